Context: an optimization exercise on an open-source flow, tuned for small area. The choices shown serve that exercise and are no tape-out recipe.
Where RTL was checked, it was by simulation tests only, not by an equivalence proof against the original.
Runs are listed by start time; runs that overlapped did not see each other's results, and the first one shown may already differ from the original design.
Not every run is shown, and edits may drop behaviour that the tests do not exercise.
No functional check of the RTL was part of runs 2, 6, 7, 10 and 15.
Power figures rest on the tool's default switching activity, not on a simulated workload.

### design/flow/run.sh
#!/bin/bash
# synth_recipe.tcl (not shown) runs the flow's synth.tcl, then flattens the netlist and writes it again
# the make line also repeats each setting of config.mk as NAME=value (left out here)
make -C /OpenROAD-flow-scripts/flow DESIGN_CONFIG=/design/flow/config.mk WORK_HOME=/design/flow/orfs CLKGATE_MAP_FILE= SYNTH_SCRIPT=/design/flow/synth_recipe.tcl finish
### design/flow/config.mk
export PLATFORM = sky130hd
export DESIGN_NAME = scrolling_avalon_interface
export DESIGN_NICKNAME = scrolling_avalon_interface
export VERILOG_FILES = /design/flow/design.v
export SDC_FILE = /design/flow/constraint.sdc
export NUM_CORES = 4
export LEC_CHECK = 0
export CAP_MARGIN = 20
export CORE_MARGIN = 2
export CORE_UTILIZATION = 40
export SLEW_MARGIN = 20
### design/flow/constraint.sdc
create_clock -name core_clock -period 10.0 [get_ports {clock}]
set_input_delay 2.0000 -clock core_clock [delete_from_list [all_inputs] [get_ports {clock}]]
set_output_delay 2.0000 -clock core_clock [all_outputs]
set_load 0.01 [all_outputs]
### design/flow/design.v
module scrolling (clock, resetn, byteenable, speed_in, val_out);
	input clock, resetn;
	input [31:0] speed_in;
	output reg [31:0] val_out;
	input [3:0] byteenable;
	reg [31:0] count;
	reg [31:0] speed, prev_speed;
	reg [3:0] hex7, hex6, hex5, hex4, hex3, hex2, hex1, hex0;
	wire [31:0] new_speed;
	assign new_speed[7:0]   = byteenable[0] ? speed_in[7:0]   : prev_speed[7:0];
	assign new_speed[15:8]  = byteenable[1] ? speed_in[15:8]  : prev_speed[15:8];
	assign new_speed[23:16] = byteenable[2] ? speed_in[23:16] : prev_speed[23:16];
	assign new_speed[31:24] = byteenable[3] ? speed_in[31:24] : prev_speed[31:24];
	always @(posedge clock or negedge resetn) begin
		if (resetn == 0) begin
			prev_speed <= 50;
			speed <= 101010000 - 1010000*50;
			hex0 <= 4'h5;
			hex1 <= 4'h5;
			hex2 <= 4'hA;
			hex3 <= 4'h0;
			hex4 <= 4'h0;
			hex5 <= 4'h0;
			hex6 <= 4'h0;
			hex7 <= 4'h0;
			count <= 0;
			val_out <= 32'h00000A55;
		end
		else begin
			if (byteenable != 4'b0000) begin
				speed <= 101010000 - 1010000*new_speed;
				prev_speed <= new_speed;
			end
			if (count < speed)begin
				count <= count + 1;
			end
			else begin
				hex0 <= hex7;
				hex1 <= hex0;
				hex2 <= hex1;
				hex3 <= hex2;
				hex4 <= hex3;
				hex5 <= hex4;
				hex6 <= hex5;
				hex7 <= hex6;
				count <= 0;
			end
			val_out[3:0] <= hex0;
			val_out[7:4] <= hex1;
			val_out[11:8] <= hex2;
			val_out[15:12] <= hex3;
			val_out[19:16] <= hex4;
			val_out[23:20] <= hex5;
			val_out[27:24] <= hex6;
			val_out[31:28] <= hex7;
		end
	end
endmodule
module scrolling_avalon_interface (clock, resetn, write, writedata, read, readdata, byteenable, chipselect, val_out);
	input clock, resetn;
	input read, write, chipselect;
	input [3:0] byteenable;
	input [31:0] writedata;
	output [31:0] readdata;
	output [31:0] val_out;
	wire [3:0] local_byteenable;
	wire [31:0] to_reg, from_reg;
	assign to_reg = writedata;
	assign local_byteenable = (chipselect & write) ? byteenable : 4'b0;
	assign readdata = from_reg;
	assign val_out = from_reg;
	scrolling U1 (.clock(clock), .resetn(resetn), .byteenable(local_byteenable), .speed_in(to_reg), .val_out(from_reg));
endmodule
==> impl_metrics.toml, run 1 <==
[cts]
cts-buffers-inserted = 17
clk_lat_worst_skew_ns = 0.44
clk_pin_slew_worst_paths_ns = 0.07
clock_tree.buffer_depth = 2
cts-root-buf = "clkbuf_16"
tritoncts_clock_tree = "built"
post_cts_resized = 0
post_cts.repair.setup_buffers = 0
ctsHoldBuffers = 0
clock_sinks = 151
cts_htree_levels = 4

[global_routing]
largest_net_degree_at_the_start_of_global_routing = 80
first_global_vias = 8973
grt_pass1_wl_mm = 44.8
initial_antenna_violation_count = 0
grt.total_usage = 0.169
global_route.overflow_total = 0

[timing]
fin_worst_hold_slack_ns = 0.374
timing.slew.headroom = 0.251
timing.final.max_slew_violations = 0
rsz_0062_raised_after_global_routing = "false"
layout_worst_path_cycle_share = 0.922
finalSetupViolations = 0
totalNegativeSetupSlack_ns = 0
finalClockSkew_ns = 0.0179
achievable-frequency_ghz = 0.108
period_minus_slack_ns = 9.22
finalHoldViolations = 0
tightest_slew_ns = 1.10

[critical_path]
reg2reg_depth = 23
worst-path-stages = 25
critical_path.slowest_cell = "fa_1"
timing_worst_setup_path_type = "input pin to register"
crit_path_dat_ns = 9.54
setup.worst_path.start_class = "input pin"
crit_path_max_fanout = 15
number_of_buffers_and_inverters_on_the_critical_path = 6
cp_data_required_time_ns = 10.31
critPathMaxStageDelay_ns = 0.55
crit_family = "adder cells"
critPathCaptureType = "register"

[finish]
nNetsFinal = 1595
drive_above_1_share = 0.122
diodes = 0
layout-area-overhead-vs-synth_pct = 14.7

[synthesis]
ys_ff_latch = 151
synth.cell_area_mm2 = 0.0128
synthDominantCellAreaShare = 0.248
number_of_flops_mapped_to_enable_cells_by_yosys = 0
synth_async_sr_flop_share = 1.00
synth_unique_cells = 66
synthTopCellsByArea = "dfrtp_1, fa_1, ha_1"
synthesis.instances = 1246
synthFlopType = "dfrtp_1"
postSynthAreaPerCell_um2 = 10.3
synth_top_area_cell = "dfrtp_1"
yosysSeqAreaShare = 0.297
synth_warnings = 1

[placed_design]
hpwlAfterDp_mm = 21.0
placement.io_buffers = 99
gp_congestion = 0.877

[job]
max-cap-violations = 0

[die]
number_of_rows_created_at_floorplan = 65
die_area_mm2 = 0.0335
floorplan.die.height_um = 183
die_x_um = 183
start_util = 0.406
pin_count = 105
core_area_mm2 = 0.0316

[detailed_routing]
drt-pass1-iter-count = 4
detailroute.via_count = 8365
vias_per_cell = 4.84
route.detailed.drc = 0
antenna_left = 0
drt_iter0_drc = 399
postRouteWirelength_mm = 26.2
routed_wire_length_per_instance_um = 15.2

[hold_path]
hold-path-cell-count = 0
min_path_type = "register to register"

[run_status]
outcome = "timing/DRC/antenna clean"
-- metal layers --
| layer | track usage | vias to the layer above | routed length (um) |
|---|---|---|---|
| met4 | 0.0381 | 0 | 265 |
| li1 | - | 4155 | - |
| met2 | 0.304 | 114 | 13400 |
| met3 | 0.0260 | 17 | 616 |
| met1 | 0.214 | 4079 | 12000 |
| met5 | 0 | - | 0 |
-- final timing paths --
| kind | from | to | slack, ns |
|---|---|---|---|
| worst max-delay path | chipselect | U1.speed[30]$_DFFE_PN0P_ | 0.78 |
| worst min-delay path | U1.hex0[2]$_DFFE_PN1N_ | U1.val_out[2]$_DFF_PN1_ | 0.37 |
| worst max register to register | U1.prev_speed[5]$_DFFE_PN1P_ | U1.speed[30]$_DFFE_PN0P_ | 2.88 |
| worst min register to register | U1.hex0[2]$_DFFE_PN1N_ | U1.val_out[2]$_DFF_PN1_ | 0.37 |
| max in group asynchronous | resetn | U1.count[20]$_DFF_PN0_ | 6.96 |
| min in group asynchronous | resetn | U1.count[2]$_DFF_PN0_ | 1.59 |
-- final cells by class --
class / count / area, um2
inverter: 233 / 875
tap: 402 / 503
sequential: 151 / 3810
timing repair buffer: 110 / 1100
clock buffer: 17 / 425
clock inverter: 15 / 206
multi-input combinational: 802 / 7790
fill: 2979 / 16900
-- kinds of logic after synthesis --
family                     after synthesis  share of synthesized area
adders and majority gates              240                      0.303
buffers and inverters                  293                     0.0969
DFF                                    151                      0.297
and+or+nand+nor                        228                     0.0859
AOI/OAI and AO/OA                      160                     0.0823
xor gates and xnor gates                90                     0.0615
muxes                                   84                     0.0735
-- cell usage after synthesis (7+ instances only) --
cell	number
a21o_1	19
a21oi_1	39
and2_1	9
and3_1	15
buf_4	33
clkbuf_1	21
dfrtp_1	127
dfstp_2	24
fa_1	118
ha_1	121
inv_1	232
mux2_2	78
nand2_1	52
nand2b_1	7
nand3_1	20
nand4_1	13
nor2_1	76
nor3_1	8
o21a_1	8
o21ai_0	35
o21ai_1	8
o31ai_1	8
xnor2_1	56
xor2_1	34
-- per-stage QoR --
stage / setup WS (ns) / cells / util / cell area [um2]
5_1_grt: 0.228 / 1730 / 0.466 / 14700
2_1_floorplan: 1.07 / 1246 / - / 12800
3_5_place_dp: 0.309 / 1698 / 0.446 / 14100
3_3_place_gp: 0.357 / 1696 / 0.445 / 14000
6_report: 0.777 / 1730 / 0.466 / 14700
4_1_cts: 0.753 / 1730 / 0.466 / 14700
-- registers in the layout (all words and copies together) (netlist names) --
signal / count
U1.count: 32
U1.hex0: 4
U1.hex1: 4
U1.hex2: 4
U1.hex3: 4
U1.hex4: 4
U1.hex5: 4
U1.hex6: 4
U1.hex7: 4
U1.prev_speed: 28
U1.speed: 27
U1.val_out: 32
-- layout by cell type, fill, tap and decap left out, types with 6 or more instances in the layout --
cell type	n
clkdlybuf4s50_1	98
ha_1	121
nand2_1	52
a21oi_1	39
nor2_1	76
xnor2_1	56
xor2_1	34
nor2b_1	6
dfrtp_1	127
dfstp_2	24
o31ai_1	7
nand3_1	20
and2_1	9
nand4_1	13
nor3_1	8
inv_1	232
buf_4	9
a211oi_1	6
o21ai_1	8
o21ai_0	35
o21a_1	8
o211ai_1	6
nand2b_1	7
a21o_1	19
and3_1	15
mux2_2	78
fa_1	118
clkbuf_16	17
Power of run 1 is not shown: default switching activity piles up to over one toggle a cycle in this logic, so the estimate is an artifact.
==> run 2, diff against run 1 <==
==> design/flow/design.v (replaced) <==
module scrolling (clock, resetn, we, byteenable, speed_in, val_out);
	input clock, resetn, we;
	input [31:0] speed_in;
	input [3:0] byteenable;
	output [31:0] val_out;
	reg [27:0] speed;
	reg [31:0] count;
	reg [2:0] rot;
	reg rotated;
	wire [27:0] m1, m2, m3, m4, t;
	sub_shl #(.W(28), .K(3)) a1 (.a(speed), .b(speed), .y(m1));  
	add_shl #(.W(28), .K(9)) a2 (.a(m1),    .b(speed), .y(m2));  
	sub_shl #(.W(28), .K(2)) a3 (.a(m2),    .b(m2),    .y(m3));  
	add_shl #(.W(28), .K(7)) a4 (.a(m3),    .b(m2),    .y(m4));  
	assign t = 28'd6313125 - m4;
	wire below = count[31:4] < t;
	always @(posedge clock or negedge resetn) begin
		if (!resetn) begin
			speed <= 28'd50;
			count <= 32'd0;
			rot <= 3'd0;
			rotated <= 1'b0;
		end else begin
			if (we & byteenable[0]) speed[7:0]   <= speed_in[7:0];
			if (we & byteenable[1]) speed[15:8]  <= speed_in[15:8];
			if (we & byteenable[2]) speed[23:16] <= speed_in[23:16];
			if (we & byteenable[3]) speed[27:24] <= speed_in[27:24];
			count <= below ? count + 32'd1 : 32'd0;
			rotated <= ~below;
			rot <= rot + {2'b00, rotated};
		end
	end
	genvar k;
	generate for (k = 0; k < 8; k = k + 1) begin : dig
		wire five = (rot == k) | (rot == ((k + 7) % 8));
		wire ten  = (rot == ((k + 6) % 8));
		assign val_out[4*k+3:4*k] = {ten, five, ten, five};
	end endgenerate
endmodule
module add_shl #(parameter W = 28, parameter K = 1) (a, b, y);
	input [W-1:0] a, b;
	output [W-1:0] y;
	wire [W-K-1:0] x = a[W-1:K];
	wire [W-K-1:0] z = b[W-K-1:0];
	wire [W-K:0] c;
	assign c[0] = 1'b0;
	genvar i;
	generate for (i = 0; i < W - K; i = i + 1) begin : fa
		assign y[K+i] = x[i] ^ z[i] ^ c[i];
		assign c[i+1] = (x[i] & z[i]) | (c[i] & (x[i] ^ z[i]));
	end endgenerate
	assign y[K-1:0] = a[K-1:0];
endmodule
module sub_shl #(parameter W = 28, parameter K = 1) (a, b, y);
	input [W-1:0] a, b;
	output [W-1:0] y;
	wire [W-K-1:0] x = a[W-1:K];
	wire [W-K-1:0] z = ~b[W-K-1:0];
	wire [W-K:0] c;
	assign c[0] = 1'b1;
	genvar i;
	generate for (i = 0; i < W - K; i = i + 1) begin : fa
		assign y[K+i] = x[i] ^ z[i] ^ c[i];
		assign c[i+1] = (x[i] & z[i]) | (c[i] & (x[i] ^ z[i]));
	end endgenerate
	assign y[K-1:0] = a[K-1:0];
endmodule
module scrolling_avalon_interface (clock, resetn, write, writedata, read, readdata, byteenable, chipselect, val_out);
	input clock, resetn;
	input read, write, chipselect;
	input [3:0] byteenable;
	input [31:0] writedata;
	output [31:0] readdata;
	output [31:0] val_out;
	wire [31:0] from_reg;
	assign readdata = from_reg;
	assign val_out = from_reg;
	scrolling U1 (.clock(clock), .resetn(resetn), .we(chipselect & write), .byteenable(byteenable),
	              .speed_in(writedata), .val_out(from_reg));
endmodule
==> run 2 against run 1 <==
Effect of this change:
- the layout now fails its checks (setup timing)
- register-to-register slack got worse by 4.9 ns
- via count decreased by 47%
- worst hold slack improved by 0.10 ns
- critical path type is now register to register
==> impl_metrics.toml, run 2 <==
[run_status]
outcome = "failed layout checks"
layout.failed_checks = "setup timing"

[synthesis]
synthDominantCellAreaShare = 0.236
ys_ff_latch = 64
most_common_cell_in_the_synthesized_netlist = "inv_1"
synthesized_area_fraction_occupied_by_xor_and_xnor_cells = 0.0988
synth_mux_area_frac = 0.0487
synthFlopType = "dfrtp_1"
synthTopCellsByArea = "dfrtp_1, fa_1, ha_1"
main_combinational_cell_family_by_area_after_synthesis = "adder cells"
netlist_top_cells_count = "inv_1, fa_1, buf_4, dfrtp_1, nor2_1"
post_synthesis_share_of_cell_area_spent_on_and_or_nand_and_nor_gates = 0.120
synth_fa_ha_area_frac = 0.312
synth_async_sr_flop_share = 1.00
area_fraction_in_compound_gates_after_synthesis = 0.0501
synth.cell_area_mm2 = 0.00647
synth_top_area_cell = "dfrtp_1"
synth_warnings = 1
synthesis.instances = 636
yosysSeqAreaShare = 0.248
postSynthAreaPerCell_um2 = 10.2
synth_unique_cells = 43
number_of_flops_mapped_to_enable_cells_by_yosys = 0

[finish]
final_core_utilization = 0.512
nNetsFinal = 894
drive_above_1_share = 0.226
mostFrequentLayoutCells = "clkdlybuf4s50_1, inv_1, dfrtp_1, buf_4, nor2_1"
diodes = 0
fin_cells = 956
final_common_cell = "clkdlybuf4s50_1"
flip_flop_count_of_the_largest_register_all_copies_and_words_added = 32
reg.largest.list = "U1.count: 32 flops, U1.speed: 28 flops, U1.rot: 3 flops"
layout-area-overhead-vs-synth_pct = 25.3
registers.top_by_ff_count = "U1.count"

[global_routing]
grt_pass1_wl_mm = 21.6
grt.total_usage = 0.152
first_global_vias = 4806
largest_net_degree_at_the_start_of_global_routing = 65
initial_antenna_violation_count = 0
global_route.overflow_total = 0

[critical_path]
cp_data_required_time_ns = 10.27
critical-path-top-cell-by-count = "fa_2"
r2r_setup_slack_ns = -2.07
setup.worst_path.start_class = "register"
crit_path_max_fanout = 33
critical_path.slowest_cell = "fa_2"
timing_worst_setup_path_type = "register to register"
critPathMaxStageDelay_ns = 0.54
critPathCaptureType = "register"
crit_path_dat_ns = 12.34

[detailed_routing]
drt-pass1-iter-count = 4
antenna_left = 0
route.detailed.drc = 0
drt_iter0_drc = 163
postRouteWirelength_mm = 12.1
detailroute.via_count = 4419
vias_per_cell = 4.62
routed_wire_length_per_instance_um = 12.7

[timing]
finalClockSkew_ns = 0.00805
finalHoldViolations = 0
setup_ws_ns = -2.07
period_minus_slack_ns = 12.07
layout_worst_path_cycle_share = 1.21
rsz_0062_raised_after_global_routing = "true"
tightest_slew_ns = 0.798
timing.slew.headroom = 0.461
timing.final.max_slew_violations = 0
finalSetupViolations = 33
achievable-frequency_ghz = 0.0829

[cts]
cts-buffers-inserted = 9
clock_sinks = 64
cts_htree_levels = 3
clk_pin_slew_worst_paths_ns = 0.06
cts-root-buf = "clkbuf_16"
tritoncts_clock_tree = "built"
clock_tree.buffer_depth = 2
clk_lat_worst_skew_ns = 0.34

[placed_design]
placement.io_buffers = 99
placed_cells = 940
hpwlAfterDp_mm = 10.4
gp_congestion = 0.799

[hold_path]
min_path_type = "register to register"

[die]
floorplan.die.height_um = 131
start_util = 0.409
pin_count = 105
die_area_mm2 = 0.0172
core_area_mm2 = 0.0158
die_x_um = 131
number_of_rows_created_at_floorplan = 46

[job]
max-cap-violations = 0
[run 2: changes by cell type in the layout (fill, tap and decap cells not counted), sizes merged, moves of 8 or more]
cell / change
inv: -161
o21ai: -29
nand2: -31
mux2: -50
dfrtp: -66
nor2: -19
fa: -46
o31ai: -8
buf: +46
ha: -75
a21oi: -28
a21o: -10
dfstp: -21
xnor2: -13
[run 2: logic make-up (layout without fill, tap and decap cells)]
family | after synthesis | after routing
AO/OA/AOI/OAI | 51 | 51
buffers and inverters | 146 | 250
multiplexers | 28 | 28
adder cells (fa/ha/maj) | 118 | 118
XOR/XNOR | 73 | 73
AND/OR/NAND/NOR | 156 | 156
flip-flops | 64 | 64
[run 2: timing repair]
| item | 4_1_cts | 5_1_grt |
|---|---|---|
| gates resized for setup | 1 | 1 |
| setup endpoints to repair | 33 | 33 |
| pin swaps | 3 | 0 |
| setup buffers | 0 | 0 |
| hold buffers | 0 | 0 |
| endpoints found under the hold margin | 0 | 0 |
[run 2: stage by stage]
stage / instance area [um2] / hold WS [ns] / setup TNS [ns] / worst slack [ns]
after global routing: 8110 / 0.497 / -82.36 / -2.53
after global placement: 7790 / 0.455 / -64.27 / -1.96
after floorplan: 6620 / 0.437 / -62.30 / -1.92
after detailed placement: 7790 / 0.470 / -69.74 / -2.14
final: 8110 / 0.475 / -67.59 / -2.07
after CTS: 8100 / 0.482 / -69.45 / -2.12
[run 2: final timing paths]
kind                                              start                      end  cells after the start
worst max-delay path            U1.speed[3]$_DFFE_PN0P_    U1.count[7]$_DFF_PN0_                     43
worst min-delay path               U1.rotated$_DFF_PN0_      U1.rot[0]$_DFF_PN0_                      1
worst max register to register  U1.speed[3]$_DFFE_PN0P_    U1.count[7]$_DFF_PN0_                     43
worst min register to register     U1.rotated$_DFF_PN0_      U1.rot[0]$_DFF_PN0_                      1
max in group asynchronous                        resetn   U1.count[29]$_DFF_PN0_                      2
min in group asynchronous                        resetn  U1.speed[8]$_DFFE_PN0P_                      2
[run 2: per-layer routing]
| layer | GRT usage | wire length, um |
|---|---|---|
| met5 | 0 | 0 |
| met2 | 0.282 | 6320 |
| met1 | 0.174 | 5100 |
| met4 | 0.0453 | 181 |
| met3 | 0.0324 | 529 |
[run 2: area by class of cell]
type                    instances  area [um2]
clock buffers                  10         229
clock inverters                 6        83.8
fillers                      1428        7720
inverters                      78         293
multi-input cells             426        4200
flip-flops and latches         64        1610
well taps                     216         270
repair buffers                156        1430
[run 2: worst max-delay path: cells and delay by family (launching register included)]
family | cells | cell delay [ns]
AOI/OAI and AO/OA | 3 | 0.64
xor gates and xnor gates | 5 | 0.80
adders and majority gates | 28 | 9.54
buffers and inverters | 4 | 0.36
DFF | 1 | 0.37
and+or+nand+nor | 3 | 0.27
Power of run 2 is left out for the same reason.
==> run 3, diff against run 2 <==
==> design/flow/design.v (replaced) <==
module scrolling (clock, resetn, we, byteenable, speed_in, val_out);
	input clock, resetn, we;
	input [31:0] speed_in;
	input [3:0] byteenable;
	output [31:0] val_out;
	reg [27:0] speed;
	reg [31:0] count;
	reg [2:0] rot;
	reg rotated;
	wire below;
	tcalc tc (.s(speed), .ch(count[31:4]), .below(below));
	always @(posedge clock or negedge resetn) begin
		if (!resetn) begin
			speed <= 28'd50;
			count <= 32'd0;
			rot <= 3'd0;
			rotated <= 1'b0;
		end else begin
			if (we & byteenable[0]) speed[7:0]   <= speed_in[7:0];
			if (we & byteenable[1]) speed[15:8]  <= speed_in[15:8];
			if (we & byteenable[2]) speed[23:16] <= speed_in[23:16];
			if (we & byteenable[3]) speed[27:24] <= speed_in[27:24];
			count <= below ? count + 32'd1 : 32'd0;
			rotated <= ~below;
			rot <= rot + {2'b00, rotated};
		end
	end
	genvar k;
	generate for (k = 0; k < 8; k = k + 1) begin : dig
		wire five = (rot == k) | (rot == ((k + 7) % 8));
		wire ten  = (rot == ((k + 6) % 8));
		assign val_out[4*k+3:4*k] = {ten, five, ten, five};
	end endgenerate
endmodule
module tcalc (s, ch, below);
	input [27:0] s, ch;
	output below;
	wire [27:0] ns = ~s;
	wire n1 = ~(ns[1] ^ ns[3]);
	wire n2 = ns[1] | ns[3];
	wire n3 = ~(ns[0] ^ ns[2]);
	wire n4 = ns[0] | ns[2];
	wire n5 = ~(ns[1] ^ ns[3]);
	wire n6 = ns[1] | ns[3];
	wire n7 = ns[2] ^ ns[4] ^ ns[6];
	wire n8 = (ns[2] & ns[4]) | (ns[2] & ns[6]) | (ns[4] & ns[6]);
	wire n9 = ns[0] ^ ns[3] ^ ns[5];
	wire n10 = (ns[0] & ns[3]) | (ns[0] & ns[5]) | (ns[3] & ns[5]);
	wire n11 = ~(ns[1] ^ ns[4]);
	wire n12 = ns[1] | ns[4];
	wire n13 = s[0] ^ ns[2] ^ ns[5];
	wire n14 = (s[0] & ns[2]) | (s[0] & ns[5]) | (ns[2] & ns[5]);
	wire n15 = ~(s[1] ^ ns[3]);
	wire n16 = s[1] | ns[3];
	wire n17 = ns[6] ^ ns[8] ^ ns[10];
	wire n18 = (ns[6] & ns[8]) | (ns[6] & ns[10]) | (ns[8] & ns[10]);
	wire n19 = s[0] ^ s[2] ^ ns[4];
	wire n20 = (s[0] & s[2]) | (s[0] & ns[4]) | (s[2] & ns[4]);
	wire n21 = ns[7] ^ ns[9] ^ ns[11];
	wire n22 = (ns[7] & ns[9]) | (ns[7] & ns[11]) | (ns[9] & ns[11]);
	wire n23 = ~(s[1] ^ s[3]);
	wire n24 = s[1] | s[3];
	wire n25 = ns[5] ^ ns[8] ^ ns[10];
	wire n26 = (ns[5] & ns[8]) | (ns[5] & ns[10]) | (ns[8] & ns[10]);
	wire n27 = s[2] ^ s[4] ^ ns[6];
	wire n28 = (s[2] & s[4]) | (s[2] & ns[6]) | (s[4] & ns[6]);
	wire n29 = ns[9] ^ ns[11] ^ ns[13];
	wire n30 = (ns[9] & ns[11]) | (ns[9] & ns[13]) | (ns[11] & ns[13]);
	wire n31 = ~(s[3] ^ s[5]);
	wire n32 = s[3] | s[5];
	wire n33 = ns[7] ^ ns[10] ^ ns[12];
	wire n34 = (ns[7] & ns[10]) | (ns[7] & ns[12]) | (ns[10] & ns[12]);
	wire n35 = s[4] ^ s[6] ^ ns[8];
	wire n36 = (s[4] & s[6]) | (s[4] & ns[8]) | (s[6] & ns[8]);
	wire n37 = ns[11] ^ ns[13] ^ ns[15];
	wire n38 = (ns[11] & ns[13]) | (ns[11] & ns[15]) | (ns[13] & ns[15]);
	wire n39 = ~(ns[0] ^ s[5]);
	wire n40 = ns[0] | s[5];
	wire n41 = s[7] ^ ns[9] ^ ns[12];
	wire n42 = (s[7] & ns[9]) | (s[7] & ns[12]) | (ns[9] & ns[12]);
	wire n43 = ns[1] ^ s[6] ^ s[8];
	wire n44 = (ns[1] & s[6]) | (ns[1] & s[8]) | (s[6] & s[8]);
	wire n45 = ns[10] ^ ns[13] ^ ns[15];
	wire n46 = (ns[10] & ns[13]) | (ns[10] & ns[15]) | (ns[13] & ns[15]);
	wire n47 = ns[2] ^ s[7] ^ s[9];
	wire n48 = (ns[2] & s[7]) | (ns[2] & s[9]) | (s[7] & s[9]);
	wire n49 = ns[11] ^ ns[14] ^ ns[16];
	wire n50 = (ns[11] & ns[14]) | (ns[11] & ns[16]) | (ns[14] & ns[16]);
	wire n51 = ns[3] ^ s[8] ^ s[10];
	wire n52 = (ns[3] & s[8]) | (ns[3] & s[10]) | (s[8] & s[10]);
	wire n53 = ns[12] ^ ns[15] ^ ns[17];
	wire n54 = (ns[12] & ns[15]) | (ns[12] & ns[17]) | (ns[15] & ns[17]);
	wire n55 = ns[4] ^ s[9] ^ s[11];
	wire n56 = (ns[4] & s[9]) | (ns[4] & s[11]) | (s[9] & s[11]);
	wire n57 = ns[13] ^ ns[16] ^ ns[18];
	wire n58 = (ns[13] & ns[16]) | (ns[13] & ns[18]) | (ns[16] & ns[18]);
	wire n59 = ~(ns[5] ^ s[10]);
	wire n60 = ns[5] | s[10];
	wire n61 = s[12] ^ ns[14] ^ ns[17];
	wire n62 = (s[12] & ns[14]) | (s[12] & ns[17]) | (ns[14] & ns[17]);
	wire n63 = ~(ns[6] ^ s[11]);
	wire n64 = ns[6] | s[11];
	wire n65 = s[13] ^ ns[15] ^ ns[18];
	wire n66 = (s[13] & ns[15]) | (s[13] & ns[18]) | (ns[15] & ns[18]);
	wire n67 = ns[7] ^ s[12] ^ s[14];
	wire n68 = (ns[7] & s[12]) | (ns[7] & s[14]) | (s[12] & s[14]);
	wire n69 = ns[16] ^ ns[19] ^ ns[21];
	wire n70 = (ns[16] & ns[19]) | (ns[16] & ns[21]) | (ns[19] & ns[21]);
	wire n71 = ns[8] ^ s[13] ^ s[15];
	wire n72 = (ns[8] & s[13]) | (ns[8] & s[15]) | (s[13] & s[15]);
	wire n73 = ns[17] ^ ns[20] ^ ns[22];
	wire n74 = (ns[17] & ns[20]) | (ns[17] & ns[22]) | (ns[20] & ns[22]);
	wire n75 = ns[9] ^ s[14] ^ s[16];
	wire n76 = (ns[9] & s[14]) | (ns[9] & s[16]) | (s[14] & s[16]);
	wire n77 = ns[18] ^ ns[21] ^ ns[23];
	wire n78 = (ns[18] & ns[21]) | (ns[18] & ns[23]) | (ns[21] & ns[23]);
	wire n79 = ns[10] ^ s[15] ^ s[17];
	wire n80 = (ns[10] & s[15]) | (ns[10] & s[17]) | (s[15] & s[17]);
	wire n81 = ns[19] ^ ns[22] ^ ns[24];
	wire n82 = (ns[19] & ns[22]) | (ns[19] & ns[24]) | (ns[22] & ns[24]);
	wire n83 = ns[11] ^ s[16] ^ s[18];
	wire n84 = (ns[11] & s[16]) | (ns[11] & s[18]) | (s[16] & s[18]);
	wire n85 = ns[20] ^ ns[23] ^ ns[25];
	wire n86 = (ns[20] & ns[23]) | (ns[20] & ns[25]) | (ns[23] & ns[25]);
	wire n87 = ns[4] ^ n3 ^ n2;
	wire n88 = (ns[4] & n3) | (ns[4] & n2) | (n3 & n2);
	wire n89 = ns[5] ^ n5 ^ n4;
	wire n90 = (ns[5] & n5) | (ns[5] & n4) | (n5 & n4);
	wire n91 = ns[7] ^ n9 ^ n8;
	wire n92 = (ns[7] & n9) | (ns[7] & n8) | (n9 & n8);
	wire n93 = ns[6] ^ ns[8] ^ n11;
	wire n94 = (ns[6] & ns[8]) | (ns[6] & n11) | (ns[8] & n11);
	wire n95 = ns[7] ^ ns[9] ^ n13;
	wire n96 = (ns[7] & ns[9]) | (ns[7] & n13) | (ns[9] & n13);
	wire n97 = n17 ^ n15 ^ n14;
	wire n98 = (n17 & n15) | (n17 & n14) | (n15 & n14);
	wire n99 = n21 ^ n19 ^ n18;
	wire n100 = (n21 & n19) | (n21 & n18) | (n19 & n18);
	wire n101 = ns[12] ^ n25 ^ n23;
	wire n102 = (ns[12] & n25) | (ns[12] & n23) | (n25 & n23);
	wire n103 = n29 ^ n27 ^ n26;
	wire n104 = (n29 & n27) | (n29 & n26) | (n27 & n26);
	wire n105 = ns[14] ^ n33 ^ n31;
	wire n106 = (ns[14] & n33) | (ns[14] & n31) | (n33 & n31);
	wire n107 = n37 ^ n35 ^ n34;
	wire n108 = (n37 & n35) | (n37 & n34) | (n35 & n34);
	wire n109 = ns[14] ^ ns[16] ^ n41;
	wire n110 = (ns[14] & ns[16]) | (ns[14] & n41) | (ns[16] & n41);
	wire n111 = n39 ^ n38 ^ n36;
	wire n112 = (n39 & n38) | (n39 & n36) | (n38 & n36);
	wire n113 = ns[17] ^ n45 ^ n43;
	wire n114 = (ns[17] & n45) | (ns[17] & n43) | (n45 & n43);
	wire n115 = ns[18] ^ n49 ^ n47;
	wire n116 = (ns[18] & n49) | (ns[18] & n47) | (n49 & n47);
	wire n117 = ns[19] ^ n53 ^ n51;
	wire n118 = (ns[19] & n53) | (ns[19] & n51) | (n53 & n51);
	wire n119 = ns[20] ^ n57 ^ n55;
	wire n120 = (ns[20] & n57) | (ns[20] & n55) | (n57 & n55);
	wire n121 = ns[19] ^ ns[21] ^ n61;
	wire n122 = (ns[19] & ns[21]) | (ns[19] & n61) | (ns[21] & n61);
	wire n123 = n59 ^ n58 ^ n56;
	wire n124 = (n59 & n58) | (n59 & n56) | (n58 & n56);
	wire n125 = ns[20] ^ ns[22] ^ n65;
	wire n126 = (ns[20] & ns[22]) | (ns[20] & n65) | (ns[22] & n65);
	wire n127 = n63 ^ n62 ^ n60;
	wire n128 = (n63 & n62) | (n63 & n60) | (n62 & n60);
	wire n129 = ns[23] ^ n69 ^ n67;
	wire n130 = (ns[23] & n69) | (ns[23] & n67) | (n69 & n67);
	wire n131 = ns[24] ^ n73 ^ n71;
	wire n132 = (ns[24] & n73) | (ns[24] & n71) | (n73 & n71);
	wire n133 = ns[25] ^ n77 ^ n75;
	wire n134 = (ns[25] & n77) | (ns[25] & n75) | (n77 & n75);
	wire n135 = ns[26] ^ n81 ^ n79;
	wire n136 = (ns[26] & n81) | (ns[26] & n79) | (n81 & n79);
	wire n137 = ns[27] ^ n85 ^ n83;
	wire n138 = (ns[27] & n85) | (ns[27] & n83) | (n85 & n83);
	wire n139 = n7 ^ n6 ^ n90;
	wire n140 = (n7 & n6) | (n7 & n90) | (n6 & n90);
	wire n141 = n10 ^ n93 ^ n92;
	wire n142 = (n10 & n93) | (n10 & n92) | (n93 & n92);
	wire n143 = n12 ^ n95 ^ n94;
	wire n144 = (n12 & n95) | (n12 & n94) | (n95 & n94);
	wire n145 = n16 ^ n99 ^ n98;
	wire n146 = (n16 & n99) | (n16 & n98) | (n99 & n98);
	wire n147 = n22 ^ n20 ^ n101;
	wire n148 = (n22 & n20) | (n22 & n101) | (n20 & n101);
	wire n149 = n24 ^ n103 ^ n102;
	wire n150 = (n24 & n103) | (n24 & n102) | (n103 & n102);
	wire n151 = n30 ^ n28 ^ n105;
	wire n152 = (n30 & n28) | (n30 & n105) | (n28 & n105);
	wire n153 = n32 ^ n107 ^ n106;
	wire n154 = (n32 & n107) | (n32 & n106) | (n107 & n106);
	wire n155 = n111 ^ n109 ^ n108;
	wire n156 = (n111 & n109) | (n111 & n108) | (n109 & n108);
	wire n157 = n42 ^ n40 ^ n113;
	wire n158 = (n42 & n40) | (n42 & n113) | (n40 & n113);
	wire n159 = n46 ^ n44 ^ n115;
	wire n160 = (n46 & n44) | (n46 & n115) | (n44 & n115);
	wire n161 = n50 ^ n48 ^ n117;
	wire n162 = (n50 & n48) | (n50 & n117) | (n48 & n117);
	wire n163 = n54 ^ n52 ^ n119;
	wire n164 = (n54 & n52) | (n54 & n119) | (n52 & n119);
	wire n165 = n123 ^ n121 ^ n120;
	wire n166 = (n123 & n121) | (n123 & n120) | (n121 & n120);
	wire n167 = n127 ^ n125 ^ n124;
	wire n168 = (n127 & n125) | (n127 & n124) | (n125 & n124);
	wire n169 = n66 ^ n64 ^ n129;
	wire n170 = (n66 & n64) | (n66 & n129) | (n64 & n129);
	wire n171 = n70 ^ n68 ^ n131;
	wire n172 = (n70 & n68) | (n70 & n131) | (n68 & n131);
	wire n173 = n74 ^ n72 ^ n133;
	wire n174 = (n74 & n72) | (n74 & n133) | (n72 & n133);
	wire n175 = n78 ^ n76 ^ n135;
	wire n176 = (n78 & n76) | (n78 & n135) | (n76 & n135);
	wire n177 = n82 ^ n80 ^ n137;
	wire n178 = (n82 & n80) | (n82 & n137) | (n80 & n137);
	wire n179 = n97 ^ n96 ^ n144;
	wire n180 = (n97 & n96) | (n97 & n144) | (n96 & n144);
	wire n181 = n100 ^ n147 ^ n146;
	wire n182 = (n100 & n147) | (n100 & n146) | (n147 & n146);
	wire n183 = n104 ^ n151 ^ n150;
	wire n184 = (n104 & n151) | (n104 & n150) | (n151 & n150);
	wire n185 = n112 ^ n110 ^ n157;
	wire n186 = (n112 & n110) | (n112 & n157) | (n110 & n157);
	wire n187 = n114 ^ n159 ^ n158;
	wire n188 = (n114 & n159) | (n114 & n158) | (n159 & n158);
	wire n189 = n116 ^ n161 ^ n160;
	wire n190 = (n116 & n161) | (n116 & n160) | (n161 & n160);
	wire n191 = n118 ^ n163 ^ n162;
	wire n192 = (n118 & n163) | (n118 & n162) | (n163 & n162);
	wire n193 = n122 ^ n167 ^ n166;
	wire n194 = (n122 & n167) | (n122 & n166) | (n167 & n166);
	wire n195 = n128 ^ n126 ^ n169;
	wire n196 = (n128 & n126) | (n128 & n169) | (n126 & n169);
	wire n197 = n130 ^ n171 ^ n170;
	wire n198 = (n130 & n171) | (n130 & n170) | (n171 & n170);
	wire n199 = n132 ^ n173 ^ n172;
	wire n200 = (n132 & n173) | (n132 & n172) | (n173 & n172);
	wire n201 = n134 ^ n175 ^ n174;
	wire n202 = (n134 & n175) | (n134 & n174) | (n175 & n174);
	wire n203 = n136 ^ n177 ^ n176;
	wire n204 = (n136 & n177) | (n136 & n176) | (n177 & n176);
	wire n205 = n149 ^ n148 ^ n182;
	wire n206 = (n149 & n148) | (n149 & n182) | (n148 & n182);
	wire n207 = n153 ^ n152 ^ n184;
	wire n208 = (n153 & n152) | (n153 & n184) | (n152 & n184);
	wire n209 = n165 ^ n164 ^ n192;
	wire n210 = (n165 & n164) | (n165 & n192) | (n164 & n192);
	wire n211 = n168 ^ n195 ^ n194;
	wire n212 = (n168 & n195) | (n168 & n194) | (n195 & n194);
	wire n213 = n155 ^ n154 ^ n208;
	wire n214 = (n155 & n154) | (n155 & n208) | (n154 & n208);
	wire n215 = n197 ^ n196 ^ n212;
	wire n216 = (n197 & n196) | (n197 & n212) | (n196 & n212);
	wire n217 = n156 ^ n185 ^ n214;
	wire n218 = (n156 & n185) | (n156 & n214) | (n185 & n214);
	wire n219 = n199 ^ n198 ^ n216;
	wire n220 = (n199 & n198) | (n199 & n216) | (n198 & n216);
	wire n221 = n187 ^ n186 ^ n218;
	wire n222 = (n187 & n186) | (n187 & n218) | (n186 & n218);
	wire n223 = n201 ^ n200 ^ n220;
	wire n224 = (n201 & n200) | (n201 & n220) | (n200 & n220);
	wire n225 = n189 ^ n188 ^ n222;
	wire n226 = (n189 & n188) | (n189 & n222) | (n188 & n222);
	wire n227 = n203 ^ n202 ^ n224;
	wire n228 = (n203 & n202) | (n203 & n224) | (n202 & n224);
	wire n229 = n191 ^ n190 ^ n226;
	wire n230 = (n191 & n190) | (n191 & n226) | (n190 & n226);
	wire [27:0] x = {n227,n223,n219,n215,n211,n210,n230,n229,n225,n221,n217,n213,n207,n206,n205,n181,n180,n179,n142,n141,n140,n139,n88,n87,n1,ns[2],ns[1],ns[0]};
	wire [27:0] y = {1'b0,1'b0,1'b0,1'b0,1'b0,n193,n209,1'b0,1'b0,1'b0,1'b0,1'b0,1'b0,n183,1'b0,1'b0,n145,1'b0,n143,1'b0,n91,1'b0,n89,1'b0,1'b0,ns[0],1'b1,1'b0};
	wire [28:0] c; assign c[0]=1'b0;
	wire [27:0] t;
	wire [28:0] d; assign d[0]=1'b0;
	genvar i;
	generate for (i=0;i<28;i=i+1) begin : cpa
		assign t[i] = x[i]^y[i]^c[i];
		assign c[i+1] = (x[i]&y[i])|(x[i]&c[i])|(y[i]&c[i]);
		assign d[i+1] = (t[i]&~ch[i])|(t[i]&d[i])|(~ch[i]&d[i]);
	end endgenerate
	assign below = d[28];
endmodule
module scrolling_avalon_interface (clock, resetn, write, writedata, read, readdata, byteenable, chipselect, val_out);
	input clock, resetn;
	input read, write, chipselect;
	input [3:0] byteenable;
	input [31:0] writedata;
	output [31:0] readdata;
	output [31:0] val_out;
	wire [31:0] from_reg;
	assign readdata = from_reg;
	assign val_out = from_reg;
	scrolling U1 (.clock(clock), .resetn(resetn), .we(chipselect & write), .byteenable(byteenable),
	              .speed_in(writedata), .val_out(from_reg));
endmodule
==> run 3 against run 2 <==
Effect of this change:
- now clean on timing, DRC and antenna
- setup slack improved by 3.0 ns
- fmax up 32%
- first-iteration DRC count is 6.7% higher
- highest routed layer unchanged
==> impl_metrics.toml, run 3 <==
[critical_path]
crit_path_max_fanout = 32
critical-path-top-cell-by-count = "ha_1"
critPathCaptureType = "register"
critical_path.slowest_cell = "nand2_1"
setup.worst_path.start_class = "register"
crit_path_dat_ns = 9.33
cp_data_required_time_ns = 10.21
timing_worst_setup_path_type = "register to register"
critPathMaxStageDelay_ns = 0.68

[synthesis]
synth_top_area_cell = "fa_1"
netlist_top_cells_count = "inv_1, fa_1, buf_4, dfrtp_1"
synth.cell_area_mm2 = 0.00699
synth_async_sr_flop_share = 1.00
ys_ff_latch = 64
synthFlopType = "dfrtp_1"
number_of_flops_mapped_to_enable_cells_by_yosys = 0
synth_unique_cells = 44
most_common_cell_in_the_synthesized_netlist = "inv_1"
postSynthAreaPerCell_um2 = 10.5
synthDominantCellAreaShare = 0.306
synthTopCellsByArea = "fa_1, dfrtp_1, inv_1"
synth_warnings = 1
synthesis.instances = 669
yosysSeqAreaShare = 0.230

[job]
max-cap-violations = 0

[detailed_routing]
antenna_left = 0
postRouteWirelength_mm = 13.7
detailroute.via_count = 4418
drt_iter0_drc = 174
vias_per_cell = 4.70
routed_wire_length_per_instance_um = 14.6
drt-pass1-iter-count = 4
route.detailed.drc = 0

[global_routing]
first_global_vias = 4726
grt_pass1_wl_mm = 23.6
initial_antenna_violation_count = 0
global_route.overflow_total = 0
grt.total_usage = 0.164
largest_net_degree_at_the_start_of_global_routing = 65

[finish]
final_common_cell = "inv_1"
drive_above_1_share = 0.0978
multi_input_area_mm2 = 0.00434
flip_flop_count_of_the_largest_register_all_copies_and_words_added = 32
mostFrequentLayoutCells = "inv_1, fa_1, clkdlybuf4s50_1, dfrtp_1"
ff_latch_area_mm2 = 0.00161
fill_cells = 1601
layout-area-overhead-vs-synth_pct = 15.5
diodes = 0
registers.top_by_ff_count = "U1.count"
reg.largest.list = "U1.count: 32 flops, U1.speed: 28 flops, U1.rot: 3 flops"
nNetsFinal = 892

[die]
start_util = 0.407
pin_count = 105
floorplan.die.height_um = 136
number_of_rows_created_at_floorplan = 48
core_area_mm2 = 0.0172
die_x_um = 136
die_area_mm2 = 0.0186

[cts]
cts_htree_levels = 3
clock_sinks = 64
ctsHoldBuffers = 0
clk_lat_worst_skew_ns = 0.34
post_cts.repair.setup_buffers = 0
clk_pin_slew_worst_paths_ns = 0.06
tritoncts_clock_tree = "built"
clock_tree.buffer_depth = 2
cts-buffers-inserted = 9
post_cts_resized = 0
cts-root-buf = "clkbuf_16"

[timing]
totalNegativeSetupSlack_ns = 0
tightest_slew_ns = 1.00
timing.slew.headroom = 0.329
layout_worst_path_cycle_share = 0.912
rsz_0062_raised_after_global_routing = "false"
finalSetupViolations = 0
achievable-frequency_ghz = 0.110
finalClockSkew_ns = 0.00612
finalHoldViolations = 0
fin_worst_hold_slack_ns = 0.478
period_minus_slack_ns = 9.12
timing.final.max_slew_violations = 0

[placed_design]
gp_congestion = 0.888
hpwlAfterDp_mm = 11.3
placement.io_buffers = 99

[run_status]
outcome = "timing/DRC/antenna clean"

[hold_path]
min_path_type = "register to register"
-- run 3: cell types whose count changed in the layout (fill, tap and decap cells not counted), moves of 10 or more --
| cell | previous run | this run |
|---|---|---|
| nor3b_2 | 0 | 12 |
| a21oi_1 | 11 | 1 |
| xor2_1 | 30 | 17 |
| xnor2_1 | 43 | 25 |
| nand2_1 | 21 | 33 |
| buf_4 | 56 | 2 |
| nor2_1 | 52 | 30 |
| nand3_1 | 25 | 13 |
| inv_1 | 76 | 142 |
| fa_2 | 44 | 0 |
| fa_1 | 28 | 107 |
| ha_1 | 43 | 33 |
| nand2b_1 | 2 | 13 |
-- run 3: metrics by stage --
stage | cell area, um2 | cells | setup slack (ns) | util
detailed placement | 7760 | 925 | 0.723 | 0.452
global placement | 7760 | 925 | 0.923 | 0.452
CTS | 8080 | 941 | 0.797 | 0.470
finish | 8080 | 941 | 0.885 | 0.470
global route | 8080 | 941 | 0.239 | 0.470
floorplan | 6990 | 669 | 1.87 | -
-- run 3: area by class of cell --
cell class,count,share of cell area
clock inverter,5,0.00790
clock buffer,11,0.0313
tap,225,0.0349
inverter,142,0.0660
timing repair buffer,101,0.124
sequential,64,0.199
multi-input combinational,393,0.537
-- run 3: cell families (layout without fill, tap and decap cells) --
family,count (synthesis),after routing,share of synthesized area
XOR/XNOR,42,42,0.0526
AND/OR/NAND/NOR,153,153,0.123
AO/OA/AOI/OAI,25,25,0.0268
adder cells (fa/ha/maj),145,145,0.373
flip-flops,64,64,0.230
multiplexers,28,28,0.0451
buffers and inverters,212,259,0.150
-- run 3: final timing paths --
kind                                           end                    start  slack (ns)  cells after the start
min reg2reg                    U1.rot[0]$_DFF_PN0_     U1.rotated$_DFF_PN0_        0.48                      1
min                            U1.rot[0]$_DFF_PN0_     U1.rotated$_DFF_PN0_        0.48                      1
max in group asynchronous      U1.rot[2]$_DFF_PN0_                   resetn        7.63                      2
max                          U1.count[0]$_DFF_PN0_  U1.speed[2]$_DFFE_PN0P_        0.88                     35
max reg2reg                  U1.count[0]$_DFF_PN0_  U1.speed[2]$_DFFE_PN0P_        0.88                     35
min in group asynchronous  U1.speed[9]$_DFFE_PN0P_                   resetn        1.83                      2
-- run 3: metal layers --
layer  part of all wire  GRT usage  vias to the layer above  wire length [um]
met5                  0          0                        -                 0
met4              0.020     0.0579                        0               273
met3              0.037     0.0235                       18               513
met2               0.49      0.276                      111              6720
met1               0.45      0.217                     2218              6210
li1                   -          -                     2071                 -
-- run 3: worst max-delay path: cells and delay by family (launching register included) --
family,cells,cell delay (ns)
fa+ha+maj,25,6.18
buf+inv,4,0.39
simple gates,2,1.09
xor+xnor,4,0.80
flops,1,0.51
Power of run 3 is left out for the same reason.
==> run 4, diff against run 3 <==
==> design/flow/flow/run.sh (new file) <==
#!/bin/bash
# Standard layout, with plain buf_1 cells as the port buffers.
set -euo pipefail
bash standard.sh finish "BUFFER_PORTS_ARGS=-buffer_cell sky130_fd_sc_hd__buf_1" > standard.log 2>&1
==> design/flow/standard.sh (new file) <==
#!/bin/bash
# synth_recipe.tcl (not shown) runs the flow's synth.tcl, then flattens the netlist and writes it again
# the make line also repeats each setting of config.mk as NAME=value (left out here)
make -C /OpenROAD-flow-scripts/flow DESIGN_CONFIG=/design/flow/config.mk WORK_HOME=/design/flow/orfs CLKGATE_MAP_FILE= SYNTH_SCRIPT=/design/flow/synth_recipe.tcl "${@:-finish}"
--- a/design/flow/config.mk
+++ b/design/flow/config.mk
@@ -10,2 +10,3 @@
 export CORE_UTILIZATION = 40
+export CTS_BUF_LIST = sky130_fd_sc_hd__clkbuf_4 sky130_fd_sc_hd__clkbuf_2
 export SLEW_MARGIN = 20
removed: design/flow/run.sh
==> run 4 against run 3 <==
Effect of this change:
- still clean on timing, DRC and antenna
- critical path depth increased by 1
- wire length decreased by 6.7%
- critical path type unchanged
- register-to-register slack gained 0.15 ns
- highest routed layer unchanged
==> impl_metrics.toml, run 4 <==
[run_status]
outcome = "timing/DRC/antenna clean"

[finish]
diodes = 0
reg.largest.list = "U1.count: 32 flops, U1.speed: 28 flops, U1.rot: 3 flops"
final_common_cell = "inv_1"
registers.top_by_ff_count = "U1.count"
mostFrequentLayoutCells = "inv_1, fa_1, buf_1, dfrtp_1"
flip_flop_count_of_the_largest_register_all_copies_and_words_added = 32
layout-area-overhead-vs-synth_pct = 4.58
drive_above_1_share = 0.0976
nNetsFinal = 893

[critical_path]
crit_path_max_fanout = 32
timing_worst_setup_path_type = "register to register"
cp_data_required_time_ns = 10.31
critPathCaptureType = "register"
critical-path-top-cell-by-count = "ha_1"
setup.worst_path.start_class = "register"
crit_path_dat_ns = 9.27
critical_path.slowest_cell = "dfrtp_1"
critPathMaxStageDelay_ns = 0.52

[timing]
finalClockSkew_ns = 0.0262
finalHoldViolations = 0
achievable-frequency_ghz = 0.112
rsz_0062_raised_after_global_routing = "false"
setup_ws_ns = 1.03
timing.final.max_slew_violations = 0
tightest_slew_ns = 0.814
finalSetupViolations = 0
fin_worst_hold_slack_ns = 0.489
totalNegativeSetupSlack_ns = 0
period_minus_slack_ns = 8.97
layout_worst_path_cycle_share = 0.897
timing.slew.headroom = 0.457

[die]
die_area_mm2 = 0.0186
number_of_rows_created_at_floorplan = 48
floorplan.die.height_um = 136
core_area_mm2 = 0.0172
start_util = 0.407
die_x_um = 136
pin_count = 105

[global_routing]
grt_pass1_wl_mm = 22.0
largest_net_degree_at_the_start_of_global_routing = 65
initial_antenna_violation_count = 0
first_global_vias = 4436
global_route.overflow_total = 0
grt.total_usage = 0.154

[cts]
clk_pin_slew_worst_paths_ns = 0.10
cts-buffers-inserted = 9
tritoncts_clock_tree = "built"
post_cts.repair.setup_buffers = 0
clock_tree.buffer_depth = 2
ctsHoldBuffers = 0
clock_sinks = 64
post_cts_resized = 0
clk_lat_worst_skew_ns = 0.45
cts-root-buf = "clkbuf_4"
cts_htree_levels = 3

[detailed_routing]
drt-pass1-iter-count = 4
postRouteWirelength_mm = 12.8
antenna_left = 0
drt_iter0_drc = 148
vias_per_cell = 4.52
routed_wire_length_per_instance_um = 13.6
detailroute.via_count = 4256
route.detailed.drc = 0

[synthesis]
synthFlopType = "dfrtp_1"
synthTopCellsByArea = "fa_1, dfrtp_1, inv_1"
synth_async_sr_flop_share = 1.00
postSynthAreaPerCell_um2 = 10.5
ys_ff_latch = 64
synth.cell_area_mm2 = 0.00699
synth_unique_cells = 44
synth_top_area_cell = "fa_1"
yosysSeqAreaShare = 0.230
netlist_top_cells_count = "inv_1, fa_1, buf_4, dfrtp_1"
number_of_flops_mapped_to_enable_cells_by_yosys = 0
synth_warnings = 1
most_common_cell_in_the_synthesized_netlist = "inv_1"
synthDominantCellAreaShare = 0.306
synthesis.instances = 669

[placed_design]
gp_congestion = 0.843
placement.io_buffers = 99
hpwlAfterDp_mm = 10.3
post-place-ws_ns = 0.960

[hold_path]
min_path_type = "register to register"

[job]
max-cap-violations = 0
## run 4: cell counts after synthesis
Identical to the previous run, type by type.
## run 4: critical path, delay by kind of cell (launching register included)
family / cells / cell delay (ns)
AOI/OAI and AO/OA: 4 / 0.78
and+or+nand+nor: 3 / 0.66
DFF: 1 / 0.52
adders and majority gates: 24 / 6.09
buffers and inverters: 5 / 0.76
## run 4: cells by family after synthesis
group | share of synthesized area
buffers and inverters | 0.150
multiplexers | 0.0451
flip-flops | 0.230
adder cells (fa/ha/maj) | 0.373
AO/OA/AOI/OAI | 0.0268
XOR/XNOR | 0.0526
AND/OR/NAND/NOR | 0.123
## run 4: final cells by class
cell class / count / area [um2]
Clock inverter: 6 / 83.8
Timing Repair Buffer: 102 / 395
Fill cell: 1716 / 9860
Multi-Input combinational cell: 393 / 4340
Inverter: 142 / 533
Sequential cell: 64 / 1610
Clock buffer: 10 / 75.1
Tap cell: 225 / 282
## run 4: per-stage QoR
stage / utilization / cells / area (um2)
6_report: 0.426 / 942 / 7310
5_1_grt: 0.426 / 942 / 7310
4_1_cts: 0.426 / 942 / 7310
3_5_place_dp: 0.416 / 926 / 7150
3_3_place_gp: 0.416 / 926 / 7150
2_1_floorplan: - / 669 / 6990
## run 4: path summary, 6_finish.rpt
path / start / to / slack, ns / cells past startpoint
setup / recovery: U1.speed[2]$_DFFE_PN0P_ / U1.count[25]$_DFF_PN0_ / 1.03 / 36
hold / removal: U1.rotated$_DFF_PN0_ / U1.rot[0]$_DFF_PN0_ / 0.49 / 1
setup reg to reg: U1.speed[2]$_DFFE_PN0P_ / U1.count[25]$_DFF_PN0_ / 1.03 / 36
hold reg to reg: U1.rotated$_DFF_PN0_ / U1.rot[0]$_DFF_PN0_ / 0.49 / 1
max in group asynchronous: resetn / U1.count[25]$_DFF_PN0_ / 7.73 / 2
min in group asynchronous: resetn / U1.count[11]$_DFF_PN0_ / 1.72 / 2
## run 4: metal layers
layer / vias to the layer above / part of all wire / routed length (um) / track usage
met3: 13 / 0.034 / 437 / 0.0231
met1: 2077 / 0.48 / 6160 / 0.213
met2: 87 / 0.47 / 6030 / 0.250
li1: 2079 / - / - / -
met4: 0 / 0.014 / 180 / 0.0463
met5: - / 0 / 0 / 0
Power of run 4 is left out for the same reason.
==> run 5, diff against run 4 <==
==> design/flow/flow/run.sh (replaced) <==
#!/bin/bash
# Standard layout without Yosys's early generic abc pass, with plain buf_1 port buffers.
set -euo pipefail
bash standard.sh finish SYNTH_ARGS=-noabc "BUFFER_PORTS_ARGS=-buffer_cell sky130_fd_sc_hd__buf_1" > standard.log 2>&1
==> run 5 against run 4 <==
Effect of this change:
- sequential cell count unchanged
- wire length increased by 1.2%
- fmax grew 0.91%
- final cell count down 5.1%
- worst hold slack improved by 0.0024 ns
- utilization up 0.37 points
- via count fell by 0.23%
- synthesized cell count down 6.3%
- still clean on timing, DRC and antenna
- clock skew decreased by 0.013 ns
- largest cell class unchanged
- final area is 2.3% lower
==> impl_metrics.toml, run 5 <==
[synthesis]
synth_fa_ha_area_frac = 0.382
area_fraction_in_compound_gates_after_synthesis = 0.0361
yosysSeqAreaShare = 0.234
most_common_cell_in_the_synthesized_netlist = "inv_1"
ys_ff_latch = 64
postSynthAreaPerCell_um2 = 10.9
synth_async_sr_flop_share = 1.00
synthDominantCellAreaShare = 0.315
number_of_flops_mapped_to_enable_cells_by_yosys = 0
synthTopCellsByArea = "fa_1, dfrtp_1, buf_4"
synth_unique_cells = 57
synth_mux_area_frac = 0.0460
synth.cell_area_mm2 = 0.00686
synthesized_area_fraction_occupied_by_xor_and_xnor_cells = 0.0498
synth_top_area_cell = "fa_1"
post_synthesis_share_of_cell_area_spent_on_and_or_nand_and_nor_gates = 0.110
synthFlopType = "dfrtp_1"
main_combinational_cell_family_by_area_after_synthesis = "adder cells"
synth_warnings = 1
netlist_top_cells_count = "inv_1, fa_1, buf_4, dfrtp_1"
synthesis.instances = 627

[finish]
registers.top_by_ff_count = "U1.count"
flip_flop_count_of_the_largest_register_all_copies_and_words_added = 32
final_cell_area_mm2 = 0.00715
fill_cells = 1602
mostFrequentLayoutCells = "inv_1, fa_1, buf_1, dfrtp_1"
layout-area-overhead-vs-synth_pct = 4.23
nNetsFinal = 850
drive_above_1_share = 0.108
final_common_cell = "inv_1"
diodes = 0
reg.largest.list = "U1.count: 32 flops, U1.speed: 28 flops, U1.rot: 3 flops"

[timing]
rsz_0062_raised_after_global_routing = "false"
totalNegativeSetupSlack_ns = 0
timing.slew.headroom = 0.452
finalHoldViolations = 0
finalSetupViolations = 0
achievable-frequency_ghz = 0.113
timing.final.max_slew_violations = 0
layout_worst_path_cycle_share = 0.889
period_minus_slack_ns = 8.89
tightest_slew_ns = 0.821
finalClockSkew_ns = 0.0128
setup_ws_ns = 1.11

[critical_path]
timing_worst_setup_path_type = "register to register"
worst_r2r_endpoint = "U1.count[6]$_DFF_PN0_"
critical-path-top-cell-by-count = "ha_1"
reg2reg_from = "U1.speed[2]$_DFFE_PN0P_"
r2r_setup_slack_ns = 1.11
crit_path_dat_ns = 9.21
critPathMaxStageDelay_ns = 0.71
critPathCaptureType = "register"
cp_data_required_time_ns = 10.32
reg2reg_depth = 33
critical_path.slowest_cell = "dfrtp_1"
crit_path_max_fanout = 23
setup.worst_path.start_class = "register"

[die]
die_area_mm2 = 0.0182
core_area_mm2 = 0.0166
floorplan.die.height_um = 135
die_x_um = 135
start_util = 0.412
number_of_rows_created_at_floorplan = 47
pin_count = 105

[job]
max-cap-violations = 0

[run_status]
outcome = "timing/DRC/antenna clean"

[global_routing]
grt_pass1_wl_mm = 22.4
grt.total_usage = 0.156
first_global_vias = 4587
global_route.overflow_total = 0
initial_antenna_violation_count = 0
largest_net_degree_at_the_start_of_global_routing = 65

[cts]
clock_sinks = 64
ctsHoldBuffers = 0
cts-buffers-inserted = 9
cts-root-buf = "clkbuf_4"
clk_lat_worst_skew_ns = 0.44
tritoncts_clock_tree = "built"
post_cts.repair.setup_buffers = 0
clock_tree.buffer_depth = 2
cts_htree_levels = 3
clk_pin_slew_worst_paths_ns = 0.10
post_cts_resized = 0

[hold_path]
worstHoldStart = "U1.rotated$_DFF_PN0_"
hold_path_end = "U1.rot[0]$_DFF_PN0_"
min_path_type = "register to register"
hold-path-cell-count = 1

[placed_design]
gp_congestion = 0.878
placedInstanceArea_mm2 = 0.00702
hpwlAfterDp_mm = 10.7
placement.io_buffers = 99
post-place-ws_ns = 1.02

[detailed_routing]
postRouteWirelength_mm = 13.0
route.detailed.drc = 0
drt_iter0_drc = 152
vias_per_cell = 4.75
detailroute.via_count = 4246
routed_wire_length_per_instance_um = 14.5
antenna_left = 0
drt-pass1-iter-count = 4
## run 5: final cells by class
class,instances,area [um2],share of cell area
Multi-Input combinational cell,370,4280,0.599
Sequential cell,64,1610,0.225
Inverter,121,454,0.0636
Timing Repair Buffer,103,403,0.0564
Tap cell,220,275,0.0385
Clock buffer,11,82.6,0.0116
Clock inverter,5,47.5,0.00665
## run 5: logic make-up (layout without fill, tap and decap cells)
logic type      after synthesis  count (layout)
flops                        64              64
compound gates               31              31
buf+inv                     193             240
xor+xnor                     39              39
simple gates                127             127
fa+ha+maj                   145             145
mux                          28              28
## run 5: worst max-delay path by stage
stage,start,slack [ns],cells after the start,end
6_report,U1.speed[2]$_DFFE_PN0P_,1.11,33,U1.count[6]$_DFF_PN0_
5_1_grt,U1.speed[2]$_DFFE_PN0P_,0.63,33,U1.count[5]$_DFF_PN0_
4_1_cts,U1.speed[2]$_DFFE_PN0P_,1.01,33,U1.count[18]$_DFF_PN0_
3_5_place_dp,U1.speed[2]$_DFFE_PN0P_,1.02,33,U1.count[6]$_DFF_PN0_
3_3_place_gp,U1.speed[2]$_DFFE_PN0P_,1.09,33,U1.count[18]$_DFF_PN0_
2_1_floorplan,U1.speed[2]$_DFFE_PN0P_,1.81,34,U1.count[7]$_DFF_PN0_
## run 5: worst max-delay path: cells and delay by family, from the launching register on
family | cells | cell delay [ns]
and+or+nand+nor | 2 | 0.57
xor gates and xnor gates | 4 | 0.69
DFF | 1 | 0.71
adders and majority gates | 25 | 6.41
buffers and inverters | 2 | 0.41
## run 5: stage by stage
stage,util,hold WS [ns],std cells
floorplan,-,0.441,627
global placement,0.422,0.464,878
detailed placement,0.422,0.472,878
CTS,0.429,0.495,894
global route,0.429,0.532,894
finish,0.429,0.491,894
## run 5: metal layers
layer	routed length (um)	up-vias	track usage
li1	-	1992	-
met1	5750	2122	0.200
met2	6560	116	0.272
met3	450	16	0.0229
met4	199	0	0.0520
met5	0	-	0
Power of run 5 is left out for the same reason.
==> run 6, diff against run 5 <==
==> design/flow/design.v (replaced) <==
module scrolling (clock, resetn, we, byteenable, speed_in, val_out);
	input clock, resetn, we;
	input [31:0] speed_in;
	input [3:0] byteenable;
	output [31:0] val_out;
	reg [27:0] speed;
	reg [31:0] count;
	reg [2:0] rot;
	reg rotated;
	wire below;
	tcalc tc (.s(speed), .ch(count[31:4]), .below(below));
	always @(posedge clock or negedge resetn) begin
		if (!resetn) begin
			speed <= 28'd50;
			count <= 32'd0;
			rot <= 3'd0;
			rotated <= 1'b0;
		end else begin
			if (we & byteenable[0]) speed[7:0]   <= speed_in[7:0];
			if (we & byteenable[1]) speed[15:8]  <= speed_in[15:8];
			if (we & byteenable[2]) speed[23:16] <= speed_in[23:16];
			if (we & byteenable[3]) speed[27:24] <= speed_in[27:24];
			count <= below ? count + 32'd1 : 32'd0;
			rotated <= ~below;
			rot <= rot + {2'b00, rotated};
		end
	end
	genvar k;
	generate for (k = 0; k < 8; k = k + 1) begin : dig
		wire five = (rot == k) | (rot == ((k + 7) % 8));
		wire ten  = (rot == ((k + 6) % 8));
		assign val_out[4*k+3:4*k] = {ten, five, ten, five};
	end endgenerate
endmodule
module tcalc (s, ch, below);
	input [27:0] s, ch;
	output below;
	wire [18:0] ns = ~s[18:0];
	wire w1;
	xn xn1 (.a(s[13]), .b(s[11]), .y(w1));
	wire w2;
	orr orr1 (.a(s[13]), .b(s[11]), .y(w2));
	wire w3, w4;
	ha ha1 (.a(s[14]), .b(s[12]), .s(w3), .y(w4));
	wire w5;
	xn xn2 (.a(s[15]), .b(s[13]), .y(w5));
	wire w6;
	orr orr2 (.a(s[15]), .b(s[13]), .y(w6));
	wire w7;
	xn xn3 (.a(s[16]), .b(s[14]), .y(w7));
	wire w8;
	orr orr3 (.a(s[16]), .b(s[14]), .y(w8));
	wire w9, w10;
	ha ha2 (.a(s[12]), .b(s[9]), .s(w9), .y(w10));
	wire w11;
	xn xn4 (.a(s[17]), .b(s[15]), .y(w11));
	wire w12;
	orr orr4 (.a(s[17]), .b(s[15]), .y(w12));
	wire w13, w14;
	fa fa1 (.a(s[13]), .b(s[10]), .c(ns[8]), .s(w13), .y(w14));
	wire w15;
	xn xn5 (.a(s[18]), .b(s[16]), .y(w15));
	wire w16;
	orr orr5 (.a(s[18]), .b(s[16]), .y(w16));
	wire w17, w18;
	fa fa2 (.a(s[14]), .b(s[11]), .c(ns[9]), .s(w17), .y(w18));
	wire w19;
	xn xn6 (.a(s[19]), .b(s[17]), .y(w19));
	wire w20;
	orr orr6 (.a(s[19]), .b(s[17]), .y(w20));
	wire w21, w22;
	fa fa3 (.a(s[15]), .b(s[12]), .c(ns[10]), .s(w21), .y(w22));
	wire w23;
	xn xn7 (.a(s[20]), .b(s[18]), .y(w23));
	wire w24;
	orr orr7 (.a(s[20]), .b(s[18]), .y(w24));
	wire w25, w26;
	fa fa4 (.a(s[16]), .b(s[13]), .c(ns[11]), .s(w25), .y(w26));
	wire w27, w28;
	fa fa5 (.a(s[21]), .b(s[19]), .c(s[17]), .s(w27), .y(w28));
	wire w29, w30;
	ha ha3 (.a(s[14]), .b(ns[12]), .s(w29), .y(w30));
	wire w31, w32;
	fa fa6 (.a(s[22]), .b(s[20]), .c(s[18]), .s(w31), .y(w32));
	wire w33, w34;
	ha ha4 (.a(s[15]), .b(ns[13]), .s(w33), .y(w34));
	wire w35;
	xn xn8 (.a(s[23]), .b(s[21]), .y(w35));
	wire w36;
	orr orr8 (.a(s[23]), .b(s[21]), .y(w36));
	wire w37, w38;
	fa fa7 (.a(s[19]), .b(s[16]), .c(ns[14]), .s(w37), .y(w38));
	wire w39;
	xn xn9 (.a(s[24]), .b(s[22]), .y(w39));
	wire w40;
	orr orr9 (.a(s[24]), .b(s[22]), .y(w40));
	wire w41, w42;
	fa fa8 (.a(s[20]), .b(s[17]), .c(ns[15]), .s(w41), .y(w42));
	wire w43;
	xn xn10 (.a(s[25]), .b(s[23]), .y(w43));
	wire w44;
	orr orr10 (.a(s[25]), .b(s[23]), .y(w44));
	wire w45, w46;
	fa fa9 (.a(s[21]), .b(s[18]), .c(ns[16]), .s(w45), .y(w46));
	wire w47;
	xn xn11 (.a(s[26]), .b(s[24]), .y(w47));
	wire w48;
	orr orr11 (.a(s[26]), .b(s[24]), .y(w48));
	wire w49, w50;
	fa fa10 (.a(s[22]), .b(s[19]), .c(ns[17]), .s(w49), .y(w50));
	wire w51;
	xn xn12 (.a(s[27]), .b(s[25]), .y(w51));
	wire w52;
	orr orr12 (.a(s[27]), .b(s[25]), .y(w52));
	wire w53, w54;
	fa fa11 (.a(s[23]), .b(s[20]), .c(ns[18]), .s(w53), .y(w54));
	wire w55, w56;
	fa fa12 (.a(s[9]), .b(s[7]), .c(s[5]), .s(w55), .y(w56));
	wire w57;
	xn xn13 (.a(s[10]), .b(s[8]), .y(w57));
	wire w58;
	orr orr13 (.a(s[10]), .b(s[8]), .y(w58));
	wire w59, w60;
	ha ha5 (.a(s[6]), .b(s[3]), .s(w59), .y(w60));
	wire w61, w62;
	fa fa13 (.a(s[11]), .b(s[9]), .c(s[7]), .s(w61), .y(w62));
	wire w63, w64;
	fa fa14 (.a(s[4]), .b(ns[2]), .c(ns[0]), .s(w63), .y(w64));
	wire w65, w66;
	fa fa15 (.a(~s[12]), .b(s[10]), .c(s[8]), .s(w65), .y(w66));
	wire w67, w68;
	fa fa16 (.a(s[5]), .b(ns[3]), .c(ns[1]), .s(w67), .y(w68));
	wire w69, w70;
	fa fa17 (.a(s[12]), .b(w1), .c(s[9]), .s(w69), .y(w70));
	wire w71, w72;
	fa fa18 (.a(s[6]), .b(ns[4]), .c(ns[2]), .s(w71), .y(w72));
	wire w73, w74;
	fa fa19 (.a(w2), .b(w3), .c(s[10]), .s(w73), .y(w74));
	wire w75, w76;
	fa fa20 (.a(s[7]), .b(ns[5]), .c(ns[3]), .s(w75), .y(w76));
	wire w77, w78;
	fa fa21 (.a(w4), .b(w5), .c(s[11]), .s(w77), .y(w78));
	wire w79, w80;
	fa fa22 (.a(s[8]), .b(ns[6]), .c(ns[4]), .s(w79), .y(w80));
	wire w81, w82;
	fa fa23 (.a(w6), .b(w7), .c(w9), .s(w81), .y(w82));
	wire w83, w84;
	fa fa24 (.a(ns[7]), .b(ns[5]), .c(s[0]), .s(w83), .y(w84));
	wire w85, w86;
	fa fa25 (.a(w8), .b(w10), .c(w11), .s(w85), .y(w86));
	wire w87, w88;
	fa fa26 (.a(w13), .b(ns[6]), .c(s[1]), .s(w87), .y(w88));
	wire w89, w90;
	fa fa27 (.a(w12), .b(w14), .c(w15), .s(w89), .y(w90));
	wire w91, w92;
	fa fa28 (.a(w17), .b(ns[7]), .c(s[2]), .s(w91), .y(w92));
	wire w93, w94;
	fa fa29 (.a(w16), .b(w18), .c(w19), .s(w93), .y(w94));
	wire w95, w96;
	fa fa30 (.a(w21), .b(ns[8]), .c(s[3]), .s(w95), .y(w96));
	wire w97, w98;
	fa fa31 (.a(w20), .b(w22), .c(w23), .s(w97), .y(w98));
	wire w99, w100;
	fa fa32 (.a(w25), .b(ns[9]), .c(s[4]), .s(w99), .y(w100));
	wire w101, w102;
	fa fa33 (.a(w24), .b(w26), .c(w27), .s(w101), .y(w102));
	wire w103, w104;
	fa fa34 (.a(w29), .b(ns[10]), .c(s[5]), .s(w103), .y(w104));
	wire w105, w106;
	fa fa35 (.a(w28), .b(w30), .c(w31), .s(w105), .y(w106));
	wire w107, w108;
	fa fa36 (.a(w33), .b(ns[11]), .c(s[6]), .s(w107), .y(w108));
	wire w109, w110;
	fa fa37 (.a(w32), .b(w34), .c(w35), .s(w109), .y(w110));
	wire w111, w112;
	fa fa38 (.a(w37), .b(ns[12]), .c(s[7]), .s(w111), .y(w112));
	wire w113, w114;
	fa fa39 (.a(w36), .b(w38), .c(w39), .s(w113), .y(w114));
	wire w115, w116;
	fa fa40 (.a(w41), .b(ns[13]), .c(s[8]), .s(w115), .y(w116));
	wire w117, w118;
	fa fa41 (.a(w40), .b(w42), .c(w43), .s(w117), .y(w118));
	wire w119, w120;
	fa fa42 (.a(w45), .b(ns[14]), .c(s[9]), .s(w119), .y(w120));
	wire w121, w122;
	fa fa43 (.a(w44), .b(w46), .c(w47), .s(w121), .y(w122));
	wire w123, w124;
	fa fa44 (.a(w49), .b(ns[15]), .c(s[10]), .s(w123), .y(w124));
	wire w125, w126;
	fa fa45 (.a(w48), .b(w50), .c(w51), .s(w125), .y(w126));
	wire w127, w128;
	fa fa46 (.a(w53), .b(ns[16]), .c(s[11]), .s(w127), .y(w128));
	wire w129, w130;
	ha ha6 (.a(s[5]), .b(s[3]), .s(w129), .y(w130));
	wire w131;
	xn xn14 (.a(s[6]), .b(s[4]), .y(w131));
	wire w132;
	orr orr14 (.a(s[6]), .b(s[4]), .y(w132));
	wire w133, w134;
	fa fa47 (.a(s[7]), .b(s[5]), .c(s[3]), .s(w133), .y(w134));
	wire w135, w136;
	fa fa48 (.a(~s[8]), .b(s[6]), .c(s[4]), .s(w135), .y(w136));
	wire w137, w138;
	fa fa49 (.a(s[8]), .b(w55), .c(s[2]), .s(w137), .y(w138));
	wire w139, w140;
	fa fa50 (.a(w56), .b(w57), .c(w59), .s(w139), .y(w140));
	wire w141, w142;
	fa fa51 (.a(w58), .b(w60), .c(w61), .s(w141), .y(w142));
	wire w143, w144;
	fa fa52 (.a(w62), .b(w64), .c(w65), .s(w143), .y(w144));
	wire w145, w146;
	fa fa53 (.a(w66), .b(w68), .c(w69), .s(w145), .y(w146));
	wire w147, w148;
	fa fa54 (.a(w70), .b(w72), .c(w73), .s(w147), .y(w148));
	wire w149, w150;
	fa fa55 (.a(w74), .b(w76), .c(w77), .s(w149), .y(w150));
	wire w151, w152;
	fa fa56 (.a(w78), .b(w80), .c(w81), .s(w151), .y(w152));
	wire w153, w154;
	fa fa57 (.a(w82), .b(w84), .c(w85), .s(w153), .y(w154));
	wire w155, w156;
	fa fa58 (.a(w86), .b(w88), .c(w89), .s(w155), .y(w156));
	wire w157, w158;
	fa fa59 (.a(w90), .b(w92), .c(w93), .s(w157), .y(w158));
	wire w159, w160;
	fa fa60 (.a(w94), .b(w96), .c(w97), .s(w159), .y(w160));
	wire w161, w162;
	fa fa61 (.a(w98), .b(w100), .c(w101), .s(w161), .y(w162));
	wire w163, w164;
	fa fa62 (.a(w102), .b(w104), .c(w105), .s(w163), .y(w164));
	wire w165, w166;
	fa fa63 (.a(w106), .b(w108), .c(w109), .s(w165), .y(w166));
	wire w167, w168;
	fa fa64 (.a(w110), .b(w112), .c(w113), .s(w167), .y(w168));
	wire w169, w170;
	fa fa65 (.a(w114), .b(w116), .c(w117), .s(w169), .y(w170));
	wire w171, w172;
	fa fa66 (.a(w118), .b(w120), .c(w121), .s(w171), .y(w172));
	wire w173, w174;
	fa fa67 (.a(w122), .b(w124), .c(w125), .s(w173), .y(w174));
	wire w175, w176;
	fa fa68 (.a(~s[4]), .b(s[2]), .c(s[0]), .s(w175), .y(w176));
	wire w177, w178;
	fa fa69 (.a(s[4]), .b(w129), .c(s[1]), .s(w177), .y(w178));
	wire w179, w180;
	fa fa70 (.a(w130), .b(w131), .c(s[2]), .s(w179), .y(w180));
	wire w181, w182;
	fa fa71 (.a(w132), .b(w133), .c(s[0]), .s(w181), .y(w182));
	wire w183, w184;
	fa fa72 (.a(w134), .b(w135), .c(s[1]), .s(w183), .y(w184));
	wire w185, w186;
	fa fa73 (.a(w136), .b(w137), .c(ns[0]), .s(w185), .y(w186));
	wire w187, w188;
	fa fa74 (.a(w138), .b(w139), .c(ns[1]), .s(w187), .y(w188));
	wire w189, w190;
	fa fa75 (.a(w140), .b(w141), .c(w63), .s(w189), .y(w190));
	wire w191, w192;
	fa fa76 (.a(w142), .b(w143), .c(w67), .s(w191), .y(w192));
	wire w193, w194;
	fa fa77 (.a(w144), .b(w145), .c(w71), .s(w193), .y(w194));
	wire w195, w196;
	fa fa78 (.a(w146), .b(w147), .c(w75), .s(w195), .y(w196));
	wire w197, w198;
	fa fa79 (.a(w148), .b(w149), .c(w79), .s(w197), .y(w198));
	wire w199, w200;
	fa fa80 (.a(w150), .b(w151), .c(w83), .s(w199), .y(w200));
	wire w201, w202;
	fa fa81 (.a(w152), .b(w153), .c(w87), .s(w201), .y(w202));
	wire w203, w204;
	fa fa82 (.a(w154), .b(w155), .c(w91), .s(w203), .y(w204));
	wire w205, w206;
	fa fa83 (.a(w156), .b(w157), .c(w95), .s(w205), .y(w206));
	wire w207, w208;
	fa fa84 (.a(w158), .b(w159), .c(w99), .s(w207), .y(w208));
	wire w209, w210;
	fa fa85 (.a(w160), .b(w161), .c(w103), .s(w209), .y(w210));
	wire w211, w212;
	fa fa86 (.a(w162), .b(w163), .c(w107), .s(w211), .y(w212));
	wire w213, w214;
	fa fa87 (.a(w164), .b(w165), .c(w111), .s(w213), .y(w214));
	wire w215, w216;
	fa fa88 (.a(w166), .b(w167), .c(w115), .s(w215), .y(w216));
	wire w217, w218;
	fa fa89 (.a(w168), .b(w169), .c(w119), .s(w217), .y(w218));
	wire w219, w220;
	fa fa90 (.a(w170), .b(w171), .c(w123), .s(w219), .y(w220));
	wire w221, w222;
	fa fa91 (.a(w172), .b(w173), .c(w127), .s(w221), .y(w222));
	wire w223, w224;
	fa fa92 (.a(w194), .b(w195), .c(ch[14]), .s(w223), .y(w224));
	wire w225, w226;
	fa fa93 (.a(w196), .b(w197), .c(ch[15]), .s(w225), .y(w226));
	wire w227, w228;
	fa fa94 (.a(w198), .b(w199), .c(ch[16]), .s(w227), .y(w228));
	wire w229, w230;
	fa fa95 (.a(w200), .b(w201), .c(ch[17]), .s(w229), .y(w230));
	wire w231, w232;
	fa fa96 (.a(w202), .b(w203), .c(ch[18]), .s(w231), .y(w232));
	wire w233, w234;
	fa fa97 (.a(w204), .b(w205), .c(ch[19]), .s(w233), .y(w234));
	wire w235, w236;
	fa fa98 (.a(w206), .b(w207), .c(ch[20]), .s(w235), .y(w236));
	wire w237, w238;
	fa fa99 (.a(w208), .b(w209), .c(ch[21]), .s(w237), .y(w238));
	wire w239, w240;
	fa fa100 (.a(w210), .b(w211), .c(ch[22]), .s(w239), .y(w240));
	wire w241, w242;
	fa fa101 (.a(w212), .b(w213), .c(ch[23]), .s(w241), .y(w242));
	wire w243, w244;
	fa fa102 (.a(w214), .b(w215), .c(ch[24]), .s(w243), .y(w244));
	wire w245, w246;
	fa fa103 (.a(w216), .b(w217), .c(ch[25]), .s(w245), .y(w246));
	wire w247, w248;
	fa fa104 (.a(w218), .b(w219), .c(ch[26]), .s(w247), .y(w248));
	wire w249, w250;
	fa fa105 (.a(w220), .b(w221), .c(ch[27]), .s(w249), .y(w250));
	wire [27:0] x = {w220, w218, w216, w214, w212, w210, w208, w206, w204, w202, w200, w198, w196, w194, w192, w190, w188, w186, w184, w182, w180, w178, w176, s[3], ~s[3], s[2], 1'b1, s[0]};
	wire [27:0] y = {w221, w219, w217, w215, w213, w211, w209, w207, w205, w203, w201, w199, w197, w195, w193, w191, w189, w187, w185, w183, w181, w179, w177, w175, s[1], s[0], s[1], 1'b0};
	wire [13:0] tn;
	wire cc, cf;
	rca #(.N(14)) lo (.x(x[13:0]), .y(y[13:0]), .ci(1'b0), .s(tn), .co(cc));
	wire [14:0] cl;
	assign cl[0] = 1'b1;
	genvar i;
	generate for (i = 0; i < 14; i = i + 1) begin : cmp
		assign cl[i+1] = (tn[i] & ch[i]) | (cl[i] & (tn[i] | ch[i]));
	end endgenerate
	assign cf = cl[14];
	wire [13:0] u = {w249, w247, w245, w243, w241, w239, w237, w235, w233, w231, w229, w227, w225, w223};
	wire [14:0] v = {w250, w248, w246, w244, w242, w240, w238, w236, w234, w232, w230, w228, w226, w224, 1'b0};
	wire [14:0] ce, cg;
	assign ce[0] = cc;
	assign cg[1] = (u[0] & cc) | (u[0] & cf) | (cc & cf);
	assign cg[0] = 1'b0;
	generate for (i = 0; i < 14; i = i + 1) begin : hi
		assign ce[i+1] = (x[14+i] & y[14+i]) | (ce[i] & (x[14+i] | y[14+i]));
		if (i > 0) begin : g
			assign cg[i+1] = (u[i] & v[i]) | (cg[i] & (u[i] | v[i]));
		end
	end endgenerate
	assign below = ce[14] ? (v[14] ^ cg[14]) : ~(v[14] | cg[14]);
endmodule
module rca #(parameter N = 4) (x, y, ci, s, co);
	input [N-1:0] x, y;
	input ci;
	output [N-1:0] s;
	output co;
	wire [N:0] c;
	assign c[0] = ci;
	genvar i;
	generate for (i = 0; i < N; i = i + 1) begin : b
		fa f (.a(x[i]), .b(y[i]), .c(c[i]), .s(s[i]), .y(c[i+1]));
	end endgenerate
	assign co = c[N];
endmodule
module fa (a, b, c, s, y);
	input a, b, c;
	output s, y;
	assign s = a ^ b ^ c;
	assign y = (a & b) | (c & (a ^ b));
endmodule
module ha (a, b, s, y);
	input a, b;
	output s, y;
	assign s = a ^ b;
	assign y = a & b;
endmodule
module xn (a, b, y);
	input a, b;
	output y;
	assign y = ~(a ^ b);
endmodule
module orr (a, b, y);
	input a, b;
	output y;
	assign y = a | b;
endmodule
module scrolling_avalon_interface (clock, resetn, write, writedata, read, readdata, byteenable, chipselect, val_out);
	input clock, resetn;
	input read, write, chipselect;
	input [3:0] byteenable;
	input [31:0] writedata;
	output [31:0] readdata;
	output [31:0] val_out;
	wire [31:0] from_reg;
	assign readdata = from_reg;
	assign val_out = from_reg;
	scrolling U1 (.clock(clock), .resetn(resetn), .we(chipselect & write), .byteenable(byteenable),
	              .speed_in(writedata), .val_out(from_reg));
endmodule
==> design/flow/flow/run.sh (replaced) <==
#!/bin/bash
# Standard layout, with plain buf_1 cells as the port buffers.
set -euo pipefail
bash standard.sh finish "BUFFER_PORTS_ARGS=-buffer_cell sky130_fd_sc_hd__buf_1" > standard.log 2>&1
--- a/design/flow/config.mk
+++ b/design/flow/config.mk
@@ -10,3 +10,5 @@
 export CORE_UTILIZATION = 40
-export CTS_BUF_LIST = sky130_fd_sc_hd__clkbuf_4 sky130_fd_sc_hd__clkbuf_2
+export CTS_BUF_LIST = sky130_fd_sc_hd__clkbuf_8 sky130_fd_sc_hd__clkbuf_4
 export SLEW_MARGIN = 20
+export SYNTH_HIERARCHICAL = 1
+export SYNTH_MINIMUM_KEEP_SIZE = 0
==> run 6 against run 5 <==
Effect of this change:
- sequential cell count is the same
- via count up 10%
- register-to-register slack better by 0.41 ns
- first-iteration DRC count increased by 26%
- sequential share of layout area shrank 0.45 points
- area after synthesis grew 0.71%
- final cell count is 1.6% lower
- critical path depth decreased by 10
- non-clock buffer count decreased by 3
- utilization shrank 0.18 points
- wire length is 13% higher
- clock skew rose by 0.0032 ns
- critical path type unchanged
==> impl_metrics.toml, run 6 <==
[synthesis]
number_of_flops_mapped_to_enable_cells_by_yosys = 0
yosysSeqAreaShare = 0.232
synth_warnings = 7
synth_async_sr_flop_share = 1.00
synth_unique_cells = 60
synthTopCellsByArea = "fa_1, dfrtp_1, buf_4"
synthFlopType = "dfrtp_1"
synthDominantCellAreaShare = 0.345
synthesis.instances = 612
most_common_cell_in_the_synthesized_netlist = "fa_1"
synth_top_area_cell = "fa_1"
netlist_top_cells_count = "fa_1, buf_4, dfrtp_1, nand2_1, mux2_1"
postSynthAreaPerCell_um2 = 11.3
ys_ff_latch = 64
synth.cell_area_mm2 = 0.00691

[finish]
fill_cells = 1683
registers.top_by_ff_count = "U1.count"
diodes = 0
final_cell_area_mm2 = 0.00729
multi_input_area_mm2 = 0.00469
ff_latch_area_mm2 = 0.00161
final_common_cell = "fa_1"
reg.largest.list = "U1.count: 32 flops, U1.speed: 28 flops, U1.rot: 3 flops"
drive_above_1_share = 0.0504
nNetsFinal = 820
flip_flop_count_of_the_largest_register_all_copies_and_words_added = 32
mostFrequentLayoutCells = "fa_1, buf_1, dfrtp_1, nand2_1, mux2_1"
layout-area-overhead-vs-synth_pct = 5.62

[global_routing]
grt.total_usage = 0.168
grt_pass1_wl_mm = 24.1
first_global_vias = 4786
globalRouteMet1Util = 0.220
largest_net_degree_at_the_start_of_global_routing = 65
globalRoute.busiestLayer = "met2"
globalRouteMet2Util = 0.287
global_routing_usage_on_met3 = 0.0269
initial_antenna_violation_count = 0
global_route.overflow_total = 0

[critical_path]
crit_path_dat_ns = 8.80
reg2reg_depth = 23
r2r_setup_slack_ns = 1.52
critical_path.slowest_cell = "or4_1"
crit_path_max_fanout = 28
cp_data_required_time_ns = 10.32
setup.worst_path.start_class = "register"
crit_chain = "fa_1 > fa_1 > fa_1 > fa_1 > fa_1 > fa_1 > fa_1 > fa_1 > fa_1 > fa_1 > fa_1 > fa_1 > fa_1 > maj3_2 > or3_1 > a31oi_2 > a41oi_1 > nand3_1 > o211ai_2 > mux2_4 > inv_1 > or4_1 > nand2_1"
critPathMaxStageDelay_ns = 0.63
reg2reg_from = "U1.speed[1]$_DFFE_PN1P_"
worst_r2r_endpoint = "U1.count[18]$_DFF_PN0_"
critPathCaptureType = "register"
timing_worst_setup_path_type = "register to register"
critical-path-top-cell-by-count = "fa_1"

[timing]
period_minus_slack_ns = 8.48
rsz_0062_raised_after_global_routing = "false"
layout_worst_path_cycle_share = 0.848
setup_ws_ns = 1.52
finalClockSkew_ns = 0.0161
totalNegativeSetupSlack_ns = 0
finalHoldViolations = 0
achievable-frequency_ghz = 0.118
tightest_slew_ns = 0.912
finalSetupViolations = 0
timing.final.max_slew_violations = 0
timing.slew.headroom = 0.391
fin_worst_hold_slack_ns = 0.479

[hold_path]
worstHoldStart = "U1.count[0]$_DFF_PN0_"
hold_path_end = "U1.count[0]$_DFF_PN0_"
min_path_type = "register to register"
hold-path-cell-count = 1

[die]
die_area_mm2 = 0.0183
pin_count = 105
floorplan.die.height_um = 135
number_of_rows_created_at_floorplan = 48
start_util = 0.405
die_x_um = 135
core_area_mm2 = 0.0171

[cts]
clk_pin_slew_worst_paths_ns = 0.09
cts-root-buf = "clkbuf_8"
post_cts_resized = 0
post_cts.repair.setup_buffers = 0
clk_lat_worst_skew_ns = 0.37
cts_htree_levels = 3
ctsHoldBuffers = 0
clock_sinks = 64
cts-buffers-inserted = 9
clock_tree.buffer_depth = 2
tritoncts_clock_tree = "built"

[placed_design]
placedInstanceArea_mm2 = 0.00704
post-place-ws_ns = 1.48
hpwlAfterDp_mm = 11.9
gp_congestion = 0.847
placement.io_buffers = 99

[detailed_routing]
routed_wire_length_per_instance_um = 16.6
antenna_left = 0
route.detailed.drc = 0
postRouteWirelength_mm = 14.6
drt-pass1-iter-count = 4
vias_per_cell = 5.33
drt_iter0_drc = 191
detailroute.via_count = 4690

[job]
max-cap-violations = 0

[run_status]
outcome = "timing/DRC/antenna clean"
[run 6: cell count changes after synthesis, moves of 21 or more]
cell	change
mux2_2	-28
mux2_1	+28
nor3_1	-24
ha_1	-22
nand2_1	+21
inv_1	-97
a21oi_1	+21
[run 6: per-module statistics from Yosys (local to each module, per instance), a selection]
| module | cells | times used |
|---|---|---|
| tcalc | 135 | 1 |
| ha | 1 | 6 |
| scrolling | 292 | 1 |
| fa | 1 | 119 |
| scrolling_avalon_interface | 33 | 1 |
| orr | 1 | 13 |
| xn | 1 | 14 |
[run 6: how the worst max path moves through the flow]
| stage | from | endpoint | depth (start not counted) |
|---|---|---|---|
| final | U1.speed[1]$_DFFE_PN1P_ | U1.count[18]$_DFF_PN0_ | 23 |
| after floorplan | U1.speed[1]$_DFFE_PN1P_ | U1.count[18]$_DFF_PN0_ | 24 |
| after detailed placement | U1.speed[1]$_DFFE_PN1P_ | U1.count[18]$_DFF_PN0_ | 23 |
| after CTS | U1.speed[1]$_DFFE_PN1P_ | U1.count[18]$_DFF_PN0_ | 23 |
| after global placement | U1.speed[1]$_DFFE_PN1P_ | U1.count[18]$_DFF_PN0_ | 23 |
| after global routing | U1.speed[1]$_DFFE_PN1P_ | U1.count[18]$_DFF_PN0_ | 25 |
[run 6: cell type report]
class / count / area share
Clock buffer: 9 / 0.0170
Clock inverter: 7 / 0.0172
Inverter: 24 / 0.0124
Multi-Input combinational cell: 451 / 0.643
Sequential cell: 64 / 0.220
Tap cell: 225 / 0.0386
Timing Repair Buffer: 100 / 0.0522
[run 6: cell families (layout without fill, tap and decap cells)]
logic type,Yosys count,in the layout,share of synthesized area
adder cells (fa/ha/maj),132,132,0.368
AND/OR/NAND/NOR,161,161,0.128
multiplexers,30,30,0.0493
flip-flops,64,64,0.232
AO/OA/AOI/OAI,97,97,0.0971
buffers and inverters,98,140,0.0893
other,2,3,0.00109
XOR/XNOR,28,28,0.0355
[run 6: routing by layer]
metal / share of wire / up-vias / routed length [um]
met3: 0.034 / 18 / 495
met4: 0.021 / 0 / 302
met2: 0.50 / 111 / 7370
li1: - / 2149 / -
met1: 0.44 / 2412 / 6450
met5: 0 / - / 0
[run 6: worst max-delay path: cells and delay by family, from the launching register on]
family	cells	cell delay (ns)
AOI/OAI and AO/OA	3	0.54
adders and majority gates	14	5.55
buffers and inverters	1	0.40
DFF	1	0.44
muxes	1	0.29
and+or+nand+nor	4	1.17
[run 6: metrics by stage]
step	utilization	cells
after CTS	0.428	880
final	0.428	880
after global routing	0.428	880
after floorplan	-	613
after detailed placement	0.413	864
after global placement	0.413	864
Power of run 6 is left out for the same reason.
==> run 7, diff against run 6 <==
--- a/design/flow/design.v
+++ b/design/flow/design.v
@@ -289,44 +289,40 @@
 	wire w223, w224;
-	fa fa92 (.a(w194), .b(w195), .c(ch[14]), .s(w223), .y(w224));
+	fa fa92 (.a(w198), .b(w199), .c(ch[16]), .s(w223), .y(w224));
 	wire w225, w226;
-	fa fa93 (.a(w196), .b(w197), .c(ch[15]), .s(w225), .y(w226));
+	fa fa93 (.a(w200), .b(w201), .c(ch[17]), .s(w225), .y(w226));
 	wire w227, w228;
-	fa fa94 (.a(w198), .b(w199), .c(ch[16]), .s(w227), .y(w228));
+	fa fa94 (.a(w202), .b(w203), .c(ch[18]), .s(w227), .y(w228));
 	wire w229, w230;
-	fa fa95 (.a(w200), .b(w201), .c(ch[17]), .s(w229), .y(w230));
+	fa fa95 (.a(w204), .b(w205), .c(ch[19]), .s(w229), .y(w230));
 	wire w231, w232;
-	fa fa96 (.a(w202), .b(w203), .c(ch[18]), .s(w231), .y(w232));
+	fa fa96 (.a(w206), .b(w207), .c(ch[20]), .s(w231), .y(w232));
 	wire w233, w234;
-	fa fa97 (.a(w204), .b(w205), .c(ch[19]), .s(w233), .y(w234));
+	fa fa97 (.a(w208), .b(w209), .c(ch[21]), .s(w233), .y(w234));
 	wire w235, w236;
-	fa fa98 (.a(w206), .b(w207), .c(ch[20]), .s(w235), .y(w236));
+	fa fa98 (.a(w210), .b(w211), .c(ch[22]), .s(w235), .y(w236));
 	wire w237, w238;
-	fa fa99 (.a(w208), .b(w209), .c(ch[21]), .s(w237), .y(w238));
+	fa fa99 (.a(w212), .b(w213), .c(ch[23]), .s(w237), .y(w238));
 	wire w239, w240;
-	fa fa100 (.a(w210), .b(w211), .c(ch[22]), .s(w239), .y(w240));
+	fa fa100 (.a(w214), .b(w215), .c(ch[24]), .s(w239), .y(w240));
 	wire w241, w242;
-	fa fa101 (.a(w212), .b(w213), .c(ch[23]), .s(w241), .y(w242));
+	fa fa101 (.a(w216), .b(w217), .c(ch[25]), .s(w241), .y(w242));
 	wire w243, w244;
-	fa fa102 (.a(w214), .b(w215), .c(ch[24]), .s(w243), .y(w244));
+	fa fa102 (.a(w218), .b(w219), .c(ch[26]), .s(w243), .y(w244));
 	wire w245, w246;
-	fa fa103 (.a(w216), .b(w217), .c(ch[25]), .s(w245), .y(w246));
-	wire w247, w248;
-	fa fa104 (.a(w218), .b(w219), .c(ch[26]), .s(w247), .y(w248));
-	wire w249, w250;
-	fa fa105 (.a(w220), .b(w221), .c(ch[27]), .s(w249), .y(w250));
+	fa fa103 (.a(w220), .b(w221), .c(ch[27]), .s(w245), .y(w246));
 	wire [27:0] x = {w220, w218, w216, w214, w212, w210, w208, w206, w204, w202, w200, w198, w196, w194, w192, w190, w188, w186, w184, w182, w180, w178, w176, s[3], ~s[3], s[2], 1'b1, s[0]};
 	wire [27:0] y = {w221, w219, w217, w215, w213, w211, w209, w207, w205, w203, w201, w199, w197, w195, w193, w191, w189, w187, w185, w183, w181, w179, w177, w175, s[1], s[0], s[1], 1'b0};
-	wire [13:0] tn;
+	wire [15:0] tn;
 	wire cc, cf;
-	rca #(.N(14)) lo (.x(x[13:0]), .y(y[13:0]), .ci(1'b0), .s(tn), .co(cc));
-	wire [14:0] cl;
+	rca #(.N(16)) lo (.x(x[15:0]), .y(y[15:0]), .ci(1'b0), .s(tn), .co(cc));
+	wire [16:0] cl;
 	assign cl[0] = 1'b1;
 	genvar i;
-	generate for (i = 0; i < 14; i = i + 1) begin : cmp
+	generate for (i = 0; i < 16; i = i + 1) begin : cmp
 		assign cl[i+1] = (tn[i] & ch[i]) | (cl[i] & (tn[i] | ch[i]));
 	end endgenerate
-	assign cf = cl[14];
-	wire [13:0] u = {w249, w247, w245, w243, w241, w239, w237, w235, w233, w231, w229, w227, w225, w223};
-	wire [14:0] v = {w250, w248, w246, w244, w242, w240, w238, w236, w234, w232, w230, w228, w226, w224, 1'b0};
-	wire [14:0] ce, cg;
+	assign cf = cl[16];
+	wire [11:0] u = {w245, w243, w241, w239, w237, w235, w233, w231, w229, w227, w225, w223};
+	wire [12:0] v = {w246, w244, w242, w240, w238, w236, w234, w232, w230, w228, w226, w224, 1'b0};
+	wire [12:0] ce, cg;
 	assign ce[0] = cc;
@@ -334,4 +330,4 @@
 	assign cg[0] = 1'b0;
-	generate for (i = 0; i < 14; i = i + 1) begin : hi
-		assign ce[i+1] = (x[14+i] & y[14+i]) | (ce[i] & (x[14+i] | y[14+i]));
+	generate for (i = 0; i < 12; i = i + 1) begin : hi
+		assign ce[i+1] = (x[16+i] & y[16+i]) | (ce[i] & (x[16+i] | y[16+i]));
 		if (i > 0) begin : g
@@ -340,3 +336,3 @@
 	end endgenerate
-	assign below = ce[14] ? (v[14] ^ cg[14]) : ~(v[14] | cg[14]);
+	assign below = ce[12] ? (v[12] ^ cg[12]) : ~(v[12] | cg[12]);
 endmodule
==> run 7 against run 6 <==
Effect of this change:
- area after synthesis is 1.4% lower
- fmax is 10% lower
- register-to-register slack worse by 0.98 ns
- final area is 1.8% lower
- wire length is 4.4% lower
- synthesized cell count is 3.9% lower
- final cell count is 3.1% lower
- utilization is 0.41 points higher
- global-route usage is 0.31 points lower
- die area is 1.4% lower
==> impl_metrics.toml, run 7 <==
[timing]
timing.final.max_slew_violations = 0
finalClockSkew_ns = 0.0172
tightest_slew_ns = 0.820
rsz_0062_raised_after_global_routing = "false"
period_minus_slack_ns = 9.46
finalSetupViolations = 0
achievable-frequency_ghz = 0.106
timing.slew.headroom = 0.453
setup_ws_ns = 0.537
layout_worst_path_cycle_share = 0.946
finalHoldViolations = 0
totalNegativeSetupSlack_ns = 0

[critical_path]
critPathMaxStageDelay_ns = 0.53
critical-path-top-cell-by-count = "fa_1"
critPathCaptureType = "register"
crit_path_max_fanout = 7
critical_path.slowest_cell = "or4_1"
timing_worst_setup_path_type = "register to register"
cp_data_required_time_ns = 10.30
crit_path_dat_ns = 9.77
r2r_setup_slack_ns = 0.54
setup.worst_path.start_class = "register"

[synthesis]
most_common_cell_in_the_synthesized_netlist = "fa_1"
synth_warnings = 7
synth_top_area_cell = "fa_1"
synth_async_sr_flop_share = 1.00
synthesis.instances = 588
synthFlopType = "dfrtp_1"
ys_ff_latch = 64
number_of_flops_mapped_to_enable_cells_by_yosys = 0
netlist_top_cells_count = "fa_1, buf_4, dfrtp_1, mux2_1, nand2_1"
synthDominantCellAreaShare = 0.350
postSynthAreaPerCell_um2 = 11.6
synthTopCellsByArea = "fa_1, dfrtp_1, buf_4"
synth_unique_cells = 61
yosysSeqAreaShare = 0.236
synth.cell_area_mm2 = 0.00681

[global_routing]
largest_net_degree_at_the_start_of_global_routing = 65
global_route.overflow_total = 0
initial_antenna_violation_count = 0
grt_pass1_wl_mm = 23.4
first_global_vias = 4698
grt.total_usage = 0.164

[detailed_routing]
drt-pass1-iter-count = 4
postRouteWirelength_mm = 14.0
route.detailed.drc = 0
vias_per_cell = 5.21
drt_iter0_drc = 236
routed_wire_length_per_instance_um = 16.4
detailroute.via_count = 4446
antenna_left = 0

[die]
floorplan.die.height_um = 134
die_area_mm2 = 0.0181
die_x_um = 134
start_util = 0.410
core_area_mm2 = 0.0166
pin_count = 105
number_of_rows_created_at_floorplan = 47

[finish]
diodes = 0
flip_flop_count_of_the_largest_register_all_copies_and_words_added = 32
nNetsFinal = 798
reg.largest.list = "U1.count: 32 flops, U1.speed: 28 flops, U1.rot: 3 flops"
layout-area-overhead-vs-synth_pct = 5.20
final_cell_area_mm2 = 0.00716
fill_cells = 1596
drive_above_1_share = 0.0537
mostFrequentLayoutCells = "fa_1, buf_1, dfrtp_1, mux2_1, nand2_1"
final_common_cell = "fa_1"
registers.top_by_ff_count = "U1.count"

[cts]
cts-root-buf = "clkbuf_8"
tritoncts_clock_tree = "built"
post_cts_resized = 0
cts-buffers-inserted = 9
post_cts.repair.setup_buffers = 0
cts_htree_levels = 3
clock_tree.buffer_depth = 2
clk_pin_slew_worst_paths_ns = 0.08
clk_lat_worst_skew_ns = 0.37
ctsHoldBuffers = 0
clock_sinks = 64

[placed_design]
gp_congestion = 0.850
post-place-ws_ns = 0.588
placement.io_buffers = 99
placedInstanceArea_mm2 = 0.00695
hpwlAfterDp_mm = 11.5

[hold_path]
min_path_type = "register to register"

[job]
max-cap-violations = 0

[run_status]
outcome = "timing/DRC/antenna clean"
-- run 7: cell types whose count changed in the layout (fill, tap and decap cells not counted), sizes merged, moves of 4 or more --
cell / change
o21ai: -8
a21oi: -5
nand2: -10
a22o: +4
nand4: -4
-- run 7: per-module statistics from Yosys (local to each module, per instance), a selection --
| module | cell area, um2 | cells inside | flip-flops and latches |
|---|---|---|---|
| xn | 8.76 | 1 | 0 |
| scrolling_avalon_interface | 246 | 33 | 0 |
| fa | 20.0 | 1 | 0 |
| ha | 12.5 | 1 | 0 |
| scrolling | 3190 | 292 | 64 |
| orr | 6.26 | 1 | 0 |
| tcalc | 706 | 111 | 0 |
-- run 7: stage by stage --
stage                     instances  utilization  hold WS, ns
after CTS                       853        0.432        0.474
after detailed placement        837        0.419        0.455
after global routing            853        0.432        0.488
after global placement          837        0.419        0.444
after floorplan                 589            -        0.438
final                           853        0.432        0.468
-- run 7: path summary, 6_finish.rpt --
path	from	endpoint	depth (start not counted)
hold / removal	U1.rotated$_DFF_PN0_	U1.rot[0]$_DFF_PN0_	1
setup reg to reg	U1.speed[1]$_DFFE_PN1P_	U1.count[18]$_DFF_PN0_	29
min in group asynchronous	resetn	U1.count[21]$_DFF_PN0_	2
max in group asynchronous	resetn	U1.speed[26]$_DFFE_PN0P_	2
setup / recovery	U1.speed[1]$_DFFE_PN1P_	U1.count[18]$_DFF_PN0_	29
hold reg to reg	U1.rotated$_DFF_PN0_	U1.rot[0]$_DFF_PN0_	1
-- run 7: layout make-up --
type / count / area [um2] / share of cell area
Multi-Input combinational cell: 427 / 4590 / 0.641
Inverter: 24 / 90.1 / 0.0126
Timing Repair Buffer: 102 / 395 / 0.0552
Sequential cell: 64 / 1610 / 0.224
Clock buffer: 10 / 138 / 0.0192
Tap cell: 220 / 275 / 0.0384
Clock inverter: 6 / 68.8 / 0.00961
-- run 7: layer usage --
| layer | wire length (um) | vias up | global-route usage | share of wire |
|---|---|---|---|---|
| met5 | 0 | - | 0 | 0 |
| met1 | 5980 | 2253 | 0.209 | 0.43 |
| met3 | 486 | 18 | 0.0321 | 0.035 |
| met2 | 7250 | 109 | 0.286 | 0.52 |
| li1 | - | 2066 | - | - |
| met4 | 258 | 0 | 0.0474 | 0.018 |
-- run 7: critical path: cells and delay by family (launching register included) --
family	cells	cell delay [ns]
flip-flops	1	0.44
adder cells (fa/ha/maj)	17	6.55
AO/OA/AOI/OAI	6	0.73
buffers and inverters	1	0.08
AND/OR/NAND/NOR	5	1.60
-- run 7: cells by family (layout without fill, tap and decap cells) --
group | after synthesis | in the layout | synth area share
xor+xnor | 28 | 28 | 0.0360
mux | 29 | 29 | 0.0478
fa+ha+maj | 134 | 134 | 0.376
compound gates | 86 | 86 | 0.0894
buf+inv | 98 | 142 | 0.0906
simple gates | 147 | 147 | 0.123
other cells | 2 | 3 | 0.00110
flops | 64 | 64 | 0.236
Power of run 7 is left out for the same reason.
==> run 8, diff against run 7 <==
--- a/design/flow/design.v
+++ b/design/flow/design.v
@@ -11,2 +11,12 @@
 	tcalc tc (.s(speed), .ch(count[31:4]), .below(below));
+	wire [32:0] cy;
+	wire [31:0] inc;
+	assign cy[0] = 1'b1;
+	genvar i;
+	generate for (i = 0; i < 32; i = i + 1) begin : ct
+		assign inc[i] = count[i] ^ cy[i];
+		assign cy[i+1] = count[i] & cy[i];
+	end endgenerate
+	always @(posedge clock)
+		count <= (below & resetn) ? inc : 32'd0;
 	always @(posedge clock or negedge resetn) begin
@@ -14,3 +24,2 @@
 			speed <= 28'd50;
-			count <= 32'd0;
 			rot <= 3'd0;
@@ -22,3 +31,2 @@
 			if (we & byteenable[3]) speed[27:24] <= speed_in[27:24];
-			count <= below ? count + 32'd1 : 32'd0;
 			rotated <= ~below;
--- a/design/flow/config.mk
+++ b/design/flow/config.mk
@@ -10,3 +10,3 @@
 export CORE_UTILIZATION = 40
-export CTS_BUF_LIST = sky130_fd_sc_hd__clkbuf_8 sky130_fd_sc_hd__clkbuf_4
+export CTS_BUF_LIST = sky130_fd_sc_hd__clkbuf_4
 export SLEW_MARGIN = 20
==> run 8 against run 7 <==
Effect of this change:
- sequential share of layout area shrank 0.71 points
- sequential cell count unchanged
- global-route usage shrank 1.9 points
- wire length down 18%
- synthesized cell count is 12% lower
- fmax rose by 6.0%
- die area shrank 6.5%
- critical path depth down 2
- first-iteration DRC count is 48% lower
- area after synthesis fell by 6.7%
- non-clock buffer count down 1
- largest cell class unchanged
- highest routed layer unchanged
==> impl_metrics.toml, run 8 <==
[run_status]
outcome = "timing/DRC/antenna clean"

[cts]
cts-buffers-inserted = 9
clk_pin_slew_worst_paths_ns = 0.11
post_cts.repair.setup_buffers = 0
ctsHoldBuffers = 0
clk_lat_worst_skew_ns = 0.44
cts-root-buf = "clkbuf_4"
clock_tree.buffer_depth = 2
tritoncts_clock_tree = "built"
cts_htree_levels = 3
clock_sinks = 64
post_cts_resized = 0

[synthesis]
synthesis.instances = 516
synthTopCellsByArea = "fa_1, dfrtp_1, dfxtp_1"
yosysSeqAreaShare = 0.227
synth_warnings = 7
netlist_top_cells_count = "fa_1, buf_4, ha_1, and3_1, dfxtp_1"
synthDominantCellAreaShare = 0.375
synth.cell_area_mm2 = 0.00635
synth_top_area_cell = "fa_1"
number_of_flops_mapped_to_enable_cells_by_yosys = 0
postSynthAreaPerCell_um2 = 12.3
most_common_cell_in_the_synthesized_netlist = "fa_1"
synth_unique_cells = 41
synth_async_sr_flop_share = 0.500
synthFlopType = "dfxtp_1"
ys_ff_latch = 64

[critical_path]
reg2reg_from = "U1.speed[1]$_DFFE_PN1P_"
critical_path.slowest_cell = "fa_1"
r2r_setup_slack_ns = 1.07
number_of_buffers_and_inverters_on_the_critical_path = 1
crit_path_dat_ns = 9.31
reg2reg_depth = 27
cp_data_required_time_ns = 10.39
critPathCaptureType = "register"
timing_worst_setup_path_type = "register to register"
worst_r2r_endpoint = "U1.count[31]$_SDFF_PN0_"
setup.worst_path.start_class = "register"
critical-path-top-cell-by-count = "fa_1"
crit_path_max_fanout = 32
crit_family = "adder cells"
critPathMaxStageDelay_ns = 0.51

[finish]
mostFrequentLayoutCells = "fa_1, buf_1, ha_1, dfxtp_1, and3_1"
drive_above_1_share = 0.103
final_common_cell = "fa_1"
layout-area-overhead-vs-synth_pct = 4.77
fin_cells = 777
nNetsFinal = 755
final_core_utilization = 0.424
reg.largest.list = "U1.count: 32 flops, U1.speed: 28 flops, U1.rot: 3 flops"
registers.top_by_ff_count = "U1.count"
diodes = 0
flip_flop_count_of_the_largest_register_all_copies_and_words_added = 32

[global_routing]
first_global_vias = 3941
grt_pass1_wl_mm = 18.8
global_route.overflow_total = 0
initial_antenna_violation_count = 0
largest_net_degree_at_the_start_of_global_routing = 64
grt.total_usage = 0.146

[die]
pin_count = 105
core_area_mm2 = 0.0157
die_area_mm2 = 0.0169
floorplan.die.height_um = 130
number_of_rows_created_at_floorplan = 46
die_x_um = 130
start_util = 0.404

[hold_path]
hold-path-cell-count = 1
min_path_type = "register to register"
hold_path_end = "U1.count[0]$_SDFF_PN0_"
worstHoldStart = "U1.count[0]$_SDFF_PN0_"

[timing]
finalSetupViolations = 0
achievable-frequency_ghz = 0.112
timing.slew.headroom = 0.561
period_minus_slack_ns = 8.93
totalNegativeSetupSlack_ns = 0
finalClockSkew_ns = 0.0159
finalHoldViolations = 0
tightest_slew_ns = 0.658
fin_worst_hold_slack_ns = 0.437
rsz_0062_raised_after_global_routing = "false"
layout_worst_path_cycle_share = 0.893
timing.final.max_slew_violations = 0

[placed_design]
placed_cells = 761
placement.io_buffers = 99
hpwlAfterDp_mm = 9.72
gp_congestion = 0.820

[detailed_routing]
route.detailed.drc = 0
vias_per_cell = 4.87
drt_iter0_drc = 123
drt-pass1-iter-count = 4
highest_layer = "met4"
postRouteWirelength_mm = 11.5
antenna_left = 0
detailroute.via_count = 3784
post_route_met1_wirelength_mm = 4.97
wl_met3_um = 481
routed_wire_length_per_instance_um = 14.8
met2RoutedLength_mm = 5.88

[job]
max-cap-violations = 0
==> run 8: cell count changes after synthesis, sizes merged, moves of 8 or more <==
cell   before  now
nor2       24   14
and3        4   32
ha         10   39
xor2        9    1
a21oi      19    6
and4        8    0
nand4      13    0
dfrtp      61   29
or4        14    0
nand2      26   14
dfxtp       0   32
nand3       9    0
==> run 8: worst max path at each step <==
stage,startpoint,cells after the start,endpoint
global placement,U1.speed[1]$_DFFE_PN1P_,27,U1.count[31]$_SDFF_PN0_
detailed placement,U1.speed[1]$_DFFE_PN1P_,27,U1.count[31]$_SDFF_PN0_
floorplan,U1.speed[1]$_DFFE_PN1P_,27,U1.count[31]$_SDFF_PN0_
finish,U1.speed[1]$_DFFE_PN1P_,27,U1.count[31]$_SDFF_PN0_
CTS,U1.speed[1]$_DFFE_PN1P_,27,U1.count[31]$_SDFF_PN0_
global route,U1.speed[1]$_DFFE_PN1P_,27,U1.count[0]$_SDFF_PN0_
==> run 8: metal layers <==
| metal | GRT usage | up-vias |
|---|---|---|
| met3 | 0.0242 | 13 |
| met1 | 0.176 | 1902 |
| met4 | 0.0582 | 0 |
| met5 | 0 | - |
| met2 | 0.261 | 109 |
| li1 | - | 1760 |
==> run 8: cells by family after synthesis <==
family / after synthesis / synth area share
simple gates: 88 / 0.0774
fa+ha+maj: 165 / 0.464
buf+inv: 95 / 0.0945
mux: 31 / 0.0544
other cells: 2 / 0.00118
xor+xnor: 17 / 0.0234
compound gates: 54 / 0.0579
flops: 64 / 0.227
==> run 8: area by class of cell <==
cell class | count | area, um2
multi-input combinational | 358 | 4310
timing repair buffer | 101 | 388
inverter | 22 | 82.6
sequential | 64 | 1450
fill | 1472 | 9060
clock buffer | 12 | 90.1
tap | 216 | 270
clock inverter | 4 | 68.8
==> run 8: modules after synthesis (local to each module, per instance), a selection <==
module	flip-flops and latches	cells inside	area (um2)
scrolling	64	224	2790
xn	0	1	8.76
fa	0	1	20.0
orr	0	1	6.26
tcalc	0	107	653
scrolling_avalon_interface	0	33	246
ha	0	1	12.5
==> run 8: worst reg2reg max path, cell delays in order, from the launching register on <==
cell,delay (ns)
dfstp_2,0.46
fa_1,0.42
fa_1,0.39
fa_1,0.39
fa_1,0.39
fa_1,0.40
fa_1,0.39
fa_1,0.39
fa_1,0.39
fa_1,0.40
fa_1,0.39
fa_1,0.39
fa_1,0.39
fa_1,0.39
fa_1,0.39
fa_1,0.52
nand2_1,0.07
and3_1,0.17
or3_1,0.32
or3_1,0.35
a31oi_1,0.26
o21ai_0,0.16
ha_1,0.31
mux2i_1,0.06
mux2i_1,0.16
buf_4,0.30
nand2_1,0.11
nor2_1,0.12
==> run 8: per-stage QoR <==
stage | instance area (um2) | setup WS [ns]
4_1_cts | 6660 | 0.972
5_1_grt | 6660 | 0.564
6_report | 6660 | 1.07
2_1_floorplan | 6360 | 1.64
3_5_place_dp | 6500 | 0.983
3_3_place_gp | 6500 | 1.09
Power of run 8 is left out for the same reason.
==> run 9, diff against run 8 <==
--- a/design/flow/design.v
+++ b/design/flow/design.v
@@ -19,4 +19,2 @@
 	end endgenerate
-	always @(posedge clock)
-		count <= (below & resetn) ? inc : 32'd0;
 	always @(posedge clock or negedge resetn) begin
@@ -24,2 +22,3 @@
 			speed <= 28'd50;
+			count <= 32'd0;
 			rot <= 3'd0;
@@ -31,2 +30,3 @@
 			if (we & byteenable[3]) speed[27:24] <= speed_in[27:24];
+			count <= below ? inc : 32'd0;
 			rotated <= ~below;
==> run 9 against run 8 <==
Effect of this change:
- still clean on timing, DRC and antenna
- clock skew rose by 0.0081 ns
- die area rose by 2.1%
- non-clock buffer count did not move
- worst hold slack got worse by 0.0015 ns
- first-iteration DRC count fell by 30%
- global-route usage fell by 0.49 points
- final area rose by 1.5%
- critical endpoint is now U1.count[0]$_DFF_PN0_
- largest cell class unchanged
==> impl_metrics.toml, run 9 <==
[run_status]
outcome = "timing/DRC/antenna clean"

[job]
max-cap-violations = 0

[timing]
layout_worst_path_cycle_share = 0.889
timing.final.max_slew_violations = 0
rsz_0062_raised_after_global_routing = "false"
tightest_slew_ns = 0.795
totalNegativeSetupSlack_ns = 0
timing.slew.headroom = 0.470
period_minus_slack_ns = 8.89
finalSetupViolations = 0
finalHoldViolations = 0
finalClockSkew_ns = 0.0241
achievable-frequency_ghz = 0.113

[cts]
cts_htree_levels = 3
ctsHoldBuffers = 0
cts-root-buf = "clkbuf_4"
post_cts_resized = 0
clock_sinks = 64
clk_pin_slew_worst_paths_ns = 0.11
clock_tree.buffer_depth = 2
tritoncts_clock_tree = "built"
cts-buffers-inserted = 9
clk_lat_worst_skew_ns = 0.44
post_cts.repair.setup_buffers = 0

[die]
floorplan.die.height_um = 131
core_area_mm2 = 0.0159
start_util = 0.409
die_area_mm2 = 0.0173
number_of_rows_created_at_floorplan = 46
die_x_um = 131
pin_count = 105

[synthesis]
synthFlopType = "dfrtp_1"
number_of_flops_mapped_to_enable_cells_by_yosys = 0
netlist_top_cells_count = "fa_1, buf_4, dfrtp_1, ha_1, and2_1"
synthesis.instances = 512
synthDominantCellAreaShare = 0.367
ys_ff_latch = 64
synth_unique_cells = 40
synth_async_sr_flop_share = 1.00
synth_top_area_cell = "fa_1"
postSynthAreaPerCell_um2 = 12.7
most_common_cell_in_the_synthesized_netlist = "fa_1"
yosysSeqAreaShare = 0.247
synth.cell_area_mm2 = 0.00649
synthTopCellsByArea = "fa_1, dfrtp_1, ha_1"
synth_warnings = 7

[detailed_routing]
drt-pass1-iter-count = 4
antenna_left = 0
drt_iter0_drc = 86
routed_wire_length_per_instance_um = 14.7
postRouteWirelength_mm = 11.4
route.detailed.drc = 0
detailroute.via_count = 3787
vias_per_cell = 4.88

[critical_path]
crit_path_max_fanout = 31
cp-endpoint = "U1.count[0]$_DFF_PN0_"
crit_path_dat_ns = 9.26
critPathMaxStageDelay_ns = 0.52
critical-path-top-cell-by-count = "fa_1"
cp_data_required_time_ns = 10.38
r2r_setup_slack_ns = 1.11
reg2reg_from = "U1.speed[1]$_DFFE_PN1P_"
critical_path.slowest_cell = "fa_1"
setup.worst_path.start_class = "register"
worst_r2r_endpoint = "U1.count[0]$_DFF_PN0_"
critPathCaptureType = "register"
timing_worst_setup_path_type = "register to register"
reg2reg_depth = 27
worstSetupStartpoint = "U1.speed[1]$_DFFE_PN1P_"

[global_routing]
largest_net_degree_at_the_start_of_global_routing = 65
grt_pass1_wl_mm = 19.4
initial_antenna_violation_count = 0
global_route.overflow_total = 0
grt.total_usage = 0.141
first_global_vias = 3957

[finish]
flip_flop_count_of_the_largest_register_all_copies_and_words_added = 32
layout-area-overhead-vs-synth_pct = 4.07
diodes = 0
final_common_cell = "fa_1"
mostFrequentLayoutCells = "fa_1, buf_1, dfrtp_1, ha_1, and2_1"
registers.top_by_ff_count = "U1.count"
nNetsFinal = 754
drive_above_1_share = 0.102
reg.largest.list = "U1.count: 32 flops, U1.speed: 28 flops, U1.rot: 3 flops"

[placed_design]
placement.io_buffers = 99
gp_congestion = 0.848
hpwlAfterDp_mm = 9.62

[hold_path]
min_path_type = "register to register"
-- run 9: cell types whose count changed after synthesis, sizes merged --
cell	change
clkbuf	-3
and3	-30
and2	+30
dfxtp	-32
dfrtp	+32
nand2	-1
-- run 9: layout make-up --
class	count	area [um2]
Inverter	22	82.6
Tap cell	216	270
Clock inverter	5	26.3
Clock buffer	11	82.6
Sequential cell	64	1610
Fill cell	1477	9130
Timing Repair Buffer	101	388
Multi-Input combinational cell	357	4300
-- run 9: layer usage --
metal,up-vias,track usage,routed length [um]
met4,0,0.0519,204
met5,-,0,0
li1,1728,-,-
met3,15,0.0262,518
met1,1915,0.178,5020
met2,129,0.242,5680
-- run 9: per-stage QoR --
stage                      util  std cells  instance area, um2  hold slack (ns)  setup WS [ns]
after floorplan               -        513                6500            0.403           1.70
after global placement    0.418        760                6650            0.424           1.09
after detailed placement  0.418        760                6650            0.425           1.00
after CTS                 0.425        776                6760            0.442          0.983
after global routing      0.425        776                6760            0.468          0.612
final                     0.425        776                6760            0.436           1.11
-- run 9: worst max-delay path, delay by kind of cell, from the launching register on --
kind,cells,cell delay [ns]
AND/OR/NAND/NOR,5,1.02
buffers and inverters,2,0.39
flip-flops,1,0.46
adder cells (fa/ha/maj),16,6.34
multiplexers,2,0.22
AO/OA/AOI/OAI,2,0.41
-- run 9: how the worst min path moves through the flow --
stage	startpoint	cells past startpoint	to	slack, ns
finish	U1.count[0]$_DFF_PN0_	1	U1.count[0]$_DFF_PN0_	0.44
global route	U1.count[0]$_DFF_PN0_	1	U1.count[0]$_DFF_PN0_	0.47
CTS	U1.count[0]$_DFF_PN0_	1	U1.count[0]$_DFF_PN0_	0.44
detailed placement	U1.count[0]$_DFF_PN0_	1	U1.count[0]$_DFF_PN0_	0.42
global placement	U1.count[0]$_DFF_PN0_	1	U1.count[0]$_DFF_PN0_	0.42
floorplan	U1.count[0]$_DFF_PN0_	1	U1.count[0]$_DFF_PN0_	0.40
-- run 9: cell families (layout without fill, tap and decap cells) --
group | count (synthesis) | after routing | synth area share
AOI/OAI and AO/OA | 54 | 54 | 0.0567
muxes | 31 | 31 | 0.0532
xor gates and xnor gates | 17 | 17 | 0.0229
DFF | 64 | 64 | 0.247
adders and majority gates | 165 | 165 | 0.454
and+or+nand+nor | 87 | 87 | 0.0744
other | 2 | 3 | 0.00116
buffers and inverters | 92 | 139 | 0.0908
-- run 9: modules after synthesis (local to each module, per instance), excerpt --
module	cells	flip-flops and latches	copies in the design
fa	1	0	119
ha	1	0	6
orr	1	0	13
scrolling	220	64	1
scrolling_avalon_interface	33	0	1
tcalc	107	0	1
xn	1	0	14
Power of run 9 is left out for the same reason.
==> run 10, diff against run 9 <==
--- a/design/flow/design.v
+++ b/design/flow/design.v
@@ -19,9 +19,8 @@
 	end endgenerate
-	always @(posedge clock or negedge resetn) begin
-		if (!resetn) begin
+	always @(posedge clock)
+		count <= (below & resetn) ? inc : 32'd0;
+	always @(posedge clock)
+		if (!resetn)
 			speed <= 28'd50;
-			count <= 32'd0;
-			rot <= 3'd0;
-			rotated <= 1'b0;
-		end else begin
+		else begin
 			if (we & byteenable[0]) speed[7:0]   <= speed_in[7:0];
@@ -30,3 +29,8 @@
 			if (we & byteenable[3]) speed[27:24] <= speed_in[27:24];
-			count <= below ? inc : 32'd0;
+		end
+	always @(posedge clock or negedge resetn) begin
+		if (!resetn) begin
+			rot <= 3'd0;
+			rotated <= 1'b0;
+		end else begin
 			rotated <= ~below;
==> design/flow/flow/run.sh (replaced) <==
#!/bin/bash
# Standard layout with plain buf_1 cells as the port buffers and a clock tree
# of clkbuf_4 cells without dummy loads.
set -euo pipefail
bash standard.sh finish "BUFFER_PORTS_ARGS=-buffer_cell sky130_fd_sc_hd__buf_1" \
  "CTS_ARGS=-sink_clustering_enable -repair_clock_nets -buf_list sky130_fd_sc_hd__clkbuf_4 -dont_use_dummy_load" \
  > standard.log 2>&1
==> run 10 against run 9 <==
Effect of this change:
- global-route usage rose by 0.99 points
- non-clock buffer count did not move
- sequential share of layout area fell by 4.1 points
- highest routed layer unchanged
==> impl_metrics.toml, run 10 <==
[placed_design]
placed_cells = 817
placement.io_buffers = 99
hpwlAfterDp_mm = 10.3
placedInstanceArea_mm2 = 0.00656
gp_congestion = 0.833

[timing]
rsz_0062_raised_after_global_routing = "false"
totalNegativeSetupSlack_ns = 0
finalSetupViolations = 0
finalHoldViolations = 0
timing.final.max_slew_violations = 0
layout_worst_path_cycle_share = 0.905
finalClockSkew_ns = 0.0344
timing.slew.headroom = 0.330
achievable-frequency_ghz = 0.110
period_minus_slack_ns = 9.05
tightest_slew_ns = 1.01

[die]
die_x_um = 132
pin_count = 105
core_area_mm2 = 0.0160
die_area_mm2 = 0.0175
number_of_rows_created_at_floorplan = 46
start_util = 0.412
floorplan.die.height_um = 132

[detailed_routing]
drt-pass1-iter-count = 4
detailroute.via_count = 4245
vias_per_cell = 5.14
routed_wire_length_per_instance_um = 15.0
drt_iter0_drc = 158
antenna_left = 0
postRouteWirelength_mm = 12.4
route.detailed.drc = 0

[cts]
clk_pin_slew_worst_paths_ns = 0.09
post_cts_resized = 0
cts-root-buf = "clkbuf_4"
post_cts.repair.setup_buffers = 0
tritoncts_clock_tree = "built"
clk_lat_worst_skew_ns = 0.44
cts-buffers-inserted = 9
cts_htree_levels = 3
clock_tree.buffer_depth = 2
clock_sinks = 64
ctsHoldBuffers = 0

[hold_path]
min_path_type = "register to register"

[synthesis]
number_of_flops_mapped_to_enable_cells_by_yosys = 0
yosysSeqAreaShare = 0.197
synthDominantCellAreaShare = 0.362
synthFlopType = "dfxtp_1"
synth.cell_area_mm2 = 0.00659
most_common_cell_in_the_synthesized_netlist = "fa_1"
netlist_top_cells_count = "fa_1, buf_4, dfxtp_1, ha_1, nand2_1"
synth_top_area_cell = "fa_1"
synth_warnings = 7
synthesis.instances = 587
synth_unique_cells = 49
synth_async_sr_flop_share = 0.0625
postSynthAreaPerCell_um2 = 11.2
ys_ff_latch = 64
synthTopCellsByArea = "fa_1, dfxtp_1, buf_4"

[global_routing]
first_global_vias = 4321
global_route.overflow_total = 0
initial_antenna_violation_count = 0
grt.total_usage = 0.151
largest_net_degree_at_the_start_of_global_routing = 89
grt_pass1_wl_mm = 21.3

[critical_path]
critical_path.slowest_cell = "fa_1"
setup.worst_path.start_class = "register"
crit_path_dat_ns = 9.40
critical-path-top-cell-by-count = "fa_1"
number_of_buffers_and_inverters_on_the_critical_path = 1
crit_family = "adder cells"
cp_data_required_time_ns = 10.35
critPathMaxStageDelay_ns = 0.52
crit_path_max_fanout = 32
critPathCaptureType = "register"
timing_worst_setup_path_type = "register to register"

[finish]
fin_cells = 826
final_core_utilization = 0.414
final_common_cell = "fa_1"
layout-area-overhead-vs-synth_pct = 0.551
reg.largest.list = "U1.count: 32 flops, U1.speed: 28 flops, U1.rot: 3 flops"
registers.top_by_ff_count = "U1.count"
nNetsFinal = 811
drive_above_1_share = 0.0705
final_cell_area_mm2 = 0.00663
diodes = 0
mostFrequentLayoutCells = "fa_1, buf_1, dfxtp_1, ha_1, nand2_1"
flip_flop_count_of_the_largest_register_all_copies_and_words_added = 32

[power_and_ir_drop]
p_per_area_mw_per_mm2 = 207
power.ir.vdd_worst_v = 0.000138
p_leak_nw = 2.75
totalPowerFinal_mw = 1.37

[run_status]
outcome = "timing/DRC/antenna clean"

[job]
max-cap-violations = 0
## run 10: cell count changes after synthesis, moves of 12 or more
cell and change:
dfxtp_1 +60, o21ai_1 +12, mux2_2 -28, dfrtp_1 -57, nand2_1 +24, buf_6 +16, and3_1 +29, nand4_1 +25
and2_1 -29, o21ai_2 +13
## run 10: cell type report
class	count	area, um2
inverter	25	93.8
timing repair buffer	101	388
tap	216	270
sequential	64	1300
clock buffer	9	67.6
multi-input combinational	411	4500
fill	1575	9380
## run 10: logic make-up (layout without fill, tap and decap cells)
family                   after synthesis  count (layout)  synth area share
other                                  2               3           0.00114
AO/OA/AOI/OAI                         82              82            0.0879
multiplexers                           3               3           0.00456
flip-flops                            64              64             0.197
AND/OR/NAND/NOR                      141             141             0.119
adder cells (fa/ha/maj)              165             165             0.447
XOR/XNOR                              17              17            0.0226
buffers and inverters                113             135             0.120
## run 10: power breakdown
part / switching [mW] / internal (mW)
sequential: 0.0335 / 0.271
combinational: 0.545 / 0.394
clock: 0.0840 / 0.0417
## run 10: path summary, 6_finish.rpt
kind / depth (start not counted) / from / to / slack [ns]
worst max-delay path: 26 / U1.speed[1]$_SDFFE_PN1P_ / U1.count[8]$_SDFF_PN0_ / 0.95
worst min-delay path: 1 / U1.count[0]$_SDFF_PN0_ / U1.count[0]$_SDFF_PN0_ / 0.42
worst max register to register: 26 / U1.speed[1]$_SDFFE_PN1P_ / U1.count[8]$_SDFF_PN0_ / 0.95
worst min register to register: 1 / U1.count[0]$_SDFF_PN0_ / U1.count[0]$_SDFF_PN0_ / 0.42
max in group asynchronous: 2 / resetn / U1.rotated$_DFF_PN0_ / 7.79
min in group asynchronous: 2 / resetn / U1.rot[2]$_DFF_PN0_ / 1.70
## run 10: worst register-to-register path: cells and delay by family (launching register included)
kind / cells / cell delay, ns
buf+inv: 1 / 0.29
simple gates: 5 / 1.13
fa+ha+maj: 16 / 6.49
compound gates: 2 / 0.37
flops: 1 / 0.48
mux: 2 / 0.22
## run 10: per-layer routing
layer	routed length, um	share of wire	GRT usage	vias up
li1	-	-	-	1972
met3	616	0.050	0.0292	10
met1	5410	0.44	0.191	2124
met2	6260	0.50	0.266	139
met4	119	0.0096	0.0376	0
met5	0	0	0	-
## run 10: modules after synthesis, one instance, submodules excluded, a selection
module	flops+latches	cells
scrolling_avalon_interface	0	33
ha	0	1
tcalc	0	107
fa	0	1
xn	0	1
orr	0	1
scrolling	64	295
## run 10: per-stage QoR
step / hold slack [ns] / setup WS [ns]
after floorplan: 0.397 / 1.63
after global placement: 0.415 / 1.04
after detailed placement: 0.419 / 0.875
after CTS: 0.433 / 0.878
after global routing: 0.463 / 0.543
final: 0.424 / 0.946
==> run 11, diff against run 10 <==
--- a/design/flow/design.v
+++ b/design/flow/design.v
@@ -21,13 +21,5 @@
 		count <= (below & resetn) ? inc : 32'd0;
-	always @(posedge clock)
-		if (!resetn)
-			speed <= 28'd50;
-		else begin
-			if (we & byteenable[0]) speed[7:0]   <= speed_in[7:0];
-			if (we & byteenable[1]) speed[15:8]  <= speed_in[15:8];
-			if (we & byteenable[2]) speed[23:16] <= speed_in[23:16];
-			if (we & byteenable[3]) speed[27:24] <= speed_in[27:24];
-		end
 	always @(posedge clock or negedge resetn) begin
 		if (!resetn) begin
+			speed <= 28'd50;
 			rot <= 3'd0;
@@ -35,2 +27,6 @@
 		end else begin
+			if (we & byteenable[0]) speed[7:0]   <= speed_in[7:0];
+			if (we & byteenable[1]) speed[15:8]  <= speed_in[15:8];
+			if (we & byteenable[2]) speed[23:16] <= speed_in[23:16];
+			if (we & byteenable[3]) speed[27:24] <= speed_in[27:24];
 			rotated <= ~below;
==> run 11 against run 10 <==
Effect of this change:
- largest cell class unchanged
- setup slack better by 0.11 ns
- via count decreased by 11%
- sequential share of layout area up 2.4 points
- wire length down 7.6%
- worst hold slack better by 0.012 ns
- non-clock buffer count is the same
- final cell count is 6.8% lower
- die area down 3.5%
- critical path depth is the same
- first-iteration DRC count is 35% lower
- clock-buffer cell count is the same
==> impl_metrics.toml, run 11 <==
[timing]
layout_worst_path_cycle_share = 0.895
finalSetupViolations = 0
setup_ws_ns = 1.05
timing.final.max_slew_violations = 0
tightest_slew_ns = 0.652
totalNegativeSetupSlack_ns = 0
achievable-frequency_ghz = 0.112
period_minus_slack_ns = 8.95
timing.slew.headroom = 0.566
finalClockSkew_ns = 0.0210
rsz_0062_raised_after_global_routing = "false"
finalHoldViolations = 0

[synthesis]
synth_async_sr_flop_share = 0.500
ys_ff_latch = 64
netlist_top_cells_count = "fa_1, buf_4, ha_1, and3_1, dfxtp_1"
synth.cell_area_mm2 = 0.00635
synthDominantCellAreaShare = 0.375
synth_top_area_cell = "fa_1"
yosysSeqAreaShare = 0.227
synth_unique_cells = 41
number_of_flops_mapped_to_enable_cells_by_yosys = 0
synthesis.instances = 516
postSynthAreaPerCell_um2 = 12.3
synth_warnings = 7
synthFlopType = "dfxtp_1"
synthTopCellsByArea = "fa_1, dfrtp_1, dfxtp_1"
most_common_cell_in_the_synthesized_netlist = "fa_1"

[hold_path]
worstHoldStart = "U1.count[0]$_SDFF_PN0_"
min_path_type = "register to register"

[critical_path]
reg2reg_from = "U1.speed[1]$_DFFE_PN1P_"
r2r_setup_slack_ns = 1.05
reg2reg_depth = 26
worstSetupStartpoint = "U1.speed[1]$_DFFE_PN1P_"
critPathMaxStageDelay_ns = 0.51
timing_worst_setup_path_type = "register to register"
number_of_buffers_and_inverters_on_the_critical_path = 1
worst_r2r_endpoint = "U1.count[15]$_SDFF_PN0_"
setup.worst_path.start_class = "register"
crit_family = "adder cells"
crit_path_max_fanout = 32
worst-path-stages = 26
cp_data_required_time_ns = 10.36
crit_path_dat_ns = 9.31
critical-path-top-cell-by-count = "fa_1"
critPathCaptureType = "register"
critical_path.slowest_cell = "fa_1"
cp-endpoint = "U1.count[15]$_SDFF_PN0_"

[global_routing]
initial_antenna_violation_count = 0
grt.total_usage = 0.145
grt_pass1_wl_mm = 18.7
global_route.overflow_total = 0
first_global_vias = 3922
largest_net_degree_at_the_start_of_global_routing = 64

[placed_design]
placement.io_buffers = 99
hpwlAfterDp_mm = 9.72
post-place-ws_ns = 0.983
gp_congestion = 0.820

[finish]
nNetsFinal = 755
registers.top_by_ff_count = "U1.count"
flip_flop_count_of_the_largest_register_all_copies_and_words_added = 32
reg.largest.list = "U1.count: 32 flops, U1.speed: 28 flops, U1.rot: 3 flops"
ff_latch_area_mm2 = 0.00145
mostFrequentLayoutCells = "fa_1, buf_1, ha_1, dfxtp_1, and3_1"
layout-area-overhead-vs-synth_pct = 3.33
drive_above_1_share = 0.0939
diodes = 0
fill_cells = 1487
multi_input_area_mm2 = 0.00431
final_common_cell = "fa_1"

[die]
number_of_rows_created_at_floorplan = 46
pin_count = 105
core_area_mm2 = 0.0157
die_x_um = 130
start_util = 0.404
die_area_mm2 = 0.0169
floorplan.die.height_um = 130

[detailed_routing]
drt-pass1-iter-count = 4
route.detailed.drc = 0
detailroute.via_count = 3775
antenna_left = 0
drt_iter0_drc = 103
postRouteWirelength_mm = 11.5
vias_per_cell = 4.90
routed_wire_length_per_instance_um = 14.9

[run_status]
outcome = "timing/DRC/antenna clean"

[cts]
clock_sinks = 64
tritoncts_clock_tree = "built"
post_cts_resized = 0
clk_lat_worst_skew_ns = 0.44
ctsHoldBuffers = 0
post_cts.repair.setup_buffers = 0
cts-root-buf = "clkbuf_4"
clk_pin_slew_worst_paths_ns = 0.11
cts-buffers-inserted = 9
clock_tree.buffer_depth = 2
cts_htree_levels = 3

[job]
max-cap-violations = 0
run 11: changes by cell type after synthesis, sizes merged, moves of 4 or more:
cell	change
and2	-4
dfrtp	+25
nand4	-25
buf	-17
nand2	-21
dfxtp	-28
mux2	+28
o21ai	-25
run 11: area by class of cell:
class                           instances  area share
Inverter                               22      0.0126
Clock buffer                            9      0.0103
Tap cell                              216      0.0412
Sequential cell                        64       0.220
Timing Repair Buffer                  101      0.0591
Multi-Input combinational cell        358       0.657
run 11: per-stage QoR:
stage               cells  cell area, um2  utilization  hold WS, ns
floorplan             517            6360            -        0.398
global route          770            6560        0.418        0.487
global placement      761            6500        0.413        0.426
finish                770            6560        0.418        0.436
CTS                   770            6560        0.418        0.444
detailed placement    761            6500        0.413        0.428
run 11: per-module statistics from Yosys (local to each module, per instance), a selection:
| module | flops+latches | cells inside | area [um2] | times used |
|---|---|---|---|---|
| scrolling | 64 | 224 | 2790 | 1 |
| tcalc | 0 | 107 | 653 | 1 |
| scrolling_avalon_interface | 0 | 33 | 246 | 1 |
| ha | 0 | 1 | 12.5 | 6 |
| xn | 0 | 1 | 8.76 | 14 |
| orr | 0 | 1 | 6.26 | 13 |
run 11: how the worst min path moves through the flow:
stage / slack (ns) / cells after the start / to
floorplan: 0.40 / 1 / U1.count[0]$_SDFF_PN0_
global placement: 0.43 / 1 / U1.count[0]$_SDFF_PN0_
detailed placement: 0.43 / 1 / U1.count[0]$_SDFF_PN0_
CTS: 0.44 / 1 / U1.count[0]$_SDFF_PN0_
global route: 0.49 / 1 / U1.count[0]$_SDFF_PN0_
finish: 0.44 / 1 / U1.count[0]$_SDFF_PN0_
run 11: logic make-up after synthesis:
kind of cell,Yosys count,share of synthesized area
DFF,64,0.227
AOI/OAI and AO/OA,54,0.0579
other,2,0.00118
xor gates and xnor gates,17,0.0234
buffers and inverters,95,0.0945
and+or+nand+nor,88,0.0774
muxes,31,0.0544
adders and majority gates,165,0.464
run 11: layer usage:
metal	wire length (um)	track usage	vias up
met2	5900	0.262	102
met5	0	0	-
met1	4930	0.174	1914
met4	176	0.0525	0
li1	-	-	1747
met3	459	0.0242	12
Power of run 11 is left out: the tool's default activity adds up to more than one toggle a clock period on the data nets, which glitch-free logic cannot reach.
==> run 12, diff against run 11 <==
--- a/design/flow/design.v
+++ b/design/flow/design.v
@@ -19,4 +19,2 @@
 	end endgenerate
-	always @(posedge clock)
-		count <= (below & resetn) ? inc : 32'd0;
 	always @(posedge clock or negedge resetn) begin
@@ -24,2 +22,3 @@
 			speed <= 28'd50;
+			count <= 32'd0;
 			rot <= 3'd0;
@@ -31,2 +30,3 @@
 			if (we & byteenable[3]) speed[27:24] <= speed_in[27:24];
+			count <= below ? inc : 32'd0;
 			rotated <= ~below;
==> run 12 against run 11 <==
Effect of this change:
- clock skew grew 0.014 ns
- non-clock buffer count is the same
- utilization grew 0.50 points
- critical path depth grew 1
- final area grew 2.3%
- fmax grew 0.38%
- wire length shrank 0.76%
- via count shrank 0.72%
- die area grew 2.1%
- final cell count shrank 0.13%
- worst hold slack lost 0.0014 ns
- setup slack gained 0.034 ns
- still clean
==> impl_metrics.toml, run 12 <==
[run_status]
outcome = "timing/DRC/antenna clean"

[critical_path]
timing_worst_setup_path_type = "register to register"
critical-path-top-cell-by-count = "fa_1"
cp_data_required_time_ns = 10.37
critical_path.slowest_cell = "fa_1"
crit_path_max_fanout = 31
critPathMaxStageDelay_ns = 0.52
crit_path_dat_ns = 9.29
setup.worst_path.start_class = "register"
critPathCaptureType = "register"

[finish]
reg.largest.list = "U1.count: 32 flops, U1.speed: 28 flops, U1.rot: 3 flops"
final_common_cell = "fa_1"
diodes = 0
ff_latch_area_mm2 = 0.00161
mostFrequentLayoutCells = "fa_1, buf_1, dfrtp_1, ha_1, and2_1"
flip_flop_count_of_the_largest_register_all_copies_and_words_added = 32
nNetsFinal = 754
drive_above_1_share = 0.0922
registers.top_by_ff_count = "U1.count"
layout-area-overhead-vs-synth_pct = 3.43
fill_cells = 1480
multi_input_area_mm2 = 0.00430

[synthesis]
most_common_cell_in_the_synthesized_netlist = "fa_1"
synthFlopType = "dfrtp_1"
synth_warnings = 7
netlist_top_cells_count = "fa_1, buf_4, dfrtp_1, ha_1, and2_1"
synth_async_sr_flop_share = 1.00
synthTopCellsByArea = "fa_1, dfrtp_1, ha_1"
synth.cell_area_mm2 = 0.00649
number_of_flops_mapped_to_enable_cells_by_yosys = 0
postSynthAreaPerCell_um2 = 12.7
synth_unique_cells = 40
synthDominantCellAreaShare = 0.367
yosysSeqAreaShare = 0.247
synthesis.instances = 512
ys_ff_latch = 64
synth_top_area_cell = "fa_1"

[hold_path]
min_path_type = "register to register"

[cts]
tritoncts_clock_tree = "built"
clock_tree.buffer_depth = 2
clk_pin_slew_worst_paths_ns = 0.11
clk_lat_worst_skew_ns = 0.44
clock_sinks = 64
cts-root-buf = "clkbuf_4"
cts_htree_levels = 3
ctsHoldBuffers = 0
post_cts_resized = 0
cts-buffers-inserted = 9
post_cts.repair.setup_buffers = 0

[placed_design]
gp_congestion = 0.848
hpwlAfterDp_mm = 9.62
placement.io_buffers = 99

[global_routing]
grt_pass1_wl_mm = 19.4
first_global_vias = 3938
global_route.overflow_total = 0
grt.total_usage = 0.141
initial_antenna_violation_count = 0
largest_net_degree_at_the_start_of_global_routing = 65

[die]
floorplan.die.height_um = 131
die_area_mm2 = 0.0173
die_x_um = 131
core_area_mm2 = 0.0159
number_of_rows_created_at_floorplan = 46
start_util = 0.409
pin_count = 105

[detailed_routing]
antenna_left = 0
drt-pass1-iter-count = 4
routed_wire_length_per_instance_um = 14.8
detailroute.via_count = 3748
route.detailed.drc = 0
postRouteWirelength_mm = 11.4
drt_iter0_drc = 100
vias_per_cell = 4.87

[job]
max-cap-violations = 0

[timing]
timing.slew.headroom = 0.470
period_minus_slack_ns = 8.91
tightest_slew_ns = 0.796
finalHoldViolations = 0
timing.final.max_slew_violations = 0
rsz_0062_raised_after_global_routing = "false"
totalNegativeSetupSlack_ns = 0
achievable-frequency_ghz = 0.112
finalClockSkew_ns = 0.0355
layout_worst_path_cycle_share = 0.891
finalSetupViolations = 0
==> run 12: cell types whose count changed after synthesis, sizes merged <==
cell and delta:
and2 +30, nand2 -1, and3 -30, clkbuf -3
dfrtp +32, dfxtp -32
==> run 12: critical path, delay by kind of cell, from the launching register on <==
kind            cells  cell delay [ns]
compound gates      2             0.42
buf+inv             2             0.39
flops               1             0.46
fa+ha+maj          16             6.33
simple gates        5             1.02
mux                 2             0.22
==> run 12: cell families (layout without fill, tap and decap cells) <==
| group | after synthesis | count (layout) | synth area share |
|---|---|---|---|
| AND/OR/NAND/NOR | 87 | 87 | 0.0744 |
| AO/OA/AOI/OAI | 54 | 54 | 0.0567 |
| multiplexers | 31 | 31 | 0.0532 |
| buffers and inverters | 92 | 132 | 0.0908 |
| other | 2 | 3 | 0.00116 |
| XOR/XNOR | 17 | 17 | 0.0229 |
| adder cells (fa/ha/maj) | 165 | 165 | 0.454 |
| flip-flops | 64 | 64 | 0.247 |
==> run 12: path summary, 6_finish.rpt <==
check,from,to,slack [ns],cells after the start
max,U1.speed[1]$_DFFE_PN1P_,U1.count[0]$_DFF_PN0_,1.09,27
min,U1.count[0]$_DFF_PN0_,U1.count[0]$_DFF_PN0_,0.43,1
max reg2reg,U1.speed[1]$_DFFE_PN1P_,U1.count[0]$_DFF_PN0_,1.09,27
min reg2reg,U1.count[0]$_DFF_PN0_,U1.count[0]$_DFF_PN0_,0.43,1
max in group asynchronous,resetn,U1.speed[16]$_DFFE_PN0P_,7.74,2
min in group asynchronous,resetn,U1.count[12]$_DFF_PN0_,1.72,2
==> run 12: modules after synthesis (local to each module, per instance), excerpt <==
module	cell area, um2	flip-flops and latches	cells inside
scrolling	2930	64	220
tcalc	653	0	107
scrolling_avalon_interface	246	0	33
fa	20.0	0	1
ha	12.5	0	1
xn	8.76	0	1
orr	6.26	0	1
==> run 12: stage by stage <==
step / utilization / worst slack [ns] / hold WS (ns) / instance area, um2 / std cells
floorplan: - / 1.70 / 0.403 / 6500 / 513
global placement: 0.418 / 1.09 / 0.424 / 6650 / 760
detailed placement: 0.418 / 1.00 / 0.425 / 6650 / 760
CTS: 0.423 / 0.977 / 0.441 / 6720 / 769
global route: 0.423 / 0.605 / 0.468 / 6720 / 769
finish: 0.423 / 1.09 / 0.435 / 6720 / 769
==> run 12: cell type report <==
type	count	share of cell area
Clock buffer	9	0.0101
Tap cell	216	0.0402
Timing Repair Buffer	101	0.0578
Multi-Input combinational cell	357	0.641
Inverter	22	0.0123
Sequential cell	64	0.239
==> run 12: routing by layer <==
metal / vias to the layer above / part of all wire / routed length, um / global-route usage
met4: 0 / 0.017 / 191 / 0.0501
met1: 1897 / 0.45 / 5070 / 0.178
met3: 15 / 0.044 / 497 / 0.0262
li1: 1719 / - / - / -
met2: 117 / 0.49 / 5620 / 0.242
met5: - / 0 / 0 / 0
Power of run 12 is left out for the same reason.
==> run 13, diff against run 12 <==
--- a/design/flow/design.v
+++ b/design/flow/design.v
@@ -19,2 +19,4 @@
 	end endgenerate
+	always @(posedge clock)
+		count <= (below & resetn) ? inc : 32'd0;
 	always @(posedge clock or negedge resetn) begin
@@ -22,3 +24,2 @@
 			speed <= 28'd50;
-			count <= 32'd0;
 			rot <= 3'd0;
@@ -30,3 +31,2 @@
 			if (we & byteenable[3]) speed[27:24] <= speed_in[27:24];
-			count <= below ? inc : 32'd0;
 			rotated <= ~below;
==> design/flow/flow/run.sh (replaced) <==
#!/bin/bash
# Standard layout with plain buf_1 cells as the port buffers and a clock tree
# of clkbuf_4 cells, larger sink clusters, without dummy loads.
set -euo pipefail
bash standard.sh finish "BUFFER_PORTS_ARGS=-buffer_cell sky130_fd_sc_hd__buf_1" \
  "CTS_ARGS=-sink_clustering_enable -repair_clock_nets -buf_list sky130_fd_sc_hd__clkbuf_4 -dont_use_dummy_load -sink_clustering_size 32 -sink_clustering_max_diameter 150" \
  > standard.log 2>&1
==> run 13 against run 12 <==
Effect of this change:
- critical endpoint is now U1.count[15]$_SDFF_PN0_
- still clean on timing, DRC and antenna
- synthesized cell count grew 0.78%
- die area is 2.1% lower
- clock skew down 0.014 ns
- largest cell class unchanged
==> impl_metrics.toml, run 13 <==
[timing]
rsz_0062_raised_after_global_routing = "false"
tightest_slew_ns = 0.652
finalHoldViolations = 0
timing.final.max_slew_violations = 0
achievable-frequency_ghz = 0.112
finalClockSkew_ns = 0.0210
layout_worst_path_cycle_share = 0.895
setup_ws_ns = 1.05
period_minus_slack_ns = 8.95
timing.slew.headroom = 0.566
totalNegativeSetupSlack_ns = 0
finalSetupViolations = 0

[placed_design]
placement.io_buffers = 99
gp_congestion = 0.820
post-place-ws_ns = 0.983
placedInstanceArea_mm2 = 0.00650
hpwlAfterDp_mm = 9.72

[detailed_routing]
drt-pass1-iter-count = 4
vias_per_cell = 4.90
antenna_left = 0
postRouteWirelength_mm = 11.5
routed_wire_length_per_instance_um = 14.9
drt_iter0_drc = 103
route.detailed.drc = 0
detailroute.via_count = 3775

[synthesis]
area_fraction_in_compound_gates_after_synthesis = 0.0579
number_of_flops_mapped_to_enable_cells_by_yosys = 0
synthTopCellsByArea = "fa_1, dfrtp_1, dfxtp_1"
synth_top_area_cell = "fa_1"
postSynthAreaPerCell_um2 = 12.3
post_synthesis_share_of_cell_area_spent_on_and_or_nand_and_nor_gates = 0.0774
most_common_cell_in_the_synthesized_netlist = "fa_1"
yosysSeqAreaShare = 0.227
ys_ff_latch = 64
synth_warnings = 7
synthesis.instances = 516
synth_fa_ha_area_frac = 0.464
synth.cell_area_mm2 = 0.00635
main_combinational_cell_family_by_area_after_synthesis = "adder cells"
synthFlopType = "dfxtp_1"
synthDominantCellAreaShare = 0.375
netlist_top_cells_count = "fa_1, buf_4, ha_1, and3_1, dfxtp_1"
synth_unique_cells = 41
synth_mux_area_frac = 0.0544
synth_async_sr_flop_share = 0.500
synthesized_area_fraction_occupied_by_xor_and_xnor_cells = 0.0234

[finish]
final_cell_area_mm2 = 0.00656
multi_input_area_mm2 = 0.00431
diodes = 0
drive_above_1_share = 0.0939
mostFrequentLayoutCells = "fa_1, buf_1, ha_1, dfxtp_1, and3_1"
flip_flop_count_of_the_largest_register_all_copies_and_words_added = 32
ff_latch_area_mm2 = 0.00145
nNetsFinal = 755
final_core_utilization = 0.418
final_common_cell = "fa_1"
registers.top_by_ff_count = "U1.count"
layout-area-overhead-vs-synth_pct = 3.33
fill_cells = 1487
reg.largest.list = "U1.count: 32 flops, U1.speed: 28 flops, U1.rot: 3 flops"

[global_routing]
global_route.overflow_total = 0
grt_pass1_wl_mm = 18.7
first_global_vias = 3922
grt.total_usage = 0.145
largest_net_degree_at_the_start_of_global_routing = 64
initial_antenna_violation_count = 0

[cts]
cts-buffers-inserted = 9
clk_lat_worst_skew_ns = 0.44
clock_tree.buffer_depth = 2
cts_htree_levels = 3
post_cts.repair.setup_buffers = 0
ctsHoldBuffers = 0
cts-root-buf = "clkbuf_4"
clock_sinks = 64
clk_pin_slew_worst_paths_ns = 0.11
post_cts_resized = 0
tritoncts_clock_tree = "built"

[die]
die_area_mm2 = 0.0169
number_of_rows_created_at_floorplan = 46
core_area_mm2 = 0.0157
die_x_um = 130
pin_count = 105
floorplan.die.height_um = 130
start_util = 0.404

[critical_path]
setup.worst_path.start_class = "register"
crit_path_max_fanout = 32
cp_data_required_time_ns = 10.36
timing_worst_setup_path_type = "register to register"
critPathCaptureType = "register"
r2r_setup_slack_ns = 1.05
crit_path_dat_ns = 9.31

[hold_path]
min_path_type = "register to register"

[job]
max-cap-violations = 0

[run_status]
outcome = "timing/DRC/antenna clean"
-- run 13: changes by cell type after synthesis, sizes merged --
cell    before  now
clkbuf       4    7
dfxtp        0   32
and2        36    6
and3         2   32
dfrtp       61   29
nand2       13   14
-- run 13: layout make-up --
type / count / share of cell area
Clock buffer: 9 / 0.0103
Inverter: 22 / 0.0126
Multi-Input combinational cell: 358 / 0.657
Sequential cell: 64 / 0.220
Tap cell: 216 / 0.0412
Timing Repair Buffer: 101 / 0.0591
-- run 13: modules after synthesis, one instance, submodules excluded, excerpt --
module / cells / copies in the design / flip-flops and latches
scrolling: 224 / 1 / 64
tcalc: 107 / 1 / 0
scrolling_avalon_interface: 33 / 1 / 0
fa: 1 / 119 / 0
ha: 1 / 6 / 0
xn: 1 / 14 / 0
orr: 1 / 13 / 0
-- run 13: cells by family (layout without fill, tap and decap cells) --
logic type / count (synthesis) / count (layout)
and+or+nand+nor: 88 / 88
DFF: 64 / 64
muxes: 31 / 31
adders and majority gates: 165 / 165
buffers and inverters: 95 / 132
other: 2 / 3
xor gates and xnor gates: 17 / 17
AOI/OAI and AO/OA: 54 / 54
-- run 13: worst max-delay path, cell delays in order, from the launching register on --
cell	delay [ns]
dfstp_2	0.46
fa_1	0.42
fa_1	0.39
fa_1	0.39
fa_1	0.39
fa_1	0.41
fa_1	0.39
fa_1	0.38
fa_1	0.39
fa_1	0.40
fa_1	0.39
fa_1	0.39
fa_1	0.39
fa_1	0.39
fa_1	0.39
fa_1	0.51
nand2_1	0.07
and3_1	0.17
or3_1	0.32
or3_1	0.35
a31oi_1	0.27
o21ai_0	0.16
ha_1	0.31
mux2i_1	0.06
mux2i_1	0.16
buf_4	0.29
and3_1	0.20
-- run 13: metrics by stage --
step           hold slack (ns)  instances
2_1_floorplan            0.398        517
3_3_place_gp             0.426        761
3_5_place_dp             0.428        761
4_1_cts                  0.444        770
5_1_grt                  0.487        770
6_report                 0.436        770
-- run 13: final timing paths --
kind | to | depth (start not counted) | start
worst max register to register | U1.count[15]$_SDFF_PN0_ | 26 | U1.speed[1]$_DFFE_PN1P_
worst min-delay path | U1.count[0]$_SDFF_PN0_ | 1 | U1.count[0]$_SDFF_PN0_
min in group asynchronous | U1.speed[0]$_DFFE_PN0P_ | 2 | resetn
max in group asynchronous | U1.speed[22]$_DFFE_PN0P_ | 2 | resetn
worst min register to register | U1.count[0]$_SDFF_PN0_ | 1 | U1.count[0]$_SDFF_PN0_
worst max-delay path | U1.count[15]$_SDFF_PN0_ | 26 | U1.speed[1]$_DFFE_PN1P_
-- run 13: metal layers --
metal | GRT usage | wire, um
met4 | 0.0525 | 176
met1 | 0.174 | 4930
met3 | 0.0242 | 459
met2 | 0.262 | 5900
met5 | 0 | 0
Power of run 13 is left out for the same reason.
==> run 14, diff against run 13 <==
==> design/flow/flow/run.sh (replaced) <==
#!/bin/bash
# Standard layout with plain buf_1 cells as the port buffers and a clock tree
# of clkbuf_4 cells, larger sink clusters, without dummy loads.
set -euo pipefail
bash standard.sh finish "BUFFER_PORTS_ARGS=-buffer_cell sky130_fd_sc_hd__buf_1" \
  "CTS_ARGS=-sink_clustering_enable -repair_clock_nets -buf_list sky130_fd_sc_hd__clkbuf_4 -dont_use_dummy_load -sink_clustering_size 16 -sink_clustering_max_diameter 80" \
  > standard.log 2>&1
==> run 14 against run 13 <==
Effect of this change:
- sequential cell count stayed put
- final cell count did not move
- setup slack stayed put
- sequential share of layout area stayed put
- critical path type unchanged
- critical endpoint unchanged
- highest routed layer unchanged
==> impl_metrics.toml, run 14 <==
[run_status]
outcome = "timing/DRC/antenna clean"

[detailed_routing]
antenna_left = 0
drt_iter0_drc = 103
detailroute.via_count = 3775
route.detailed.drc = 0
postRouteWirelength_mm = 11.5
drt-pass1-iter-count = 4
vias_per_cell = 4.90
routed_wire_length_per_instance_um = 14.9

[finish]
layout-area-overhead-vs-synth_pct = 3.33
flip_flop_count_of_the_largest_register_all_copies_and_words_added = 32
reg.largest.list = "U1.count: 32 flops, U1.speed: 28 flops, U1.rot: 3 flops"
mostFrequentLayoutCells = "fa_1, buf_1, ha_1, dfxtp_1, and3_1"
final_cell_area_mm2 = 0.00656
drive_above_1_share = 0.0939
registers.top_by_ff_count = "U1.count"
diodes = 0
final_common_cell = "fa_1"
nNetsFinal = 755

[cts]
cts_htree_levels = 3
ctsHoldBuffers = 0
clk_lat_worst_skew_ns = 0.44
cts-buffers-inserted = 9
clock_tree.buffer_depth = 2
tritoncts_clock_tree = "built"
clock_sinks = 64
post_cts_resized = 0
cts-root-buf = "clkbuf_4"
post_cts.repair.setup_buffers = 0
clk_pin_slew_worst_paths_ns = 0.11

[critical_path]
worst-path-stages = 26
critical-path-top-cell-by-count = "fa_1"
critical_path.slowest_cell = "fa_1"
reg2reg_depth = 26
cp_data_required_time_ns = 10.36
crit_family = "adder cells"
critPathMaxStageDelay_ns = 0.51
worstSetupStartpoint = "U1.speed[1]$_DFFE_PN1P_"
critPathCaptureType = "register"
crit_path_max_fanout = 32
reg2reg_from = "U1.speed[1]$_DFFE_PN1P_"
timing_worst_setup_path_type = "register to register"
number_of_buffers_and_inverters_on_the_critical_path = 1
setup.worst_path.start_class = "register"
crit_path_dat_ns = 9.31

[placed_design]
placement.io_buffers = 99
gp_congestion = 0.820
placedInstanceArea_mm2 = 0.00650
hpwlAfterDp_mm = 9.72

[synthesis]
number_of_flops_mapped_to_enable_cells_by_yosys = 0
synthFlopType = "dfxtp_1"
synth_mux_area_frac = 0.0544
synth_warnings = 7
area_fraction_in_compound_gates_after_synthesis = 0.0579
postSynthAreaPerCell_um2 = 12.3
synth_top_area_cell = "fa_1"
netlist_top_cells_count = "fa_1, buf_4, ha_1, and3_1, dfxtp_1"
main_combinational_cell_family_by_area_after_synthesis = "adder cells"
synth.cell_area_mm2 = 0.00635
ys_ff_latch = 64
synth_async_sr_flop_share = 0.500
post_synthesis_share_of_cell_area_spent_on_and_or_nand_and_nor_gates = 0.0774
yosysSeqAreaShare = 0.227
synthesized_area_fraction_occupied_by_xor_and_xnor_cells = 0.0234
synth_unique_cells = 41
most_common_cell_in_the_synthesized_netlist = "fa_1"
synthesis.instances = 516
synthDominantCellAreaShare = 0.375
synth_fa_ha_area_frac = 0.464
synthTopCellsByArea = "fa_1, dfrtp_1, dfxtp_1"

[die]
number_of_rows_created_at_floorplan = 46
pin_count = 105
floorplan.die.height_um = 130
start_util = 0.404
core_area_mm2 = 0.0157
die_area_mm2 = 0.0169
die_x_um = 130

[timing]
timing.slew.headroom = 0.566
layout_worst_path_cycle_share = 0.895
achievable-frequency_ghz = 0.112
totalNegativeSetupSlack_ns = 0
finalSetupViolations = 0
finalHoldViolations = 0
period_minus_slack_ns = 8.95
timing.final.max_slew_violations = 0
tightest_slew_ns = 0.652
rsz_0062_raised_after_global_routing = "false"
finalClockSkew_ns = 0.0210

[global_routing]
global_route.overflow_total = 0
grt_pass1_wl_mm = 18.7
grt.total_usage = 0.145
initial_antenna_violation_count = 0
first_global_vias = 3922
largest_net_degree_at_the_start_of_global_routing = 64

[hold_path]
min_path_type = "register to register"
worstHoldStart = "U1.count[0]$_SDFF_PN0_"
hold-path-cell-count = 1

[job]
max-cap-violations = 0
## run 14: per-stage QoR
stage | setup WS (ns) | utilization | hold slack (ns) | instances
floorplan | 1.64 | - | 0.398 | 517
global placement | 1.09 | 0.413 | 0.426 | 761
detailed placement | 0.983 | 0.413 | 0.428 | 761
CTS | 0.958 | 0.418 | 0.444 | 770
global route | 0.557 | 0.418 | 0.487 | 770
finish | 1.05 | 0.418 | 0.436 | 770
## run 14: worst paths after layout
check / end / slack (ns)
max in group asynchronous: U1.speed[22]$_DFFE_PN0P_ / 7.87
min reg2reg: U1.count[0]$_SDFF_PN0_ / 0.44
max reg2reg: U1.count[15]$_SDFF_PN0_ / 1.05
min in group asynchronous: U1.speed[0]$_DFFE_PN0P_ / 1.67
max: U1.count[15]$_SDFF_PN0_ / 1.05
min: U1.count[0]$_SDFF_PN0_ / 0.44
## run 14: logic make-up (layout without fill, tap and decap cells)
kind of cell,after synthesis,in the layout
AND/OR/NAND/NOR,88,88
flip-flops,64,64
XOR/XNOR,17,17
other,2,3
adder cells (fa/ha/maj),165,165
buffers and inverters,95,132
multiplexers,31,31
AO/OA/AOI/OAI,54,54
## run 14: worst register-to-register path, cell delays in order, from the launching register on
cell and delay, ns:
dfstp_2 0.46, fa_1 0.42, fa_1 0.39, fa_1 0.39, fa_1 0.39, fa_1 0.41, fa_1 0.39, fa_1 0.38
fa_1 0.39, fa_1 0.40, fa_1 0.39, fa_1 0.39, fa_1 0.39, fa_1 0.39, fa_1 0.39, fa_1 0.51
nand2_1 0.07, and3_1 0.17, or3_1 0.32, or3_1 0.35, a31oi_1 0.27, o21ai_0 0.16, ha_1 0.31, mux2i_1 0.06
mux2i_1 0.16, buf_4 0.30, and3_1 0.21
## run 14: area by class of cell
type / instances / area [um2]
Inverter: 22 / 82.6
Sequential cell: 64 / 1450
Tap cell: 216 / 270
Timing Repair Buffer: 101 / 388
Clock buffer: 9 / 67.6
Multi-Input combinational cell: 358 / 4310
Fill cell: 1487 / 9150
## run 14: modules after synthesis, one instance, submodules excluded, a selection
module	cells inside	times used	flops+latches	area [um2]
fa	1	119	0	20.0
ha	1	6	0	12.5
orr	1	13	0	6.26
scrolling	224	1	64	2790
scrolling_avalon_interface	33	1	0	246
xn	1	14	0	8.76
## run 14: layer usage
metal  vias to the layer above  global-route usage  wire length, um
met2                       102               0.262             5900
met1                      1914               0.174             4930
met4                         0              0.0525              176
met5                         -                   0                0
li1                       1747                   -                -
met3                        12              0.0242              459
Power of run 14 is left out for the same reason.
==> run 15, diff against run 14 <==
--- a/design/flow/design.v
+++ b/design/flow/design.v
@@ -297,30 +297,58 @@
 	wire w223, w224;
-	fa fa92 (.a(w198), .b(w199), .c(ch[16]), .s(w223), .y(w224));
+	fa fa92 (.a(s[2]), .b(s[0]), .c(s[1]), .s(w223), .y(w224));
 	wire w225, w226;
-	fa fa93 (.a(w200), .b(w201), .c(ch[17]), .s(w225), .y(w226));
+	fa fa93 (.a(~s[3]), .b(s[1]), .c(w224), .s(w225), .y(w226));
 	wire w227, w228;
-	fa fa94 (.a(w202), .b(w203), .c(ch[18]), .s(w227), .y(w228));
+	fa fa94 (.a(s[3]), .b(w175), .c(w226), .s(w227), .y(w228));
 	wire w229, w230;
-	fa fa95 (.a(w204), .b(w205), .c(ch[19]), .s(w229), .y(w230));
+	fa fa95 (.a(w176), .b(w177), .c(w228), .s(w229), .y(w230));
 	wire w231, w232;
-	fa fa96 (.a(w206), .b(w207), .c(ch[20]), .s(w231), .y(w232));
+	fa fa96 (.a(w178), .b(w179), .c(w230), .s(w231), .y(w232));
 	wire w233, w234;
-	fa fa97 (.a(w208), .b(w209), .c(ch[21]), .s(w233), .y(w234));
+	fa fa97 (.a(w180), .b(w181), .c(w232), .s(w233), .y(w234));
 	wire w235, w236;
-	fa fa98 (.a(w210), .b(w211), .c(ch[22]), .s(w235), .y(w236));
+	fa fa98 (.a(w182), .b(w183), .c(w234), .s(w235), .y(w236));
 	wire w237, w238;
-	fa fa99 (.a(w212), .b(w213), .c(ch[23]), .s(w237), .y(w238));
+	fa fa99 (.a(w184), .b(w185), .c(w236), .s(w237), .y(w238));
 	wire w239, w240;
-	fa fa100 (.a(w214), .b(w215), .c(ch[24]), .s(w239), .y(w240));
+	fa fa100 (.a(w186), .b(w187), .c(w238), .s(w239), .y(w240));
 	wire w241, w242;
-	fa fa101 (.a(w216), .b(w217), .c(ch[25]), .s(w241), .y(w242));
+	fa fa101 (.a(w188), .b(w189), .c(w240), .s(w241), .y(w242));
 	wire w243, w244;
-	fa fa102 (.a(w218), .b(w219), .c(ch[26]), .s(w243), .y(w244));
+	fa fa102 (.a(w190), .b(w191), .c(w242), .s(w243), .y(w244));
 	wire w245, w246;
-	fa fa103 (.a(w220), .b(w221), .c(ch[27]), .s(w245), .y(w246));
+	fa fa103 (.a(w192), .b(w193), .c(w244), .s(w245), .y(w246));
+	wire w247, w248;
+	fa fa104 (.a(w194), .b(w195), .c(w246), .s(w247), .y(w248));
+	wire w249, w250;
+	fa fa105 (.a(w196), .b(w197), .c(w248), .s(w249), .y(w250));
+	wire w251, w252;
+	fa fa106 (.a(w198), .b(w199), .c(ch[16]), .s(w251), .y(w252));
+	wire w253, w254;
+	fa fa107 (.a(w200), .b(w201), .c(ch[17]), .s(w253), .y(w254));
+	wire w255, w256;
+	fa fa108 (.a(w202), .b(w203), .c(ch[18]), .s(w255), .y(w256));
+	wire w257, w258;
+	fa fa109 (.a(w204), .b(w205), .c(ch[19]), .s(w257), .y(w258));
+	wire w259, w260;
+	fa fa110 (.a(w206), .b(w207), .c(ch[20]), .s(w259), .y(w260));
+	wire w261, w262;
+	fa fa111 (.a(w208), .b(w209), .c(ch[21]), .s(w261), .y(w262));
+	wire w263, w264;
+	fa fa112 (.a(w210), .b(w211), .c(ch[22]), .s(w263), .y(w264));
+	wire w265, w266;
+	fa fa113 (.a(w212), .b(w213), .c(ch[23]), .s(w265), .y(w266));
+	wire w267, w268;
+	fa fa114 (.a(w214), .b(w215), .c(ch[24]), .s(w267), .y(w268));
+	wire w269, w270;
+	fa fa115 (.a(w216), .b(w217), .c(ch[25]), .s(w269), .y(w270));
+	wire w271, w272;
+	fa fa116 (.a(w218), .b(w219), .c(ch[26]), .s(w271), .y(w272));
+	wire w273, w274;
+	fa fa117 (.a(w220), .b(w221), .c(ch[27]), .s(w273), .y(w274));
 	wire [27:0] x = {w220, w218, w216, w214, w212, w210, w208, w206, w204, w202, w200, w198, w196, w194, w192, w190, w188, w186, w184, w182, w180, w178, w176, s[3], ~s[3], s[2], 1'b1, s[0]};
 	wire [27:0] y = {w221, w219, w217, w215, w213, w211, w209, w207, w205, w203, w201, w199, w197, w195, w193, w191, w189, w187, w185, w183, w181, w179, w177, w175, s[1], s[0], s[1], 1'b0};
-	wire [15:0] tn;
-	wire cc, cf;
-	rca #(.N(16)) lo (.x(x[15:0]), .y(y[15:0]), .ci(1'b0), .s(tn), .co(cc));
+	wire [15:0] tn = {w249, w247, w245, w243, w241, w239, w237, w235, w233, w231, w229, w227, w225, w223, ~s[1], s[0]};
+	wire cc = w250;
+	wire cf;
 	wire [16:0] cl;
@@ -332,4 +360,4 @@
 	assign cf = cl[16];
-	wire [11:0] u = {w245, w243, w241, w239, w237, w235, w233, w231, w229, w227, w225, w223};
-	wire [12:0] v = {w246, w244, w242, w240, w238, w236, w234, w232, w230, w228, w226, w224, 1'b0};
+	wire [11:0] u = {w273, w271, w269, w267, w265, w263, w261, w259, w257, w255, w253, w251};
+	wire [12:0] v = {w274, w272, w270, w268, w266, w264, w262, w260, w258, w256, w254, w252, 1'b0};
 	wire [12:0] ce, cg;
@@ -346,15 +374,2 @@
 endmodule
-module rca #(parameter N = 4) (x, y, ci, s, co);
-	input [N-1:0] x, y;
-	input ci;
-	output [N-1:0] s;
-	output co;
-	wire [N:0] c;
-	assign c[0] = ci;
-	genvar i;
-	generate for (i = 0; i < N; i = i + 1) begin : b
-		fa f (.a(x[i]), .b(y[i]), .c(c[i]), .s(s[i]), .y(c[i+1]));
-	end endgenerate
-	assign co = c[N];
-endmodule
 module fa (a, b, c, s, y);
==> design/flow/flow/run.sh (replaced) <==
#!/bin/bash
# Standard layout with plain buf_1 cells as the port buffers and a clock tree
# of clkbuf_4 cells without dummy loads.
set -euo pipefail
bash standard.sh finish "BUFFER_PORTS_ARGS=-buffer_cell sky130_fd_sc_hd__buf_1" \
  "CTS_ARGS=-sink_clustering_enable -repair_clock_nets -buf_list sky130_fd_sc_hd__clkbuf_4 -dont_use_dummy_load" \
  > standard.log 2>&1
==> run 15 against run 14 <==
Effect of this change:
- critical path depth is 1 lower
- first-iteration DRC count is 29% higher
- global-route usage is 0.35 points higher
- non-clock buffer count stayed put
- clock skew is 0.0035 ns lower
==> impl_metrics.toml, run 15 <==
[run_status]
outcome = "timing/DRC/antenna clean"

[timing]
timing.final.max_slew_violations = 0
period_minus_slack_ns = 8.52
finalClockSkew_ns = 0.0175
finalHoldViolations = 0
timing.slew.headroom = 0.568
achievable-frequency_ghz = 0.117
layout_worst_path_cycle_share = 0.852
tightest_slew_ns = 0.648
rsz_0062_raised_after_global_routing = "false"
finalSetupViolations = 0
totalNegativeSetupSlack_ns = 0

[cts]
clock_sinks = 64
clk_pin_slew_worst_paths_ns = 0.10
cts-root-buf = "clkbuf_4"
post_cts_resized = 0
clock_tree.buffer_depth = 2
post_cts.repair.setup_buffers = 0
clk_lat_worst_skew_ns = 0.44
tritoncts_clock_tree = "built"
cts-buffers-inserted = 9
ctsHoldBuffers = 0
cts_htree_levels = 3

[synthesis]
netlist_top_cells_count = "fa_1, buf_4, ha_1, and3_1, dfxtp_1"
synthFlopType = "dfxtp_1"
synthTopCellsByArea = "fa_1, dfrtp_1, dfxtp_1"
most_common_cell_in_the_synthesized_netlist = "fa_1"
ys_ff_latch = 64
synth_warnings = 7
synth_top_area_cell = "fa_1"
synthesis.instances = 533
synth_unique_cells = 53
synth.cell_area_mm2 = 0.00643
postSynthAreaPerCell_um2 = 12.1
synthDominantCellAreaShare = 0.364
number_of_flops_mapped_to_enable_cells_by_yosys = 0
synth_async_sr_flop_share = 0.500
yosysSeqAreaShare = 0.225

[placed_design]
placedInstanceArea_mm2 = 0.00658
placement.io_buffers = 99
gp_congestion = 0.828
hpwlAfterDp_mm = 10.0

[die]
die_x_um = 131
floorplan.die.height_um = 131
number_of_rows_created_at_floorplan = 46
core_area_mm2 = 0.0158
pin_count = 105
die_area_mm2 = 0.0171
start_util = 0.407

[finish]
final_cell_area_mm2 = 0.00664
mostFrequentLayoutCells = "fa_1, buf_1, ha_1, and3_1, dfxtp_1"
diodes = 0
flip_flop_count_of_the_largest_register_all_copies_and_words_added = 32
final_common_cell = "fa_1"
drive_above_1_share = 0.0912
final_core_utilization = 0.420
fill_cells = 1482
nNetsFinal = 769
layout-area-overhead-vs-synth_pct = 3.23
registers.top_by_ff_count = "U1.count"
reg.largest.list = "U1.count: 32 flops, U1.speed: 28 flops, U1.rot: 3 flops"

[global_routing]
first_global_vias = 4075
initial_antenna_violation_count = 0
grt.total_usage = 0.148
grt_pass1_wl_mm = 19.5
largest_net_degree_at_the_start_of_global_routing = 64
global_route.overflow_total = 0

[job]
max-cap-violations = 0

[critical_path]
cp_data_required_time_ns = 10.32
timing_worst_setup_path_type = "register to register"
crit_path_dat_ns = 8.85
setup.worst_path.start_class = "register"
critPathCaptureType = "register"
crit_path_max_fanout = 32

[detailed_routing]
route.detailed.drc = 0
vias_per_cell = 5.05
drt-pass1-iter-count = 4
routed_wire_length_per_instance_um = 15.1
postRouteWirelength_mm = 11.9
antenna_left = 0
drt_iter0_drc = 133
detailroute.via_count = 3966

[hold_path]
min_path_type = "register to register"
run 15: critical path, cell delays in order (launching register included):
cell       delay (ns)
dfrtp_1          0.57
fa_1             0.50
fa_1             0.39
fa_1             0.39
fa_1             0.39
fa_1             0.40
fa_1             0.40
fa_1             0.39
fa_1             0.39
fa_1             0.39
fa_1             0.39
fa_1             0.39
fa_1             0.40
fa_1             0.39
fa_1             0.47
a22oi_1          0.25
nand3_1          0.10
a21oi_1          0.14
o2111ai_1        0.21
a41oi_2          0.20
ha_1             0.28
and3_1           0.18
a211oi_1         0.25
o211ai_1         0.11
buf_4            0.24
and3_1           0.18
run 15: modules after synthesis, one instance, submodules excluded, excerpt:
| module | times used | cells | cell area (um2) |
|---|---|---|---|
| xn | 14 | 1 | 8.76 |
| scrolling | 1 | 224 | 2790 |
| tcalc | 1 | 126 | 776 |
| scrolling_avalon_interface | 1 | 33 | 246 |
| ha | 6 | 1 | 12.5 |
| orr | 13 | 1 | 6.26 |
run 15: cell type report:
class | count | area, um2 | share of cell area
Multi-Input combinational cell | 372 | 4380 | 0.660
Inverter | 24 | 90.1 | 0.0136
Sequential cell | 64 | 1450 | 0.218
Clock buffer | 9 | 67.6 | 0.0102
Timing Repair Buffer | 101 | 388 | 0.0584
Tap cell | 216 | 270 | 0.0407
run 15: metal layers:
metal  up-vias  global-route usage  wire, um
li1       1835                   -         -
met1      1982               0.177      5240
met2       128               0.267      5990
met3        21              0.0257       443
met4         0              0.0569       237
met5         -                   0         0
run 15: per-stage QoR:
step | setup WS, ns | instances | hold slack (ns)
after floorplan | 2.17 | 533 | 0.398
after global placement | 1.60 | 777 | 0.416
after detailed placement | 1.47 | 777 | 0.416
after CTS | 1.44 | 786 | 0.429
after global routing | 1.01 | 786 | 0.460
final | 1.48 | 786 | 0.425
run 15: final timing paths:
check | from | endpoint | slack (ns) | cells after the start
min in group asynchronous | resetn | U1.speed[2]$_DFFE_PN0P_ | 1.67 | 2
max in group asynchronous | resetn | U1.speed[18]$_DFFE_PN0P_ | 7.89 | 2
worst min register to register | U1.count[0]$_SDFF_PN0_ | U1.count[0]$_SDFF_PN0_ | 0.43 | 1
worst max register to register | U1.speed[2]$_DFFE_PN0P_ | U1.count[17]$_SDFF_PN0_ | 1.48 | 25
worst max-delay path | U1.speed[2]$_DFFE_PN0P_ | U1.count[17]$_SDFF_PN0_ | 1.48 | 25
worst min-delay path | U1.count[0]$_SDFF_PN0_ | U1.count[0]$_SDFF_PN0_ | 0.43 | 1
run 15: cells by family after synthesis:
logic type               share of synthesized area
AND/OR/NAND/NOR                             0.0863
buffers and inverters                       0.0945
multiplexers                                0.0506
XOR/XNOR                                    0.0231
flip-flops                                   0.225
adder cells (fa/ha/maj)                      0.445
AO/OA/AOI/OAI                               0.0762
Power of run 15 is left out for the same reason.

## separate check: timing with driven ports
How much do the figures lean on ideal ports? The routed layouts below were timed once more, with nothing changed but the port constraints.
Step 1 assumes that a clkbuf_16 drives the clock port and a buf_2 every other input.
Step 2 adds t to the input delays and takes it off the output delays; t is the mean of the earliest and latest rising clock arrival at the registers after step 1. Input paths then give back, and output paths get back, about the clock's delay inside the block.
Slacks: no drivers / after step 1 / after step 2; pairs: no drivers / after step 1.
run	t, ns	setup slack, ns	hold slack, ns	worst slew at a driven data input, ns
run 1	0.477	0.777 / 0.800 / 0.323	0.374 / 0.374 / 0.374	0.05
run 2	0.374	-2.068 / -2.068 / -2.068	0.475 / 0.475 / 0.475	0.04
run 3	0.377	0.885 / 0.885 / 0.885	0.478 / 0.478 / 0.478	0.05
run 4	0.472	1.034 / 1.034 / 1.034	0.489 / 0.489 / 0.489	0.04
run 5	0.468	1.115 / 1.115 / 1.115	0.491 / 0.491 / 0.491	0.04
run 6	0.397	1.520 / 1.520 / 1.520	0.479 / 0.479 / 0.479	0.05
run 7	0.401	0.537 / 0.537 / 0.537	0.468 / 0.468 / 0.468	0.04
run 8	0.466	1.073 / 1.073 / 1.073	0.437 / 0.437 / 0.437	0.04
run 9	0.461	1.111 / 1.111 / 1.111	0.436 / 0.436 / 0.436	0.03
run 10	0.456	0.946 / 0.946 / 0.946	0.424 / 0.424 / 0.424	0.05
run 11	0.460	1.053 / 1.053 / 1.053	0.436 / 0.436 / 0.436	0.04
run 12	0.456	1.087 / 1.087 / 1.087	0.435 / 0.435 / 0.435	0.04
run 13	0.460	1.053 / 1.053 / 1.053	0.436 / 0.436 / 0.436	0.04
run 14	0.460	1.053 / 1.053 / 1.053	0.436 / 0.436 / 0.436	0.04
run 15	0.460	1.475 / 1.475 / 1.475	0.425 / 0.425 / 0.425	0.04
For run 1, which loses most, drivers alone change the setup slack by +0.023 ns; drivers and shift together by -0.454 ns.
